This is an optimization exercise on Yosys and OpenROAD, whose aim is small area, not a production implementation. At most, simulation tests tie the RTL to the original design; equivalence was not proved. The runs stand in the order in which they began. Some may have run side by side, so a run need not build on the results above it, and the first need not be the original design. The series may have gaps, and a smaller design here may also do less where the tests do not look. Function not checked in runs 1, 11 to 14, 18, 19, 25 and 26: the RTL went through the layout flow alone.

[design.v]
`timescale 1ns / 1ps
module clock_divider #(
    parameter ONE_HZ_DIV = 100_000_000,
    parameter FAST_DIV = 5_000
)(
    input wire clk,
    input wire rst,
    output reg one_hz_clk,
    output reg fast_clk,
    output wire fast_tick  
);
    reg [27:0] counter1;
    reg [18:0] counterFast;
    always @(posedge clk) begin
        if (rst) begin
            counter1 <= 0;
            one_hz_clk <= 0;
        end
        else if (counter1 >= ONE_HZ_DIV - 1) begin
            counter1 <= 0;
            one_hz_clk <= 1;
        end else begin
            counter1 <= counter1 + 1;
            one_hz_clk <= 0;
        end
    end
    assign fast_tick = !rst && (counterFast >= FAST_DIV - 1) && !fast_clk;
    always @(posedge clk) begin
        if (rst) begin
            counterFast <= 0;
            fast_clk <= 0;
        end
        else if (counterFast >= FAST_DIV - 1) begin
            counterFast <= 0;
            fast_clk <= ~fast_clk;
        end else begin
            counterFast <= counterFast + 1;
        end
    end
endmodule
`timescale 1ns / 1ps
module decoder(
    input clk,
    input rst,
    input [3:0] row,
    output reg [3:0] col,
    output reg [3:0] dec_out,
    output reg button_pressed
    );
    parameter SCAN_INTERVAL = 100_000;   
    parameter SAMPLE_DELAY = 3_000_000; 
    reg [30:0] timer;
    reg [1:0] col_select;
    reg sampling;
    always @(posedge clk) begin
      if (rst) begin
        timer <= 0;
        col_select <= 0;
        sampling <= 0;
        col <= 4'b0111;
        dec_out <= 4'b0000;
        button_pressed <= 0;
      end
      else begin
        timer <= timer + 1;
        if (!sampling && timer >= SCAN_INTERVAL) begin
            timer <= 0;
            col_select <= col_select + 1;
            sampling <= 1;
        end
        case (col_select)
            2'b00: col <= 4'b0111;
            2'b01: col <= 4'b1011;
            2'b10: col <= 4'b1101;
            2'b11: col <= 4'b1110;
        endcase
        if (sampling && timer >= SAMPLE_DELAY) begin
            sampling <= 0;   
            if (row != 4'b1111 && button_pressed == 0) begin
                button_pressed <= 1;
                case(col_select)
                    2'b00: begin
                        case(row)
                            4'b0111: dec_out <= 4'b0001;
                            4'b1011: dec_out <= 4'b0100;
                            4'b1101: dec_out <= 4'b0111;
                            4'b1110: dec_out <= 4'b0000;
                        endcase
                    end
                    2'b01: begin
                        case(row)
                            4'b0111: dec_out <= 4'b0010;
                            4'b1011: dec_out <= 4'b0101;
                            4'b1101: dec_out <= 4'b1000;
                            4'b1110: dec_out <= 4'b1111;
                        endcase
                    end
                    2'b10: begin
                        case(row)
                            4'b0111: dec_out <= 4'b0011;
                            4'b1011: dec_out <= 4'b0110;
                            4'b1101: dec_out <= 4'b1001;
                            4'b1110: dec_out <= 4'b1110;
                        endcase
                    end
                    2'b11: begin
                        case(row)
                            4'b0111: dec_out <= 4'b1010;
                            4'b1011: dec_out <= 4'b1011;
                            4'b1101: dec_out <= 4'b1100;
                            4'b1110: dec_out <= 4'b1101;
                        endcase
                    end
                endcase
            end
            if (row == 4'b1111 && button_pressed == 1) begin
                button_pressed <= 0;
            end
        end
      end
    end
endmodule
`timescale 1ns / 1ps
module random_gen(
    input wire clk,
    input wire rst,
    output reg [3:0] rand_one, 
    output reg [3:0] rand_two,
    output reg [3:0] rand_three,
    output reg [3:0] rand_four
);
    reg [15:0] random;
    always @(posedge clk) begin
        if (rst) begin
            random <= 16'hACE1;
            rand_one <= 0;
            rand_two <= 0;
            rand_three <= 0;
            rand_four <= 0;
        end
        else begin
            random <= {random[14:0], random[15] ^ random[13] ^ random[12] ^ random[10]};
            rand_one <= random[3:0] % 10;
            rand_two <= random[7:4] % 10;
            rand_three <= random[11:8] % 10;
            rand_four <= random[15:12] % 10;
        end
    end
endmodule
`timescale 1ns / 1ps
module game(
    input wire clk,  
    input wire rst,  
    input wire one_hz_clk,  
    input [3:0] dec,  
    input wire button_pressed,  
    input wire [3:0] rand_one,  
    input wire [3:0] rand_two,
    input wire [3:0] rand_three,
    input wire [3:0] rand_four,
    output reg one_en,  
    output reg two_en,
    output reg three_en, 
    output reg four_en,
    output reg acc_one_en,  
    output reg acc_two_en,
    output reg [3:0] acc_digit_one,  
    output reg [3:0] acc_digit_two,
    output reg [3:0] digit_one,  
    output reg [3:0] digit_two,
    output reg [3:0] digit_three,
    output reg [3:0] digit_four
    );
    reg [3:0] num_words [0:3];
    integer total_words;
    reg [1:0] mode;  
    integer missed;
    reg [31:0] elapsed_time;
    integer wpm;
    reg [3:0] wpm_one;
    reg [3:0] wpm_two;
    integer accuracy;  
    reg [3:0] curr_word [0:3];  
    integer completed;  
    integer completed_digits;  
    integer current_digit;  
    reg button_pressed_last;
    reg button_rising_edge;
    always @(posedge clk) begin
      if (rst) begin
        num_words[3] <= 4'b0000;
        num_words[2] <= 4'b0000;
        num_words[1] <= 4'b0000;
        num_words[0] <= 4'b0000;
        one_en <= 1;
        two_en <= 1;
        three_en <= 1;
        four_en <= 1;
        acc_one_en <= 0;
        acc_two_en <= 0;
        current_digit <= 3;
        mode <= 2'b00;
        missed <= 0;
        elapsed_time <= 0;
        accuracy <= 100;
        completed <= 1;
        completed_digits <= 0;
        button_pressed_last <= 0;
        button_rising_edge <= 0;
        total_words <= 0;
        curr_word[0] <= 4'b0000;
        curr_word[1] <= 4'b0000;
        curr_word[2] <= 4'b0000;
        curr_word[3] <= 4'b0000;
        acc_digit_one <= 4'b0000;
        acc_digit_two <= 4'b0000;
      end
      else begin
        if (mode == 2'b01 && one_hz_clk) begin
            elapsed_time <= elapsed_time + 1;
        end
        else if (mode == 2'b00) begin
            elapsed_time <= 0;
        end
        button_rising_edge <= button_pressed & ~button_pressed_last;
        button_pressed_last <= button_pressed;
        if (button_rising_edge) begin
            if (dec == 4'b1011) begin
                if(mode == 2'b00) begin  
                    num_words[3] = 4'b0000;
                    num_words[2] = 4'b0000;
                    num_words[1] = 4'b0000;
                    num_words[0] = 4'b0000;
                end
                else begin
                    mode <= 2'b00;  
                end
                current_digit <= 3;
                completed_digits <= 0;
                completed <= 1;
                accuracy <= 100;
                acc_digit_one <= 0;
                acc_digit_two <= 0;
                missed <= 0;
                one_en <= 1;
                two_en <= 1;
                three_en <= 1;
                four_en <= 1;
                acc_one_en <= 0;
                acc_two_en <= 0;
            end
            else if (mode == 2'b00) begin
                one_en <= 1;
                two_en <= 1;
                three_en <= 1;
                four_en <= 1;
                if (dec == 4'b1010 &&
                    !(num_words[3] == 4'b0000 &&
                    num_words[2] == 4'b0000 &&
                    num_words[1] == 4'b0000 &&
                    num_words[0] == 4'b0000))
                begin
                    mode <= 2'b01;
                    current_digit <= 3;
                    missed <= 0;
                    acc_one_en <= 1;
                    acc_two_en <= 1;
                    total_words <= num_words[0] + num_words[1] * 10 + num_words[2] * 100 + num_words[3] * 1000;
                    curr_word[0] <= rand_four;
                    curr_word[1] <= rand_three;
                    curr_word[2] <= rand_two;
                    curr_word[3] <= rand_one;
                end
                else begin
                    num_words[3] <= num_words[2];
                    num_words[2] <= num_words[1];
                    num_words[1] <= num_words[0];
                    num_words[0] <= dec;
                end
            end
            else if (mode == 2'b01) begin
                if (completed_digits != 0) begin
                    accuracy <= (completed_digits * 100) / (completed_digits + missed);
                end
                else begin
                    accuracy <= 100;  
                end
                if (accuracy == 100) begin
                    acc_digit_one <= 4'b1010;
                    acc_digit_two <= 4'b1010;
                end
                else begin
                    acc_digit_two <= accuracy % 10;  
                    acc_digit_one <= (accuracy - acc_digit_two) / 10;  
                end
                if (dec == curr_word[current_digit]) begin
                    completed_digits <= completed_digits + 1;
                    if (current_digit > 0) begin
                        current_digit <= current_digit - 1;
                        if (current_digit == 3) begin
                            one_en <= 0;
                        end
                        else if (current_digit == 2) begin
                            two_en <= 0;
                        end
                        else if (current_digit == 1) begin
                            three_en <= 0;
                        end
                    end
                    else begin
                        curr_word[0] <= rand_one;
                        curr_word[1] <= rand_two;
                        curr_word[2] <= rand_three;
                        curr_word[3] <= rand_four;
                        one_en <= 1;
                        two_en <= 1;
                        three_en <= 1;
                        current_digit <= 3;
                        completed <= completed + 1;
                        if (completed >= total_words) begin
                            mode <= 2'b10;
                        end
                    end
                end
                else begin
                    missed <= missed + 1;
                end
            end
        end
        if (mode == 2'b10) begin
            one_en <= 0;
            two_en <= 0;
            three_en <= 1;
            four_en <= 1;
        end
        else if(mode == 2'b00) begin
            one_en <= 1;
            two_en <= 1;
            three_en <= 1;
            four_en <= 1;
        end
      end
    end
    always @(*) begin
        wpm = 0;
        wpm_one = 4'b0000;
        wpm_two = 4'b0000;
        if (mode == 2'b00) begin
            digit_one = num_words[3];
            digit_two = num_words[2];
            digit_three = num_words[1];
            digit_four = num_words[0];
        end
        else if (mode == 2'b01) begin
            digit_one = curr_word[3];
            digit_two = curr_word[2];
            digit_three = curr_word[1];
            digit_four = curr_word[0];
        end
        else if (mode == 2'b10) begin
            if (elapsed_time == 0)
                wpm = 0;  
            else
                wpm = (total_words) * 60 / elapsed_time;
            wpm_one = (wpm - (wpm % 10)) / 10;
            wpm_two = wpm % 10;
            digit_one = (elapsed_time / 10);
            digit_two = elapsed_time % 10;
            digit_three = wpm_one;
            digit_four = wpm_two;
        end
        else begin
            digit_one = 4'b0000;
            digit_two = 4'b0000;
            digit_three = 4'b0000;
            digit_four = 4'b0000;
        end
    end
endmodule
`timescale 1ns / 1ps
module basys3display(
    input wire [3:0] digit_one,
    input wire [3:0] digit_two,
    input wire [3:0] digit_three,
    input wire [3:0] digit_four,
    input wire clk,
    input wire rst,
    input wire fast_tick,
    input wire one_en,
    input wire two_en,
    input wire three_en,
    input wire four_en,
    output reg [3:0] Anode_Activate,
    output reg [6:0] LED_out
    );
    reg[3:0] LED_BCD;
    reg [1:0] led_select;
    always @(posedge clk) begin
        if (rst)
            led_select <= 0;
        else if (!fast_tick)
            led_select <= led_select;
        else if (led_select < 3)
            led_select <= led_select + 1;
        else
            led_select <= 0;
    end
    always @(*) begin
        if(led_select == 2'b00 && one_en) begin
            Anode_Activate = 4'b0111;
            LED_BCD = digit_one;
        end
        else if(led_select == 2'b01 && two_en) begin
            Anode_Activate = 4'b1011;
            LED_BCD = digit_two;
        end
        else if(led_select == 2'b10 && three_en) begin
            Anode_Activate = 4'b1101; 
            LED_BCD = digit_three;
        end
        else if(led_select == 2'b11 && four_en) begin
            Anode_Activate = 4'b1110; 
            LED_BCD = digit_four;
        end
        else begin  
            Anode_Activate = 4'b1111; 
            LED_BCD = 4'b0000;  
        end
    end
    always @(*)
    begin
        case(LED_BCD)
        4'b0000: LED_out = 7'b0000001;  
        4'b0001: LED_out = 7'b1001111;  
        4'b0010: LED_out = 7'b0010010;  
        4'b0011: LED_out = 7'b0000110;  
        4'b0100: LED_out = 7'b1001100;  
        4'b0101: LED_out = 7'b0100100;  
        4'b0110: LED_out = 7'b0100000;  
        4'b0111: LED_out = 7'b0001111;  
        4'b1000: LED_out = 7'b0000000;  
        4'b1001: LED_out = 7'b0000100;  
        default: LED_out = 7'b0000001;  
        endcase
    end
endmodule
`timescale 1ns / 1ps
module ssd_display(
    input wire [3:0] digit_one,
    input wire [3:0] digit_two,
    input wire clk,
    input wire rst,
    input wire fast_tick,
    input wire one_en,
    input wire two_en,
    output reg SSD_Anode_Activate,  
    output reg [6:0] SSD_LED_out
    );
    reg[3:0] LED_BCD;
    reg led_select;
    always @(posedge clk) begin
        if (rst)
            led_select <= 0;
        else if (fast_tick)
            led_select <= ~led_select;
    end
    always @(*) begin
        if(led_select == 1'b0 && one_en) begin
            SSD_Anode_Activate = 0;
            LED_BCD = digit_one;
        end
        else if(led_select == 1'b1 && two_en) begin
            SSD_Anode_Activate = 1;
            LED_BCD = digit_two;
        end
        else begin
            SSD_Anode_Activate = led_select;
            LED_BCD = 4'b1111;  
        end
    end
    always @(*)
    begin
        case(LED_BCD)
        4'b0000: SSD_LED_out = 7'b0111111;  
        4'b0001: SSD_LED_out = 7'b0110000;  
        4'b0010: SSD_LED_out = 7'b1011011;  
        4'b0011: SSD_LED_out = 7'b1111001;  
        4'b0100: SSD_LED_out = 7'b1110100;  
        4'b0101: SSD_LED_out = 7'b1101101;  
        4'b0110: SSD_LED_out = 7'b1101111;  
        4'b0111: SSD_LED_out = 7'b0111000;  
        4'b1000: SSD_LED_out = 7'b1111111;  
        4'b1001: SSD_LED_out = 7'b1111101;  
        4'b1010: SSD_LED_out = 7'b1111110;  
        default: SSD_LED_out = 7'b1000000;  
        endcase
    end
endmodule
`timescale 1ns / 1ps
module typing_test_top(
        input wire clk,
        input wire rst,  
        input wire [3:0] rows,  
        output wire [3:0] cols,
        output wire [3:0] Anode_Activate,
        output wire [6:0] LED_out,
        output wire SSD_Anode_Activate,
        output wire [6:0] SSD_LED_out
    );
    localparam ONE_HZ_DIV = 6_000;     
    localparam FAST_DIV = 8;           
    localparam SCAN_INTERVAL = 40;     
    localparam SAMPLE_DELAY = 120;     
    wire one_hz_clk, fast_clk, fast_tick;
    clock_divider #(
        .ONE_HZ_DIV(ONE_HZ_DIV),
        .FAST_DIV(FAST_DIV)
    ) cd_inst (
        .clk(clk),
        .rst(rst),
        .one_hz_clk(one_hz_clk),
        .fast_clk(fast_clk),
        .fast_tick(fast_tick)
    );
    wire [3:0] dec_out;
    wire button_pressed;
    decoder #(
        .SCAN_INTERVAL(SCAN_INTERVAL),
        .SAMPLE_DELAY(SAMPLE_DELAY)
    ) dec_inst (
        .clk(clk),
        .rst(rst),
        .row(rows),
        .col(cols),
        .dec_out(dec_out),
        .button_pressed(button_pressed)
    );
    wire [3:0] rand_one, rand_two, rand_three, rand_four;
    random_gen rg_inst(
        .clk(clk),
        .rst(rst),
        .rand_one(rand_one),
        .rand_two(rand_two),
        .rand_three(rand_three),
        .rand_four(rand_four)
    );
    wire one_en, two_en, three_en, four_en;
    wire [3:0] digit_one, digit_two, digit_three, digit_four;
    wire acc_one_en, acc_two_en;
    wire [3:0] acc_digit_one, acc_digit_two;
    game game_inst(
        .clk(clk),
        .rst(rst),
        .one_hz_clk(one_hz_clk),
        .dec(dec_out),
        .button_pressed(button_pressed),
        .rand_one(rand_one),
        .rand_two(rand_two),
        .rand_three(rand_three),
        .rand_four(rand_four),
        .one_en(one_en),
        .two_en(two_en),
        .three_en(three_en),
        .four_en(four_en),
        .acc_one_en(acc_one_en),
        .acc_two_en(acc_two_en),
        .acc_digit_one(acc_digit_one),
        .acc_digit_two(acc_digit_two),
        .digit_one(digit_one),
        .digit_two(digit_two),
        .digit_three(digit_three),
        .digit_four(digit_four)
    );
    basys3display disp_inst(
        .digit_one(digit_one),
        .digit_two(digit_two),
        .digit_three(digit_three),
        .digit_four(digit_four),
        .clk(clk),
        .rst(rst),
        .fast_tick(fast_tick),
        .one_en(one_en),
        .two_en(two_en),
        .three_en(three_en),
        .four_en(four_en),
        .Anode_Activate(Anode_Activate),
        .LED_out(LED_out)
    );
    ssd_display ssd_inst(
        .digit_one(acc_digit_one),
        .digit_two(acc_digit_two),
        .clk(clk),
        .rst(rst),
        .fast_tick(fast_tick),
        .one_en(acc_one_en),
        .two_en(acc_two_en),
        .SSD_Anode_Activate(SSD_Anode_Activate),
        .SSD_LED_out(SSD_LED_out)
    );
endmodule
[run.sh]
#!/bin/bash
# synth_recipe.tcl (not shown) runs the flow's synth.tcl, then flattens the netlist and writes it again
# the make line also repeats each setting of config.mk as NAME=value (left out here)
make -C /OpenROAD-flow-scripts/flow DESIGN_CONFIG=/design/flow/config.mk WORK_HOME=/design/flow/orfs CLKGATE_MAP_FILE= SYNTH_SCRIPT=/design/flow/synth_recipe.tcl finish
[constraint.sdc]
create_clock -name core_clock -period 160.0 [get_ports {clk}]
set_input_delay 32.0000 -clock core_clock [delete_from_list [all_inputs] [get_ports {clk}]]
set_output_delay 32.0000 -clock core_clock [all_outputs]
set_load 0.01 [all_outputs]
[config.mk]
export PLATFORM = sky130hd
export DESIGN_NAME = typing_test_top
export DESIGN_NICKNAME = typing_test_top
export VERILOG_FILES = /design/flow/design.v
export SDC_FILE = /design/flow/constraint.sdc
export NUM_CORES = 4
export LEC_CHECK = 0
export CAP_MARGIN = 20
export CORE_MARGIN = 2
export CORE_UTILIZATION = 40
export SLEW_MARGIN = 20
==> results.py, run 1 <==
metrics = {
    "run_status": {
        "status": "no timing/DRC/antenna violations",
    },
    "critical_path": {
        "cp_max_fo": 48,
        "crit_path_end_kind": "primary output",
        "critical_path.endpoint": "LED_out[2]",
        "critPathLaunch": "game_inst.elapsed_time[9]",
        "critical_path.slowest_cell": "or4_2",
        "worst_path_dominant_cell_family": "compound AO/OA/AOI/OAI gates",
        "start_kind": "register",
        "timing.critical_path.arrival_ns": 117.70,
        "reg2reg_depth": 674,
        "cp_depth": 465,
        "buf_inv_on_cp": 21,
        "r2r-end": "game_inst.accuracy[31]",
        "category_of_the_most_critical_setup_path": "register to primary output",
        "beginning_of_the_worst_register_to_register_path": "game_inst.completed_digits[0]",
        "critPathMaxStageDelay_ns": 1.08,
        "timing.critical_path.required_ns": 128.00,
        "rrSetupSlack_ns": 27.09,
        "crit_top_cell": "a21o_1",
    },
    "drt": {
        "routed-via-count": 113650,
        "drt_wl_total_um": 362000,
        "first_iter_violations": 9798,
        "wl_per_cell_um": 19.1,
        "remaining_drc_errors": 0,
        "via_per_inst": 6.01,
        "drt_pre_antenna_iters": 6,
        "drt.antenna.violating_nets": 0,
    },
    "yosys": {
        "synth_edf_count": 0,
        "post_synth_instance_area_sq_mm": 0.108,
        "synth-async-reset-ratio_pct": 0,
        "synth_warnings": 8,
        "synth.lib_cells_used.distinct": 168,
        "synth.avg_cell_area_sq_um": 6.95,
        "ys.flop_type": "dfxtp_1",
        "syn-instance-count": 15544,
        "fraction_of_the_yosys_area_taken_by_sequential_cells_pct": 7.04,
        "synthesis_stage_register_bit_count": 380,
    },
    "clock_tree": {
        "ctsHtreeMaxLevel": 2,
        "cts_buffers": 43,
        "post_cts.repair.setup_buffers": 0,
        "post_cts_resized": 0,
        "tritoncts_num_sinks": 380,
        "tritoncts": "yes",
        "worst_skew_pair.late_latency_ns": 0.66,
        "clock-root-buffer": "clkbuf_16",
        "cts_hold_buffers": 0,
        "cts-root-to-sink-buffers": 3,
        "clkSlewWorstSetupHoldPaths_ns": 0.07,
    },
    "sta": {
        "timing.final.setup_violations": 0,
        "final.setup.worst_slack_ns": 10.30,
        "report.final.slew_viol_count": 0,
        "finalCritPeriodShare_pct": 93.6,
        "timing.max_slew.rel_slack_pct": 20.7,
        "setup_repair_after_global_routing_missed_its_margin": "no",
        "tightest_slew_ns": 1.18,
        "finalClockSkew_ns": 0.0405,
        "timing.setup.tns_ns": 0,
        "post-route-min-period_ns": 149.70,
        "maximum_achievable_frequency_mhz": 6.68,
        "report.final.hold_viol_count": 0,
    },
    "floorplan": {
        "die_width_um": 524,
        "placement_rows": 190,
        "die-area_sq_mm": 0.274,
        "fp.coreArea_sq_mm": 0.268,
        "start_util_pct": 40.3,
        "floorplan.die.height_um": 524,
        "ios": 29,
    },
    "cells_and_area": {
        "multiInputGateArea_sq_mm": 0.0961,
        "ff_latch_area_sq_mm": 0.00761,
        "relative_area_change_from_synthesis_to_final_layout_pct": 5.61,
        "num-fill-cells": 28048,
        "post_route_cells_drive_above_1_share_pct": 6.23,
        "finalNetCount": 16754,
    },
    "placed_design": {
        "placement.io_buffers": 28,
        "gp_congestion": 0.964,
        "dp_hpwl_um": 287000,
        "preCtsSetupSlack_ns": 12.65,
    },
    "job": {
        "max_cap_violations": 0,
    },
    "grt": {
        "global_route.overflow_total": 0,
        "antenna_violations_before_repair": 9,
        "number_of_global_route_vias_before_repair": 102595,
        "pin_count_of_the_biggest_net_entering_global_routing": 77,
        "track_usage_pct": 25.2,
        "grt_first_pass_wirelength_um": 569000,
    },
    "hold_path": {
        "hold_path.class": "register to register",
    },
}
## synth_stat cells (50+ instances only)
master	number	area share, %
o21bai_1	80	0.56
a22oi_1	63	0.44
o21ai_0	1003	4.6
nand2b_1	297	1.7
clkbuf_1	391	1.4
nand2_1	1337	4.6
or2_2	93	0.54
o211ai_1	139	0.97
nor3_1	501	2.3
or3_1	171	0.99
xor2_1	517	4.2
mux2i_1	167	1.5
dfxtp_1	380	7.0
buf_2	50	0.23
o31ai_1	267	1.9
and2_1	253	1.5
nand4_1	241	1.4
mux2_2	276	2.9
o21a_1	311	2.2
nor4_1	127	0.74
and3_1	152	0.88
nor2_1	1765	6.1
nand3_1	438	2.0
o21ai_1	73	0.34
inv_1	658	2.3
xnor2_1	867	7.0
a21oi_1	1407	6.5
a31oi_1	119	0.69
or4_1	53	0.37
a21o_1	409	2.8
nor2b_1	193	1.1
fa_1	73	1.4
a211oi_1	127	0.88
ha_1	1356	16
## worst min-delay path by stage
stage,startpoint,endpoint,slack [ns],cells past startpoint
floorplan,game_inst.button_pressed_last,game_inst.button_rising_edge,0.37,1
global placement,game_inst.button_pressed_last,game_inst.button_rising_edge,0.37,1
detailed placement,game_inst.button_pressed_last,game_inst.button_rising_edge,0.38,1
CTS,game_inst.button_pressed_last,game_inst.button_rising_edge,0.39,1
global route,game_inst.button_pressed_last,game_inst.button_rising_edge,0.42,1
finish,game_inst.button_pressed_last,game_inst.button_rising_edge,0.39,1
## worst register-to-register path, delay by kind of cell (launching register included)
| family | cells | cell delay, ns |
|---|---|---|
| compound gates | 328 | 62.44 |
| simple gates | 265 | 43.79 |
| fa+ha+maj | 35 | 11.46 |
| buf+inv | 34 | 10.32 |
| mux | 7 | 2.58 |
| xor+xnor | 5 | 1.57 |
| flops | 1 | 0.70 |
## routing by layer
metal | share of wire (%) | up-vias | wire length, um | track usage (%)
met3 | 6.1 | 507 | 22000 | 2.35
met2 | 44 | 3362 | 158000 | 40.3
li1 | - | 56666 | - | -
met1 | 47 | 53111 | 171000 | 35.5
met4 | 3.2 | 4 | 11500 | 7.28
met5 | 0.0072 | - | 26 | 0
## kinds of logic after synthesis
logic type / count (synthesis) / share of synthesized area (%)
DFF: 380 / 7.04
adders and majority gates: 1445 / 17.2
xor gates and xnor gates: 1398 / 11.4
AOI/OAI and AO/OA: 4793 / 28.8
other: 1 / 0.00347
and+or+nand+nor: 5855 / 26.3
buffers and inverters: 1222 / 4.68
muxes: 450 / 4.54
## registers in the layout, summed over array words and instances, names as in the netlist, 15 cells and up
register	count
game_inst.curr_word	16
game_inst.completed_digits	32
cd_inst.counterFast	19
game_inst.current_digit	32
game_inst.num_words	16
rg_inst.random	16
game_inst.completed	32
game_inst.elapsed_time	32
dec_inst.timer	31
game_inst.missed	32
game_inst.total_words	15
game_inst.accuracy	32
cd_inst.counter1	28
## metrics by stage
step           hold WS [ns]  util [%]  instances  area (sq um)
2_1_floorplan         0.367         -      15583        108000
3_3_place_gp          0.373      41.9      18823        112000
3_5_place_dp          0.382      41.9      18823        112000
4_1_cts               0.391      42.5      18902        114000
5_1_grt               0.415      42.5      18906        114000
6_report              0.387      42.5      18910        114000
## layout make-up
type	instances	share of cell area [%]
antenna	5	0.0110
clock buffer	49	1.01
sequential	380	6.67
multi-input combinational	13981	84.2
inverter	674	2.22
tap	3552	3.89
timing repair buffer	239	1.63
clock inverter	30	0.366
## layout by cell type, fill, tap and decap left out, types with 124 or more instances in the layout
cell type  count
nand4_1      241
o21ai_0     1001
o211ai_1     139
ha_1        1355
a211oi_1     126
nor2b_1      192
nor4_1       124
nand3_1      437
nor3_1       497
and3_1       152
and2_1       253
nor2_1      1760
o21a_1       310
a21oi_1     1402
inv_1        655
nand2_1     1335
mux2_2       276
xnor2_1      848
o31ai_1      266
xor2_1       512
buf_4        208
nand2b_1     295
a21o_1       409
or3_1        170
mux2i_1      165
dfxtp_1      380
Power of run 1 is not shown: default switching activity piles up to over one toggle a cycle in this logic, so the estimate is an artifact.
==> run 2: changes to the inputs <==
==> design.v (replaced) <==
`timescale 1ns / 1ps
module typing_test_top(
        input wire clk,
        input wire rst,  
        input wire [3:0] rows,
        output wire [3:0] cols,
        output wire [3:0] Anode_Activate,
        output wire [6:0] LED_out,
        output wire SSD_Anode_Activate,
        output wire [6:0] SSD_LED_out
    );
    reg [12:0] cnt;
    wire cnt_wrap = &{cnt[12], cnt[10:8], cnt[6:5], cnt[3:0]};  
    wire one_hz = (cnt == 13'd0);
    wire fast_tick = (cnt[3:0] == 4'd7);
    always @(posedge clk) begin
        if (rst || cnt_wrap) cnt <= 13'd0;
        else cnt <= cnt + 13'd1;
    end
    reg [1:0] led_select;
    always @(posedge clk) begin
        if (rst) led_select <= 2'd0;
        else if (fast_tick) led_select <= led_select + 2'd1;
    end
    reg [6:0] timer;
    reg sampling;
    reg [1:0] col_select;    
    reg [3:0] dec;
    reg bp;                  
    reg rise;                
    wire scan   = !sampling && timer[5] && timer[3];                
    wire sample = sampling && (&timer[6:3]);                        
    wire scan1  = sampling && (timer == 7'd0);                      
    wire press  = scan1 && rise;                                    
    wire any_row = (rows != 4'b1111);
    reg [3:0] dec_next;
    reg dec_hit;
    always @(*) begin
        dec_hit = 1'b1;
        dec_next = 4'd0;
        case ({col_select, rows})
            6'b00_0111: dec_next = 4'h1;
            6'b00_1011: dec_next = 4'h4;
            6'b00_1101: dec_next = 4'h7;
            6'b00_1110: dec_next = 4'h0;
            6'b01_0111: dec_next = 4'h2;
            6'b01_1011: dec_next = 4'h5;
            6'b01_1101: dec_next = 4'h8;
            6'b01_1110: dec_next = 4'hF;
            6'b10_0111: dec_next = 4'h3;
            6'b10_1011: dec_next = 4'h6;
            6'b10_1101: dec_next = 4'h9;
            6'b10_1110: dec_next = 4'hE;
            6'b11_0111: dec_next = 4'hA;
            6'b11_1011: dec_next = 4'hB;
            6'b11_1101: dec_next = 4'hC;
            6'b11_1110: dec_next = 4'hD;
            default: dec_hit = 1'b0;
        endcase
    end
    always @(posedge clk) begin
        if (rst) begin
            timer <= 7'd0;
            sampling <= 1'b0;
            col_select <= 2'd0;
            dec <= 4'd0;
            bp <= 1'b0;
            rise <= 1'b0;
        end else begin
            if (scan) begin
                timer <= 7'd0;
                sampling <= 1'b1;
            end else begin
                timer <= timer + 7'd1;
                if (sample) sampling <= 1'b0;
            end
            if (scan1) col_select <= col_select + 2'd1;
            if (sample) begin
                rise <= any_row && !bp;
                if (any_row && !bp) begin
                    bp <= 1'b1;
                    if (dec_hit) dec <= dec_next;
                end
                if (!any_row && bp) bp <= 1'b0;
            end
        end
    end
    assign cols = (col_select == 2'd0) ? 4'b0111 :
                  (col_select == 2'd1) ? 4'b1011 :
                  (col_select == 2'd2) ? 4'b1101 : 4'b1110;
    reg [15:0] lfsr;
    always @(posedge clk) begin
        if (rst) lfsr <= 16'hD670;
        else lfsr <= {lfsr[14:0], lfsr[15] ^ lfsr[13] ^ lfsr[12] ^ lfsr[10]};
    end
    function [3:0] mod10(input [3:0] x);
        mod10 = (x >= 4'd10) ? x - 4'd10 : x;
    endfunction
    wire [3:0] rand_one   = mod10(lfsr[3:0]);
    wire [3:0] rand_two   = mod10(lfsr[7:4]);
    wire [3:0] rand_three = mod10(lfsr[11:8]);
    wire [3:0] rand_four  = mod10(lfsr[15:12]);
    reg [1:0] mode;          
    reg pm10;                
    reg [1:0] cdig;          
    reg [3:0] nw0, nw1, nw2, nw3;    
    reg [3:0] cw0, cw1, cw2, cw3;    
    reg [3:0] rw0, rw1, rw2, rw3;    
    reg [3:0] acc_d1, acc_d2;        
    reg [6:0] acc;                   
    reg [15:0] S;            
    reg signed [17:0] D;
    reg [6:0] q;
    reg nz;                  
    reg [15:0] E;
    reg [3:0] e_one, e_ten;          
    wire is_sel  = (mode == 2'd0);
    wire is_test = (mode == 2'd1);
    wire is_res  = (mode == 2'd2);
    wire key_b = (dec == 4'hB);
    wire nw_zero = (nw0 == 4'd0) && (nw1 == 4'd0) && (nw2 == 4'd0) && (nw3 == 4'd0);
    wire start = press && !key_b && is_sel && (dec == 4'hA) && !nw_zero;
    wire tpress = press && !key_b && is_test;
    reg [3:0] cur_digit;
    always @(*) begin
        case (cdig)
            2'd0: cur_digit = cw0;
            2'd1: cur_digit = cw1;
            2'd2: cur_digit = cw2;
            default: cur_digit = cw3;
        endcase
    end
    wire correct = (dec == cur_digit);
    wire word_done = tpress && correct && (cdig == 2'd0);
    wire last_word = (rw3 == 4'd0) && (rw2 == 4'd0) && (rw1 == 4'd0) && (rw0 == 4'd1);
    wire tick = one_hz && is_test;
    wire [6:0] acc_m = acc - {3'd0, acc_d2};
    reg [3:0] nd1, nd2;
    always @(*) begin
        if (acc == 7'd100) begin
            nd1 = 4'd10;
            nd2 = 4'd10;
        end else begin
            nd2 = acc % 7'd10;
            if (acc >= {3'd0, acc_d2}) nd1 = acc_m / 7'd10;
            else if ({3'd0, acc_d2} - acc <= 7'd6) nd1 = 4'd9;
            else nd1 = 4'd8;
        end
    end
    wire [7:0] kq = (correct ? 8'd100 : 8'd0) - {1'b0, q};
    wire signed [17:0] addend = tpress ? {{10{kq[7]}}, kq} :
                                D[17] ? {2'b00, S} : ~{2'b00, S};
    wire signed [17:0] dsum = D + addend + ((!tpress && !D[17]) ? 18'sd1 : 18'sd0);
    always @(posedge clk) begin
        if (rst) begin
            mode <= 2'd0;
            pm10 <= 1'b0;
            cdig <= 2'd3;
            {nw3, nw2, nw1, nw0} <= 16'd0;
            {cw3, cw2, cw1, cw0} <= 16'd0;
            {rw3, rw2, rw1, rw0} <= 16'd0;
            acc_d1 <= 4'd0;
            acc_d2 <= 4'd0;
            acc <= 7'd100;
            S <= 16'd0;
            D <= 18'sd0;
            q <= 7'd0;
            nz <= 1'b0;
            E <= 16'd0;
            e_one <= 4'd0;
            e_ten <= 4'd0;
        end else begin
            pm10 <= is_res;
            if (tick) begin
                E <= E + 16'd1;
                if (e_one == 4'd9) begin
                    e_one <= 4'd0;
                    e_ten <= e_ten + 4'd1;
                end else e_one <= e_one + 4'd1;
            end else if (is_sel) begin
                E <= 16'd0;
                e_one <= 4'd0;
                e_ten <= 4'd0;
            end
            if (!tpress && nz) begin
                if (D[17]) begin
                    D <= dsum;
                    q <= q - 7'd1;
                end else if (!dsum[17]) begin
                    D <= dsum;
                    q <= q + 7'd1;
                end
            end
            if (press) begin
                if (key_b) begin
                    if (is_sel) {nw3, nw2, nw1, nw0} <= 16'd0;
                    else mode <= 2'd0;
                    cdig <= 2'd3;
                    acc <= 7'd100;
                    acc_d1 <= 4'd0;
                    acc_d2 <= 4'd0;
                    S <= 16'd0;
                    D <= 18'sd0;
                    q <= 7'd0;
                    nz <= 1'b0;
                end else if (is_sel) begin
                    if (start) begin
                        mode <= 2'd1;
                        cdig <= 2'd3;
                        {rw3, rw2, rw1, rw0} <= {nw3, nw2, nw1, nw0};
                        cw0 <= rand_four;
                        cw1 <= rand_three;
                        cw2 <= rand_two;
                        cw3 <= rand_one;
                    end else begin
                        {nw3, nw2, nw1, nw0} <= {nw2, nw1, nw0, dec};
                    end
                end else if (is_test) begin
                    acc <= nz ? q : 7'd100;
                    acc_d1 <= nd1;
                    acc_d2 <= nd2;
                    S <= S + 16'd1;
                    D <= dsum;
                    if (correct) begin
                        nz <= 1'b1;
                        cdig <= cdig - 2'd1;
                        if (cdig == 2'd0) begin
                            cw0 <= rand_one;
                            cw1 <= rand_two;
                            cw2 <= rand_three;
                            cw3 <= rand_four;
                            if (last_word) mode <= 2'd2;
                            else begin
                                if (rw0 != 4'd0) rw0 <= rw0 - 4'd1;
                                else begin
                                    rw0 <= 4'd9;
                                    if (rw1 != 4'd0) rw1 <= rw1 - 4'd1;
                                    else begin
                                        rw1 <= 4'd9;
                                        if (rw2 != 4'd0) rw2 <= rw2 - 4'd1;
                                        else begin
                                            rw2 <= 4'd9;
                                            rw3 <= rw3 - 4'd1;
                                        end
                                    end
                                end
                            end
                        end
                    end
                end
            end
        end
    end
    wire [19:0] N = nw0 * 20'd60 + nw1 * 20'd600 + nw2 * 20'd6000 + nw3 * 20'd60000;
    reg busy, job1;
    reg [4:0] bc;
    reg [15:0] R;
    reg [3:0] wm, wh;        
    reg [3:0] cur_m, cur_h;
    wire nbit = N[5'd19 - bc];
    wire [16:0] R2 = {R, nbit};
    wire [17:0] rdiff = {1'b0, R2} - {2'b00, E} - {17'd0, !job1};
    wire qb = !rdiff[17];
    wire [4:0] m2 = {wm, qb};
    wire qq = (m2 >= 5'd10);
    wire [3:0] wm_n = qq ? m2 - 5'd10 : m2[3:0];
    wire [3:0] wh_n = {wh[2:0], qq};
    wire last = busy && (bc == 5'd19);
    always @(posedge clk) begin
        if (rst) begin
            busy <= 1'b0;
            job1 <= 1'b0;
            bc <= 5'd0;
            R <= 16'd0;
            wm <= 4'd0;
            wh <= 4'd0;
            cur_m <= 4'd0;
            cur_h <= 4'd0;
        end else if (start || (is_test && ((tick && !busy) || (last && (job1 || tick))))) begin
            if (start) begin
                cur_m <= 4'd0;
                cur_h <= 4'd0;
            end else if (last) begin
                cur_m <= wm_n;
                cur_h <= wh_n;
            end else begin
                cur_m <= wm;
                cur_h <= wh;
            end
            busy <= 1'b1;
            job1 <= 1'b0;
            bc <= 5'd0;
            R <= 16'd0;
            wm <= 4'd0;
            wh <= 4'd0;
        end else if (busy) begin
            if (tick) job1 <= 1'b1;
            bc <= bc + 5'd1;
            R <= qb ? rdiff[15:0] : R2[15:0];
            wm <= wm_n;
            wh <= wh_n;
            if (last) busy <= 1'b0;
        end
    end
    wire one_en = !pm10 && (cdig == 2'd3);
    wire two_en = !pm10 && cdig[1];
    wire three_en = (cdig != 2'd0);
    reg [3:0] digit_one, digit_two, digit_three, digit_four;
    always @(*) begin
        case (mode)
            2'd0: {digit_one, digit_two, digit_three, digit_four} = {nw3, nw2, nw1, nw0};
            2'd1: {digit_one, digit_two, digit_three, digit_four} = {cw3, cw2, cw1, cw0};
            2'd2: {digit_one, digit_two, digit_three, digit_four} = {e_ten, e_one, cur_h, cur_m};
            default: {digit_one, digit_two, digit_three, digit_four} = 16'd0;
        endcase
    end
    reg [3:0] an;
    reg [3:0] bcd;
    always @(*) begin
        an = 4'b1111;
        bcd = 4'd0;
        case (led_select)
            2'd0: if (one_en) begin an = 4'b0111; bcd = digit_one; end
            2'd1: if (two_en) begin an = 4'b1011; bcd = digit_two; end
            2'd2: if (three_en) begin an = 4'b1101; bcd = digit_three; end
            default: begin an = 4'b1110; bcd = digit_four; end
        endcase
    end
    assign Anode_Activate = an;
    reg [6:0] seg;
    always @(*) begin
        case (bcd)
            4'd1: seg = 7'b1001111;
            4'd2: seg = 7'b0010010;
            4'd3: seg = 7'b0000110;
            4'd4: seg = 7'b1001100;
            4'd5: seg = 7'b0100100;
            4'd6: seg = 7'b0100000;
            4'd7: seg = 7'b0001111;
            4'd8: seg = 7'b0000000;
            4'd9: seg = 7'b0000100;
            default: seg = 7'b0000001;
        endcase
    end
    assign LED_out = seg;
    wire acc_en = !is_sel;
    wire [3:0] sbcd = !acc_en ? 4'hF : (led_select[0] ? acc_d2 : acc_d1);
    assign SSD_Anode_Activate = led_select[0];
    reg [6:0] sseg;
    always @(*) begin
        case (sbcd)
            4'd0: sseg = 7'b0111111;
            4'd1: sseg = 7'b0110000;
            4'd2: sseg = 7'b1011011;
            4'd3: sseg = 7'b1111001;
            4'd4: sseg = 7'b1110100;
            4'd5: sseg = 7'b1101101;
            4'd6: sseg = 7'b1101111;
            4'd7: sseg = 7'b0111000;
            4'd8: sseg = 7'b1111111;
            4'd9: sseg = 7'b1111101;
            4'd10: sseg = 7'b1111110;
            default: sseg = 7'b1000000;
        endcase
    end
    assign SSD_LED_out = sseg;
endmodule
==> run 2 against run 1 <==
Worst setup slack improved by 110 ns. Non-clock buffer count decreased by 197. Still clean. Cell count decreased by 86%. Largest cell class unchanged. Die area decreased by 84%. Sequential cell count decreased by 160.
==> results.py, run 2 <==
metrics = {
    "sta": {
        "finalCritPeriodShare_pct": 22.7,
        "finalClockSkew_ns": 0.0176,
        "report.final.slew_viol_count": 0,
        "maximum_achievable_frequency_mhz": 27.6,
        "post-route-min-period_ns": 36.25,
        "tightest_slew_ns": 1.08,
        "final.setup.worst_slack_ns": 123.75,
        "timing.max_slew.rel_slack_pct": 28.1,
        "timing.setup.tns_ns": 0,
        "report.final.hold_viol_count": 0,
        "timing.final.setup_violations": 0,
        "setup_repair_after_global_routing_missed_its_margin": "no",
        "whs_ns": 0.451,
    },
    "yosys": {
        "synth_top_cell_area_share_pct": 25.3,
        "fraction_of_the_yosys_area_taken_by_sequential_cells_pct": 25.3,
        "synthesis_stage_register_bit_count": 220,
        "synth.avg_cell_area_sq_um": 8.05,
        "synth_top_cell_by_area": "dfxtp_1",
        "syn-instance-count": 2164,
        "synth.lib_cells_used.distinct": 83,
        "synth-async-reset-ratio_pct": 0,
        "synth_edf_count": 0,
        "post_synth_instance_area_sq_mm": 0.0174,
        "synth_warnings": 1,
        "post_synth_most_frequent_cells": "nor2_1, dfxtp_1, ha_1",
        "synthMostInstantiatedCell": "nor2_1",
        "ys.flop_type": "dfxtp_1",
        "synth.top_cells.by_area": "dfxtp_1, ha_1, nor2_1",
    },
    "critical_path": {
        "worst_path_dominant_cell_family": "buffers and inverters",
        "critPathMaxStageDelay_ns": 1.03,
        "reg2reg_depth": 35,
        "crit_path_end_kind": "primary output",
        "timing.critical_path.required_ns": 128.00,
        "cp_max_fo": 22,
        "timing.critical_path.arrival_ns": 4.25,
        "timing.critical_path.cells": "inv_1, nand2_1, o22ai_1, a222oi_1, o21ai_0, nand2_1, inv_1, ha_1, nor3b_1, clkdlybuf4s50_1",
        "start_kind": "register",
        "critical_path.slowest_cell": "dfxtp_1",
        "buf_inv_on_cp": 3,
        "cp_depth": 10,
        "category_of_the_most_critical_setup_path": "register to primary output",
    },
    "cells_and_area": {
        "layout.cells.most_common_list": "nor2_1, dfxtp_1, ha_1, inv_1, a21oi_1",
        "multiInputGateArea_sq_mm": 0.0119,
        "num-fill-cells": 4295,
        "post-route-util_pct": 44.1,
        "relative_area_change_from_synthesis_to_final_layout_pct": 8.71,
        "post_route_cells_drive_above_1_share_pct": 4.23,
        "finalNetCount": 2383,
        "mostFrequentLayoutCell": "nor2_1",
        "largest-register": "D",
        "largest_register_ff_count": 18,
        "ff_latch_area_sq_mm": 0.00440,
    },
    "clock_tree": {
        "tritoncts": "yes",
        "post_cts.repair.setup_buffers": 0,
        "tritoncts_num_sinks": 220,
        "cts_buffers": 26,
        "cts-root-to-sink-buffers": 3,
        "ctsHtreeMaxLevel": 1,
        "cts_hold_buffers": 0,
        "clock-root-buffer": "clkbuf_16",
        "post_cts_resized": 0,
        "worst_skew_pair.late_latency_ns": 0.55,
        "clkSlewWorstSetupHoldPaths_ns": 0.06,
    },
    "hold_path": {
        "hold_path.class": "register to register",
        "min_path_cells": 1,
    },
    "drt": {
        "drt.antenna.violating_nets": 0,
        "first_iter_violations": 899,
        "remaining_drc_errors": 0,
        "wl_per_cell_um": 15.2,
        "drt_wl_total_um": 41700,
        "drt_pre_antenna_iters": 5,
        "routed-via-count": 14908,
        "via_per_inst": 5.45,
    },
    "grt": {
        "pin_count_of_the_biggest_net_entering_global_routing": 76,
        "global_route.overflow_total": 0,
        "antenna_violations_before_repair": 0,
        "number_of_global_route_vias_before_repair": 14129,
        "track_usage_pct": 18.4,
        "grt_first_pass_wirelength_um": 69400,
    },
    "placed_design": {
        "placement.io_buffers": 28,
        "gp_congestion": 0.871,
        "preCtsSetupSlack_ns": 124.36,
        "dp_hpwl_um": 30900,
    },
    "floorplan": {
        "fp.coreArea_sq_mm": 0.0430,
        "floorplan.die.height_um": 213,
        "die-area_sq_mm": 0.0452,
        "ios": 29,
        "placement_rows": 76,
        "die_width_um": 213,
        "start_util_pct": 40.5,
    },
    "run_status": {
        "status": "no timing/DRC/antenna violations",
    },
    "job": {
        "max_cap_violations": 0,
    },
}
-- run 2: cell types whose count changed after synthesis, sizes merged, moves of 334 or more --
cell and change:
nor2 -1519, ha -1150, nor3 -469, clkbuf -334, o21ai -964, xnor2 -786
nand2 -1202, a21oi -1265, inv -457, xor2 -475, a21o -378, nand3 -383
-- run 2: area by class of cell --
type                    instances  area share, %
multi-input cells            1641           62.6
flip-flops and latches        220           23.3
inverters                     203           4.02
clock buffers                  38           3.99
well taps                     585           3.87
repair buffers                 42           2.00
clock inverters                 6          0.218
diodes                          1         0.0132
-- run 2: layer usage --
layer	vias to the layer above	GRT usage (%)	wire, um
met5	-	0	0
met4	0	3.91	633
met2	286	31.6	19500
met1	7027	24.6	19800
met3	44	2.40	1760
li1	7551	-	-
-- run 2: cell families (layout without fill, tap and decap cells) --
| logic type | after synthesis | after routing | synth area share, % |
|---|---|---|---|
| simple gates | 634 | 634 | 17.1 |
| compound gates | 567 | 567 | 21.5 |
| buf+inv | 303 | 289 | 6.71 |
| fa+ha+maj | 244 | 244 | 19.1 |
| flops | 220 | 220 | 25.3 |
| xor+xnor | 135 | 135 | 6.79 |
| mux | 61 | 61 | 3.51 |
| other cells | 0 | 1 | 0 |
-- run 2: per-stage QoR --
stage | instances | instance area (sq um)
after detailed placement | 2691 | 18100
after global placement | 2690 | 18100
after floorplan | 2164 | 17400
after CTS | 2735 | 18900
after global routing | 2735 | 18900
final | 2736 | 18900
-- run 2: path summary, 6_finish.rpt --
path | slack [ns] | from | end
worst max-delay path | 123.75 | mode[1] | LED_out[5]
worst min-delay path | 0.45 | timer[0] | timer[0]
worst max register to register | 150.48 | nw0[2] | R[12]
worst min register to register | 0.45 | timer[0] | timer[0]
Power of run 2 is not shown: the default activity estimate is doubtful for this run.
==> run 3: changes to the inputs <==
==> design.v (replaced) <==
`timescale 1ns / 1ps
module typing_test_top(
        input wire clk,
        input wire rst,  
        input wire [3:0] rows,
        output wire [3:0] cols,
        output wire [3:0] Anode_Activate,
        output wire [6:0] LED_out,
        output wire SSD_Anode_Activate,
        output wire [6:0] SSD_LED_out
    );
    function [20:0] add20(input [19:0] a, input [19:0] b, input ci);
        integer i;
        reg c;
        begin
            c = ci;
            for (i = 0; i < 20; i = i + 1) begin
                add20[i] = a[i] ^ b[i] ^ c;
                c = (a[i] & b[i]) | (c & (a[i] ^ b[i]));
            end
            add20[20] = c;
        end
    endfunction
    function [15:0] inc16(input [15:0] a);
        integer i;
        reg c;
        begin
            c = 1'b1;
            for (i = 0; i < 16; i = i + 1) begin
                inc16[i] = a[i] ^ c;
                c = c & a[i];
            end
        end
    endfunction
    function [3:0] mod10(input [3:0] x);
        mod10 = (x[3] & (x[2] | x[1])) ? {1'b0, x[2] & x[1], ~x[1], x[0]} : x;
    endfunction
    reg [12:0] cnt;
    wire cnt_wrap = &{cnt[12], cnt[10:8], cnt[6:5], cnt[3:0]};  
    wire one_hz = ~|cnt;
    wire fast_tick = (cnt[3:0] == 4'd7);
    wire [15:0] cnt_inc = inc16({3'd0, cnt});
    always @(posedge clk) begin
        if (rst || cnt_wrap) cnt <= 13'd0;
        else cnt <= cnt_inc[12:0];
    end
    reg [1:0] led_select;
    always @(posedge clk) begin
        if (rst) led_select <= 2'd0;
        else if (fast_tick) led_select <= {led_select[1] ^ led_select[0], ~led_select[0]};
    end
    reg [6:0] timer;
    reg sampling;
    reg [1:0] col_select;    
    reg [3:0] dec;
    reg bp;                  
    reg rise;                
    wire scan   = !sampling && timer[5] && timer[3];                
    wire sample = sampling && (&timer[6:3]);                        
    wire scan1  = sampling && ~|timer;                              
    wire press  = scan1 && rise;                                    
    wire any_row = ~&rows;
    wire [15:0] timer_inc = inc16({9'd0, timer});
    reg [3:0] dec_next;
    reg dec_hit;
    always @(*) begin
        dec_hit = 1'b1;
        dec_next = 4'd0;
        case ({col_select, rows})
            6'b00_0111: dec_next = 4'h1;
            6'b00_1011: dec_next = 4'h4;
            6'b00_1101: dec_next = 4'h7;
            6'b00_1110: dec_next = 4'h0;
            6'b01_0111: dec_next = 4'h2;
            6'b01_1011: dec_next = 4'h5;
            6'b01_1101: dec_next = 4'h8;
            6'b01_1110: dec_next = 4'hF;
            6'b10_0111: dec_next = 4'h3;
            6'b10_1011: dec_next = 4'h6;
            6'b10_1101: dec_next = 4'h9;
            6'b10_1110: dec_next = 4'hE;
            6'b11_0111: dec_next = 4'hA;
            6'b11_1011: dec_next = 4'hB;
            6'b11_1101: dec_next = 4'hC;
            6'b11_1110: dec_next = 4'hD;
            default: dec_hit = 1'b0;
        endcase
    end
    always @(posedge clk) begin
        if (rst) begin
            timer <= 7'd0;
            sampling <= 1'b0;
            col_select <= 2'd0;
            dec <= 4'd0;
            bp <= 1'b0;
            rise <= 1'b0;
        end else begin
            if (scan) begin
                timer <= 7'd0;
                sampling <= 1'b1;
            end else begin
                timer <= timer_inc[6:0];
                if (sample) sampling <= 1'b0;
            end
            if (scan1) col_select <= {col_select[1] ^ col_select[0], ~col_select[0]};
            if (sample) begin
                rise <= any_row && !bp;
                if (any_row && !bp) begin
                    bp <= 1'b1;
                    if (dec_hit) dec <= dec_next;
                end
                if (!any_row && bp) bp <= 1'b0;
            end
        end
    end
    assign cols = {~(col_select == 2'd0), ~(col_select == 2'd1),
                   ~(col_select == 2'd2), ~(col_select == 2'd3)};
    reg [15:0] lfsr;
    always @(posedge clk) begin
        if (rst) lfsr <= 16'hD670;
        else lfsr <= {lfsr[14:0], lfsr[15] ^ lfsr[13] ^ lfsr[12] ^ lfsr[10]};
    end
    reg [1:0] mode;          
    reg pm10;                
    reg [1:0] cdig;          
    reg [3:0] nw0, nw1, nw2, nw3;    
    reg [15:0] cw;           
    reg cw_rev;              
    reg [3:0] rw0, rw1, rw2, rw3;    
    reg [3:0] acc_d1, acc_d2;        
    reg [6:0] acc;                   
    reg [15:0] S;            
    reg [17:0] D;            
    reg [6:0] q;
    reg nz;                  
    reg [15:0] E;
    reg [3:0] e_one, e_ten;          
    wire is_sel  = (mode == 2'd0);
    wire is_test = (mode == 2'd1);
    wire is_res  = mode[1];
    wire key_b = (dec == 4'hB);
    wire nw_zero = ~|{nw3, nw2, nw1, nw0};
    wire start = press && !key_b && is_sel && (dec == 4'hA) && !nw_zero;
    wire tpress = press && !key_b && is_test;
    function [3:0] cw_nib(input [1:0] i);
        case (i ^ {cw_rev, cw_rev})
            2'd0: cw_nib = cw[3:0];
            2'd1: cw_nib = cw[7:4];
            2'd2: cw_nib = cw[11:8];
            default: cw_nib = cw[15:12];
        endcase
    endfunction
    wire correct = (dec == mod10(cw_nib(cdig)));
    wire last_word = ~|{rw3, rw2, rw1, rw0[3:1]} & rw0[0];
    wire tick = one_hz && is_test;
    reg [3:0] at, ao;
    always @(*) begin
        at = acc / 7'd10;
        ao = acc % 7'd10;
    end
    wire o_lt = (ao < acc_d2);
    wire [3:0] dlt = acc_d2 - ao;
    reg [3:0] nd1, nd2;
    always @(*) begin
        if (acc[6] & acc[5] & acc[2]) begin      
            nd1 = 4'd10;
            nd2 = 4'd10;
        end else begin
            nd2 = ao;
            if (at == 4'd0 && o_lt) nd1 = (dlt <= 4'd6) ? 4'd9 : 4'd8;
            else nd1 = at - {3'd0, o_lt};
        end
    end
    wire [7:0] kq = add20({12'd0, correct, correct, 2'b00, correct, 2'b00}, {12'hFFF, 1'b1, ~q}, 1'b1);
    wire [17:0] addend = tpress ? {{10{kq[7]}}, kq} :
                         D[17] ? {2'b00, S} : ~{2'b00, S};
    wire [20:0] dsum_w = add20({{2{D[17]}}, D}, {{2{addend[17]}}, addend}, !tpress && !D[17]);
    wire [17:0] dsum = dsum_w[17:0];
    wire [15:0] q_up = inc16({9'd0, q});
    wire [15:0] q_dn = ~inc16({9'd0, ~q});
    wire [15:0] S_inc = inc16(S);
    wire [15:0] E_inc = inc16(E);
    wire rz0 = ~|rw0, rz1 = ~|rw1, rz2 = ~|rw2;
    wire [15:0] rd0 = ~inc16({12'd0, ~rw0});
    wire [15:0] rd1 = ~inc16({12'd0, ~rw1});
    wire [15:0] rd2 = ~inc16({12'd0, ~rw2});
    wire [15:0] rd3 = ~inc16({12'd0, ~rw3});
    always @(posedge clk) begin
        if (rst) begin
            mode <= 2'd0;
            pm10 <= 1'b0;
            cdig <= 2'd3;
            {nw3, nw2, nw1, nw0} <= 16'd0;
        end else begin
            pm10 <= is_res;
            if (press) begin
                if (key_b) begin
                    if (is_sel) {nw3, nw2, nw1, nw0} <= 16'd0;
                    else mode <= 2'd0;
                    cdig <= 2'd3;
                end else if (is_sel) begin
                    if (start) begin
                        mode <= 2'd1;
                        cdig <= 2'd3;
                    end else begin
                        {nw3, nw2, nw1, nw0} <= {nw2, nw1, nw0, dec};
                    end
                end else if (is_test && correct) begin
                    cdig <= cdig - 2'd1;
                    if (cdig == 2'd0 && last_word) mode <= 2'd2;
                end
            end
        end
    end
    always @(posedge clk) begin
        if (start || (tpress && correct && cdig == 2'd0)) begin
            cw <= lfsr;
            cw_rev <= start;
        end
        if (start) {rw3, rw2, rw1, rw0} <= {nw3, nw2, nw1, nw0};
        else if (tpress && correct && cdig == 2'd0) begin
            rw0 <= rz0 ? 4'd9 : rd0[3:0];
            if (rz0) begin
                rw1 <= rz1 ? 4'd9 : rd1[3:0];
                if (rz1) begin
                    rw2 <= rz2 ? 4'd9 : rd2[3:0];
                    if (rz2) rw3 <= rd3[3:0];
                end
            end
        end
        if (start) begin
            E <= 16'd0;
            e_one <= 4'd0;
            e_ten <= 4'd0;
        end else if (tick) begin
            E <= E_inc;
            if (e_one == 4'd9) begin
                e_one <= 4'd0;
                e_ten <= e_ten + 4'd1;
            end else e_one <= e_one + 4'd1;
        end
        if (start) begin
            acc <= 7'd100;
            acc_d1 <= 4'd0;
            acc_d2 <= 4'd0;
            S <= 16'd0;
            D <= 18'd0;
            q <= 7'd0;
            nz <= 1'b0;
        end else if (tpress) begin
            acc <= nz ? q : 7'd100;
            acc_d1 <= nd1;
            acc_d2 <= nd2;
            S <= S_inc;
            D <= dsum;
            if (correct) nz <= 1'b1;
        end else if (nz) begin
            if (D[17]) begin
                D <= dsum;
                q <= q_dn[6:0];
            end else if (!dsum[17]) begin
                D <= dsum;
                q <= q_up[6:0];
            end
        end
    end
    reg [19:0] X;
    reg [3:0] vh, vo;
    reg [3:0] ch, co;        
    reg [2:0] p;             
    reg [1:0] st;            
    reg busy, job1;
    reg [3:0] a;
    always @(*) begin
        case (p)
            3'd0: a = nw3;
            3'd1: a = nw2;
            3'd2: a = nw1;
            3'd3: a = nw0;
            default: a = 4'd0;
        endcase
    end
    wire st_add = st[0];
    wire [20:0] xs = add20(X, st_add ? {16'd0, a} : {4'hF, ~E}, !st_add && job1);
    wire fits = xs[20];
    wire p5 = p[2] & p[0];
    wire [20:0] xm = add20({2'd0, X[17:0]}, p5 ? {1'b0, X[17:0], 1'b0} : {X[17:0], 2'b00}, 1'b0);
    wire [19:0] xsc = {xm[18:0], 1'b0};
    wire [3:0] vh10 = vo + {vh[2:0], 1'b0} + {vh[0], 3'b000};            
    reg [3:0] f6, g6;
    always @(*) begin
        case (vo)
            4'd0: begin f6 = 4'd0; g6 = 4'd0; end
            4'd1: begin f6 = 4'd0; g6 = 4'd6; end
            4'd2: begin f6 = 4'd1; g6 = 4'd2; end
            4'd3: begin f6 = 4'd1; g6 = 4'd8; end
            4'd4: begin f6 = 4'd2; g6 = 4'd4; end
            4'd5: begin f6 = 4'd3; g6 = 4'd0; end
            4'd6: begin f6 = 4'd3; g6 = 4'd6; end
            4'd7: begin f6 = 4'd4; g6 = 4'd2; end
            4'd8: begin f6 = 4'd4; g6 = 4'd8; end
            default: begin f6 = 4'd5; g6 = 4'd4; end
        endcase
    end
    wire [3:0] vh6 = {vh[1:0], 2'b00} + {vh[2:0], 1'b0} + f6;              
    wire vo9 = vo[3] & vo[0];
    wire done = busy && st[1] && !fits && p5;
    wire restart = start || (is_test && ((tick && !busy) || (done && (job1 || tick))));
    always @(posedge clk) begin
        if (restart) begin
            if (start) begin
                ch <= 4'd0;
                co <= 4'd0;
            end else begin
                ch <= vh;
                co <= vo;
            end
            busy <= 1'b1;
            job1 <= 1'b0;
            X <= 20'd0;
            vh <= 4'd0;
            vo <= 4'd0;
            p <= 3'd0;
            st <= 2'd0;
        end else if (busy) begin
            if (tick) job1 <= 1'b1;
            case (st)
                2'd0: begin
                    X <= xsc;
                    if (p5) begin
                        vh <= vh6;
                        vo <= g6;
                    end else begin
                        vh <= vh10;
                        vo <= 4'd0;
                    end
                    st <= 2'd1;
                end
                2'd1: begin
                    X <= xs[19:0];
                    st <= 2'd2;
                end
                default: begin
                    if (fits) begin
                        X <= xs[19:0];
                        vo <= vo9 ? 4'd0 : vo + 4'd1;
                        if (vo9) vh <= vh + 4'd1;
                    end else if (p5) begin
                        busy <= 1'b0;
                    end else begin
                        p <= p + 3'd1;
                        st <= 2'd0;
                    end
                end
            endcase
        end
    end
    wire one_en = !pm10 && (cdig == 2'd3);
    wire two_en = !pm10 && cdig[1];
    wire three_en = |cdig;
    wire [1:0] ls = led_select;
    wire en = (ls == 2'd0) ? one_en : (ls == 2'd1) ? two_en : (ls == 2'd2) ? three_en : 1'b1;
    reg [3:0] dsel;
    always @(*) begin
        case ({mode[1], ls})
            3'b000: dsel = mode[0] ? mod10(cw_nib(2'd3)) : nw3;
            3'b001: dsel = mode[0] ? mod10(cw_nib(2'd2)) : nw2;
            3'b010: dsel = mode[0] ? mod10(cw_nib(2'd1)) : nw1;
            3'b011: dsel = mode[0] ? mod10(cw_nib(2'd0)) : nw0;
            3'b100: dsel = e_ten;
            3'b101: dsel = e_one;
            3'b110: dsel = ch;
            default: dsel = co;
        endcase
    end
    wire [3:0] bcd = en ? dsel : 4'd0;
    assign Anode_Activate = en ? ~(4'b1000 >> ls) : 4'b1111;
    reg [6:0] seg;
    always @(*) begin
        case (bcd)
            4'd1: seg = 7'b1001111;
            4'd2: seg = 7'b0010010;
            4'd3: seg = 7'b0000110;
            4'd4: seg = 7'b1001100;
            4'd5: seg = 7'b0100100;
            4'd6: seg = 7'b0100000;
            4'd7: seg = 7'b0001111;
            4'd8: seg = 7'b0000000;
            4'd9: seg = 7'b0000100;
            default: seg = 7'b0000001;
        endcase
    end
    assign LED_out = seg;
    wire [3:0] sbcd = is_sel ? 4'hF : (ls[0] ? acc_d2 : acc_d1);
    assign SSD_Anode_Activate = ls[0];
    reg [6:0] sseg;
    always @(*) begin
        case (sbcd)
            4'd0: sseg = 7'b0111111;
            4'd1: sseg = 7'b0110000;
            4'd2: sseg = 7'b1011011;
            4'd3: sseg = 7'b1111001;
            4'd4: sseg = 7'b1110100;
            4'd5: sseg = 7'b1101101;
            4'd6: sseg = 7'b1101111;
            4'd7: sseg = 7'b0111000;
            4'd8: sseg = 7'b1111111;
            4'd9: sseg = 7'b1111101;
            4'd10: sseg = 7'b1111110;
            default: sseg = 7'b1000000;
        endcase
    end
    assign SSD_LED_out = sseg;
endmodule
==> run 3 against run 2 <==
First-iteration DRC count shrank 38%. Maximum frequency is essentially flat. Clock-buffer cell count grew 2. Cell area shrank 16%. Via count shrank 25%. Highest routed layer unchanged. Largest cell class unchanged.
==> results.py, run 3 <==
metrics = {
    "run_status": {
        "status": "no timing/DRC/antenna violations",
    },
    "cells_and_area": {
        "multiInputGateArea_sq_mm": 0.00870,
        "n_antenna_cell": 0,
        "relative_area_change_from_synthesis_to_final_layout_pct": 10.0,
        "largestRegisters": "X (20), D (18)",
        "ff_latch_area_sq_mm": 0.00503,
        "largest_register_ff_count": 20,
        "num-fill-cells": 3488,
        "post_route_cells_drive_above_1_share_pct": 5.99,
        "largest-register": "X",
        "finalNetCount": 1795,
        "mostFrequentLayoutCell": "dfxtp_1",
        "layout.cells.most_common_list": "dfxtp_1, nor2_1, nand2_1, a21oi_1, ha_1",
    },
    "floorplan": {
        "ios": 29,
        "start_util_pct": 40.7,
        "placement_rows": 69,
        "fp.coreArea_sq_mm": 0.0357,
        "die_width_um": 195,
        "floorplan.die.height_um": 195,
        "die-area_sq_mm": 0.0379,
    },
    "sta": {
        "finalClockSkew_ns": 0.0215,
        "timing.max_slew.rel_slack_pct": 32.7,
        "report.final.hold_viol_count": 0,
        "finalCritPeriodShare_pct": 22.6,
        "timing.final.setup_violations": 0,
        "maximum_achievable_frequency_mhz": 27.6,
        "timing.setup.tns_ns": 0,
        "post-route-min-period_ns": 36.23,
        "tightest_slew_ns": 1.01,
        "setup_repair_after_global_routing_missed_its_margin": "no",
        "report.final.slew_viol_count": 0,
    },
    "clock_tree": {
        "cts_buffers": 27,
        "ctsHtreeMaxLevel": 1,
        "post_cts.repair.setup_buffers": 0,
        "tritoncts_num_sinks": 231,
        "clkSlewWorstSetupHoldPaths_ns": 0.06,
        "post_cts_resized": 0,
        "worst_skew_pair.late_latency_ns": 0.54,
        "cts-root-to-sink-buffers": 3,
        "cts_hold_buffers": 0,
        "tritoncts": "yes",
        "clock-root-buffer": "clkbuf_16",
    },
    "yosys": {
        "synth.lib_cells_used.distinct": 83,
        "fraction_of_the_yosys_area_taken_by_sequential_cells_pct": 34.7,
        "synth-simple-area-share_pct": 17.7,
        "synth_warnings": 1,
        "synthAdderAreaFrac_pct": 18.0,
        "syn-instance-count": 1629,
        "synth.avg_cell_area_sq_um": 8.92,
        "post_synth_instance_area_sq_mm": 0.0145,
        "synthesis_stage_register_bit_count": 231,
        "synth_top_cell_area_share_pct": 26.2,
        "ys.flop_type": "dfxtp_1",
        "synthMostInstantiatedCell": "dfxtp_1",
        "synth_top_cell_by_area": "dfxtp_1",
        "synth-xor-area-share_pct": 3.26,
        "synth_top_family_by_area": "adder cells",
        "synth-async-reset-ratio_pct": 0,
        "post_synth_most_frequent_cells": "dfxtp_1, nor2_1, nand2_1",
        "synth.mux.area_fraction_pct": 4.68,
        "synth.top_cells.by_area": "dfxtp_1, ha_1, edfxtp_1",
        "synth_edf_count": 41,
        "synth-compound-area-share_pct": 16.2,
    },
    "grt": {
        "antenna_violations_before_repair": 1,
        "track_usage_pct": 17.1,
        "pin_count_of_the_biggest_net_entering_global_routing": 97,
        "grt_first_pass_wirelength_um": 54900,
        "number_of_global_route_vias_before_repair": 11044,
        "global_route.overflow_total": 0,
    },
    "placed_design": {
        "gp_congestion": 0.856,
        "dp_hpwl_um": 22300,
        "placement.io_buffers": 28,
    },
    "drt": {
        "routed-via-count": 11190,
        "drt_wl_total_um": 31900,
        "drt.antenna.violating_nets": 0,
        "via_per_inst": 5.34,
        "remaining_drc_errors": 0,
        "wl_per_cell_um": 15.2,
        "drt_pre_antenna_iters": 5,
        "first_iter_violations": 558,
    },
    "critical_path": {
        "category_of_the_most_critical_setup_path": "register to primary output",
        "cp_max_fo": 14,
        "timing.critical_path.required_ns": 128.00,
        "crit_path_end_kind": "primary output",
        "timing.critical_path.arrival_ns": 4.23,
        "start_kind": "register",
    },
    "job": {
        "max_cap_violations": 0,
    },
    "hold_path": {
        "hold_path.class": "register to register",
    },
}
==> run 3: cell types whose count changed after synthesis, moves of 41 or more <==
cell / delta
edfxtp_1: +41
inv_1: -92
o21ai_0: -61
ha_1: -90
xnor2_1: -53
nor2_1: -88
==> run 3: metrics by stage <==
| stage | instances | hold slack [ns] | util (%) | cell area [sq um] | worst slack [ns] |
|---|---|---|---|---|---|
| after floorplan | 1629 | 0.400 | - | 14500 | 125.29 |
| after global routing | 2097 | 0.444 | 44.8 | 16000 | 123.44 |
| final | 2097 | 0.419 | 44.8 | 16000 | 123.77 |
| after CTS | 2096 | 0.420 | 44.7 | 16000 | 123.75 |
| after detailed placement | 2046 | 0.407 | 42.5 | 15100 | 124.33 |
| after global placement | 2045 | 0.407 | 42.4 | 15100 | 124.44 |
==> run 3: kinds of logic after synthesis <==
group,Yosys count
muxes,58
xor gates and xnor gates,54
AOI/OAI and AO/OA,367
buffers and inverters,203
and+or+nand+nor,542
DFF,231
adders and majority gates,174
==> run 3: final cells by class <==
type,instances,area share (%)
Inverter,116,2.72
Clock inverter,10,0.360
Multi-Input combinational cell,1195,54.4
Timing Repair Buffer,44,2.65
Sequential cell,231,31.5
Clock buffer,40,4.72
Tap cell,461,3.61
==> run 3: routing by layer <==
layer | part of all wire [%] | global-route usage [%] | up-vias
met1 | 50 | 24.4 | 5315
met5 | 0 | 0 | -
met3 | 3.8 | 2.08 | 37
li1 | - | - | 5638
met4 | 2.0 | 3.93 | 0
met2 | 45 | 27.6 | 200
==> run 3: critical path, stage by stage (launching register included) <==
cell and delay [ns]:
dfxtp_1 0.64, ha_1 0.57, o21ai_0 0.17, o21ai_1 0.55, o21ai_0 0.39, inv_1 0.18
ha_1 0.19, o22ai_1 0.08, mux2i_1 0.29, clkdlybuf4s50_1 0.62
==> run 3: final timing paths <==
path                                    to  slack, ns          start  cells after the start
worst max register to register        D[0]     149.17         dec[3]                     27
worst max-delay path            LED_out[0]     123.77  led_select[0]                      9
worst min-delay path                 cw[0]       0.42        lfsr[0]                      0
worst min register to register       cw[0]       0.42        lfsr[0]                      0
Power of run 3 is not shown: the default activity estimate is doubtful for this run.
==> run 4: changes to the inputs <==
--- a/design.v
+++ b/design.v
@@ -129,9 +129,8 @@
     reg [3:0] rw0, rw1, rw2, rw3;    
     reg [3:0] acc_d1, acc_d2;        
-    reg [6:0] acc;                   
-    reg [15:0] S;            
-    reg [17:0] D;            
-    reg [6:0] q;
-    reg nz;                  
+    reg [3:0] at, ao;                
+    reg [15:0] cd;                   
+    reg [15:0] S;                    
+    reg nz;                          
     reg [15:0] E;
     reg [3:0] e_one, e_ten;          
@@ -152,32 +151,24 @@
     endfunction
     wire correct = (dec == mod10(cw_nib(cdig)));
+    wire word_done = tpress && correct && (cdig == 2'd0);
     wire last_word = ~|{rw3, rw2, rw1, rw0[3:1]} & rw0[0];
     wire tick = one_hz && is_test;
-    reg [3:0] at, ao;
-    always @(*) begin
-        at = acc / 7'd10;
-        ao = acc % 7'd10;
-    end
-    wire o_lt = (ao < acc_d2);
-    wire [3:0] dlt = acc_d2 - ao;
+    wire [4:0] dlt_w = add20({16'd0, ao}, {16'hFFFF, ~acc_d2}, 1'b1);    
+    wire o_lt = dlt_w[4];                        
+    wire le6 = dlt_w[3] & (dlt_w[2] | dlt_w[1]);  
+    wire [4:0] at_m = add20({16'd0, at}, {19'h7FFFF, 1'b1}, 1'b0);       
     reg [3:0] nd1, nd2;
     always @(*) begin
-        if (acc[6] & acc[5] & acc[2]) begin      
+        if (at[3] & at[1]) begin                 
             nd1 = 4'd10;
             nd2 = 4'd10;
         end else begin
             nd2 = ao;
-            if (at == 4'd0 && o_lt) nd1 = (dlt <= 4'd6) ? 4'd9 : 4'd8;
-            else nd1 = at - {3'd0, o_lt};
+            if (at == 4'd0 && o_lt) nd1 = le6 ? 4'd9 : 4'd8;
+            else nd1 = o_lt ? at_m[3:0] : at;
         end
     end
-    wire [7:0] kq = add20({12'd0, correct, correct, 2'b00, correct, 2'b00}, {12'hFFF, 1'b1, ~q}, 1'b1);
-    wire [17:0] addend = tpress ? {{10{kq[7]}}, kq} :
-                         D[17] ? {2'b00, S} : ~{2'b00, S};
-    wire [20:0] dsum_w = add20({{2{D[17]}}, D}, {{2{addend[17]}}, addend}, !tpress && !D[17]);
-    wire [17:0] dsum = dsum_w[17:0];
-    wire [15:0] q_up = inc16({9'd0, q});
-    wire [15:0] q_dn = ~inc16({9'd0, ~q});
     wire [15:0] S_inc = inc16(S);
+    wire [15:0] cd_inc = inc16(cd);
     wire [15:0] E_inc = inc16(E);
     wire rz0 = ~|rw0, rz1 = ~|rw1, rz2 = ~|rw2;
@@ -213,56 +204,4 @@
         end
     end
-    always @(posedge clk) begin
-        if (start || (tpress && correct && cdig == 2'd0)) begin
-            cw <= lfsr;
-            cw_rev <= start;
-        end
-        if (start) {rw3, rw2, rw1, rw0} <= {nw3, nw2, nw1, nw0};
-        else if (tpress && correct && cdig == 2'd0) begin
-            rw0 <= rz0 ? 4'd9 : rd0[3:0];
-            if (rz0) begin
-                rw1 <= rz1 ? 4'd9 : rd1[3:0];
-                if (rz1) begin
-                    rw2 <= rz2 ? 4'd9 : rd2[3:0];
-                    if (rz2) rw3 <= rd3[3:0];
-                end
-            end
-        end
-        if (start) begin
-            E <= 16'd0;
-            e_one <= 4'd0;
-            e_ten <= 4'd0;
-        end else if (tick) begin
-            E <= E_inc;
-            if (e_one == 4'd9) begin
-                e_one <= 4'd0;
-                e_ten <= e_ten + 4'd1;
-            end else e_one <= e_one + 4'd1;
-        end
-        if (start) begin
-            acc <= 7'd100;
-            acc_d1 <= 4'd0;
-            acc_d2 <= 4'd0;
-            S <= 16'd0;
-            D <= 18'd0;
-            q <= 7'd0;
-            nz <= 1'b0;
-        end else if (tpress) begin
-            acc <= nz ? q : 7'd100;
-            acc_d1 <= nd1;
-            acc_d2 <= nd2;
-            S <= S_inc;
-            D <= dsum;
-            if (correct) nz <= 1'b1;
-        end else if (nz) begin
-            if (D[17]) begin
-                D <= dsum;
-                q <= q_dn[6:0];
-            end else if (!dsum[17]) begin
-                D <= dsum;
-                q <= q_up[6:0];
-            end
-        end
-    end
     reg [19:0] X;
     reg [3:0] vh, vo;
@@ -270,5 +209,8 @@
     reg [2:0] p;             
     reg [1:0] st;            
-    reg busy, job1;
+    reg aj;                  
+    reg wjp;                 
+    reg job1;
+    wire running = aj || wjp;
     reg [3:0] a;
     always @(*) begin
@@ -282,13 +224,18 @@
     end
     wire st_add = st[0];
-    wire [20:0] xs = add20(X, st_add ? {16'd0, a} : {4'hF, ~E}, !st_add && job1);
+    wire [15:0] dv = aj ? S : E;
+    wire [20:0] xs = add20(X, st_add ? {16'd0, a} : {4'hF, ~dv}, !st_add && (aj || job1));
     wire fits = xs[20];
     wire p5 = p[2] & p[0];
-    wire [20:0] xm = add20({2'd0, X[17:0]}, p5 ? {1'b0, X[17:0], 1'b0} : {X[17:0], 2'b00}, 1'b0);
+    wire m6 = p5 && !aj;
+    wire [20:0] xm = add20({2'd0, X[17:0]}, m6 ? {1'b0, X[17:0], 1'b0} : {X[17:0], 2'b00}, 1'b0);
     wire [19:0] xsc = {xm[18:0], 1'b0};
-    wire [3:0] vh10 = vo + {vh[2:0], 1'b0} + {vh[0], 3'b000};            
+    wire [3:0] uh = aj ? at : vh;
+    wire [3:0] uo = aj ? ao : vo;
+    wire [20:0] uh10_w = add20({16'd0, uo}, {16'd0, uh[2:0], 1'b0}, 1'b0);
+    wire [3:0] uh10 = {uh10_w[3] ^ uh[0], uh10_w[2:0]};                   
     reg [3:0] f6, g6;
     always @(*) begin
-        case (vo)
+        case (uo)
             4'd0: begin f6 = 4'd0; g6 = 4'd0; end
             4'd1: begin f6 = 4'd0; g6 = 4'd6; end
@@ -303,36 +250,70 @@
         endcase
     end
-    wire [3:0] vh6 = {vh[1:0], 2'b00} + {vh[2:0], 1'b0} + f6;              
-    wire vo9 = vo[3] & vo[0];
-    wire done = busy && st[1] && !fits && p5;
-    wire restart = start || (is_test && ((tick && !busy) || (done && (job1 || tick))));
-    always @(posedge clk) begin
-        if (restart) begin
-            if (start) begin
-                ch <= 4'd0;
-                co <= 4'd0;
+    wire [20:0] uh6_w = add20({16'd0, uh[1:0], 2'b00}, {16'd0, uh[2:0], 1'b0}, 1'b0);
+    wire [20:0] uh6_x = add20({16'd0, uh6_w[3:0]}, {16'd0, f6}, 1'b0);
+    wire [3:0] uh6 = uh6_x[3:0];                                           
+    wire uo9 = uo[3] & uo[0];
+    wire [15:0] uh_inc = inc16({12'd0, uh});
+    wire [15:0] uo_inc = inc16({12'd0, uo});
+    reg [3:0] un_h, un_o;    
+    always @(*) begin
+        un_h = uh;
+        un_o = uo;
+        if (st == 2'd0) begin
+            if (m6) begin
+                un_h = uh6;
+                un_o = g6;
             end else begin
-                ch <= vh;
-                co <= vo;
+                un_h = uh10;
+                un_o = 4'd0;
             end
-            busy <= 1'b1;
+        end else if (st[1] && fits) begin
+            un_h = uo9 ? uh_inc[3:0] : uh;
+            un_o = uo9 ? 4'd0 : uo_inc[3:0];
+        end
+    end
+    wire done = running && st[1] && !fits && p5;
+    wire aj_done = done && aj;
+    wire wj_done = done && !aj;
+    wire init_aj = tpress && nz;
+    wire init_wj = start || (tick && !wjp && !aj) || (wj_done && (job1 || tick)) ||
+                   (aj_done && (wjp || tick));
+    always @(posedge clk) begin
+        if (start) begin
+            ch <= 4'd0;
+            co <= 4'd0;
+            wjp <= 1'b1;
             job1 <= 1'b0;
+        end else begin
+            if (wj_done) begin
+                if (job1 || tick) begin
+                    ch <= vh;
+                    co <= vo;
+                    job1 <= 1'b0;
+                end else wjp <= 1'b0;
+            end else if (tick) begin
+                if (wjp) job1 <= 1'b1;
+                else begin
+                    ch <= vh;
+                    co <= vo;
+                    wjp <= 1'b1;
+                end
+            end
+        end
+        if (init_aj) begin
+            X <= {4'd0, cd};
+            p <= 3'd3;
+            st <= 2'd2;
+            aj <= 1'b1;
+        end else if (init_wj) begin
             X <= 20'd0;
-            vh <= 4'd0;
-            vo <= 4'd0;
             p <= 3'd0;
             st <= 2'd0;
-        end else if (busy) begin
-            if (tick) job1 <= 1'b1;
+            aj <= 1'b0;
+        end else if (running) begin
+            if (aj_done) aj <= 1'b0;
             case (st)
                 2'd0: begin
                     X <= xsc;
-                    if (p5) begin
-                        vh <= vh6;
-                        vo <= g6;
-                    end else begin
-                        vh <= vh10;
-                        vo <= 4'd0;
-                    end
                     st <= 2'd1;
                 end
@@ -342,11 +323,6 @@
                 end
                 default: begin
-                    if (fits) begin
-                        X <= xs[19:0];
-                        vo <= vo9 ? 4'd0 : vo + 4'd1;
-                        if (vo9) vh <= vh + 4'd1;
-                    end else if (p5) begin
-                        busy <= 1'b0;
-                    end else begin
+                    if (fits) X <= xs[19:0];
+                    else if (!p5) begin
                         p <= p + 3'd1;
                         st <= 2'd0;
@@ -355,4 +331,69 @@
             endcase
         end
+        if (init_wj) begin
+            vh <= 4'd0;
+            vo <= 4'd0;
+        end else if (running && !aj) begin
+            vh <= un_h;
+            vo <= un_o;
+        end
+        if (start) begin
+            at <= 4'd10;
+            ao <= 4'd0;
+            acc_d1 <= 4'd0;
+            acc_d2 <= 4'd0;
+            cd <= 16'd0;
+            S <= 16'd0;
+            nz <= 1'b0;
+        end else if (tpress) begin
+            acc_d1 <= nd1;
+            acc_d2 <= nd2;
+            if (correct) begin
+                cd <= cd_inc;
+                nz <= 1'b1;
+            end
+            if (nz) begin
+                at <= 4'd0;
+                ao <= 4'd0;
+            end else begin
+                at <= 4'd10;
+                ao <= 4'd0;
+                S <= S_inc;
+            end
+        end else begin
+            if (aj) begin
+                at <= un_h;
+                ao <= un_o;
+            end
+            if (aj_done) S <= S_inc;
+        end
+    end
+    always @(posedge clk) begin
+        if (start || word_done) begin
+            cw <= lfsr;
+            cw_rev <= start;
+        end
+        if (start) {rw3, rw2, rw1, rw0} <= {nw3, nw2, nw1, nw0};
+        else if (word_done) begin
+            rw0 <= rz0 ? 4'd9 : rd0[3:0];
+            if (rz0) begin
+                rw1 <= rz1 ? 4'd9 : rd1[3:0];
+                if (rz1) begin
+                    rw2 <= rz2 ? 4'd9 : rd2[3:0];
+                    if (rz2) rw3 <= rd3[3:0];
+                end
+            end
+        end
+        if (start) begin
+            E <= 16'd0;
+            e_one <= 4'd0;
+            e_ten <= 4'd0;
+        end else if (tick) begin
+            E <= E_inc;
+            if (e_one == 4'd9) begin
+                e_one <= 4'd0;
+                e_ten <= e_ten + 4'd1;
+            end else e_one <= e_one + 4'd1;
+        end
     end
     wire one_en = !pm10 && (cdig == 2'd3);
@@ -361,17 +402,9 @@
     wire [1:0] ls = led_select;
     wire en = (ls == 2'd0) ? one_en : (ls == 2'd1) ? two_en : (ls == 2'd2) ? three_en : 1'b1;
-    reg [3:0] dsel;
-    always @(*) begin
-        case ({mode[1], ls})
-            3'b000: dsel = mode[0] ? mod10(cw_nib(2'd3)) : nw3;
-            3'b001: dsel = mode[0] ? mod10(cw_nib(2'd2)) : nw2;
-            3'b010: dsel = mode[0] ? mod10(cw_nib(2'd1)) : nw1;
-            3'b011: dsel = mode[0] ? mod10(cw_nib(2'd0)) : nw0;
-            3'b100: dsel = e_ten;
-            3'b101: dsel = e_one;
-            3'b110: dsel = ch;
-            default: dsel = co;
-        endcase
-    end
+    wire [1:0] ci = ~ls ^ {cw_rev, cw_rev};
+    wire [3:0] cwn = ci[1] ? (ci[0] ? cw[15:12] : cw[11:8]) : (ci[0] ? cw[7:4] : cw[3:0]);
+    wire [3:0] nwn = ls[1] ? (ls[0] ? nw0 : nw1) : (ls[0] ? nw2 : nw3);
+    wire [3:0] rsn = ls[1] ? (ls[0] ? co : ch) : (ls[0] ? e_one : e_ten);
+    wire [3:0] dsel = mode[1] ? rsn : mode[0] ? mod10(cwn) : nwn;
     wire [3:0] bcd = en ? dsel : 4'd0;
     assign Anode_Activate = en ? ~(4'b1000 >> ls) : 4'b1111;
==> run 4 against run 3 <==
Die area shrank 7.5%. Cell count fell by 9.5%. Maximum frequency is 0.96% lower. Clock skew grew 0.0017 ns. Non-clock buffer count decreased by 5. Critical path depth grew 1. Highest routed layer unchanged. First-iteration DRC count grew 14%. Register-to-register slack got worse by 0.06 ns. Sequential share of layout area grew 1.1 points. Critical endpoint is now LED_out[2]. Synthesized area shrank 7.6%. Critical path type unchanged.
==> results.py, run 4 <==
metrics = {
    "run_status": {
        "status": "no timing/DRC/antenna violations",
    },
    "clock_tree": {
        "clock-root-buffer": "clkbuf_16",
        "clkSlewWorstSetupHoldPaths_ns": 0.06,
        "cts-root-to-sink-buffers": 3,
        "worst_skew_pair.late_latency_ns": 0.55,
        "ctsHtreeMaxLevel": 1,
        "cts_hold_buffers": 0,
        "post_cts.repair.setup_buffers": 0,
        "tritoncts_num_sinks": 218,
        "post_cts_resized": 0,
        "cts_buffers": 27,
        "tritoncts": "yes",
    },
    "sta": {
        "finalCritPeriodShare_pct": 22.9,
        "timing.setup.tns_ns": 0,
        "post-route-min-period_ns": 36.58,
        "timing.max_slew.rel_slack_pct": 31.7,
        "report.final.slew_viol_count": 0,
        "timing.final.setup_violations": 0,
        "maximum_achievable_frequency_mhz": 27.3,
        "setup_repair_after_global_routing_missed_its_margin": "no",
        "tightest_slew_ns": 1.02,
        "report.final.hold_viol_count": 0,
        "finalClockSkew_ns": 0.0232,
    },
    "critical_path": {
        "timing.critical_path.required_ns": 128.00,
        "start_kind": "register",
        "timing.critical_path.arrival_ns": 4.58,
        "crit_path_end_kind": "primary output",
        "cp_max_fo": 18,
        "category_of_the_most_critical_setup_path": "register to primary output",
    },
    "job": {
        "max_cap_violations": 0,
    },
    "floorplan": {
        "die-area_sq_mm": 0.0350,
        "start_util_pct": 40.3,
        "floorplan.die.height_um": 187,
        "die_width_um": 187,
        "placement_rows": 67,
        "ios": 29,
        "fp.coreArea_sq_mm": 0.0333,
    },
    "hold_path": {
        "hold_path.class": "register to register",
    },
    "cells_and_area": {
        "largest_register_ff_count": 20,
        "finalNetCount": 1588,
        "layout.cells.most_common_list": "nand2_1, dfxtp_1, nor2_1, ha_1",
        "largest-register": "X",
        "mostFrequentLayoutCell": "nand2_1",
        "relative_area_change_from_synthesis_to_final_layout_pct": 11.1,
        "n_antenna_cell": 0,
        "layoutNonFillerInstCount": 1898,
        "post_route_cells_drive_above_1_share_pct": 7.10,
        "post-route-util_pct": 44.8,
        "num-fill-cells": 3217,
        "finalInstanceArea_sq_mm": 0.0149,
    },
    "grt": {
        "track_usage_pct": 17.0,
        "number_of_global_route_vias_before_repair": 9835,
        "pin_count_of_the_biggest_net_entering_global_routing": 83,
        "grt_first_pass_wirelength_um": 49900,
        "antenna_violations_before_repair": 0,
        "global_route.overflow_total": 0,
    },
    "yosys": {
        "synth.top_cells.by_area": "dfxtp_1, edfxtp_1, ha_1",
        "post_synth_most_frequent_cells": "nand2_1, dfxtp_1, nor2_1",
        "fraction_of_the_yosys_area_taken_by_sequential_cells_pct": 36.2,
        "post_synth_instance_area_sq_mm": 0.0134,
        "ys.flop_type": "dfxtp_1",
        "synth.avg_cell_area_sq_um": 9.29,
        "synth-async-reset-ratio_pct": 0,
        "syn-instance-count": 1444,
        "synth_warnings": 1,
        "synthesis_stage_register_bit_count": 218,
        "synth_top_cell_by_area": "dfxtp_1",
        "synth_top_cell_area_share_pct": 25.2,
        "synth_edf_count": 49,
        "synth.lib_cells_used.distinct": 81,
        "synthMostInstantiatedCell": "nand2_1",
    },
    "drt": {
        "routed-via-count": 10050,
        "via_per_inst": 5.30,
        "drt.antenna.violating_nets": 0,
        "first_iter_violations": 637,
        "drt_pre_antenna_iters": 6,
        "wl_per_cell_um": 15.7,
        "remaining_drc_errors": 0,
        "drt_wl_total_um": 29800,
    },
    "placed_design": {
        "gp_congestion": 0.848,
        "place_inst": 1847,
        "placedInstanceArea_sq_mm": 0.0139,
        "dp_hpwl_um": 20900,
        "placement.io_buffers": 28,
    },
}
-- run 4: cell count changes after synthesis, sizes merged, moves of 21 or more --
cell	delta
nor2	-36
mux2i	+30
a211oi	-32
dfxtp	-21
a21oi	-54
inv	-29
nand2	+39
-- run 4: worst paths after layout --
| kind | endpoint | cells past startpoint | startpoint | slack [ns] |
|---|---|---|---|---|
| hold reg to reg | cw[0] | 0 | lfsr[0] | 0.42 |
| hold / removal | cw[0] | 0 | lfsr[0] | 0.42 |
| setup / recovery | LED_out[2] | 10 | led_select[0] | 123.42 |
| setup reg to reg | X[0] | 34 | aj | 149.11 |
-- run 4: kinds of logic after synthesis --
group | count (synthesis) | synth area share, %
AOI/OAI and AO/OA | 257 | 12.3
xor gates and xnor gates | 34 | 2.32
adders and majority gates | 153 | 16.6
buffers and inverters | 168 | 5.27
DFF | 218 | 36.2
muxes | 105 | 9.83
and+or+nand+nor | 509 | 17.5
-- run 4: through the flow --
| stage | hold WS (ns) | worst slack (ns) |
|---|---|---|
| 2_1_floorplan | 0.400 | 125.02 |
| 3_5_place_dp | 0.408 | 123.92 |
| 4_1_cts | 0.422 | 123.33 |
| 5_1_grt | 0.436 | 123.06 |
| 6_report | 0.419 | 123.42 |
| 3_3_place_gp | 0.407 | 124.07 |
-- run 4: critical path, stage by stage, from the launching register on --
cell,delay [ns]
dfxtp_1,0.97
xor2_1,0.51
mux4_2,0.60
nand2b_1,0.10
a311oi_1,0.09
o21ai_0,0.45
inv_1,0.14
ha_1,0.22
mux2_2,0.25
o21ai_0,0.14
clkdlybuf4s50_1,0.55
-- run 4: area by class of cell --
type	count	area, sq um	area share, %
inverters	85	319	2.14
well taps	448	561	3.76
clock inverters	13	204	1.37
multi-input cells	1058	7860	52.7
clock buffers	37	743	4.98
flip-flops and latches	218	4860	32.6
repair buffers	39	365	2.45
-- run 4: metal layers --
layer	GRT usage, %	up-vias	part of all wire (%)
li1	-	5013	-
met1	22.9	4836	47
met2	29.2	163	48
met3	2.05	38	3.5
met4	4.12	0	1.9
met5	0	-	0
Power of run 4 is not shown: the default activity estimate is doubtful for this run.
==> run 5: changes to the inputs <==
--- a/config.mk
+++ b/config.mk
@@ -6,6 +6,8 @@
 export NUM_CORES = 4
 export LEC_CHECK = 0
+export ABC_AREA = 1
 export CAP_MARGIN = 20
 export CORE_MARGIN = 2
-export CORE_UTILIZATION = 40
+export CORE_UTILIZATION = 60
+export CTS_BUF_LIST = sky130_fd_sc_hd__clkbuf_4
 export SLEW_MARGIN = 20
==> run 5 against run 4 <==
Die area decreased by 34%. Worst hold slack improved by 0.0035 ns. Maximum frequency decreased by 1.3%. Worst setup slack got worse by 0.49 ns. Register-to-register slack improved by 0.86 ns. Clock skew increased by 0.011 ns. Non-clock buffer count decreased by 5. Synthesized cell count increased by 13%. Via count increased by 7.6%. Sequential cell count unchanged. Cell area decreased by 4.1%. Critical path depth increased by 2. Critical endpoint is now LED_out[1]. Largest cell class unchanged. Highest routed layer unchanged.
==> results.py, run 5 <==
metrics = {
    "yosys": {
        "synth_edf_count": 49,
        "synth.avg_cell_area_sq_um": 8.07,
        "synth_top_cell_area_share_pct": 25.7,
        "synth_top_cell_by_area": "dfxtp_1",
        "syn-instance-count": 1629,
        "synthMostInstantiatedCell": "nand2_1",
        "post_synth_most_frequent_cells": "nand2_1, inv_1, dfxtp_1",
        "synth_warnings": 1,
        "synthesis_stage_register_bit_count": 218,
        "synth.top_cells.by_area": "dfxtp_1, edfxtp_1, ha_1",
        "fraction_of_the_yosys_area_taken_by_sequential_cells_pct": 36.9,
        "ys.flop_type": "dfxtp_1",
        "synth.lib_cells_used.distinct": 65,
        "synth-async-reset-ratio_pct": 0,
        "post_synth_instance_area_sq_mm": 0.0132,
    },
    "drt": {
        "drt_pre_antenna_iters": 5,
        "drt-met1-wl_um": 13400,
        "wl_met3_um": 1530,
        "via_per_inst": 5.42,
        "drt_wl_total_um": 30800,
        "top_signal_layer_used": "met4",
        "met2_wirelength_um": 15200,
        "wl_per_cell_um": 15.4,
        "routed-via-count": 10814,
        "first_iter_violations": 595,
        "drt.antenna.violating_nets": 0,
        "remaining_drc_errors": 0,
    },
    "run_status": {
        "status": "no timing/DRC/antenna violations",
    },
    "sta": {
        "maximum_achievable_frequency_mhz": 27.0,
        "setup_repair_after_global_routing_missed_its_margin": "no",
        "timing.final.setup_violations": 0,
        "report.final.slew_viol_count": 0,
        "finalCritPeriodShare_pct": 23.2,
        "timing.max_slew.rel_slack_pct": 30.5,
        "post-route-min-period_ns": 37.08,
        "finalClockSkew_ns": 0.0345,
        "report.final.hold_viol_count": 0,
        "tightest_slew_ns": 1.04,
        "whs_ns": 0.422,
        "timing.setup.tns_ns": 0,
    },
    "grt": {
        "pin_count_of_the_biggest_net_entering_global_routing": 44,
        "antenna_violations_before_repair": 1,
        "grt_first_pass_wirelength_um": 51600,
        "number_of_global_route_vias_before_repair": 10703,
        "global_route.overflow_total": 0,
        "track_usage_pct": 26.8,
    },
    "cells_and_area": {
        "layout.cells.most_common_list": "nand2_1, inv_1, dfxtp_1, nor2_1, o21ai_0",
        "finalNetCount": 1828,
        "mostFrequentLayoutCell": "nand2_1",
        "largest-register": "X",
        "relative_area_change_from_synthesis_to_final_layout_pct": 8.73,
        "post_route_cells_drive_above_1_share_pct": 9.62,
        "largest_register_ff_count": 20,
        "finalInstanceArea_sq_mm": 0.0143,
        "post-route-util_pct": 65.9,
    },
    "hold_path": {
        "min_path_cells": 2,
        "hold_path.class": "register to register",
    },
    "job": {
        "max_cap_violations": 0,
    },
    "critical_path": {
        "r2r-end": "X[15]",
        "timing.critical_path.required_ns": 128.00,
        "reg2reg_depth": 38,
        "critical_path.slowest_cell": "dfxtp_1",
        "crit_path_end_kind": "primary output",
        "beginning_of_the_worst_register_to_register_path": "st[0]",
        "timing.critical_path.cells": "clkinv_1, ha_1, nand2_1, o21ai_0, o21ai_2, inv_1, a21oi_1, inv_1, ha_1, or2_2, a21oi_1, clkdlybuf4s50_1",
        "rrSetupSlack_ns": 149.97,
        "critPathMaxStageDelay_ns": 1.01,
        "timing.critical_path.arrival_ns": 5.08,
        "category_of_the_most_critical_setup_path": "register to primary output",
        "critical_path.endpoint": "LED_out[1]",
        "start_kind": "register",
        "critPathLaunch": "led_select[0]",
        "cp_max_fo": 29,
    },
    "floorplan": {
        "die_width_um": 152,
        "ios": 29,
        "placement_rows": 54,
        "fp.coreArea_sq_mm": 0.0217,
        "start_util_pct": 60.6,
        "die-area_sq_mm": 0.0231,
        "floorplan.die.height_um": 152,
    },
    "clock_tree": {
        "ctsHtreeMaxLevel": 2,
        "worst_skew_pair.late_latency_ns": 0.69,
        "cts-root-to-sink-buffers": 3,
        "post_cts.repair.setup_buffers": 0,
        "tritoncts": "yes",
        "cts_hold_buffers": 0,
        "clock-root-buffer": "clkbuf_4",
        "post_cts_resized": 0,
        "cts_buffers": 60,
        "clkSlewWorstSetupHoldPaths_ns": 0.07,
        "tritoncts_num_sinks": 218,
    },
    "placed_design": {
        "gp_congestion": 0.914,
        "placement.io_buffers": 28,
        "dp_hpwl_um": 22500,
        "placedInstanceArea_sq_mm": 0.0135,
    },
}
-- run 5: cell types whose count changed after synthesis, sizes merged, moves of 30 or more --
cell | previous run | this run
nand3 | 33 | 72
o21ai | 54 | 157
nor2 | 130 | 162
mux2i | 75 | 3
a21oi | 83 | 117
nor2b | 30 | 0
nand2 | 200 | 297
inv | 84 | 226
clkbuf | 67 | 31
-- run 5: per-stage QoR --
| step | cells | setup slack (ns) |
|---|---|---|
| final | 1997 | 122.92 |
| after global routing | 1997 | 122.58 |
| after CTS | 1996 | 122.92 |
| after detailed placement | 1887 | 123.69 |
| after global placement | 1887 | 123.77 |
| after floorplan | 1629 | 125.34 |
-- run 5: routing by layer --
metal	vias up	GRT usage (%)
met5	-	0
li1	5516	-
met4	0	8.32
met1	4960	33.4
met2	282	47.4
met3	56	4.51
-- run 5: worst min-delay path by stage --
| stage | end | from | slack [ns] |
|---|---|---|---|
| after global placement | cw[14] | lfsr[14] | 0.40 |
| final | lfsr[8] | lfsr[7] | 0.42 |
| after CTS | lfsr[8] | lfsr[7] | 0.43 |
| after detailed placement | lfsr[8] | lfsr[7] | 0.41 |
| after floorplan | cw[11] | lfsr[11] | 0.40 |
| after global routing | cw[11] | lfsr[11] | 0.43 |
-- run 5: cell type report --
type	count	area, sq um
Clock inverter	18	75.1
Antenna cell	1	2.50
Tap cell	280	350
Fill cell	1923	7390
Multi-Input combinational cell	1127	7150
Inverter	228	861
Clock buffer	91	683
Timing Repair Buffer	34	325
Sequential cell	218	4850
-- run 5: cells by family after synthesis --
family | after synthesis | synth area share (%)
buffers and inverters | 284 | 8.87
adder cells (fa/ha/maj) | 153 | 16.9
AO/OA/AOI/OAI | 356 | 15.2
multiplexers | 4 | 0.314
XOR/XNOR | 28 | 2.06
flip-flops | 218 | 36.9
AND/OR/NAND/NOR | 586 | 19.8
-- run 5: worst max-delay path: cells and delay by family (launching register included) --
kind | cells | cell delay (ns)
compound gates | 4 | 0.82
fa+ha+maj | 2 | 0.68
buf+inv | 4 | 1.52
flops | 1 | 1.01
simple gates | 2 | 0.35
Power of run 5 is not shown: the default activity estimate is doubtful for this run.
==> run 6: changes to the inputs <==
--- a/design.v
+++ b/design.v
@@ -127,5 +127,4 @@
     reg [15:0] cw;           
     reg cw_rev;              
-    reg [3:0] rw0, rw1, rw2, rw3;    
     reg [3:0] acc_d1, acc_d2;        
     reg [3:0] at, ao;                
@@ -152,5 +151,4 @@
     wire correct = (dec == mod10(cw_nib(cdig)));
     wire word_done = tpress && correct && (cdig == 2'd0);
-    wire last_word = ~|{rw3, rw2, rw1, rw0[3:1]} & rw0[0];
     wire tick = one_hz && is_test;
     wire [4:0] dlt_w = add20({16'd0, ao}, {16'hFFFF, ~acc_d2}, 1'b1);    
@@ -172,9 +170,6 @@
     wire [15:0] cd_inc = inc16(cd);
     wire [15:0] E_inc = inc16(E);
-    wire rz0 = ~|rw0, rz1 = ~|rw1, rz2 = ~|rw2;
-    wire [15:0] rd0 = ~inc16({12'd0, ~rw0});
-    wire [15:0] rd1 = ~inc16({12'd0, ~rw1});
-    wire [15:0] rd2 = ~inc16({12'd0, ~rw2});
-    wire [15:0] rd3 = ~inc16({12'd0, ~rw3});
+    wire [15:0] e_one_inc = inc16({12'd0, e_one});
+    wire [15:0] e_ten_inc = inc16({12'd0, e_ten});
     always @(posedge clk) begin
         if (rst) begin
@@ -198,6 +193,6 @@
                     end
                 end else if (is_test && correct) begin
-                    cdig <= cdig - 2'd1;
-                    if (cdig == 2'd0 && last_word) mode <= 2'd2;
+                    cdig <= {cdig[1] ^ ~cdig[0], ~cdig[0]};
+                    if (cdig == 2'd0 && lastw) mode <= 2'd2;
                 end
             end
@@ -208,9 +203,12 @@
     reg [3:0] ch, co;        
     reg [2:0] p;             
-    reg [1:0] st;            
+    reg st;                  
     reg aj;                  
+    reg lj;                  
     reg wjp;                 
     reg job1;
-    wire running = aj || wjp;
+    reg lastw;
+    wire ax = aj || lj;
+    wire running = ax || wjp;
     reg [3:0] a;
     always @(*) begin
@@ -223,10 +221,13 @@
         endcase
     end
-    wire st_add = st[0];
-    wire [15:0] dv = aj ? S : E;
-    wire [20:0] xs = add20(X, st_add ? {16'd0, a} : {4'hF, ~dv}, !st_add && (aj || job1));
+    wire st_add = !st;
+    wire [15:0] dv = aj ? S : lj ? {2'd0, cd_inc[15:2]} : E;
+    wire [20:0] xs = add20(X, st_add ? {16'd0, a} : {4'hF, ~dv}, !st_add && (aj || (!lj && job1)));
     wire fits = xs[20];
+    wire fits_e = fits && !lj;
     wire p5 = p[2] & p[0];
-    wire m6 = p5 && !aj;
+    wire p3 = !p[2] & p[1] & p[0];
+    wire last = lj ? p3 : p5;
+    wire m6 = p[2] && !p[0] && !ax;      
     wire [20:0] xm = add20({2'd0, X[17:0]}, m6 ? {1'b0, X[17:0], 1'b0} : {X[17:0], 2'b00}, 1'b0);
     wire [19:0] xsc = {xm[18:0], 1'b0};
@@ -260,5 +261,8 @@
         un_h = uh;
         un_o = uo;
-        if (st == 2'd0) begin
+        if (st && fits) begin
+            un_h = uo9 ? uh_inc[3:0] : uh;
+            un_o = uo9 ? 4'd0 : uo_inc[3:0];
+        end else if (st && !p5) begin
             if (m6) begin
                 un_h = uh6;
@@ -268,15 +272,14 @@
                 un_o = 4'd0;
             end
-        end else if (st[1] && fits) begin
-            un_h = uo9 ? uh_inc[3:0] : uh;
-            un_o = uo9 ? 4'd0 : uo_inc[3:0];
         end
     end
-    wire done = running && st[1] && !fits && p5;
+    wire done = running && st && !fits_e && last;
     wire aj_done = done && aj;
-    wire wj_done = done && !aj;
+    wire lj_done = done && lj;
+    wire wj_done = done && !ax;
     wire init_aj = tpress && nz;
-    wire init_wj = start || (tick && !wjp && !aj) || (wj_done && (job1 || tick)) ||
-                   (aj_done && (wjp || tick));
+    wire init_lj = (tpress && !nz) || aj_done;
+    wire init_wj = start || (tick && !wjp && !ax) || (wj_done && (job1 || tick)) ||
+                   (lj_done && (wjp || tick));
     always @(posedge clk) begin
         if (start) begin
@@ -301,38 +304,34 @@
             end
         end
+        if (lj_done) lastw <= !fits;
         if (init_aj) begin
             X <= {4'd0, cd};
             p <= 3'd3;
-            st <= 2'd2;
-            aj <= 1'b1;
-        end else if (init_wj) begin
+            st <= 1'b1;
+        end else if (init_lj || init_wj) begin
             X <= 20'd0;
             p <= 3'd0;
-            st <= 2'd0;
+            st <= 1'b0;
+        end else begin
+            X <= (!st || fits_e) ? xs[19:0] : xsc;
+            if (!st) st <= 1'b1;
+            else if (!fits_e && !last) begin
+                p <= {p[2] | (p[1] & p[0]), p[1] ^ p[0], ~p[0]};
+                st <= 1'b0;
+            end
+        end
+        if (start) begin
             aj <= 1'b0;
-        end else if (running) begin
-            if (aj_done) aj <= 1'b0;
-            case (st)
-                2'd0: begin
-                    X <= xsc;
-                    st <= 2'd1;
-                end
-                2'd1: begin
-                    X <= xs[19:0];
-                    st <= 2'd2;
-                end
-                default: begin
-                    if (fits) X <= xs[19:0];
-                    else if (!p5) begin
-                        p <= p + 3'd1;
-                        st <= 2'd0;
-                    end
-                end
-            endcase
+            lj <= 1'b0;
+        end else begin
+            if (init_aj) aj <= 1'b1;
+            else if (aj_done) aj <= 1'b0;
+            if (init_lj) lj <= 1'b1;
+            else if (lj_done) lj <= 1'b0;
         end
         if (init_wj) begin
             vh <= 4'd0;
             vo <= 4'd0;
-        end else if (running && !aj) begin
+        end else if (running && !ax) begin
             vh <= un_h;
             vo <= un_o;
@@ -374,15 +373,4 @@
             cw_rev <= start;
         end
-        if (start) {rw3, rw2, rw1, rw0} <= {nw3, nw2, nw1, nw0};
-        else if (word_done) begin
-            rw0 <= rz0 ? 4'd9 : rd0[3:0];
-            if (rz0) begin
-                rw1 <= rz1 ? 4'd9 : rd1[3:0];
-                if (rz1) begin
-                    rw2 <= rz2 ? 4'd9 : rd2[3:0];
-                    if (rz2) rw3 <= rd3[3:0];
-                end
-            end
-        end
         if (start) begin
             E <= 16'd0;
@@ -391,8 +379,8 @@
         end else if (tick) begin
             E <= E_inc;
-            if (e_one == 4'd9) begin
+            if (e_one[3] & e_one[0]) begin
                 e_one <= 4'd0;
-                e_ten <= e_ten + 4'd1;
-            end else e_one <= e_one + 4'd1;
+                e_ten <= e_ten_inc[3:0];
+            end else e_one <= e_one_inc[3:0];
         end
     end
--- a/config.mk
+++ b/config.mk
@@ -11,3 +11,5 @@
 export CORE_UTILIZATION = 60
 export CTS_BUF_LIST = sky130_fd_sc_hd__clkbuf_4
+export CTS_CLUSTER_DIAMETER = 50
+export CTS_CLUSTER_SIZE = 8
 export SLEW_MARGIN = 20
==> run 6 against run 5 <==
Clock skew grew 0.0061 ns. Synthesized area fell by 6.8%. Critical path depth did not move. Critical path type unchanged. Highest routed layer unchanged. Sequential cell count decreased by 15. Core utilization is 1.4 points lower. Non-clock buffer count increased by 3. First-iteration DRC count decreased by 10%. Still clean on timing, DRC and antenna. Worst setup slack better by 0.85 ns.
==> results.py, run 6 <==
metrics = {
    "yosys": {
        "ys.flop_type": "dfxtp_1",
        "syn-instance-count": 1569,
        "post_synth_most_frequent_cells": "nand2_1, dfxtp_1, inv_1",
        "synth.lib_cells_used.distinct": 65,
        "synth_top_family_by_area": "simple AND/OR/NAND/NOR gates",
        "post_synth_instance_area_sq_mm": 0.0123,
        "synth.mux.area_fraction_pct": 0.245,
        "synthAdderAreaFrac_pct": 17.5,
        "synthesis_stage_register_bit_count": 203,
        "synth-xor-area-share_pct": 1.49,
        "synth-simple-area-share_pct": 21.2,
        "synth.avg_cell_area_sq_um": 7.81,
        "synth-async-reset-ratio_pct": 0,
        "synth.top_cells.by_area": "dfxtp_1, ha_1, nand2_1",
        "synth_edf_count": 18,
        "synth_top_cell_area_share_pct": 30.2,
        "synth_warnings": 1,
        "synth_top_cell_by_area": "dfxtp_1",
        "fraction_of_the_yosys_area_taken_by_sequential_cells_pct": 34.6,
        "synthMostInstantiatedCell": "nand2_1",
        "synth-compound-area-share_pct": 16.2,
    },
    "drt": {
        "routed-via-count": 10268,
        "drt.antenna.violating_nets": 0,
        "first_iter_violations": 534,
        "wl_per_cell_um": 15.0,
        "drt_pre_antenna_iters": 5,
        "via_per_inst": 5.50,
        "remaining_drc_errors": 0,
        "drt_wl_total_um": 28100,
    },
    "hold_path": {
        "worst_hold_startpoint": "lfsr[7]",
        "hold_path.class": "register to register",
        "hold_crit_endpoint": "lfsr[8]",
        "min_path_cells": 2,
    },
    "floorplan": {
        "start_util_pct": 60.8,
        "fp.coreArea_sq_mm": 0.0202,
        "die_width_um": 147,
        "placement_rows": 52,
        "die-area_sq_mm": 0.0216,
        "floorplan.die.height_um": 147,
        "ios": 29,
    },
    "sta": {
        "timing.final.setup_violations": 0,
        "finalClockSkew_ns": 0.0406,
        "timing.max_slew.rel_slack_pct": 42.4,
        "report.final.hold_viol_count": 0,
        "setup_repair_after_global_routing_missed_its_margin": "no",
        "maximum_achievable_frequency_mhz": 27.6,
        "post-route-min-period_ns": 36.23,
        "report.final.slew_viol_count": 0,
        "timing.setup.tns_ns": 0,
        "tightest_slew_ns": 0.863,
        "finalCritPeriodShare_pct": 22.6,
    },
    "clock_tree": {
        "ctsHtreeMaxLevel": 1,
        "clock-root-buffer": "clkbuf_4",
        "post_cts.repair.setup_buffers": 0,
        "cts_hold_buffers": 0,
        "clkSlewWorstSetupHoldPaths_ns": 0.09,
        "cts-root-to-sink-buffers": 3,
        "post_cts_resized": 0,
        "cts_buffers": 30,
        "worst_skew_pair.late_latency_ns": 0.69,
        "tritoncts": "yes",
        "tritoncts_num_sinks": 203,
    },
    "cells_and_area": {
        "relative_area_change_from_synthesis_to_final_layout_pct": 6.26,
        "largest_register_ff_count": 20,
        "largest-register": "X",
        "mostFrequentLayoutCell": "nand2_1",
        "finalNetCount": 1738,
        "layout.cells.most_common_list": "nand2_1, dfxtp_1, inv_1, nor2_1, o21ai_0",
        "post_route_cells_drive_above_1_share_pct": 7.90,
        "post-route-util_pct": 64.6,
    },
    "job": {
        "max_cap_violations": 0,
    },
    "critical_path": {
        "r2r-end": "X[16]",
        "timing.critical_path.cells": "inv_2, ha_1, nand2_1, o21ai_0, o21ai_2, inv_1, a21oi_1, inv_1, ha_1, or2_0, a21oi_1, clkdlybuf4s50_1",
        "timing.critical_path.arrival_ns": 4.23,
        "critical_path.slowest_cell": "dfxtp_1",
        "cp_max_fo": 25,
        "critPathMaxStageDelay_ns": 0.86,
        "timing.critical_path.required_ns": 128.00,
        "category_of_the_most_critical_setup_path": "register to primary output",
        "crit_path_end_kind": "primary output",
        "beginning_of_the_worst_register_to_register_path": "st",
        "rrSetupSlack_ns": 149.78,
        "reg2reg_depth": 37,
        "start_kind": "register",
    },
    "grt": {
        "grt_first_pass_wirelength_um": 47200,
        "pin_count_of_the_biggest_net_entering_global_routing": 43,
        "number_of_global_route_vias_before_repair": 9631,
        "track_usage_pct": 26.5,
        "antenna_violations_before_repair": 1,
        "global_route.overflow_total": 0,
    },
    "placed_design": {
        "dp_hpwl_um": 20700,
        "placement.io_buffers": 28,
        "gp_congestion": 0.878,
    },
    "run_status": {
        "status": "no timing/DRC/antenna violations",
    },
}
## run 6: cell count changes in the layout (fill, tap and decap cells not counted), sizes merged, moves of 5 or more
cell | previous run | this run
clkinv | 20 | 5
edfxtp | 49 | 18
ha | 112 | 106
a21oi | 117 | 122
nand2 | 297 | 288
clkbuf | 91 | 37
inv | 226 | 207
dfxtp | 169 | 185
## run 6: kinds of logic after synthesis
group / after synthesis
and+or+nand+nor: 583
DFF: 203
buffers and inverters: 262
xor gates and xnor gates: 20
adders and majority gates: 147
AOI/OAI and AO/OA: 351
muxes: 3
## run 6: stage by stage
| step | instances | instance area, sq um | setup WS, ns | hold slack, ns |
|---|---|---|---|---|
| after floorplan | 1569 | 12300 | 125.66 | 0.400 |
| after global placement | 1823 | 12700 | 124.60 | 0.402 |
| after detailed placement | 1823 | 12700 | 124.49 | 0.411 |
| after CTS | 1864 | 13000 | 123.75 | 0.425 |
| after global routing | 1866 | 13000 | 123.36 | 0.434 |
| final | 1866 | 13000 | 123.77 | 0.421 |
## run 6: cell type report
cell class                      count  area [sq um]
Fill cell                        1871          7140
Multi-Input combinational cell   1104          6970
Sequential cell                   203          4240
Inverter                          209           797
Timing Repair Buffer               37           348
Tap cell                          270           338
Clock buffer                       37           278
Clock inverter                      4          42.5
Antenna cell                        2          5.00
## run 6: layer usage
| layer | part of all wire (%) | global-route usage (%) | wire, um |
|---|---|---|---|
| met5 | 0 | 0 | 0 |
| met2 | 45 | 42.8 | 12700 |
| met4 | 2.8 | 7.26 | 775 |
| met1 | 48 | 37.9 | 13400 |
| met3 | 4.1 | 3.32 | 1140 |
## run 6: worst max path at each step
stage | startpoint | endpoint | slack (ns) | cells past startpoint
after floorplan | led_select[0] | LED_out[1] | 125.66 | 12
after global placement | led_select[0] | LED_out[1] | 124.60 | 12
after detailed placement | led_select[0] | LED_out[1] | 124.49 | 12
after CTS | led_select[0] | LED_out[1] | 123.75 | 12
after global routing | led_select[0] | LED_out[1] | 123.36 | 15
final | led_select[0] | LED_out[1] | 123.77 | 12
## run 6: worst max-delay path, delay by kind of cell (launching register included)
| family | cells | cell delay, ns |
|---|---|---|
| flip-flops | 1 | 0.86 |
| adder cells (fa/ha/maj) | 2 | 0.55 |
| AND/OR/NAND/NOR | 2 | 0.28 |
| AO/OA/AOI/OAI | 4 | 0.78 |
| buffers and inverters | 4 | 1.11 |
Power of run 6 is not shown: the default activity estimate is doubtful for this run.
==> run 7: changes to the inputs <==
--- a/config.mk
+++ b/config.mk
@@ -10,6 +10,6 @@
 export CORE_MARGIN = 2
 export CORE_UTILIZATION = 60
-export CTS_BUF_LIST = sky130_fd_sc_hd__clkbuf_4
-export CTS_CLUSTER_DIAMETER = 50
-export CTS_CLUSTER_SIZE = 8
+export CTS_BUF_LIST = sky130_fd_sc_hd__clkbuf_8
+export CTS_CLUSTER_DIAMETER = 60
+export CTS_CLUSTER_SIZE = 10
 export SLEW_MARGIN = 20
==> run 7 against run 6 <==
Synthesized cell count unchanged. Maximum frequency grew 0.31%. Cell count is 0.43% lower. Non-clock buffer count unchanged. Largest cell class unchanged.
==> results.py, run 7 <==
metrics = {
    "run_status": {
        "status": "no timing/DRC/antenna violations",
    },
    "floorplan": {
        "die-area_sq_mm": 0.0216,
        "start_util_pct": 60.8,
        "die_width_um": 147,
        "fp.coreArea_sq_mm": 0.0202,
        "placement_rows": 52,
        "floorplan.die.height_um": 147,
        "ios": 29,
    },
    "yosys": {
        "post_synth_instance_area_sq_mm": 0.0123,
        "synth.avg_cell_area_sq_um": 7.81,
        "synth_edf_count": 18,
        "synthesis_stage_register_bit_count": 203,
        "synth.top_cells.by_area": "dfxtp_1, ha_1, nand2_1",
        "syn-instance-count": 1569,
        "synth-async-reset-ratio_pct": 0,
        "ys.flop_type": "dfxtp_1",
        "synth.lib_cells_used.distinct": 65,
        "synth_top_cell_area_share_pct": 30.2,
        "synth_warnings": 1,
        "synth_top_cell_by_area": "dfxtp_1",
        "synthMostInstantiatedCell": "nand2_1",
        "fraction_of_the_yosys_area_taken_by_sequential_cells_pct": 34.6,
        "post_synth_most_frequent_cells": "nand2_1, dfxtp_1, inv_1",
    },
    "cells_and_area": {
        "largest-register": "X",
        "largest_register_ff_count": 20,
        "relative_area_change_from_synthesis_to_final_layout_pct": 7.05,
        "layout.cells.most_common_list": "nand2_1, inv_1, dfxtp_1, nor2_1, o21ai_0",
        "layoutNonFillerInstCount": 1858,
        "n_antenna_cell": 0,
        "num-fill-cells": 1852,
        "finalNetCount": 1733,
        "mostFrequentLayoutCell": "nand2_1",
        "post_route_cells_drive_above_1_share_pct": 7.24,
    },
    "critical_path": {
        "critical_path.slowest_cell": "dfxtp_1",
        "r2r-end": "X[16]",
        "crit_path_end_kind": "primary output",
        "timing.critical_path.cells": "inv_2, ha_1, nand2_1, o21ai_0, o21ai_2, nand3_1, a31oi_1, inv_1, ha_1, or2_0, a21oi_1, clkdlybuf4s50_1",
        "crit_top_cell": "ha_1",
        "timing.critical_path.arrival_ns": 4.12,
        "critPathMaxStageDelay_ns": 0.87,
        "beginning_of_the_worst_register_to_register_path": "st",
        "cp_max_fo": 25,
        "timing.critical_path.required_ns": 128.00,
        "start_kind": "register",
        "rrSetupSlack_ns": 149.80,
        "reg2reg_depth": 37,
        "category_of_the_most_critical_setup_path": "register to primary output",
    },
    "drt": {
        "remaining_drc_errors": 0,
        "drt_wl_total_um": 28100,
        "drt_pre_antenna_iters": 5,
        "wl_per_cell_um": 15.1,
        "first_iter_violations": 616,
        "routed-via-count": 10225,
        "via_per_inst": 5.50,
        "drt.antenna.violating_nets": 0,
    },
    "clock_tree": {
        "post_cts.repair.setup_buffers": 0,
        "clkSlewWorstSetupHoldPaths_ns": 0.08,
        "tritoncts": "yes",
        "post_cts_resized": 0,
        "ctsHtreeMaxLevel": 1,
        "worst_skew_pair.late_latency_ns": 0.53,
        "cts_buffers": 25,
        "cts-root-to-sink-buffers": 3,
        "tritoncts_num_sinks": 203,
        "clock-root-buffer": "clkbuf_8",
        "cts_hold_buffers": 0,
    },
    "sta": {
        "setup_repair_after_global_routing_missed_its_margin": "no",
        "timing.setup.tns_ns": 0,
        "maximum_achievable_frequency_mhz": 27.7,
        "post-route-min-period_ns": 36.12,
        "finalCritPeriodShare_pct": 22.6,
        "timing.max_slew.rel_slack_pct": 43.0,
        "report.final.slew_viol_count": 0,
        "report.final.hold_viol_count": 0,
        "timing.final.setup_violations": 0,
        "tightest_slew_ns": 0.855,
        "finalClockSkew_ns": 0.0272,
    },
    "grt": {
        "antenna_violations_before_repair": 0,
        "global_route.overflow_total": 0,
        "number_of_global_route_vias_before_repair": 9601,
        "grt_first_pass_wirelength_um": 47300,
        "track_usage_pct": 26.6,
        "pin_count_of_the_biggest_net_entering_global_routing": 43,
    },
    "placed_design": {
        "gp_congestion": 0.878,
        "placement.io_buffers": 28,
        "place_inst": 1823,
        "dp_hpwl_um": 20700,
    },
    "hold_path": {
        "min_path_cells": 2,
        "worst_hold_startpoint": "lfsr[7]",
        "hold_path.class": "register to register",
        "hold_crit_endpoint": "lfsr[8]",
    },
    "job": {
        "max_cap_violations": 0,
    },
}
[run 7: kinds of logic after synthesis]
logic type / after synthesis / synth area share [%]
mux: 3 / 0.245
compound gates: 351 / 16.2
xor+xnor: 20 / 1.49
simple gates: 583 / 21.2
fa+ha+maj: 147 / 17.5
buf+inv: 262 / 8.65
flops: 203 / 34.6
[run 7: area by class of cell]
type	instances	area (sq um)	share of cell area (%)
multi-input combinational	1104	6970	53.1
clock buffer	26	358	2.73
clock inverter	9	65.1	0.496
timing repair buffer	37	348	2.65
sequential	203	4240	32.3
inverter	209	797	6.07
tap	270	338	2.57
[run 7: per-stage QoR]
stage | area, sq um | worst slack, ns | utilization (%) | hold WS (ns)
3_5_place_dp | 12700 | 124.49 | 62.9 | 0.411
3_3_place_gp | 12700 | 124.60 | 62.9 | 0.402
6_report | 13100 | 123.88 | 65.1 | 0.421
2_1_floorplan | 12300 | 125.66 | - | 0.400
4_1_cts | 13100 | 123.90 | 65.0 | 0.418
5_1_grt | 13100 | 123.52 | 65.1 | 0.433
[run 7: worst max-delay path by stage]
stage,start,to,slack (ns)
3_3_place_gp,led_select[0],LED_out[1],124.60
6_report,led_select[0],LED_out[1],123.88
4_1_cts,led_select[0],LED_out[1],123.90
5_1_grt,led_select[0],LED_out[1],123.52
3_5_place_dp,led_select[0],LED_out[1],124.49
2_1_floorplan,led_select[0],LED_out[1],125.66
[run 7: critical path, delay by kind of cell, from the launching register on]
| kind | cells | cell delay, ns |
|---|---|---|
| AO/OA/AOI/OAI | 4 | 0.73 |
| adder cells (fa/ha/maj) | 2 | 0.53 |
| flip-flops | 1 | 0.87 |
| buffers and inverters | 3 | 1.05 |
| AND/OR/NAND/NOR | 3 | 0.42 |
[run 7: per-layer routing]
layer / global-route usage (%) / vias up / wire length, um
met1: 38.2 / 4786 / 13500
met2: 43.0 / 205 / 12800
met3: 3.07 / 44 / 1170
met5: 0 / - / 0
met4: 6.78 / 0 / 672
li1: - / 5190 / -
Power of run 7 is not shown: the default activity estimate is doubtful for this run.
==> run 8: changes to the inputs <==
==> config.mk (replaced) <==
export PLATFORM = sky130hd
export DESIGN_NAME = typing_test_top
export DESIGN_NICKNAME = typing_test_top
export VERILOG_FILES = /design/flow/design.v
export SDC_FILE = /design/flow/constraint.sdc
export NUM_CORES = 4
export LEC_CHECK = 0
export ABC_AREA = 1
export CAP_MARGIN = 0
export CORE_MARGIN = 2
export CORE_UTILIZATION = 60
export CTS_BUF_LIST = sky130_fd_sc_hd__clkbuf_4
export CTS_CLUSTER_DIAMETER = 50
export CTS_CLUSTER_SIZE = 8
export SLEW_MARGIN = 0
==> run 8 against run 7 <==
Still clean. Register-to-register slack got worse by 0.02 ns. Maximum frequency shrank 0.36%. Clock skew rose by 0.017 ns. Sequential cell count did not move. Critical path type unchanged. Critical endpoint unchanged. Largest cell class unchanged.
==> results.py, run 8 <==
metrics = {
    "critical_path": {
        "category_of_the_most_critical_setup_path": "register to primary output",
        "reg2reg_depth": 37,
        "crit_path_end_kind": "primary output",
        "start_kind": "register",
        "rrSetupSlack_ns": 149.78,
        "cp_max_fo": 25,
        "timing.critical_path.arrival_ns": 4.25,
        "timing.critical_path.required_ns": 128.00,
        "beginning_of_the_worst_register_to_register_path": "st",
        "r2r-end": "X[19]",
    },
    "grt": {
        "pin_count_of_the_biggest_net_entering_global_routing": 43,
        "antenna_violations_before_repair": 1,
        "global_route.overflow_total": 0,
        "grt_first_pass_wirelength_um": 47200,
        "track_usage_pct": 26.5,
        "number_of_global_route_vias_before_repair": 9631,
    },
    "sta": {
        "post-route-min-period_ns": 36.25,
        "setup_repair_after_global_routing_missed_its_margin": "no",
        "timing.final.setup_violations": 0,
        "timing.max_slew.rel_slack_pct": 19.8,
        "timing.setup.tns_ns": 0,
        "report.final.slew_viol_count": 0,
        "finalClockSkew_ns": 0.0440,
        "finalCritPeriodShare_pct": 22.7,
        "tightest_slew_ns": 1.19,
        "maximum_achievable_frequency_mhz": 27.6,
        "report.final.hold_viol_count": 0,
    },
    "cells_and_area": {
        "largest_register_ff_count": 20,
        "mostFrequentLayoutCell": "nand2_1",
        "num-fill-cells": 1872,
        "largest-register": "X",
        "relative_area_change_from_synthesis_to_final_layout_pct": 6.16,
        "post_route_cells_drive_above_1_share_pct": 7.90,
        "finalInstanceArea_sq_mm": 0.0130,
        "layout.cells.most_common_list": "nand2_1, dfxtp_1, inv_1, nor2_1, o21ai_0",
        "finalNetCount": 1738,
    },
    "drt": {
        "first_iter_violations": 579,
        "remaining_drc_errors": 0,
        "via_per_inst": 5.51,
        "routed-via-count": 10275,
        "drt_pre_antenna_iters": 4,
        "wl_per_cell_um": 15.1,
        "drt.antenna.violating_nets": 0,
        "drt_wl_total_um": 28100,
    },
    "yosys": {
        "synthMostInstantiatedCell": "nand2_1",
        "fraction_of_the_yosys_area_taken_by_sequential_cells_pct": 34.6,
        "synth_top_cell_area_share_pct": 30.2,
        "synth.lib_cells_used.distinct": 65,
        "synth_edf_count": 18,
        "synth-async-reset-ratio_pct": 0,
        "syn-instance-count": 1569,
        "ys.flop_type": "dfxtp_1",
        "synth.top_cells.by_area": "dfxtp_1, ha_1, nand2_1",
        "synth.avg_cell_area_sq_um": 7.81,
        "synth_warnings": 1,
        "synthesis_stage_register_bit_count": 203,
        "synth_top_cell_by_area": "dfxtp_1",
        "post_synth_instance_area_sq_mm": 0.0123,
        "post_synth_most_frequent_cells": "nand2_1, dfxtp_1, inv_1",
    },
    "hold_path": {
        "hold_crit_endpoint": "lfsr[8]",
        "min_path_cells": 2,
        "worst_hold_startpoint": "lfsr[7]",
        "hold_path.class": "register to register",
    },
    "clock_tree": {
        "cts_buffers": 30,
        "cts_hold_buffers": 0,
        "clkSlewWorstSetupHoldPaths_ns": 0.09,
        "post_cts_resized": 0,
        "tritoncts": "yes",
        "ctsHtreeMaxLevel": 1,
        "worst_skew_pair.late_latency_ns": 0.69,
        "cts-root-to-sink-buffers": 3,
        "clock-root-buffer": "clkbuf_4",
        "tritoncts_num_sinks": 203,
        "post_cts.repair.setup_buffers": 0,
    },
    "floorplan": {
        "start_util_pct": 60.8,
        "die_width_um": 147,
        "ios": 29,
        "floorplan.die.height_um": 147,
        "fp.coreArea_sq_mm": 0.0202,
        "die-area_sq_mm": 0.0216,
        "placement_rows": 52,
    },
    "placed_design": {
        "dp_hpwl_um": 20700,
        "placedInstanceArea_sq_mm": 0.0127,
        "placement.io_buffers": 28,
        "gp_congestion": 0.878,
    },
    "run_status": {
        "status": "no timing/DRC/antenna violations",
    },
    "job": {
        "max_cap_violations": 0,
    },
}
==> run 8: cell counts after synthesis <==
No cell type changed its count.
==> run 8: routing by layer <==
| layer | share of wire, % | GRT usage [%] |
|---|---|---|
| met5 | 0 | 0 |
| met4 | 2.6 | 7.26 |
| met3 | 4.1 | 3.32 |
| met2 | 45 | 42.8 |
| met1 | 48 | 37.9 |
==> run 8: area by class of cell <==
class	instances	area, sq um	share of cell area (%)
clock inverter	4	42.5	0.327
antenna	2	5.00	0.0385
multi-input combinational	1104	6960	53.5
clock buffer	37	278	2.13
sequential	203	4240	32.6
inverter	209	797	6.12
timing repair buffer	37	348	2.67
tap	270	338	2.60
==> run 8: how the worst max path moves through the flow <==
stage | startpoint | to | slack [ns]
after CTS | led_select[0] | LED_out[1] | 123.75
after global placement | led_select[0] | LED_out[1] | 124.60
after detailed placement | led_select[0] | LED_out[1] | 124.49
after global routing | led_select[0] | LED_out[1] | 123.36
after floorplan | led_select[0] | LED_out[1] | 125.66
final | led_select[0] | LED_out[1] | 123.75
==> run 8: cell families (layout without fill, tap and decap cells) <==
group           after synthesis  after routing  share of synthesized area, %
simple gates                583            583                          21.2
compound gates              351            351                          16.2
buf+inv                     262            287                          8.65
flops                       203            203                          34.6
fa+ha+maj                   147            147                          17.5
xor+xnor                     20             20                          1.49
mux                           3              3                         0.245
other cells                   0              2                             0
==> run 8: critical path: stages (launching register included) <==
cell and delay [ns]:
dfxtp_1 0.87, inv_2 0.37, ha_1 0.32, nand2_1 0.06, o21ai_0 0.09, o21ai_2 0.25, inv_1 0.09, a21oi_1 0.31
inv_1 0.11, ha_1 0.23, or2_0 0.22, a21oi_1 0.13, clkdlybuf4s50_1 0.55
==> run 8: metrics by stage <==
stage | worst slack (ns) | instances | util (%) | hold WS [ns]
after floorplan | 125.66 | 1569 | - | 0.400
after global placement | 124.60 | 1823 | 62.9 | 0.402
after detailed placement | 124.49 | 1823 | 62.9 | 0.411
after CTS | 123.75 | 1864 | 64.5 | 0.425
after global routing | 123.36 | 1866 | 64.5 | 0.434
final | 123.75 | 1866 | 64.5 | 0.421
Power of run 8 is not shown: the default activity estimate is doubtful for this run.
==> run 9: changes to the inputs <==
==> flow/run.sh (new file) <==
#!/bin/bash
# The standard layout (standard.sh), with two changes: the ports are buffered
# with the smallest buffer, and clock tree synthesis adds no dummy loads.
set -euo pipefail
export BUFFER_PORTS_ARGS="-buffer_cell sky130_fd_sc_hd__buf_1"
export CTS_ARGS="-sink_clustering_enable -repair_clock_nets -dont_use_dummy_load -buf_list sky130_fd_sc_hd__clkbuf_4 -sink_clustering_size 8 -sink_clustering_max_diameter 50"
bash standard.sh finish > standard.log 2>&1
==> standard.sh (new file) <==
#!/bin/bash
# synth_recipe.tcl (not shown) runs the flow's synth.tcl, then flattens the netlist and writes it again
# the make line also repeats each setting of config.mk as NAME=value (left out here)
make -C /OpenROAD-flow-scripts/flow DESIGN_CONFIG=/design/flow/config.mk WORK_HOME=/design/flow/orfs CLKGATE_MAP_FILE= SYNTH_SCRIPT=/design/flow/synth_recipe.tcl "${@:-finish}"
--- a/config.mk
+++ b/config.mk
@@ -7,5 +7,5 @@
 export LEC_CHECK = 0
 export ABC_AREA = 1
-export CAP_MARGIN = 0
+export CAP_MARGIN = 20
 export CORE_MARGIN = 2
 export CORE_UTILIZATION = 60
@@ -13,3 +13,3 @@
 export CTS_CLUSTER_DIAMETER = 50
 export CTS_CLUSTER_SIZE = 8
-export SLEW_MARGIN = 0
+export SLEW_MARGIN = 20
removed: run.sh
==> run 9 against run 8 <==
Cell area down 2.1%. Synthesized cell count unchanged. Cell count down 0.70%. Sequential share of layout area up 0.69 points. Synthesized area unchanged. Critical path depth unchanged. Critical path type unchanged. Sequential cell count unchanged. Clock skew up 0.059 ns.
==> results.py, run 9 <==
metrics = {
    "drt": {
        "drt.antenna.violating_nets": 0,
        "remaining_drc_errors": 0,
        "drt_wl_total_um": 27800,
        "drt_pre_antenna_iters": 5,
        "drt-met1-wl_um": 13200,
        "wl_met3_um": 1440,
        "via_per_inst": 5.46,
        "met2_wirelength_um": 12500,
        "top_signal_layer_used": "met4",
        "wl_per_cell_um": 15.0,
        "first_iter_violations": 667,
        "routed-via-count": 10111,
    },
    "critical_path": {
        "cp_depth": 12,
        "reg2reg_depth": 37,
        "category_of_the_most_critical_setup_path": "register to primary output",
        "timing.critical_path.required_ns": 128.00,
        "buf_inv_on_cp": 4,
        "timing.critical_path.cells": "inv_2, ha_1, nand2_1, o21ai_0, o21ai_2, inv_1, a21oi_1, inv_1, ha_1, or2_0, a21oi_1, buf_1",
        "worst_path_dominant_cell_family": "flip-flops",
        "crit_path_end_kind": "primary output",
        "cp_max_fo": 25,
        "start_kind": "register",
        "critPathMaxStageDelay_ns": 0.85,
        "critical_path.slowest_cell": "dfxtp_1",
        "timing.critical_path.arrival_ns": 3.82,
    },
    "sta": {
        "timing.setup.tns_ns": 0,
        "finalCritPeriodShare_pct": 22.4,
        "timing.max_slew.rel_slack_pct": 40.6,
        "report.final.slew_viol_count": 0,
        "timing.final.setup_violations": 0,
        "tightest_slew_ns": 0.891,
        "setup_repair_after_global_routing_missed_its_margin": "no",
        "post-route-min-period_ns": 35.82,
        "finalClockSkew_ns": 0.103,
        "maximum_achievable_frequency_mhz": 27.9,
        "report.final.hold_viol_count": 0,
    },
    "yosys": {
        "synth.avg_cell_area_sq_um": 7.81,
        "synthMostInstantiatedCell": "nand2_1",
        "synthesis_stage_register_bit_count": 203,
        "post_synth_most_frequent_cells": "nand2_1, dfxtp_1, inv_1",
        "post_synth_instance_area_sq_mm": 0.0123,
        "synth_top_cell_by_area": "dfxtp_1",
        "synth_top_cell_area_share_pct": 30.2,
        "synth_warnings": 1,
        "synth_edf_count": 18,
        "synth-async-reset-ratio_pct": 0,
        "syn-instance-count": 1569,
        "synth.top_cells.by_area": "dfxtp_1, ha_1, nand2_1",
        "ys.flop_type": "dfxtp_1",
        "fraction_of_the_yosys_area_taken_by_sequential_cells_pct": 34.6,
        "synth.lib_cells_used.distinct": 65,
    },
    "clock_tree": {
        "post_cts.repair.setup_buffers": 0,
        "ctsHtreeMaxLevel": 1,
        "cts_hold_buffers": 0,
        "worst_skew_pair.late_latency_ns": 0.71,
        "clock-root-buffer": "clkbuf_4",
        "tritoncts_num_sinks": 203,
        "tritoncts": "yes",
        "clkSlewWorstSetupHoldPaths_ns": 0.10,
        "post_cts_resized": 0,
        "cts-root-to-sink-buffers": 3,
        "cts_buffers": 30,
    },
    "grt": {
        "grt_first_pass_wirelength_um": 46700,
        "number_of_global_route_vias_before_repair": 9570,
        "track_usage_pct": 26.1,
        "global_route.overflow_total": 0,
        "pin_count_of_the_biggest_net_entering_global_routing": 43,
        "antenna_violations_before_repair": 1,
    },
    "floorplan": {
        "start_util_pct": 60.8,
        "ios": 29,
        "die_width_um": 147,
        "floorplan.die.height_um": 147,
        "die-area_sq_mm": 0.0216,
        "placement_rows": 52,
        "fp.coreArea_sq_mm": 0.0202,
    },
    "placed_design": {
        "gp_congestion": 0.888,
        "place_inst": 1822,
        "placement.io_buffers": 28,
        "dp_hpwl_um": 20400,
    },
    "cells_and_area": {
        "largest_register_ff_count": 20,
        "layoutNonFillerInstCount": 1853,
        "finalNetCount": 1737,
        "largest-register": "X",
        "layout.cells.most_common_list": "nand2_1, dfxtp_1, inv_1, nor2_1, o21ai_0",
        "relative_area_change_from_synthesis_to_final_layout_pct": 3.97,
        "post_route_cells_drive_above_1_share_pct": 7.33,
        "mostFrequentLayoutCell": "nand2_1",
        "num-fill-cells": 1875,
    },
    "job": {
        "max_cap_violations": 0,
    },
    "run_status": {
        "status": "no timing/DRC/antenna violations",
    },
    "hold_path": {
        "min_path_cells": 2,
        "hold_path.class": "register to register",
    },
}
run 9: cell counts after synthesis:
No cell type changed its count.
run 9: layer usage:
metal	global-route usage, %	vias up
li1	-	5209
met1	37.0	4639
met2	42.0	210
met3	3.94	53
met4	6.78	0
met5	0	-
run 9: path summary, 6_finish.rpt:
path,startpoint,slack [ns],end
min,lfsr[1],0.40,lfsr[2]
max reg2reg,st,149.85,X[19]
max,led_select[0],124.18,LED_out[1]
min reg2reg,lfsr[1],0.40,lfsr[2]
run 9: tightest hold or removal path: stages (launching register included):
cell and delay [ns]:
dfxtp_1 0.33, inv_1 0.06, nor2_1 0.03
run 9: cells by family after synthesis:
group	synth area share (%)
fa+ha+maj	17.5
buf+inv	8.65
compound gates	16.2
mux	0.245
simple gates	21.2
flops	34.6
xor+xnor	1.49
run 9: final cells by class:
cell class              instances  area, sq um  share of cell area, %
clock buffers                  30          225                   1.77
repair buffers                 36          165                   1.30
inverters                     209          797                   6.25
diodes                          1         2.50                 0.0196
flip-flops and latches        203         4240                   33.3
multi-input cells            1104         6970                   54.7
well taps                     270          338                   2.65
run 9: metrics by stage:
step | area, sq um | setup slack, ns | hold slack [ns] | util [%]
2_1_floorplan | 12300 | 125.66 | 0.400 | -
3_3_place_gp | 12500 | 125.00 | 0.403 | 62.0
3_5_place_dp | 12500 | 124.90 | 0.408 | 62.1
4_1_cts | 12700 | 124.15 | 0.395 | 63.2
5_1_grt | 12700 | 123.81 | 0.404 | 63.2
6_report | 12700 | 124.18 | 0.400 | 63.2
Power of run 9 is not shown: the default activity estimate is doubtful for this run.
==> run 10: changes to the inputs <==
--- a/config.mk
+++ b/config.mk
@@ -6,5 +6,5 @@
 export NUM_CORES = 4
 export LEC_CHECK = 0
-export ABC_AREA = 1
+export ABC_AREA = 0
 export CAP_MARGIN = 20
 export CORE_MARGIN = 2
==> run 10 against run 9 <==
Synthesized cell count down 14%. Clock skew decreased by 0.058 ns. Clock-buffer cell count did not move. Sequential cell count stayed put. Global-route usage fell by 0.35 points. Via count decreased by 6.8%. Critical path depth decreased by 4. Critical path type unchanged.
==> results.py, run 10 <==
metrics = {
    "run_status": {
        "status": "no timing/DRC/antenna violations",
    },
    "drt": {
        "via_per_inst": 5.83,
        "remaining_drc_errors": 0,
        "wl_per_cell_um": 16.8,
        "first_iter_violations": 590,
        "drt_wl_total_um": 27200,
        "routed-via-count": 9419,
        "drt.antenna.violating_nets": 0,
        "drt_pre_antenna_iters": 5,
    },
    "yosys": {
        "synthesis_stage_register_bit_count": 203,
        "post_synth_instance_area_sq_mm": 0.0122,
        "synth.lib_cells_used.distinct": 75,
        "post_synth_most_frequent_cells": "dfxtp_1, nand2_1, nor2_1",
        "synthMostInstantiatedCell": "dfxtp_1",
        "syn-instance-count": 1345,
        "fraction_of_the_yosys_area_taken_by_sequential_cells_pct": 34.7,
        "synth.top_cells.by_area": "dfxtp_1, ha_1, fa_1",
        "synth_edf_count": 18,
        "synth-async-reset-ratio_pct": 0,
        "ys.flop_type": "dfxtp_1",
        "synth.avg_cell_area_sq_um": 9.08,
        "synth_top_cell_by_area": "dfxtp_1",
        "synth_top_cell_area_share_pct": 30.3,
        "synth_warnings": 1,
    },
    "clock_tree": {
        "tritoncts": "yes",
        "tritoncts_num_sinks": 203,
        "clock-root-buffer": "clkbuf_4",
        "ctsHtreeMaxLevel": 1,
        "cts_buffers": 30,
        "clkSlewWorstSetupHoldPaths_ns": 0.09,
        "post_cts_resized": 0,
        "cts_hold_buffers": 0,
        "cts-root-to-sink-buffers": 3,
        "post_cts.repair.setup_buffers": 0,
        "worst_skew_pair.late_latency_ns": 0.69,
    },
    "critical_path": {
        "timing.critical_path.required_ns": 128.00,
        "timing.critical_path.arrival_ns": 4.09,
        "critical_path.slowest_cell": "dfxtp_1",
        "cp_max_fo": 18,
        "buf_inv_on_cp": 1,
        "start_kind": "register",
        "worst_path_dominant_cell_family": "flip-flops",
        "crit_path_end_kind": "primary output",
        "timing.critical_path.cells": "xor2_2, mux4_2, mux2_1, a221o_1, ha_1, nand2b_1, a21oi_1, buf_1",
        "category_of_the_most_critical_setup_path": "register to primary output",
        "critPathMaxStageDelay_ns": 0.97,
    },
    "sta": {
        "timing.final.setup_violations": 0,
        "report.final.slew_viol_count": 0,
        "final.setup.worst_slack_ns": 123.91,
        "finalCritPeriodShare_pct": 22.6,
        "report.final.hold_viol_count": 0,
        "timing.setup.tns_ns": 0,
        "maximum_achievable_frequency_mhz": 27.7,
        "timing.max_slew.rel_slack_pct": 35.4,
        "finalClockSkew_ns": 0.0454,
        "setup_repair_after_global_routing_missed_its_margin": "no",
        "tightest_slew_ns": 0.968,
        "post-route-min-period_ns": 36.10,
    },
    "cells_and_area": {
        "largest_register_ff_count": 20,
        "mostFrequentLayoutCell": "dfxtp_1",
        "finalNetCount": 1500,
        "largest-register": "X",
        "num-fill-cells": 1745,
        "relative_area_change_from_synthesis_to_final_layout_pct": 4.03,
        "post_route_cells_drive_above_1_share_pct": 7.51,
        "layout.cells.most_common_list": "dfxtp_1, nand2_1, nor2_1, ha_1, a21oi_1",
    },
    "grt": {
        "track_usage_pct": 25.7,
        "grt_first_pass_wirelength_um": 45900,
        "antenna_violations_before_repair": 3,
        "global_route.overflow_total": 0,
        "pin_count_of_the_biggest_net_entering_global_routing": 76,
        "number_of_global_route_vias_before_repair": 9076,
    },
    "floorplan": {
        "die-area_sq_mm": 0.0215,
        "fp.coreArea_sq_mm": 0.0201,
        "die_width_um": 147,
        "placement_rows": 52,
        "start_util_pct": 60.8,
        "floorplan.die.height_um": 147,
        "ios": 29,
    },
    "placed_design": {
        "gp_congestion": 0.911,
        "placement.io_buffers": 28,
        "preCtsSetupSlack_ns": 124.61,
        "dp_hpwl_um": 19300,
    },
    "hold_path": {
        "hold_path.class": "register to register",
    },
    "job": {
        "max_cap_violations": 0,
    },
}
## run 10: layout make-up
class	count	area, sq um	share of cell area (%)
antenna	1	2.50	0.0197
clock buffer	30	225	1.77
inverter	75	282	2.22
multi-input combinational	995	7400	58.3
sequential	203	4250	33.4
tap	270	338	2.66
timing repair buffer	42	211	1.66
## run 10: layer usage
| layer | vias to the layer above | GRT usage (%) | wire length (um) | share of wire (%) |
|---|---|---|---|---|
| met5 | - | 0 | 16 | 0.059 |
| met2 | 199 | 40.4 | 12100 | 45 |
| met4 | 4 | 6.65 | 610 | 2.2 |
| li1 | 4693 | - | - | - |
| met3 | 57 | 3.28 | 1210 | 4.4 |
| met1 | 4466 | 37.8 | 13200 | 49 |
## run 10: kinds of logic (layout without fill, tap and decap cells)
kind of cell / count (synthesis) / after routing / share of synthesized area [%]
buffers and inverters: 147 / 147 / 4.79
flip-flops: 203 / 203 / 34.7
other: 0 / 1 / 0
AND/OR/NAND/NOR: 437 / 437 / 16.2
adder cells (fa/ha/maj): 147 / 147 / 17.6
AO/OA/AOI/OAI: 284 / 284 / 14.1
XOR/XNOR: 26 / 26 / 2.04
multiplexers: 101 / 101 / 10.5
## run 10: path summary, 6_finish.rpt
path	start	to	slack (ns)	cells after the start
worst max-delay path	led_select[0]	LED_out[3]	123.91	8
worst min-delay path	lfsr[4]	cw[4]	0.42	0
worst max register to register	cd[0]	X[19]	150.05	34
worst min register to register	lfsr[4]	cw[4]	0.42	0
## run 10: per-stage QoR
step	utilization [%]	cell area [sq um]	hold WS, ns	cells
global route	63.2	12700	0.427	1616
finish	63.2	12700	0.420	1616
floorplan	-	12200	0.400	1345
detailed placement	62.0	12500	0.407	1585
CTS	63.2	12700	0.425	1615
global placement	62.0	12500	0.411	1585
## run 10: worst reg2reg max path, delay by kind of cell (launching register included)
family | cells | cell delay, ns
adders and majority gates | 22 | 6.95
AOI/OAI and AO/OA | 4 | 0.98
and+or+nand+nor | 4 | 0.98
muxes | 2 | 0.49
DFF | 1 | 0.35
buffers and inverters | 2 | 0.12
Power of run 10 is not shown: the default activity estimate is doubtful for this run.
==> run 11: changes to the inputs <==
--- a/design.v
+++ b/design.v
@@ -343,27 +343,19 @@
             acc_d2 <= 4'd0;
             cd <= 16'd0;
-            S <= 16'd0;
+            S <= 16'hFFFF;
             nz <= 1'b0;
         end else if (tpress) begin
             acc_d1 <= nd1;
             acc_d2 <= nd2;
+            S <= S_inc;
             if (correct) begin
                 cd <= cd_inc;
                 nz <= 1'b1;
             end
-            if (nz) begin
-                at <= 4'd0;
-                ao <= 4'd0;
-            end else begin
-                at <= 4'd10;
-                ao <= 4'd0;
-                S <= S_inc;
-            end
-        end else begin
-            if (aj) begin
-                at <= un_h;
-                ao <= un_o;
-            end
-            if (aj_done) S <= S_inc;
+            at <= nz ? 4'd0 : 4'd10;
+            ao <= 4'd0;
+        end else if (aj) begin
+            at <= un_h;
+            ao <= un_o;
         end
     end
--- a/config.mk
+++ b/config.mk
@@ -6,10 +6,11 @@
 export NUM_CORES = 4
 export LEC_CHECK = 0
-export ABC_AREA = 0
+export ABC_AREA = 1
 export CAP_MARGIN = 20
 export CORE_MARGIN = 2
-export CORE_UTILIZATION = 60
+export CORE_UTILIZATION = 70
 export CTS_BUF_LIST = sky130_fd_sc_hd__clkbuf_4
 export CTS_CLUSTER_DIAMETER = 50
 export CTS_CLUSTER_SIZE = 8
+export GPL_TIMING_DRIVEN = 0
 export SLEW_MARGIN = 20
==> run 11 against run 10 <==
Still clean. Critical path depth is 7 higher. Clock skew is 0.011 ns lower. Sequential share of layout area is 0.34 points lower. Worst setup slack better by 0.0060 ns. Worst hold slack better by 0.0041 ns. Via count is 13% higher. Synthesized area hardly changed.
==> results.py, run 11 <==
metrics = {
    "run_status": {
        "status": "no timing/DRC/antenna violations",
    },
    "sta": {
        "finalCritPeriodShare_pct": 22.6,
        "timing.setup.tns_ns": 0,
        "whs_ns": 0.425,
        "post-route-min-period_ns": 36.09,
        "finalClockSkew_ns": 0.0341,
        "report.final.hold_viol_count": 0,
        "timing.max_slew.rel_slack_pct": 38.1,
        "setup_repair_after_global_routing_missed_its_margin": "no",
        "timing.final.setup_violations": 0,
        "tightest_slew_ns": 0.929,
        "maximum_achievable_frequency_mhz": 27.7,
        "report.final.slew_viol_count": 0,
    },
    "hold_path": {
        "worst_hold_startpoint": "lfsr[14]",
        "hold_path.class": "register to register",
        "min_path_cells": 0,
        "hold_crit_endpoint": "cw[14]",
    },
    "critical_path": {
        "critPathMaxStageDelay_ns": 0.61,
        "crit_top_cell": "nand2_1",
        "beginning_of_the_worst_register_to_register_path": "st",
        "buf_inv_on_cp": 5,
        "timing.critical_path.arrival_ns": 4.09,
        "category_of_the_most_critical_setup_path": "register to primary output",
        "start_kind": "register",
        "worst_path_dominant_cell_family": "buffers and inverters",
        "critical_path.slowest_cell": "dfxtp_1",
        "r2r-end": "p[1]",
        "crit_path_end_kind": "primary output",
        "timing.critical_path.required_ns": 128.00,
        "timing.critical_path.cells": "inv_1, buf_2, buf_1, ha_1, nand2_1, o21ai_0, o21ai_1, nor3b_1, nand2_1, inv_2, nand2_1, nand2_1, nand2_1, nand2_1, buf_1",
        "cp_max_fo": 11,
        "cp_depth": 15,
        "reg2reg_depth": 36,
        "rrSetupSlack_ns": 150.06,
    },
    "yosys": {
        "synth_top_cell_by_area": "dfxtp_1",
        "synth_top_cell_area_share_pct": 30.3,
        "synth.top_cells.by_area": "dfxtp_1, ha_1, nand2_1",
        "synth_warnings": 1,
        "fraction_of_the_yosys_area_taken_by_sequential_cells_pct": 34.7,
        "syn-instance-count": 1585,
        "synth.avg_cell_area_sq_um": 7.71,
        "post_synth_most_frequent_cells": "nand2_1, dfxtp_1, inv_1",
        "post_synth_instance_area_sq_mm": 0.0122,
        "ys.flop_type": "dfxtp_1",
        "synthMostInstantiatedCell": "nand2_1",
        "synth-async-reset-ratio_pct": 0,
        "synth.lib_cells_used.distinct": 57,
        "synth_edf_count": 18,
        "synthesis_stage_register_bit_count": 203,
    },
    "grt": {
        "grt_first_pass_wirelength_um": 48000,
        "number_of_global_route_vias_before_repair": 10155,
        "global_route.overflow_total": 0,
        "antenna_violations_before_repair": 1,
        "track_usage_pct": 32.5,
        "pin_count_of_the_biggest_net_entering_global_routing": 18,
    },
    "floorplan": {
        "placement_rows": 48,
        "floorplan.die.height_um": 136,
        "die-area_sq_mm": 0.0185,
        "die_width_um": 136,
        "fp.coreArea_sq_mm": 0.0172,
        "start_util_pct": 71.1,
        "ios": 29,
    },
    "cells_and_area": {
        "post_route_cells_drive_above_1_share_pct": 7.19,
        "post-route-util_pct": 74.7,
        "relative_area_change_from_synthesis_to_final_layout_pct": 5.03,
        "largest_register_ff_count": 20,
        "layout.cells.most_common_list": "nand2_1, dfxtp_1, inv_1, nor2_1, o21ai_0",
        "finalNetCount": 1797,
        "mostFrequentLayoutCell": "nand2_1",
        "largest-register": "X",
    },
    "drt": {
        "via_per_inst": 5.71,
        "routed-via-count": 10664,
        "drt.antenna.violating_nets": 0,
        "remaining_drc_errors": 0,
        "drt_pre_antenna_iters": 5,
        "first_iter_violations": 857,
        "wl_per_cell_um": 15.9,
        "drt_wl_total_um": 29600,
    },
    "clock_tree": {
        "clkSlewWorstSetupHoldPaths_ns": 0.09,
        "post_cts_resized": 0,
        "clock-root-buffer": "clkbuf_4",
        "cts_buffers": 30,
        "ctsHtreeMaxLevel": 1,
        "tritoncts": "yes",
        "cts-root-to-sink-buffers": 3,
        "tritoncts_num_sinks": 203,
        "cts_hold_buffers": 0,
        "post_cts.repair.setup_buffers": 0,
        "worst_skew_pair.late_latency_ns": 0.68,
    },
    "placed_design": {
        "gp_congestion": 0.918,
        "placement.io_buffers": 27,
        "dp_hpwl_um": 22800,
    },
    "job": {
        "max_cap_violations": 0,
    },
}
==> run 11: cell types whose count changed in the layout (fill, tap and decap cells not counted), moves of 22 or more <==
| cell | before | now |
|---|---|---|
| clkbuf_1 | 0 | 22 |
| nor2_1 | 122 | 150 |
| and2_1 | 25 | 0 |
| nand3_1 | 32 | 89 |
| o21ai_0 | 68 | 116 |
| inv_1 | 70 | 180 |
| nand2_1 | 169 | 346 |
| mux2i_1 | 62 | 3 |
==> run 11: worst register-to-register path: cells and delay by family (launching register included) <==
family                   cells  cell delay [ns]
AND/OR/NAND/NOR              4             0.78
buffers and inverters        7             1.02
flip-flops                   1             0.48
AO/OA/AOI/OAI                5             1.19
adder cells (fa/ha/maj)     20             6.42
==> run 11: per-stage QoR <==
step / worst slack [ns] / std cells / cell area, sq um
3_5_place_dp: 124.67 / 1837 / 12600
2_1_floorplan: 125.48 / 1585 / 12200
4_1_cts: 123.94 / 1867 / 12800
6_report: 123.91 / 1868 / 12800
3_3_place_gp: 124.71 / 1837 / 12600
5_1_grt: 123.53 / 1868 / 12800
==> run 11: cells by family after synthesis <==
group / synth area share [%]
AND/OR/NAND/NOR: 23.6
AO/OA/AOI/OAI: 14.3
buffers and inverters: 8.05
flip-flops: 34.7
adder cells (fa/ha/maj): 17.6
XOR/XNOR: 1.58
multiplexers: 0.246
==> run 11: layout make-up <==
type	instances	area, sq um
antenna	1	2.50
buffer	53	265
clock buffer	30	225
fill	1356	4340
inverter	190	718
multi-input combinational	1139	7000
sequential	203	4240
tap	225	282
timing repair buffer	27	101
==> run 11: worst max path at each step <==
stage / start / endpoint
2_1_floorplan: led_select[0] / LED_out[1]
3_3_place_gp: led_select[0] / LED_out[0]
3_5_place_dp: led_select[0] / LED_out[3]
4_1_cts: led_select[0] / LED_out[0]
5_1_grt: led_select[0] / LED_out[0]
6_report: led_select[0] / LED_out[0]
==> run 11: routing by layer <==
layer  up-vias  global-route usage [%]  wire length, um  share of wire (%)
li1       5307                       -                -                  -
met1      4895                    40.5            12600                 43
met2       360                    55.1            13900                 47
met3       102                    5.11             1750                5.9
met4         0                    15.6             1410                4.7
met5         -                       0                0                  0
Power of run 11 is not shown: the default activity estimate is doubtful for this run.
==> run 12: changes to the inputs <==
--- a/config.mk
+++ b/config.mk
@@ -6,11 +6,10 @@
 export NUM_CORES = 4
 export LEC_CHECK = 0
-export ABC_AREA = 1
+export ABC_AREA = 0
 export CAP_MARGIN = 20
 export CORE_MARGIN = 2
-export CORE_UTILIZATION = 70
+export CORE_UTILIZATION = 60
 export CTS_BUF_LIST = sky130_fd_sc_hd__clkbuf_4
 export CTS_CLUSTER_DIAMETER = 50
 export CTS_CLUSTER_SIZE = 8
-export GPL_TIMING_DRIVEN = 0
 export SLEW_MARGIN = 20
==> run 12 against run 11 <==
Still clean. Register-to-register slack better by 0.03 ns. Cell count decreased by 12%. Global-route usage is 6.8 points lower. Synthesized cell count shrank 14%. Clock skew grew 0.015 ns.
==> results.py, run 12 <==
metrics = {
    "yosys": {
        "syn-instance-count": 1359,
        "synthMostInstantiatedCell": "nand2_1",
        "post_synth_instance_area_sq_mm": 0.0122,
        "synth_top_cell_by_area": "dfxtp_1",
        "synth-async-reset-ratio_pct": 0,
        "synth.top_cells.by_area": "dfxtp_1, ha_1, nand2_1",
        "synth.lib_cells_used.distinct": 72,
        "synth_edf_count": 18,
        "post_synth_most_frequent_cells": "nand2_1, dfxtp_1, nor2_1",
        "fraction_of_the_yosys_area_taken_by_sequential_cells_pct": 34.9,
        "synth.avg_cell_area_sq_um": 8.96,
        "synth_warnings": 1,
        "synthesis_stage_register_bit_count": 203,
        "synth_top_cell_area_share_pct": 30.4,
        "ys.flop_type": "dfxtp_1",
    },
    "clock_tree": {
        "post_cts.repair.setup_buffers": 0,
        "worst_skew_pair.late_latency_ns": 0.68,
        "clock-root-buffer": "clkbuf_4",
        "cts_hold_buffers": 0,
        "ctsHtreeMaxLevel": 1,
        "cts_buffers": 31,
        "post_cts_resized": 0,
        "tritoncts": "yes",
        "clkSlewWorstSetupHoldPaths_ns": 0.09,
        "cts-root-to-sink-buffers": 3,
        "tritoncts_num_sinks": 203,
    },
    "floorplan": {
        "fp.coreArea_sq_mm": 0.0200,
        "die_width_um": 146,
        "placement_rows": 52,
        "ios": 29,
        "start_util_pct": 60.7,
        "floorplan.die.height_um": 146,
        "die-area_sq_mm": 0.0214,
    },
    "cells_and_area": {
        "ff_latch_area_sq_mm": 0.00425,
        "layout.cells.most_common_list": "nand2_1, dfxtp_1, nor2_1, ha_1, o21ai_0",
        "multiInputGateArea_sq_mm": 0.00741,
        "post_route_cells_drive_above_1_share_pct": 8.19,
        "largest-register": "X",
        "relative_area_change_from_synthesis_to_final_layout_pct": 4.56,
        "mostFrequentLayoutCell": "nand2_1",
        "largest_register_ff_count": 20,
        "num-fill-cells": 1784,
        "finalNetCount": 1523,
    },
    "drt": {
        "remaining_drc_errors": 0,
        "drt.antenna.violating_nets": 0,
        "wl_per_cell_um": 16.3,
        "first_iter_violations": 767,
        "drt_pre_antenna_iters": 5,
        "routed-via-count": 9376,
        "drt_wl_total_um": 26700,
        "via_per_inst": 5.72,
    },
    "critical_path": {
        "r2r-end": "X[15]",
        "timing.critical_path.required_ns": 128.00,
        "rrSetupSlack_ns": 150.09,
        "reg2reg_depth": 36,
        "beginning_of_the_worst_register_to_register_path": "cd[0]",
        "cp_max_fo": 22,
        "critPathMaxStageDelay_ns": 0.71,
        "crit_path_end_kind": "primary output",
        "critical_path.slowest_cell": "edfxtp_1",
        "start_kind": "register",
        "timing.critical_path.cells": "xnor2_1, mux4_2, nor2b_2, a21oi_1, a211oi_1, inv_2, ha_1, o21ai_0, buf_1",
        "timing.critical_path.arrival_ns": 4.00,
        "category_of_the_most_critical_setup_path": "register to primary output",
    },
    "hold_path": {
        "hold_crit_endpoint": "cw[2]",
        "hold_path.class": "register to register",
        "min_path_cells": 0,
        "worst_hold_startpoint": "lfsr[2]",
    },
    "sta": {
        "finalClockSkew_ns": 0.0492,
        "timing.setup.tns_ns": 0,
        "setup_repair_after_global_routing_missed_its_margin": "no",
        "maximum_achievable_frequency_mhz": 27.8,
        "report.final.slew_viol_count": 0,
        "finalCritPeriodShare_pct": 22.5,
        "timing.final.setup_violations": 0,
        "tightest_slew_ns": 1.00,
        "report.final.hold_viol_count": 0,
        "timing.max_slew.rel_slack_pct": 32.8,
        "post-route-min-period_ns": 36.00,
    },
    "placed_design": {
        "gp_congestion": 0.916,
        "dp_hpwl_um": 19300,
        "placement.io_buffers": 28,
    },
    "grt": {
        "antenna_violations_before_repair": 1,
        "pin_count_of_the_biggest_net_entering_global_routing": 56,
        "grt_first_pass_wirelength_um": 45900,
        "number_of_global_route_vias_before_repair": 9143,
        "global_route.overflow_total": 0,
        "track_usage_pct": 25.7,
    },
    "run_status": {
        "status": "no timing/DRC/antenna violations",
    },
    "job": {
        "max_cap_violations": 0,
    },
}
-- run 12: changes by cell type in the layout (fill, tap and decap cells not counted), sizes merged, moves of 18 or more --
| cell | change |
|---|---|
| nand3 | -57 |
| buf | -18 |
| nor2 | -49 |
| inv | -114 |
| clkbuf | -20 |
| mux2 | +19 |
| mux2i | +59 |
| and2 | +25 |
| nor2b | +18 |
| o21ai | -43 |
| a21oi | -28 |
| nand2 | -134 |
-- run 12: stage by stage --
stage	area (sq um)	hold WS (ns)	utilization (%)	cells	setup slack, ns
2_1_floorplan	12200	0.400	-	1359	125.18
3_3_place_gp	12500	0.409	62.2	1606	124.76
3_5_place_dp	12500	0.413	62.2	1606	124.68
4_1_cts	12700	0.415	63.4	1637	123.93
5_1_grt	12700	0.442	63.5	1640	123.62
6_report	12700	0.420	63.5	1640	124.00
-- run 12: logic make-up after synthesis --
| kind of cell | share of synthesized area (%) |
|---|---|
| AOI/OAI and AO/OA | 13.1 |
| xor gates and xnor gates | 2.00 |
| adders and majority gates | 17.7 |
| buffers and inverters | 4.47 |
| DFF | 34.9 |
| muxes | 10.0 |
| and+or+nand+nor | 17.8 |
-- run 12: worst max path at each step --
stage           start          to  slack [ns]  depth (start not counted)
3_5_place_dp   cw_rev  LED_out[3]      124.68                          9
5_1_grt        cw_rev  LED_out[3]      123.62                          9
6_report       cw_rev  LED_out[3]      124.00                          9
4_1_cts        cw_rev  LED_out[3]      123.93                          9
3_3_place_gp   cw_rev  LED_out[2]      124.76                         10
2_1_floorplan  cw_rev  LED_out[3]      125.18                          9
-- run 12: worst max-delay path: cells and delay by family (launching register included) --
family | cells | cell delay, ns
compound gates | 3 | 0.80
xor+xnor | 1 | 0.51
fa+ha+maj | 1 | 0.31
buf+inv | 2 | 0.27
flops | 1 | 0.71
mux | 1 | 0.58
simple gates | 1 | 0.17
-- run 12: metal layers --
metal / up-vias / routed length, um / global-route usage (%)
met4: 0 / 619 / 6.12
met2: 185 / 11600 / 40.4
met1: 4422 / 13200 / 37.8
met5: - / 0 / 0
met3: 43 / 1310 / 3.81
li1: 4726 / - / -
-- run 12: final cells by class --
cell class / instances / area share, %
antenna: 2 / 0.0393
clock buffer: 31 / 1.83
inverter: 76 / 2.24
multi-input combinational: 1017 / 58.2
sequential: 203 / 33.4
tap: 270 / 2.65
timing repair buffer: 41 / 1.66
Power of run 12 is not shown: the default activity estimate is doubtful for this run.
==> run 13: changes to the inputs <==
--- a/config.mk
+++ b/config.mk
@@ -6,5 +6,5 @@
 export NUM_CORES = 4
 export LEC_CHECK = 0
-export ABC_AREA = 0
+export ABC_AREA = 1
 export CAP_MARGIN = 20
 export CORE_MARGIN = 2
==> run 13 against run 12 <==
Still clean on timing, DRC and antenna. First-iteration DRC count shrank 26%. Cell area about the same. Clock-buffer cell count down 1. Via count rose by 11%. Global-route usage rose by 1.5 points. Critical endpoint is now LED_out[1].
==> results.py, run 13 <==
metrics = {
    "yosys": {
        "ys.flop_type": "dfxtp_1",
        "post_synth_instance_area_sq_mm": 0.0122,
        "synth-async-reset-ratio_pct": 0,
        "synth_edf_count": 18,
        "synth_warnings": 1,
        "synth_top_cell_by_area": "dfxtp_1",
        "fraction_of_the_yosys_area_taken_by_sequential_cells_pct": 34.7,
        "synthMostInstantiatedCell": "nand2_1",
        "synth_top_cell_area_share_pct": 30.3,
        "synth.avg_cell_area_sq_um": 7.71,
        "post_synth_most_frequent_cells": "nand2_1, dfxtp_1, inv_1",
        "synth.top_cells.by_area": "dfxtp_1, ha_1, nand2_1",
        "syn-instance-count": 1585,
        "synth.lib_cells_used.distinct": 57,
        "synthesis_stage_register_bit_count": 203,
    },
    "cells_and_area": {
        "post_route_cells_drive_above_1_share_pct": 6.31,
        "relative_area_change_from_synthesis_to_final_layout_pct": 4.09,
        "ff_latch_area_sq_mm": 0.00424,
        "finalNetCount": 1755,
        "mostFrequentLayoutCell": "nand2_1",
        "multiInputGateArea_sq_mm": 0.00701,
        "layout.cells.most_common_list": "nand2_1, dfxtp_1, inv_1, nor2_1, o21ai_0",
        "largest_register_ff_count": 20,
        "num-fill-cells": 1890,
        "largest-register": "X",
    },
    "clock_tree": {
        "cts_buffers": 30,
        "post_cts_resized": 0,
        "clkSlewWorstSetupHoldPaths_ns": 0.09,
        "tritoncts_num_sinks": 203,
        "clock-root-buffer": "clkbuf_4",
        "ctsHtreeMaxLevel": 1,
        "cts_hold_buffers": 0,
        "cts-root-to-sink-buffers": 3,
        "post_cts.repair.setup_buffers": 0,
        "tritoncts": "yes",
        "worst_skew_pair.late_latency_ns": 0.71,
    },
    "critical_path": {
        "r2r-end": "X[7]",
        "crit_path_end_kind": "primary output",
        "rrSetupSlack_ns": 149.86,
        "timing.critical_path.required_ns": 128.00,
        "reg2reg_depth": 36,
        "timing.critical_path.arrival_ns": 4.20,
        "beginning_of_the_worst_register_to_register_path": "aj",
        "category_of_the_most_critical_setup_path": "register to primary output",
        "cp_max_fo": 28,
        "start_kind": "register",
    },
    "sta": {
        "timing.final.setup_violations": 0,
        "tightest_slew_ns": 1.08,
        "post-route-min-period_ns": 36.20,
        "finalCritPeriodShare_pct": 22.6,
        "finalClockSkew_ns": 0.0669,
        "timing.max_slew.rel_slack_pct": 27.6,
        "setup_repair_after_global_routing_missed_its_margin": "no",
        "maximum_achievable_frequency_mhz": 27.6,
        "report.final.hold_viol_count": 0,
        "report.final.slew_viol_count": 0,
        "timing.setup.tns_ns": 0,
    },
    "grt": {
        "track_usage_pct": 27.2,
        "number_of_global_route_vias_before_repair": 9800,
        "global_route.usage.met3_pct": 3.39,
        "pin_count_of_the_biggest_net_entering_global_routing": 39,
        "met1_global_route_usage_pct": 35.3,
        "antenna_violations_before_repair": 1,
        "grt_first_pass_wirelength_um": 48000,
        "globalRouteMet2Util_pct": 47.5,
        "grt-busiest-layer": "met2",
        "global_route.overflow_total": 0,
    },
    "drt": {
        "via_per_inst": 5.56,
        "first_iter_violations": 569,
        "drt.antenna.violating_nets": 0,
        "remaining_drc_errors": 0,
        "routed-via-count": 10410,
        "drt_pre_antenna_iters": 6,
        "drt_wl_total_um": 29200,
        "wl_per_cell_um": 15.6,
    },
    "hold_path": {
        "hold_crit_endpoint": "lfsr[7]",
        "min_path_cells": 2,
        "hold_path.class": "register to register",
        "worst_hold_startpoint": "lfsr[6]",
    },
    "floorplan": {
        "die_width_um": 147,
        "start_util_pct": 60.8,
        "ios": 29,
        "die-area_sq_mm": 0.0215,
        "fp.coreArea_sq_mm": 0.0201,
        "placement_rows": 52,
        "floorplan.die.height_um": 147,
    },
    "job": {
        "max_cap_violations": 0,
    },
    "run_status": {
        "status": "no timing/DRC/antenna violations",
    },
    "placed_design": {
        "dp_hpwl_um": 21400,
        "gp_congestion": 0.931,
        "placement.io_buffers": 28,
    },
}
-- run 13: layout make-up --
class / count / share of cell area (%)
multi-input combinational: 1139 / 55.1
antenna: 1 / 0.0197
inverter: 190 / 5.65
tap: 270 / 2.66
clock buffer: 30 / 1.77
sequential: 203 / 33.4
timing repair buffer: 38 / 1.42
-- run 13: worst max-delay path by stage --
| stage | depth (start not counted) | slack, ns | start | to |
|---|---|---|---|---|
| floorplan | 13 | 125.48 | led_select[0] | LED_out[1] |
| global placement | 12 | 124.66 | led_select[0] | LED_out[1] |
| detailed placement | 12 | 124.60 | led_select[0] | LED_out[1] |
| CTS | 12 | 123.81 | led_select[0] | LED_out[1] |
| global route | 15 | 123.46 | led_select[0] | LED_out[1] |
| finish | 12 | 123.80 | led_select[0] | LED_out[1] |
-- run 13: kinds of logic (layout without fill, tap and decap cells) --
logic type	count (synthesis)	in the layout	share of synthesized area (%)
AO/OA/AOI/OAI	306	306	14.3
XOR/XNOR	22	22	1.58
adder cells (fa/ha/maj)	147	147	17.6
buffers and inverters	243	258	8.05
flip-flops	203	203	34.7
multiplexers	3	3	0.246
other	0	1	0
AND/OR/NAND/NOR	661	661	23.6
-- run 13: through the flow --
stage	worst slack [ns]	cells	util, %	cell area, sq um	hold slack, ns
after floorplan	125.48	1585	-	12200	0.400
after global placement	124.66	1840	62.1	12500	0.404
after detailed placement	124.60	1840	62.1	12500	0.404
after CTS	123.81	1870	63.2	12700	0.425
after global routing	123.46	1871	63.3	12700	0.432
final	123.80	1871	63.3	12700	0.422
-- run 13: layer usage --
metal	routed length (um)	vias to the layer above	share of wire, %
li1	-	5218	-
met1	12900	4877	44
met2	13900	254	48
met3	1430	61	4.9
met4	914	0	3.1
met5	0	-	0
-- run 13: worst max-delay path, stage by stage (launching register included) --
cell and delay (ns):
dfxtp_1 0.93, inv_1 0.60, ha_1 0.40, nand2_1 0.06, o21ai_0 0.07, o21ai_1 0.34, nand2_1 0.11, inv_1 0.07
nand3_1 0.15, ha_1 0.24, or2_1 0.22, a21oi_1 0.13, buf_1 0.16
Power of run 13 is not shown: the default activity estimate is doubtful for this run.
==> run 14: changes to the inputs <==
==> flow/run.sh (replaced) <==
#!/bin/bash
# The standard layout (standard.sh), with two changes: the ports are buffered
# with the smallest buffer, and clock tree synthesis adds no dummy loads.
set -euo pipefail
export BUFFER_PORTS_ARGS="-buffer_cell sky130_fd_sc_hd__buf_1"
export CTS_ARGS="-sink_clustering_enable -repair_clock_nets -dont_use_dummy_load -buf_list sky130_fd_sc_hd__clkbuf_4 -sink_clustering_size 10 -sink_clustering_max_diameter 60"
bash standard.sh finish > standard.log 2>&1
--- a/config.mk
+++ b/config.mk
@@ -6,10 +6,7 @@
 export NUM_CORES = 4
 export LEC_CHECK = 0
-export ABC_AREA = 1
+export ABC_AREA = 0
 export CAP_MARGIN = 20
 export CORE_MARGIN = 2
 export CORE_UTILIZATION = 60
-export CTS_BUF_LIST = sky130_fd_sc_hd__clkbuf_4
-export CTS_CLUSTER_DIAMETER = 50
-export CTS_CLUSTER_SIZE = 8
 export SLEW_MARGIN = 20
==> run 14 against run 13 <==
Still clean on timing, DRC and antenna. Maximum frequency rose by 0.77%. Sequential cell count stayed put. Register-to-register slack better by 0.23 ns. Worst setup slack better by 0.28 ns. Sequential share of layout area grew 0.11 points. Synthesized cell count down 14%. Synthesized area fell by 0.40%. Core utilization hardly changed. Global-route usage is 1.4 points lower.
==> results.py, run 14 <==
metrics = {
    "run_status": {
        "status": "no timing/DRC/antenna violations",
    },
    "yosys": {
        "synth.top_cells.by_area": "dfxtp_1, ha_1, nand2_1",
        "synth.lib_cells_used.distinct": 72,
        "synth_top_family_by_area": "simple AND/OR/NAND/NOR gates",
        "post_synth_instance_area_sq_mm": 0.0122,
        "synth_top_cell_area_share_pct": 30.4,
        "synth.mux.area_fraction_pct": 10.0,
        "fraction_of_the_yosys_area_taken_by_sequential_cells_pct": 34.9,
        "synth_top_cell_by_area": "dfxtp_1",
        "synth-simple-area-share_pct": 17.8,
        "post_synth_most_frequent_cells": "nand2_1, dfxtp_1, nor2_1",
        "synth-compound-area-share_pct": 13.1,
        "synthAdderAreaFrac_pct": 17.7,
        "synth_edf_count": 18,
        "synthesis_stage_register_bit_count": 203,
        "synth_warnings": 1,
        "synth.avg_cell_area_sq_um": 8.96,
        "synthMostInstantiatedCell": "nand2_1",
        "syn-instance-count": 1359,
        "synth-xor-area-share_pct": 2.00,
        "ys.flop_type": "dfxtp_1",
        "synth-async-reset-ratio_pct": 0,
    },
    "drt": {
        "first_iter_violations": 742,
        "drt.antenna.violating_nets": 0,
        "wl_per_cell_um": 16.3,
        "via_per_inst": 5.73,
        "drt_wl_total_um": 26700,
        "routed-via-count": 9365,
        "remaining_drc_errors": 0,
        "drt_pre_antenna_iters": 5,
    },
    "sta": {
        "timing.setup.tns_ns": 0,
        "report.final.slew_viol_count": 0,
        "post-route-min-period_ns": 35.92,
        "timing.max_slew.rel_slack_pct": 34.8,
        "tightest_slew_ns": 0.974,
        "report.final.hold_viol_count": 0,
        "maximum_achievable_frequency_mhz": 27.8,
        "finalClockSkew_ns": 0.0789,
        "finalCritPeriodShare_pct": 22.5,
        "setup_repair_after_global_routing_missed_its_margin": "no",
        "timing.final.setup_violations": 0,
    },
    "hold_path": {
        "hold_crit_endpoint": "cw[8]",
        "worst_hold_startpoint": "lfsr[8]",
        "min_path_cells": 0,
        "hold_path.class": "register to register",
    },
    "floorplan": {
        "die_width_um": 146,
        "placement_rows": 52,
        "fp.coreArea_sq_mm": 0.0200,
        "die-area_sq_mm": 0.0214,
        "start_util_pct": 60.7,
        "ios": 29,
        "floorplan.die.height_um": 146,
    },
    "clock_tree": {
        "post_cts.repair.setup_buffers": 0,
        "clkSlewWorstSetupHoldPaths_ns": 0.10,
        "cts-root-to-sink-buffers": 3,
        "cts_buffers": 25,
        "cts_hold_buffers": 0,
        "post_cts_resized": 0,
        "tritoncts_num_sinks": 203,
        "tritoncts": "yes",
        "clock-root-buffer": "clkbuf_4",
        "worst_skew_pair.late_latency_ns": 0.66,
        "ctsHtreeMaxLevel": 1,
    },
    "grt": {
        "track_usage_pct": 25.8,
        "number_of_global_route_vias_before_repair": 9131,
        "global_route.overflow_total": 0,
        "pin_count_of_the_biggest_net_entering_global_routing": 56,
        "antenna_violations_before_repair": 1,
        "grt_first_pass_wirelength_um": 45900,
    },
    "critical_path": {
        "start_kind": "register",
        "timing.critical_path.required_ns": 128.00,
        "timing.critical_path.arrival_ns": 3.92,
        "r2r-end": "X[9]",
        "category_of_the_most_critical_setup_path": "register to primary output",
        "critPathLaunch": "cw_rev",
        "beginning_of_the_worst_register_to_register_path": "cd[0]",
        "crit_path_end_kind": "primary output",
        "rrSetupSlack_ns": 150.09,
        "reg2reg_depth": 36,
        "cp_max_fo": 22,
    },
    "cells_and_area": {
        "mostFrequentLayoutCell": "nand2_1",
        "layout.cells.most_common_list": "nand2_1, dfxtp_1, nor2_1, ha_1, o21ai_0",
        "ff_latch_area_sq_mm": 0.00425,
        "largest_register_ff_count": 20,
        "multiInputGateArea_sq_mm": 0.00741,
        "finalNetCount": 1517,
        "post_route_cells_drive_above_1_share_pct": 7.78,
        "relative_area_change_from_synthesis_to_final_layout_pct": 4.19,
        "largest-register": "X",
        "num-fill-cells": 1790,
    },
    "placed_design": {
        "gp_congestion": 0.916,
        "dp_hpwl_um": 19300,
        "placement.io_buffers": 28,
    },
    "job": {
        "max_cap_violations": 0,
    },
}
[run 14: cell count changes in the layout (fill, tap and decap cells not counted), moves of 25 or more]
cell	before	now
a21oi_1	99	74
mux2i_1	3	62
nand2_1	346	221
and2_1	0	25
o21ai_0	116	78
nor2_1	150	111
nand3_1	89	37
inv_1	180	71
[run 14: worst max-delay path by stage]
stage,end,cells after the start
after floorplan,LED_out[3],9
after global placement,LED_out[2],10
after detailed placement,LED_out[3],9
after CTS,LED_out[3],9
after global routing,LED_out[3],9
final,LED_out[3],9
[run 14: cell families (layout without fill, tap and decap cells)]
family                     after synthesis  count (layout)
DFF                                    203             203
xor gates and xnor gates                27              27
adders and majority gates              148             148
and+or+nand+nor                        484             484
AOI/OAI and AO/OA                      260             260
other                                    0               2
buffers and inverters                  139             142
muxes                                   98              98
[run 14: worst max-delay path: stages (launching register included)]
cell	delay (ns)
edfxtp_1	0.71
xnor2_1	0.51
mux4_2	0.58
nor2b_2	0.17
a21oi_1	0.09
a211oi_1	0.55
inv_2	0.10
ha_1	0.31
o21ai_0	0.16
buf_1	0.17
[run 14: per-layer routing]
| metal | GRT usage [%] | share of wire, % |
|---|---|---|
| met1 | 38.2 | 49 |
| met2 | 40.5 | 44 |
| met3 | 3.50 | 4.4 |
| met4 | 5.73 | 2.1 |
| met5 | 0 | 0 |
[run 14: stage by stage]
| step | worst slack (ns) | std cells | area (sq um) | hold WS, ns | utilization (%) |
|---|---|---|---|---|---|
| after global placement | 124.76 | 1606 | 12500 | 0.409 | 62.2 |
| final | 124.08 | 1634 | 12700 | 0.402 | 63.3 |
| after floorplan | 125.18 | 1359 | 12200 | 0.400 | - |
| after detailed placement | 124.68 | 1606 | 12500 | 0.413 | 62.2 |
| after CTS | 124.00 | 1631 | 12700 | 0.402 | 63.2 |
| after global routing | 123.72 | 1634 | 12700 | 0.428 | 63.3 |
[run 14: final cells by class]
cell class | instances | area share (%)
multi-input cells | 1017 | 58.4
flip-flops and latches | 203 | 33.5
well taps | 270 | 2.66
inverters | 76 | 2.25
repair buffers | 41 | 1.67
clock buffers | 25 | 1.48
diodes | 2 | 0.0395
Power of run 14 is not shown: the default activity estimate is doubtful for this run.
==> run 15: changes to the inputs <==
--- a/design.v
+++ b/design.v
@@ -129,7 +129,6 @@
     reg [3:0] acc_d1, acc_d2;        
     reg [3:0] at, ao;                
-    reg [15:0] cd;                   
+    reg [13:0] wc;                   
     reg [15:0] S;                    
-    reg nz;                          
     reg [15:0] E;
     reg [3:0] e_one, e_ten;          
@@ -168,5 +167,6 @@
     end
     wire [15:0] S_inc = inc16(S);
-    wire [15:0] cd_inc = inc16(cd);
+    wire [15:0] wc_inc = inc16({2'd0, wc});
+    wire nz = (|wc) | ~&cdig;        
     wire [15:0] E_inc = inc16(E);
     wire [15:0] e_one_inc = inc16({12'd0, e_one});
@@ -222,5 +222,5 @@
     end
     wire st_add = !st;
-    wire [15:0] dv = aj ? S : lj ? {2'd0, cd_inc[15:2]} : E;
+    wire [15:0] dv = aj ? S : lj ? wc_inc : E;
     wire [20:0] xs = add20(X, st_add ? {16'd0, a} : {4'hF, ~dv}, !st_add && (aj || (!lj && job1)));
     wire fits = xs[20];
@@ -306,5 +306,5 @@
         if (lj_done) lastw <= !fits;
         if (init_aj) begin
-            X <= {4'd0, cd};
+            X <= {4'd0, wc, ~cdig};
             p <= 3'd3;
             st <= 1'b1;
@@ -342,15 +342,11 @@
             acc_d1 <= 4'd0;
             acc_d2 <= 4'd0;
-            cd <= 16'd0;
+            wc <= 14'd0;
             S <= 16'hFFFF;
-            nz <= 1'b0;
         end else if (tpress) begin
             acc_d1 <= nd1;
             acc_d2 <= nd2;
             S <= S_inc;
-            if (correct) begin
-                cd <= cd_inc;
-                nz <= 1'b1;
-            end
+            if (correct && cdig == 2'd0) wc <= wc_inc[13:0];
             at <= nz ? 4'd0 : 4'd10;
             ao <= 4'd0;
==> flow/run.sh (replaced) <==
#!/bin/bash
# The standard layout (standard.sh), with two changes: the ports are buffered
# with the smallest buffer, and clock tree synthesis adds no dummy loads and
# builds its tree from clkbuf_8.
set -euo pipefail
export BUFFER_PORTS_ARGS="-buffer_cell sky130_fd_sc_hd__buf_1"
export CTS_ARGS="-sink_clustering_enable -repair_clock_nets -dont_use_dummy_load -buf_list sky130_fd_sc_hd__clkbuf_8"
bash standard.sh finish > standard.log 2>&1
==> run 15 against run 14 <==
Cell count fell by 3.4%. Worst setup slack improved by 0.24 ns. Cell area fell by 1.3%. Clock-buffer cell count fell by 8. Die area fell by 1.1%. Critical path depth rose by 1. Core utilization rose by 0.64 points. Wire length rose by 2.4%. Highest routed layer unchanged.
==> results.py, run 15 <==
metrics = {
    "drt": {
        "drt_pre_antenna_iters": 5,
        "wl_per_cell_um": 17.3,
        "drt_wl_total_um": 27300,
        "remaining_drc_errors": 0,
        "via_per_inst": 5.80,
        "first_iter_violations": 668,
        "routed-via-count": 9157,
        "drt.antenna.violating_nets": 0,
    },
    "sta": {
        "timing.final.setup_violations": 0,
        "post-route-min-period_ns": 35.69,
        "maximum_achievable_frequency_mhz": 28.0,
        "report.final.hold_viol_count": 0,
        "setup_repair_after_global_routing_missed_its_margin": "no",
        "timing.max_slew.rel_slack_pct": 33.2,
        "finalClockSkew_ns": 0.0374,
        "finalCritPeriodShare_pct": 22.3,
        "report.final.slew_viol_count": 0,
        "whs_ns": 0.429,
        "timing.setup.tns_ns": 0,
        "tightest_slew_ns": 0.999,
    },
    "floorplan": {
        "die-area_sq_mm": 0.0212,
        "ios": 29,
        "die_width_um": 146,
        "start_util_pct": 61.4,
        "floorplan.die.height_um": 146,
        "fp.coreArea_sq_mm": 0.0196,
        "placement_rows": 51,
    },
    "critical_path": {
        "timing.critical_path.required_ns": 128.00,
        "start_kind": "register",
        "critical_path.endpoint": "LED_out[0]",
        "cp_max_fo": 11,
        "beginning_of_the_worst_register_to_register_path": "lj",
        "rrSetupSlack_ns": 149.66,
        "crit_path_end_kind": "primary output",
        "reg2reg_depth": 35,
        "timing.critical_path.arrival_ns": 3.69,
        "category_of_the_most_critical_setup_path": "register to primary output",
        "r2r-end": "X[19]",
        "critPathLaunch": "cw_rev",
    },
    "run_status": {
        "status": "no timing/DRC/antenna violations",
    },
    "yosys": {
        "synthMostInstantiatedCell": "nand2_1",
        "synth_warnings": 1,
        "post_synth_most_frequent_cells": "nand2_1, dfxtp_1, nor2_1",
        "synth.avg_cell_area_sq_um": 9.12,
        "post_synth_instance_area_sq_mm": 0.0120,
        "synth_edf_count": 18,
        "fraction_of_the_yosys_area_taken_by_sequential_cells_pct": 34.8,
        "ys.flop_type": "dfxtp_1",
        "synthesis_stage_register_bit_count": 200,
        "synth-async-reset-ratio_pct": 0,
        "synth.top_cells.by_area": "dfxtp_1, ha_1, fa_1",
        "syn-instance-count": 1320,
        "synth_top_cell_area_share_pct": 30.3,
        "synth.lib_cells_used.distinct": 73,
        "synth_top_cell_by_area": "dfxtp_1",
    },
    "clock_tree": {
        "tritoncts_num_sinks": 200,
        "cts_buffers": 17,
        "clkSlewWorstSetupHoldPaths_ns": 0.10,
        "post_cts.repair.setup_buffers": 0,
        "ctsHtreeMaxLevel": 4,
        "clock-root-buffer": "clkbuf_8",
        "cts-root-to-sink-buffers": 2,
        "tritoncts": "yes",
        "cts_hold_buffers": 0,
        "worst_skew_pair.late_latency_ns": 0.49,
        "post_cts_resized": 0,
    },
    "cells_and_area": {
        "post_route_cells_drive_above_1_share_pct": 7.00,
        "finalNetCount": 1469,
        "post-route-util_pct": 63.9,
        "largest-register": "X",
        "n_antenna_cell": 0,
        "layout.cells.most_common_list": "nand2_1, dfxtp_1, nor2_1, ha_1, a21oi_1",
        "mostFrequentLayoutCell": "nand2_1",
        "largest_register_ff_count": 20,
        "relative_area_change_from_synthesis_to_final_layout_pct": 4.07,
    },
    "grt": {
        "grt_first_pass_wirelength_um": 45100,
        "pin_count_of_the_biggest_net_entering_global_routing": 59,
        "global_route.overflow_total": 0,
        "track_usage_pct": 26.4,
        "number_of_global_route_vias_before_repair": 8515,
        "antenna_violations_before_repair": 0,
    },
    "placed_design": {
        "dp_hpwl_um": 20200,
        "placement.io_buffers": 28,
        "gp_congestion": 0.849,
    },
    "job": {
        "max_cap_violations": 0,
    },
    "hold_path": {
        "hold_path.class": "register to register",
    },
}
## run 15: changes by cell type after synthesis, moves of 4 or more
cell and change:
buf_1 -4, inv_1 -6, inv_2 -4, mux2i_1 -4, nand2_1 -33, nand2b_1 +5
nor2_1 +12, nor3_1 -5, o21ai_0 -4
## run 15: layer usage
layer | part of all wire (%) | up-vias | global-route usage, %
li1 | - | 4545 | -
met3 | 4.8 | 16 | 4.83
met4 | 0.76 | 0 | 4.90
met1 | 51 | 4392 | 40.7
met5 | 0 | - | 0
met2 | 43 | 204 | 39.2
## run 15: cell families (layout without fill, tap and decap cells)
logic type / count (synthesis) / in the layout / synth area share [%]
flip-flops: 200 / 200 / 34.8
XOR/XNOR: 29 / 29 / 2.30
buffers and inverters: 132 / 126 / 4.49
AND/OR/NAND/NOR: 464 / 464 / 17.6
AO/OA/AOI/OAI: 249 / 249 / 12.5
adder cells (fa/ha/maj): 148 / 148 / 17.9
multiplexers: 98 / 98 / 10.4
## run 15: critical path, stage by stage (launching register included)
cell and delay, ns:
edfxtp_1 0.61, xnor2_1 0.46, mux4_2 0.58, mux2_1 0.22, a21oi_1 0.06, o211ai_1 0.38, inv_1 0.11, ha_1 0.22
mux2_2 0.26, o22a_1 0.18, buf_1 0.13
## run 15: stage by stage
step	setup slack [ns]	instances	cell area [sq um]
finish	124.31	1579	12500
global route	124.04	1579	12500
CTS	124.28	1579	12500
detailed placement	124.81	1562	12300
global placement	124.89	1562	12300
floorplan	125.18	1320	12000
## run 15: final cells by class
type | instances | area [sq um]
clock buffer | 17 | 234
fill | 1774 | 7070
inverter | 68 | 255
tap | 265 | 332
timing repair buffer | 41 | 204
sequential | 200 | 4190
multi-input combinational | 988 | 7310
## run 15: how the worst min path moves through the flow
stage	cells past startpoint	slack, ns	endpoint	startpoint
2_1_floorplan	0	0.40	cw[11]	lfsr[11]
3_3_place_gp	0	0.40	cw[8]	lfsr[8]
3_5_place_dp	0	0.40	cw[7]	lfsr[7]
4_1_cts	0	0.43	cw[7]	lfsr[7]
5_1_grt	0	0.45	cw[2]	lfsr[2]
6_report	0	0.43	cw[7]	lfsr[7]
Power of run 15 is not shown: the default activity estimate is doubtful for this run.
==> run 16: changes to the inputs <==
--- a/config.mk
+++ b/config.mk
@@ -9,4 +9,4 @@
 export CAP_MARGIN = 20
 export CORE_MARGIN = 2
-export CORE_UTILIZATION = 60
+export CORE_UTILIZATION = 75
 export SLEW_MARGIN = 20
==> run 16 against run 15 <==
Synthesized area unchanged. Worst setup slack got worse by 0.082 ns. Sequential cell count unchanged. Cell area decreased by 0.56%. Maximum frequency decreased by 0.23%. Wire length decreased by 1.6%. Die area decreased by 19%. Register-to-register slack improved by 0.11 ns. Critical path depth unchanged. Non-clock buffer count decreased by 2.
==> results.py, run 16 <==
metrics = {
    "grt": {
        "global_route.overflow_total": 0,
        "grt_first_pass_wirelength_um": 43500,
        "number_of_global_route_vias_before_repair": 8753,
        "track_usage_pct": 32.6,
        "antenna_violations_before_repair": 0,
        "pin_count_of_the_biggest_net_entering_global_routing": 55,
    },
    "sta": {
        "maximum_achievable_frequency_mhz": 28.0,
        "timing.setup.tns_ns": 0,
        "whs_ns": 0.398,
        "finalCritPeriodShare_pct": 22.4,
        "report.final.hold_viol_count": 0,
        "timing.final.setup_violations": 0,
        "final.setup.worst_slack_ns": 124.23,
        "finalClockSkew_ns": 0.0408,
        "tightest_slew_ns": 1.04,
        "report.final.slew_viol_count": 0,
        "timing.max_slew.rel_slack_pct": 30.6,
        "setup_repair_after_global_routing_missed_its_margin": "no",
        "post-route-min-period_ns": 35.77,
    },
    "yosys": {
        "synth_edf_count": 18,
        "synth_top_cell_by_area": "dfxtp_1",
        "synth.top_cells.by_area": "dfxtp_1, ha_1, fa_1",
        "syn-instance-count": 1320,
        "ys.flop_type": "dfxtp_1",
        "synth-simple-area-share_pct": 17.6,
        "post_synth_instance_area_sq_mm": 0.0120,
        "synthAdderAreaFrac_pct": 17.9,
        "synth.mux.area_fraction_pct": 10.4,
        "synth.lib_cells_used.distinct": 73,
        "synthesis_stage_register_bit_count": 200,
        "synth_top_cell_area_share_pct": 30.3,
        "synthMostInstantiatedCell": "nand2_1",
        "synth.avg_cell_area_sq_um": 9.12,
        "synth_top_family_by_area": "adder cells",
        "fraction_of_the_yosys_area_taken_by_sequential_cells_pct": 34.8,
        "synth-compound-area-share_pct": 12.5,
        "synth-async-reset-ratio_pct": 0,
        "synth_warnings": 1,
        "post_synth_most_frequent_cells": "nand2_1, dfxtp_1, nor2_1",
        "synth-xor-area-share_pct": 2.30,
    },
    "critical_path": {
        "timing.critical_path.required_ns": 128.00,
        "timing.critical_path.arrival_ns": 3.77,
        "critPathMaxStageDelay_ns": 0.61,
        "start_kind": "register",
        "category_of_the_most_critical_setup_path": "register to primary output",
        "crit_path_end_kind": "primary output",
        "cp_max_fo": 11,
        "timing.critical_path.cells": "xnor2_1, mux4_2, mux2_1, a21oi_1, o211ai_1, inv_1, ha_1, mux2_2, mux2i_1, buf_1",
        "critical_path.slowest_cell": "edfxtp_1",
    },
    "floorplan": {
        "die-area_sq_mm": 0.0171,
        "placement_rows": 46,
        "fp.coreArea_sq_mm": 0.0158,
        "ios": 29,
        "floorplan.die.height_um": 131,
        "die_width_um": 131,
        "start_util_pct": 76.3,
    },
    "drt": {
        "remaining_drc_errors": 0,
        "first_iter_violations": 907,
        "via_per_inst": 6.16,
        "drt_wl_total_um": 26900,
        "routed-via-count": 9409,
        "wl_per_cell_um": 17.6,
        "drt.antenna.violating_nets": 0,
        "drt_pre_antenna_iters": 6,
    },
    "placed_design": {
        "placement.io_buffers": 28,
        "preCtsSetupSlack_ns": 124.49,
        "gp_congestion": 0.883,
        "place_inst": 1511,
        "dp_hpwl_um": 19900,
    },
    "run_status": {
        "status": "no timing/DRC/antenna violations",
    },
    "hold_path": {
        "hold_path.class": "register to register",
    },
    "cells_and_area": {
        "largest_register_ff_count": 20,
        "relative_area_change_from_synthesis_to_final_layout_pct": 3.48,
        "post_route_cells_drive_above_1_share_pct": 7.01,
        "n_antenna_cell": 0,
        "layout.cells.most_common_list": "nand2_1, dfxtp_1, nor2_1, ha_1, a21oi_1",
        "finalNetCount": 1467,
        "mostFrequentLayoutCell": "nand2_1",
        "largest-register": "X",
        "layoutNonFillerInstCount": 1528,
    },
    "clock_tree": {
        "clock-root-buffer": "clkbuf_8",
        "cts_hold_buffers": 0,
        "ctsHtreeMaxLevel": 4,
        "worst_skew_pair.late_latency_ns": 0.49,
        "tritoncts": "yes",
        "clkSlewWorstSetupHoldPaths_ns": 0.11,
        "cts_buffers": 17,
        "post_cts.repair.setup_buffers": 0,
        "post_cts_resized": 0,
        "cts-root-to-sink-buffers": 2,
        "tritoncts_num_sinks": 200,
    },
    "job": {
        "max_cap_violations": 0,
    },
}
[run 16: changes by cell type in the layout (fill, tap and decap cells not counted), sizes merged]
cell  before  now
buf       40   38
[run 16: path summary, 6_finish.rpt]
check                               from          to  slack (ns)  cells past startpoint
worst min-delay path            lfsr[11]      cw[11]        0.40                      0
worst max-delay path              cw_rev  LED_out[2]      124.23                     10
worst max register to register        lj       X[19]      149.77                     36
worst min register to register  lfsr[11]      cw[11]        0.40                      0
[run 16: cell families (layout without fill, tap and decap cells)]
group | after synthesis | count (layout)
simple gates | 464 | 464
compound gates | 249 | 249
flops | 200 | 200
fa+ha+maj | 148 | 148
buf+inv | 132 | 124
mux | 98 | 98
xor+xnor | 29 | 29
[run 16: metal layers]
| metal | GRT usage (%) | wire, um | vias up |
|---|---|---|---|
| li1 | - | - | 4547 |
| met1 | 46.9 | 12400 | 4451 |
| met2 | 50.4 | 12100 | 359 |
| met3 | 6.39 | 1930 | 52 |
| met4 | 9.95 | 521 | 0 |
| met5 | 0 | 0 | - |
[run 16: worst max-delay path: cells and delay by family, from the launching register on]
family | cells | cell delay, ns
multiplexers | 4 | 1.23
flip-flops | 1 | 0.61
XOR/XNOR | 1 | 0.51
AO/OA/AOI/OAI | 2 | 0.45
buffers and inverters | 2 | 0.30
adder cells (fa/ha/maj) | 1 | 0.21
[run 16: layout make-up]
type                    count  area, sq um
fillers                  1131         3320
repair buffers             39          189
clock buffers              17          234
well taps                 216          270
multi-input cells         988         7320
inverters                  68          255
flip-flops and latches    200         4190
[run 16: through the flow]
step,util (%),instance area [sq um]
after floorplan,-,12000
after global placement,77.5,12200
after detailed placement,77.5,12200
after CTS,79.0,12500
after global routing,79.0,12500
final,79.0,12500
Power of run 16 is not shown: the default activity estimate is doubtful for this run.
==> run 17: changes to the inputs <==
--- a/design.v
+++ b/design.v
@@ -211,14 +211,7 @@
     wire ax = aj || lj;
     wire running = ax || wjp;
-    reg [3:0] a;
-    always @(*) begin
-        case (p)
-            3'd0: a = nw3;
-            3'd1: a = nw2;
-            3'd2: a = nw1;
-            3'd3: a = nw0;
-            default: a = 4'd0;
-        endcase
-    end
+    wire [1:0] ni = is_sel ? led_select : p[1:0];
+    wire [3:0] nwn = ni[1] ? (ni[0] ? nw0 : nw1) : (ni[0] ? nw2 : nw3);
+    wire [3:0] a = p[2] ? 4'd0 : nwn;
     wire st_add = !st;
     wire [15:0] dv = aj ? S : lj ? wc_inc : E;
@@ -380,5 +373,4 @@
     wire [1:0] ci = ~ls ^ {cw_rev, cw_rev};
     wire [3:0] cwn = ci[1] ? (ci[0] ? cw[15:12] : cw[11:8]) : (ci[0] ? cw[7:4] : cw[3:0]);
-    wire [3:0] nwn = ls[1] ? (ls[0] ? nw0 : nw1) : (ls[0] ? nw2 : nw3);
     wire [3:0] rsn = ls[1] ? (ls[0] ? co : ch) : (ls[0] ? e_one : e_ten);
     wire [3:0] dsel = mode[1] ? rsn : mode[0] ? mod10(cwn) : nwn;
==> run 17 against run 16 <==
Still clean. Worst setup slack got worse by 0.11 ns. Non-clock buffer count increased by 1. Clock skew decreased by 0.0059 ns. Core utilization increased by 0.19 points. Via count decreased by 0.52%. Die area about the same. Synthesized cell count increased by 0.38%. Wire length decreased by 3.2%. Synthesized area about the same. Cell area increased by 0.24%. First-iteration DRC count decreased by 29%. Clock-buffer cell count unchanged.
==> results.py, run 17 <==
metrics = {
    "run_status": {
        "status": "no timing/DRC/antenna violations",
    },
    "placed_design": {
        "gp_congestion": 0.881,
        "place_inst": 1516,
        "placement.io_buffers": 28,
        "dp_hpwl_um": 18800,
    },
    "grt": {
        "grt-busiest-layer": "met2",
        "track_usage_pct": 31.7,
        "global_route.usage.met3_pct": 6.43,
        "antenna_violations_before_repair": 0,
        "pin_count_of_the_biggest_net_entering_global_routing": 53,
        "globalRouteMet2Util_pct": 54.1,
        "grt_first_pass_wirelength_um": 42400,
        "met1_global_route_usage_pct": 41.2,
        "global_route.overflow_total": 0,
        "number_of_global_route_vias_before_repair": 8921,
    },
    "yosys": {
        "synthesis_stage_register_bit_count": 200,
        "fraction_of_the_yosys_area_taken_by_sequential_cells_pct": 34.8,
        "post_synth_most_frequent_cells": "nand2_1, dfxtp_1, ha_1",
        "ys.flop_type": "dfxtp_1",
        "synth.avg_cell_area_sq_um": 9.09,
        "post_synth_instance_area_sq_mm": 0.0120,
        "synth.lib_cells_used.distinct": 77,
        "synthMostInstantiatedCell": "nand2_1",
        "synth_edf_count": 18,
        "synth_top_cell_by_area": "dfxtp_1",
        "synth_warnings": 1,
        "synth_top_cell_area_share_pct": 30.3,
        "syn-instance-count": 1325,
        "synth.top_cells.by_area": "dfxtp_1, ha_1, fa_1",
        "synth-async-reset-ratio_pct": 0,
    },
    "floorplan": {
        "start_util_pct": 76.3,
        "fp.coreArea_sq_mm": 0.0158,
        "die-area_sq_mm": 0.0171,
        "placement_rows": 46,
        "die_width_um": 131,
        "ios": 29,
        "floorplan.die.height_um": 131,
    },
    "cells_and_area": {
        "layout.cells.most_common_list": "nand2_1, dfxtp_1, ha_1, nor2_1, a21oi_1",
        "relative_area_change_from_synthesis_to_final_layout_pct": 3.67,
        "finalNetCount": 1469,
        "layoutNonFillerInstCount": 1533,
        "multiInputGateArea_sq_mm": 0.00733,
        "num-fill-cells": 1132,
        "n_antenna_cell": 0,
        "largest-register": "X",
        "post_route_cells_drive_above_1_share_pct": 8.20,
        "ff_latch_area_sq_mm": 0.00419,
        "mostFrequentLayoutCell": "nand2_1",
        "largest_register_ff_count": 20,
    },
    "sta": {
        "report.final.slew_viol_count": 0,
        "timing.final.setup_violations": 0,
        "setup_repair_after_global_routing_missed_its_margin": "no",
        "maximum_achievable_frequency_mhz": 27.9,
        "finalClockSkew_ns": 0.0350,
        "report.final.hold_viol_count": 0,
        "finalCritPeriodShare_pct": 22.4,
        "post-route-min-period_ns": 35.88,
        "timing.setup.tns_ns": 0,
        "tightest_slew_ns": 1.06,
        "timing.max_slew.rel_slack_pct": 29.1,
    },
    "clock_tree": {
        "clkSlewWorstSetupHoldPaths_ns": 0.11,
        "ctsHtreeMaxLevel": 4,
        "cts-root-to-sink-buffers": 2,
        "tritoncts": "yes",
        "worst_skew_pair.late_latency_ns": 0.48,
        "cts_buffers": 17,
        "post_cts.repair.setup_buffers": 0,
        "clock-root-buffer": "clkbuf_8",
        "post_cts_resized": 0,
        "tritoncts_num_sinks": 200,
        "cts_hold_buffers": 0,
    },
    "drt": {
        "routed-via-count": 9360,
        "remaining_drc_errors": 0,
        "first_iter_violations": 641,
        "drt_pre_antenna_iters": 5,
        "drt.antenna.violating_nets": 0,
        "wl_per_cell_um": 17.0,
        "drt_wl_total_um": 26000,
        "via_per_inst": 6.11,
    },
    "critical_path": {
        "timing.critical_path.required_ns": 128.00,
        "crit_path_end_kind": "primary output",
        "category_of_the_most_critical_setup_path": "register to primary output",
        "start_kind": "register",
        "timing.critical_path.arrival_ns": 3.88,
        "cp_max_fo": 16,
    },
    "hold_path": {
        "hold_path.class": "register to register",
    },
    "job": {
        "max_cap_violations": 0,
    },
}
## run 17: cell types whose count changed after synthesis, sizes merged, moves of 4 or more
| cell | delta |
|---|---|
| a21oi | +18 |
| a22oi | -16 |
| and3 | -4 |
| buf | +4 |
| inv | +4 |
| nand2 | +25 |
| nand2b | -8 |
| nand3 | +17 |
| nor2 | -26 |
| o211ai | -4 |
| o21ai | -5 |
| o22ai | -5 |
| o311ai | -4 |
| o31ai | +12 |
## run 17: per-stage QoR
stage | cell area [sq um] | hold slack, ns | util [%] | worst slack, ns
2_1_floorplan | 12000 | 0.400 | - | 125.25
3_3_place_gp | 12200 | 0.410 | 77.7 | 124.82
3_5_place_dp | 12200 | 0.407 | 77.7 | 124.70
4_1_cts | 12500 | 0.414 | 79.1 | 124.18
5_1_grt | 12500 | 0.425 | 79.1 | 123.79
6_report | 12500 | 0.411 | 79.1 | 124.12
## run 17: worst paths after layout
| kind | start | endpoint | cells past startpoint | slack, ns |
|---|---|---|---|---|
| setup / recovery | led_select[0] | LED_out[1] | 12 | 124.12 |
| hold / removal | lfsr[6] | cw[6] | 0 | 0.41 |
| setup reg to reg | led_select[0] | X[19] | 34 | 149.26 |
| hold reg to reg | lfsr[6] | cw[6] | 0 | 0.41 |
## run 17: kinds of logic after synthesis
| kind of cell | count (synthesis) | synth area share (%) |
|---|---|---|
| AND/OR/NAND/NOR | 471 | 18.1 |
| AO/OA/AOI/OAI | 245 | 12.1 |
| flip-flops | 200 | 34.8 |
| adder cells (fa/ha/maj) | 144 | 17.5 |
| buffers and inverters | 136 | 4.52 |
| multiplexers | 97 | 10.5 |
| XOR/XNOR | 32 | 2.51 |
## run 17: cell type report
cell class	count	share of cell area, %
multi-input cells	989	58.7
flip-flops and latches	200	33.5
well taps	216	2.17
inverters	71	2.14
clock buffers	17	1.87
repair buffers	40	1.57
## run 17: layer usage
metal	vias to the layer above	part of all wire, %
li1	4553	-
met1	4491	44
met2	278	48
met3	38	6.0
met4	0	1.8
met5	-	0
## run 17: critical path, cell delays in order (launching register included)
cell and delay, ns:
dfxtp_1 0.86, inv_1 0.23, ha_1 0.28, nand2_1 0.06, o21ai_0 0.07, o21ai_1 0.41, o221ai_1 0.22, a21oi_1 0.42
inv_1 0.13, ha_1 0.22, or2_1 0.22, a21oi_1 0.14, buf_1 0.17
Power of run 17 is not shown: the default activity estimate is doubtful for this run.
==> run 18: changes to the inputs <==
--- a/design.v
+++ b/design.v
@@ -225,6 +225,6 @@
     wire [20:0] xm = add20({2'd0, X[17:0]}, m6 ? {1'b0, X[17:0], 1'b0} : {X[17:0], 2'b00}, 1'b0);
     wire [19:0] xsc = {xm[18:0], 1'b0};
-    wire [3:0] uh = aj ? at : vh;
-    wire [3:0] uo = aj ? ao : vo;
+    wire [3:0] uh = vh;
+    wire [3:0] uo = vo;
     wire [20:0] uh10_w = add20({16'd0, uo}, {16'd0, uh[2:0], 1'b0}, 1'b0);
     wire [3:0] uh10 = {uh10_w[3] ^ uh[0], uh10_w[2:0]};                   
@@ -287,5 +287,7 @@
                     co <= vo;
                     job1 <= 1'b0;
-                end else wjp <= 1'b0;
+                end else if (!init_aj) wjp <= 1'b0;
+            end else if (init_aj) begin
+                wjp <= 1'b1;     
             end else if (tick) begin
                 if (wjp) job1 <= 1'b1;
@@ -323,8 +325,8 @@
             else if (lj_done) lj <= 1'b0;
         end
-        if (init_wj) begin
+        if (init_wj || init_aj) begin
             vh <= 4'd0;
             vo <= 4'd0;
-        end else if (running && !ax) begin
+        end else if (running && !lj) begin
             vh <= un_h;
             vo <= un_o;
@@ -342,9 +344,11 @@
             S <= S_inc;
             if (correct && cdig == 2'd0) wc <= wc_inc[13:0];
-            at <= nz ? 4'd0 : 4'd10;
-            ao <= 4'd0;
-        end else if (aj) begin
-            at <= un_h;
-            ao <= un_o;
+            if (!nz) begin
+                at <= 4'd10;
+                ao <= 4'd0;
+            end
+        end else if (aj_done) begin
+            at <= vh;
+            ao <= vo;
         end
     end
--- a/config.mk
+++ b/config.mk
@@ -9,4 +9,4 @@
 export CAP_MARGIN = 20
 export CORE_MARGIN = 2
-export CORE_UTILIZATION = 75
+export CORE_UTILIZATION = 60
 export SLEW_MARGIN = 20
==> run 18 against run 17 <==
Still clean. Sequential cell count grew 6. Clock skew rose by 0.015 ns. Clock-buffer cell count increased by 19. Synthesized area rose by 0.68%. Cell area up 3.0%. Non-clock buffer count grew 2. Register-to-register slack improved by 0.07 ns. Critical endpoint is now LED_out[3]. Highest routed layer unchanged.
==> results.py, run 18 <==
metrics = {
    "cells_and_area": {
        "layoutNonFillerInstCount": 1598,
        "mostFrequentLayoutCell": "nand2_1",
        "num-fill-cells": 1742,
        "post_route_cells_drive_above_1_share_pct": 9.60,
        "largest-register": "X",
        "layout.cells.most_common_list": "nand2_1, dfxtp_1, nor2_1, ha_1, a21oi_1",
        "largest_register_ff_count": 20,
        "n_antenna_cell": 0,
        "finalNetCount": 1484,
        "relative_area_change_from_synthesis_to_final_layout_pct": 6.10,
    },
    "yosys": {
        "synth.avg_cell_area_sq_um": 9.16,
        "synthMostInstantiatedCell": "nand2_1",
        "synth_top_cell_by_area": "dfxtp_1",
        "post_synth_most_frequent_cells": "nand2_1, dfxtp_1, ha_1, nor2_1, a21oi_1",
        "synth.top_cells.by_area": "dfxtp_1, ha_1, fa_1",
        "synth_warnings": 1,
        "synth-async-reset-ratio_pct": 0,
        "synth.lib_cells_used.distinct": 78,
        "synth_edf_count": 18,
        "syn-instance-count": 1324,
        "synth_top_cell_area_share_pct": 31.0,
        "post_synth_instance_area_sq_mm": 0.0121,
        "ys.flop_type": "dfxtp_1",
        "synthesis_stage_register_bit_count": 206,
        "fraction_of_the_yosys_area_taken_by_sequential_cells_pct": 35.5,
    },
    "floorplan": {
        "placement_rows": 51,
        "ios": 29,
        "die-area_sq_mm": 0.0214,
        "floorplan.die.height_um": 146,
        "fp.coreArea_sq_mm": 0.0197,
        "start_util_pct": 61.7,
        "die_width_um": 146,
    },
    "grt": {
        "global_route.overflow_total": 0,
        "grt_first_pass_wirelength_um": 44900,
        "pin_count_of_the_biggest_net_entering_global_routing": 54,
        "number_of_global_route_vias_before_repair": 8852,
        "track_usage_pct": 25.6,
        "antenna_violations_before_repair": 0,
    },
    "clock_tree": {
        "ctsHtreeMaxLevel": 2,
        "post_cts_resized": 0,
        "cts-root-to-sink-buffers": 3,
        "tritoncts_num_sinks": 206,
        "post_cts.repair.setup_buffers": 0,
        "cts_hold_buffers": 0,
        "tritoncts": "yes",
        "worst_skew_pair.late_latency_ns": 0.52,
        "clkSlewWorstSetupHoldPaths_ns": 0.05,
        "clock-root-buffer": "clkbuf_8",
        "cts_buffers": 36,
    },
    "sta": {
        "timing.final.setup_violations": 0,
        "post-route-min-period_ns": 35.75,
        "timing.setup.tns_ns": 0,
        "setup_repair_after_global_routing_missed_its_margin": "no",
        "tightest_slew_ns": 1.07,
        "report.final.hold_viol_count": 0,
        "report.final.slew_viol_count": 0,
        "maximum_achievable_frequency_mhz": 28.0,
        "finalClockSkew_ns": 0.0497,
        "finalCritPeriodShare_pct": 22.3,
        "timing.max_slew.rel_slack_pct": 28.4,
    },
    "critical_path": {
        "timing.critical_path.arrival_ns": 3.75,
        "start_kind": "register",
        "timing.critical_path.required_ns": 128.00,
        "crit_path_end_kind": "primary output",
        "category_of_the_most_critical_setup_path": "register to primary output",
        "cp_max_fo": 11,
    },
    "placed_design": {
        "place_inst": 1561,
        "placement.io_buffers": 28,
        "dp_hpwl_um": 19100,
        "gp_congestion": 0.898,
    },
    "drt": {
        "routed-via-count": 9252,
        "first_iter_violations": 583,
        "via_per_inst": 5.79,
        "drt_wl_total_um": 26900,
        "wl_per_cell_um": 16.9,
        "remaining_drc_errors": 0,
        "drt.antenna.violating_nets": 0,
        "drt_pre_antenna_iters": 5,
    },
    "hold_path": {
        "hold_path.class": "register to register",
    },
    "job": {
        "max_cap_violations": 0,
    },
    "run_status": {
        "status": "no timing/DRC/antenna violations",
    },
}
-- run 18: changes by cell type after synthesis, moves of 5 or more --
| cell | change |
|---|---|
| a22oi_1 | +13 |
| o31ai_1 | -12 |
| o21ai_0 | +8 |
| a21oi_1 | -15 |
| nor2b_1 | -6 |
| nor2_1 | +5 |
| a31oi_1 | -5 |
| dfxtp_1 | +6 |
-- run 18: cells by family after synthesis --
kind of cell / share of synthesized area (%)
compound gates: 11.7
xor+xnor: 2.29
fa+ha+maj: 17.3
buf+inv: 4.60
flops: 35.5
mux: 9.97
simple gates: 18.6
-- run 18: final timing paths --
| path | from | end | slack [ns] | depth (start not counted) |
|---|---|---|---|---|
| hold / removal | lfsr[14] | cw[14] | 0.42 | 0 |
| setup reg to reg | mode[1] | add20$func$/design/flow/design.v:247$5487.$result[0] | 149.33 | 36 |
| hold reg to reg | lfsr[14] | cw[14] | 0.42 | 0 |
| setup / recovery | mode[1] | LED_out[3] | 124.25 | 11 |
-- run 18: area by class of cell --
class	instances	area, sq um	area share [%]
inverter	66	248	1.93
timing repair buffer	42	209	1.62
sequential	206	4300	33.5
multi-input combinational	983	7270	56.6
tap	265	332	2.58
clock buffer	36	495	3.85
-- run 18: stage by stage --
| step | cell area (sq um) | hold WS [ns] | util [%] | setup WS [ns] |
|---|---|---|---|---|
| final | 12900 | 0.419 | 65.4 | 124.25 |
| after floorplan | 12100 | 0.400 | - | 125.29 |
| after detailed placement | 12400 | 0.407 | 62.9 | 124.79 |
| after global routing | 12900 | 0.431 | 65.4 | 123.95 |
| after CTS | 12900 | 0.418 | 65.4 | 124.24 |
| after global placement | 12400 | 0.405 | 62.9 | 124.92 |
-- run 18: routing by layer --
layer / global-route usage (%) / vias to the layer above / share of wire, %
met5: 0 / - / 0
met4: 6.99 / 0 / 1.9
met3: 3.84 / 43 / 5.4
met2: 41.5 / 237 / 46
met1: 36.1 / 4386 / 47
li1: - / 4586 / -
-- run 18: critical path: stages (launching register included) --
cell and delay, ns:
dfxtp_1 0.42, nor2_2 0.48, mux2i_2 0.50, mux4_2 0.31, nand2_1 0.06, a311oi_1 0.57, inv_1 0.17, ha_1 0.32
inv_1 0.07, mux2i_1 0.07, nor2_1 0.11, buf_1 0.16
Power of run 18 is not shown: the default activity estimate is doubtful for this run.
==> run 19: changes to the inputs <==
--- a/config.mk
+++ b/config.mk
@@ -6,5 +6,5 @@
 export NUM_CORES = 4
 export LEC_CHECK = 0
-export ABC_AREA = 0
+export ABC_AREA = 1
 export CAP_MARGIN = 20
 export CORE_MARGIN = 2
==> run 19 against run 18 <==
Still clean. First-iteration DRC count grew 36%. Via count grew 10%. Core utilization grew 0.46 points. Cell count grew 16%. Non-clock buffer count shrank 4. Maximum frequency grew 0.26%. Sequential cell count is the same. Sequential share of layout area shrank 0.12 points. Global-route usage grew 2.4 points. Worst setup slack gained 0.092 ns. Cell area grew 0.37%. Critical path type unchanged.
==> results.py, run 19 <==
metrics = {
    "sta": {
        "timing.final.setup_violations": 0,
        "tightest_slew_ns": 0.835,
        "maximum_achievable_frequency_mhz": 28.0,
        "finalCritPeriodShare_pct": 22.3,
        "post-route-min-period_ns": 35.66,
        "whs_ns": 0.396,
        "report.final.hold_viol_count": 0,
        "report.final.slew_viol_count": 0,
        "finalClockSkew_ns": 0.0652,
        "timing.setup.tns_ns": 0,
        "setup_repair_after_global_routing_missed_its_margin": "no",
        "timing.max_slew.rel_slack_pct": 44.2,
    },
    "hold_path": {
        "hold_path.class": "register to register",
    },
    "run_status": {
        "status": "no timing/DRC/antenna violations",
    },
    "floorplan": {
        "placement_rows": 51,
        "ios": 29,
        "die_width_um": 146,
        "die-area_sq_mm": 0.0213,
        "start_util_pct": 61.7,
        "floorplan.die.height_um": 146,
        "fp.coreArea_sq_mm": 0.0196,
    },
    "critical_path": {
        "critPathMaxStageDelay_ns": 0.71,
        "start_kind": "register",
        "category_of_the_most_critical_setup_path": "register to primary output",
        "timing.critical_path.arrival_ns": 3.66,
        "critical_path.slowest_cell": "dfxtp_1",
        "timing.critical_path.cells": "inv_2, ha_1, nand2_1, o21ai_0, o21ai_1, nand2_1, o21bai_1, inv_1, nand2_1, inv_1, ha_1, inv_1, nor2_1, o21ai_0, o21ai_0, buf_1",
        "buf_inv_on_cp": 5,
        "rrSetupSlack_ns": 148.97,
        "timing.critical_path.required_ns": 128.00,
        "cp_max_fo": 19,
        "worst_path_dominant_cell_family": "compound AO/OA/AOI/OAI gates",
        "crit_path_end_kind": "primary output",
    },
    "yosys": {
        "ys.flop_type": "dfxtp_1",
        "synth.top_cells.by_area": "dfxtp_1, ha_1, nand2_1",
        "synthMostInstantiatedCell": "nand2_1",
        "synth_warnings": 1,
        "syn-instance-count": 1567,
        "post_synth_instance_area_sq_mm": 0.0121,
        "synth_top_cell_by_area": "dfxtp_1",
        "synth_edf_count": 18,
        "synthesis_stage_register_bit_count": 206,
        "synth.lib_cells_used.distinct": 57,
        "post_synth_most_frequent_cells": "nand2_1, dfxtp_1, inv_1",
        "synth_top_cell_area_share_pct": 31.1,
        "fraction_of_the_yosys_area_taken_by_sequential_cells_pct": 35.6,
        "synth-async-reset-ratio_pct": 0,
        "synth.avg_cell_area_sq_um": 7.72,
    },
    "drt": {
        "via_per_inst": 5.48,
        "drt.antenna.violating_nets": 0,
        "routed-via-count": 10177,
        "drt_pre_antenna_iters": 7,
        "first_iter_violations": 790,
        "wl_per_cell_um": 15.6,
        "remaining_drc_errors": 0,
        "drt_wl_total_um": 29100,
    },
    "grt": {
        "number_of_global_route_vias_before_repair": 9944,
        "antenna_violations_before_repair": 0,
        "pin_count_of_the_biggest_net_entering_global_routing": 43,
        "track_usage_pct": 28.1,
        "grt_first_pass_wirelength_um": 49300,
        "global_route.overflow_total": 0,
    },
    "clock_tree": {
        "worst_skew_pair.late_latency_ns": 0.54,
        "post_cts_resized": 0,
        "tritoncts_num_sinks": 206,
        "clkSlewWorstSetupHoldPaths_ns": 0.05,
        "ctsHtreeMaxLevel": 2,
        "cts-root-to-sink-buffers": 3,
        "post_cts.repair.setup_buffers": 0,
        "cts_buffers": 39,
        "tritoncts": "yes",
        "clock-root-buffer": "clkbuf_8",
        "cts_hold_buffers": 0,
    },
    "cells_and_area": {
        "finalInstanceArea_sq_mm": 0.0129,
        "largest_register_ff_count": 20,
        "n_antenna_cell": 0,
        "largest-register": "X",
        "relative_area_change_from_synthesis_to_final_layout_pct": 6.75,
        "layoutNonFillerInstCount": 1857,
        "finalNetCount": 1743,
        "mostFrequentLayoutCell": "nand2_1",
        "layout.cells.most_common_list": "nand2_1, dfxtp_1, inv_1, nor2_1, o21ai_0",
        "post_route_cells_drive_above_1_share_pct": 7.41,
    },
    "job": {
        "max_cap_violations": 0,
    },
    "placed_design": {
        "placedInstanceArea_sq_mm": 0.0124,
        "place_inst": 1818,
        "dp_hpwl_um": 20800,
        "placement.io_buffers": 28,
        "gp_congestion": 0.971,
    },
}
[run 19: changes by cell type in the layout (fill, tap and decap cells not counted), sizes merged, moves of 26 or more]
cell,before,now
inv,64,200
mux2i,56,2
nor2,104,184
and2,27,1
nand2,210,346
o21ai,85,121
[run 19: stage by stage]
stage	util, %	worst slack (ns)
finish	65.9	124.35
CTS	65.9	124.36
global route	65.9	123.91
global placement	63.1	125.02
floorplan	-	125.59
detailed placement	63.2	124.94
[run 19: worst reg2reg max path: cells and delay by family (launching register included)]
kind | cells | cell delay (ns)
adders and majority gates | 21 | 6.63
and+or+nand+nor | 13 | 1.42
buffers and inverters | 8 | 1.21
AOI/OAI and AO/OA | 5 | 0.97
DFF | 1 | 0.71
[run 19: path summary, 6_finish.rpt]
| kind | startpoint | endpoint | cells past startpoint |
|---|---|---|---|
| max | led_select[0] | LED_out[0] | 16 |
| min | lfsr[1] | lfsr[2] | 2 |
| max reg2reg | led_select[0] | g6[2] | 47 |
| min reg2reg | lfsr[1] | lfsr[2] | 2 |
[run 19: layer usage]
layer	vias to the layer above	GRT usage [%]	share of wire, %
met5	-	0	0
met4	0	7.94	2.4
met3	60	4.33	6.0
met2	259	45.2	45
met1	4718	39.3	46
li1	5140	-	-
[run 19: final cells by class]
| cell class | count | area, sq um |
|---|---|---|
| clock buffers | 39 | 537 |
| multi-input cells | 1108 | 6800 |
| flip-flops and latches | 206 | 4300 |
| inverters | 201 | 759 |
| repair buffers | 38 | 180 |
| fillers | 1770 | 6680 |
| well taps | 265 | 332 |
[run 19: cell families after synthesis]
logic type,count (synthesis),synth area share [%]
simple gates,641,22.6
flops,206,35.6
compound gates,299,14.3
fa+ha+maj,143,17.3
buf+inv,253,8.31
xor+xnor,23,1.67
mux,2,0.166
Power of run 19 is not shown: the default activity estimate is doubtful for this run.
==> run 20: changes to the inputs <==
--- a/design.v
+++ b/design.v
@@ -33,4 +33,15 @@
         end
     endfunction
+    function [15:0] inc16c(input [15:0] a, input ci);
+        integer i;
+        reg c;
+        begin
+            c = ci;
+            for (i = 0; i < 16; i = i + 1) begin
+                inc16c[i] = a[i] ^ c;
+                c = c & a[i];
+            end
+        end
+    endfunction
     function [3:0] mod10(input [3:0] x);
         mod10 = (x[3] & (x[2] | x[1])) ? {1'b0, x[2] & x[1], ~x[1], x[0]} : x;
@@ -48,5 +59,5 @@
     always @(posedge clk) begin
         if (rst) led_select <= 2'd0;
-        else if (fast_tick) led_select <= {led_select[1] ^ led_select[0], ~led_select[0]};
+        else led_select <= {led_select[1] ^ (led_select[0] & fast_tick), led_select[0] ^ fast_tick};
     end
     reg [6:0] timer;
@@ -103,5 +114,5 @@
                 if (sample) sampling <= 1'b0;
             end
-            if (scan1) col_select <= {col_select[1] ^ col_select[0], ~col_select[0]};
+            col_select <= {col_select[1] ^ (col_select[0] & scan1), col_select[0] ^ scan1};
             if (sample) begin
                 rise <= any_row && !bp;
@@ -166,10 +177,11 @@
         end
     end
-    wire [15:0] S_inc = inc16(S);
     wire [15:0] wc_inc = inc16({2'd0, wc});
     wire nz = (|wc) | ~&cdig;        
-    wire [15:0] E_inc = inc16(E);
-    wire [15:0] e_one_inc = inc16({12'd0, e_one});
-    wire [15:0] e_ten_inc = inc16({12'd0, e_ten});
+    wire e_one9 = e_one[3] & e_one[0];
+    wire [15:0] E_next = inc16c(E, tick);
+    wire [15:0] e_one_next = inc16c({12'd0, e_one}, tick);
+    wire [15:0] e_ten_next = inc16c({12'd0, e_ten}, tick && e_one9);
+    wire [15:0] S_next = inc16c(S, tpress);
     always @(posedge clk) begin
         if (rst) begin
@@ -229,19 +241,10 @@
     wire [20:0] uh10_w = add20({16'd0, uo}, {16'd0, uh[2:0], 1'b0}, 1'b0);
     wire [3:0] uh10 = {uh10_w[3] ^ uh[0], uh10_w[2:0]};                   
-    reg [3:0] f6, g6;
-    always @(*) begin
-        case (uo)
-            4'd0: begin f6 = 4'd0; g6 = 4'd0; end
-            4'd1: begin f6 = 4'd0; g6 = 4'd6; end
-            4'd2: begin f6 = 4'd1; g6 = 4'd2; end
-            4'd3: begin f6 = 4'd1; g6 = 4'd8; end
-            4'd4: begin f6 = 4'd2; g6 = 4'd4; end
-            4'd5: begin f6 = 4'd3; g6 = 4'd0; end
-            4'd6: begin f6 = 4'd3; g6 = 4'd6; end
-            4'd7: begin f6 = 4'd4; g6 = 4'd2; end
-            4'd8: begin f6 = 4'd4; g6 = 4'd8; end
-            default: begin f6 = 4'd5; g6 = 4'd4; end
-        endcase
-    end
+    wire [3:0] f6 = {1'b0,
+                     uo[3] | (uo[2] & uo[1] & uo[0]),
+                     ~uo[3] & uo[2] & ~(uo[1] & uo[0]),
+                     (~uo[3] & ~uo[2] & uo[1]) | (uo[2] & (uo[1] ^ uo[0])) | (uo[3] & uo[0])};
+    wire [3:0] g6 = uo[0] ? {~uo[3] & ~uo[2] & uo[1], ~uo[2] & ~uo[1],
+                             (~uo[3] & ~uo[2] & ~uo[1]) | (uo[2] & uo[1]), 1'b0} : uo;
     wire [20:0] uh6_w = add20({16'd0, uh[1:0], 2'b00}, {16'd0, uh[2:0], 1'b0}, 1'b0);
     wire [20:0] uh6_x = add20({16'd0, uh6_w[3:0]}, {16'd0, f6}, 1'b0);
@@ -332,4 +335,5 @@
             vo <= un_o;
         end
+        S <= start ? 16'hFFFF : S_next;
         if (start) begin
             at <= 4'd10;
@@ -338,9 +342,7 @@
             acc_d2 <= 4'd0;
             wc <= 14'd0;
-            S <= 16'hFFFF;
         end else if (tpress) begin
             acc_d1 <= nd1;
             acc_d2 <= nd2;
-            S <= S_inc;
             if (correct && cdig == 2'd0) wc <= wc_inc[13:0];
             if (!nz) begin
@@ -358,15 +360,7 @@
             cw_rev <= start;
         end
-        if (start) begin
-            E <= 16'd0;
-            e_one <= 4'd0;
-            e_ten <= 4'd0;
-        end else if (tick) begin
-            E <= E_inc;
-            if (e_one[3] & e_one[0]) begin
-                e_one <= 4'd0;
-                e_ten <= e_ten_inc[3:0];
-            end else e_one <= e_one_inc[3:0];
-        end
+        E <= start ? 16'd0 : E_next;
+        e_one <= (start || (tick && e_one9)) ? 4'd0 : e_one_next[3:0];
+        e_ten <= start ? 4'd0 : e_ten_next[3:0];
     end
     wire one_en = !pm10 && (cdig == 2'd3);
--- a/config.mk
+++ b/config.mk
@@ -6,5 +6,5 @@
 export NUM_CORES = 4
 export LEC_CHECK = 0
-export ABC_AREA = 1
+export ABC_AREA = 0
 export CAP_MARGIN = 20
 export CORE_MARGIN = 2
==> run 20 against run 19 <==
Core utilization decreased by 2.8 points. Wire length decreased by 14%. Synthesized cell count decreased by 20%. Sequential share of layout area increased by 1.1 points. Register-to-register slack improved by 0.26 ns. Clock-buffer cell count decreased by 22.
==> results.py, run 20 <==
metrics = {
    "clock_tree": {
        "cts-root-to-sink-buffers": 2,
        "cts_buffers": 17,
        "ctsHtreeMaxLevel": 4,
        "clock-root-buffer": "clkbuf_8",
        "worst_skew_pair.late_latency_ns": 0.47,
        "tritoncts": "yes",
        "post_cts.repair.setup_buffers": 0,
        "post_cts_resized": 0,
        "cts_hold_buffers": 0,
        "clkSlewWorstSetupHoldPaths_ns": 0.08,
        "tritoncts_num_sinks": 200,
    },
    "sta": {
        "timing.max_slew.rel_slack_pct": 35.1,
        "finalClockSkew_ns": 0.0382,
        "timing.setup.tns_ns": 0,
        "maximum_achievable_frequency_mhz": 27.8,
        "tightest_slew_ns": 0.972,
        "setup_repair_after_global_routing_missed_its_margin": "no",
        "finalCritPeriodShare_pct": 22.5,
        "post-route-min-period_ns": 36.00,
        "final.setup.worst_slack_ns": 124.01,
        "report.final.hold_viol_count": 0,
        "timing.final.setup_violations": 0,
        "report.final.slew_viol_count": 0,
    },
    "drt": {
        "wl_per_cell_um": 16.7,
        "remaining_drc_errors": 0,
        "routed-via-count": 8635,
        "first_iter_violations": 587,
        "via_per_inst": 5.76,
        "drt.antenna.violating_nets": 0,
        "drt_wl_total_um": 25100,
        "drt_pre_antenna_iters": 5,
    },
    "grt": {
        "pin_count_of_the_biggest_net_entering_global_routing": 67,
        "number_of_global_route_vias_before_repair": 8053,
        "global_route.overflow_total": 0,
        "antenna_violations_before_repair": 0,
        "grt_first_pass_wirelength_um": 41200,
        "track_usage_pct": 25.3,
    },
    "yosys": {
        "synth_top_cell_area_share_pct": 31.1,
        "synth_top_cell_by_area": "dfxtp_1",
        "synth.avg_cell_area_sq_um": 9.39,
        "synth.lib_cells_used.distinct": 82,
        "syn-instance-count": 1246,
        "synth_warnings": 1,
        "post_synth_most_frequent_cells": "dfxtp_1, nand2_1, ha_1",
        "synth.top_cells.by_area": "dfxtp_1, ha_1, fa_1",
        "synthesis_stage_register_bit_count": 200,
        "fraction_of_the_yosys_area_taken_by_sequential_cells_pct": 35.7,
        "synth_edf_count": 18,
        "ys.flop_type": "dfxtp_1",
        "synthMostInstantiatedCell": "dfxtp_1",
        "post_synth_instance_area_sq_mm": 0.0117,
        "synth-async-reset-ratio_pct": 0,
    },
    "critical_path": {
        "cp_max_fo": 19,
        "start_kind": "register",
        "timing.critical_path.required_ns": 128.00,
        "timing.critical_path.arrival_ns": 4.00,
        "category_of_the_most_critical_setup_path": "register to primary output",
        "crit_path_end_kind": "primary output",
    },
    "cells_and_area": {
        "multiInputGateArea_sq_mm": 0.00697,
        "ff_latch_area_sq_mm": 0.00418,
        "finalNetCount": 1380,
        "largest_register_ff_count": 20,
        "n_antenna_cell": 0,
        "mostFrequentLayoutCell": "dfxtp_1",
        "relative_area_change_from_synthesis_to_final_layout_pct": 3.83,
        "layoutNonFillerInstCount": 1500,
        "largest-register": "X",
        "num-fill-cells": 1718,
        "layout.cells.most_common_list": "dfxtp_1, nand2_1, ha_1, nor2_1, inv_1",
        "post-route-util_pct": 63.1,
        "post_route_cells_drive_above_1_share_pct": 7.21,
    },
    "job": {
        "max_cap_violations": 0,
    },
    "run_status": {
        "status": "no timing/DRC/antenna violations",
    },
    "floorplan": {
        "floorplan.die.height_um": 144,
        "die-area_sq_mm": 0.0206,
        "fp.coreArea_sq_mm": 0.0193,
        "start_util_pct": 60.7,
        "die_width_um": 144,
        "placement_rows": 51,
        "ios": 29,
    },
    "placed_design": {
        "gp_congestion": 0.902,
        "dp_hpwl_um": 18300,
        "place_inst": 1483,
        "placement.io_buffers": 28,
        "preCtsSetupSlack_ns": 124.46,
    },
    "hold_path": {
        "hold_path.class": "register to register",
    },
}
-- run 20: changes by cell type after synthesis, moves of 16 or more --
cell	change
nand2_1	-177
inv_1	-120
nor2_1	-81
mux2i_1	+53
o21ai_0	-47
and2_1	+43
a21oi_1	-40
nand2b_1	+24
nand3_1	-23
nor2b_1	+17
o211ai_1	-17
mux4_2	+16
-- run 20: stage by stage --
stage / hold WS, ns / area [sq um]
5_1_grt: 0.437 / 12200
4_1_cts: 0.424 / 12100
6_report: 0.426 / 12200
3_5_place_dp: 0.409 / 11900
2_1_floorplan: 0.400 / 11700
3_3_place_gp: 0.409 / 11900
-- run 20: area by class of cell --
cell class / instances / share of cell area, %
Sequential cell: 200 / 34.4
Timing Repair Buffer: 40 / 1.62
Clock buffer: 17 / 1.93
Multi-Input combinational cell: 914 / 57.3
Inverter: 64 / 1.98
Tap cell: 265 / 2.73
-- run 20: worst max-delay path, cell delays in order, from the launching register on --
cell and delay [ns]:
dfxtp_1 0.92, xnor2_2 0.28, mux4_2 0.60, o211ai_1 0.20, or4b_1 0.55, ha_1 0.33, or3_1 0.37, a21boi_1 0.13
buf_1 0.16
-- run 20: routing by layer --
| metal | GRT usage, % | vias to the layer above | part of all wire, % |
|---|---|---|---|
| met1 | 37.1 | 4142 | 51 |
| met2 | 39.6 | 169 | 44 |
| li1 | - | 4302 | - |
| met4 | 6.04 | 0 | 1.2 |
| met5 | 0 | - | 0 |
| met3 | 3.53 | 22 | 3.7 |
-- run 20: final timing paths --
check | start | cells after the start | slack (ns) | to
worst max register to register | led_select[0] | 34 | 149.23 | X[9]
worst min register to register | lfsr[8] | 0 | 0.43 | cw[8]
worst max-delay path | led_select[0] | 8 | 124.01 | LED_out[3]
worst min-delay path | lfsr[8] | 0 | 0.43 | cw[8]
-- run 20: logic make-up (layout without fill, tap and decap cells) --
kind of cell	Yosys count	after routing	share of synthesized area (%)
muxes	83	83	8.94
DFF	200	200	35.7
xor gates and xnor gates	25	25	1.93
buffers and inverters	132	121	4.84
adders and majority gates	137	137	17.3
AOI/OAI and AO/OA	208	208	11.4
and+or+nand+nor	461	461	19.9
Power of run 20 is not shown: the default activity estimate is doubtful for this run.
==> run 21: changes to the inputs <==
--- a/config.mk
+++ b/config.mk
@@ -6,5 +6,5 @@
 export NUM_CORES = 4
 export LEC_CHECK = 0
-export ABC_AREA = 0
+export ABC_AREA = 1
 export CAP_MARGIN = 20
 export CORE_MARGIN = 2
==> run 21 against run 20 <==
Clock-buffer cell count is the same. Synthesized area fell by 2.2%. Critical path depth up 4. Non-clock buffer count down 5.
==> results.py, run 21 <==
metrics = {
    "sta": {
        "post-route-min-period_ns": 35.34,
        "report.final.hold_viol_count": 0,
        "tightest_slew_ns": 0.837,
        "finalCritPeriodShare_pct": 22.1,
        "setup_repair_after_global_routing_missed_its_margin": "no",
        "whs_ns": 0.405,
        "maximum_achievable_frequency_mhz": 28.3,
        "finalClockSkew_ns": 0.0387,
        "timing.final.setup_violations": 0,
        "timing.setup.tns_ns": 0,
        "report.final.slew_viol_count": 0,
        "timing.max_slew.rel_slack_pct": 43.8,
    },
    "yosys": {
        "synth.lib_cells_used.distinct": 58,
        "post_synth_most_frequent_cells": "nand2_1, inv_1, dfxtp_1",
        "ys.flop_type": "dfxtp_1",
        "synth.avg_cell_area_sq_um": 7.88,
        "synth_edf_count": 18,
        "synth.top_cells.by_area": "dfxtp_1, ha_1, nand2_1",
        "synth_top_cell_area_share_pct": 31.8,
        "post_synth_instance_area_sq_mm": 0.0115,
        "fraction_of_the_yosys_area_taken_by_sequential_cells_pct": 36.5,
        "synthesis_stage_register_bit_count": 200,
        "synth-async-reset-ratio_pct": 0,
        "synth_top_cell_by_area": "dfxtp_1",
        "syn-instance-count": 1453,
        "synth_warnings": 1,
        "synthMostInstantiatedCell": "nand2_1",
    },
    "floorplan": {
        "fp.coreArea_sq_mm": 0.0187,
        "placement_rows": 50,
        "die-area_sq_mm": 0.0202,
        "floorplan.die.height_um": 142,
        "ios": 29,
        "die_width_um": 142,
        "start_util_pct": 61.2,
    },
    "critical_path": {
        "reg2reg_depth": 43,
        "crit_path_end_kind": "primary output",
        "timing.critical_path.required_ns": 128.00,
        "timing.critical_path.arrival_ns": 3.34,
        "beginning_of_the_worst_register_to_register_path": "led_select[0]",
        "r2r-end": "X[4]",
        "category_of_the_most_critical_setup_path": "register to primary output",
        "rrSetupSlack_ns": 149.33,
        "start_kind": "register",
        "cp_max_fo": 13,
    },
    "cells_and_area": {
        "layoutNonFillerInstCount": 1691,
        "multiInputGateArea_sq_mm": 0.00625,
        "post_route_cells_drive_above_1_share_pct": 6.45,
        "n_antenna_cell": 0,
        "mostFrequentLayoutCell": "nand2_1",
        "finalNetCount": 1602,
        "relative_area_change_from_synthesis_to_final_layout_pct": 3.98,
        "num-fill-cells": 1731,
        "largest_register_ff_count": 20,
        "ff_latch_area_sq_mm": 0.00418,
        "layout.cells.most_common_list": "nand2_1, inv_1, dfxtp_1, nor2_1, o21ai_0",
        "largest-register": "X",
    },
    "drt": {
        "drt_wl_total_um": 25000,
        "first_iter_violations": 654,
        "wl_per_cell_um": 14.8,
        "drt.antenna.violating_nets": 0,
        "drt_pre_antenna_iters": 5,
        "remaining_drc_errors": 0,
        "routed-via-count": 9137,
        "via_per_inst": 5.40,
    },
    "clock_tree": {
        "cts-root-to-sink-buffers": 2,
        "post_cts.repair.setup_buffers": 0,
        "clkSlewWorstSetupHoldPaths_ns": 0.09,
        "worst_skew_pair.late_latency_ns": 0.48,
        "cts_buffers": 17,
        "clock-root-buffer": "clkbuf_8",
        "ctsHtreeMaxLevel": 4,
        "cts_hold_buffers": 0,
        "tritoncts": "yes",
        "tritoncts_num_sinks": 200,
        "post_cts_resized": 0,
    },
    "grt": {
        "pin_count_of_the_biggest_net_entering_global_routing": 52,
        "antenna_violations_before_repair": 0,
        "track_usage_pct": 26.0,
        "number_of_global_route_vias_before_repair": 8633,
        "global_route.overflow_total": 0,
        "grt_first_pass_wirelength_um": 41800,
    },
    "run_status": {
        "status": "no timing/DRC/antenna violations",
    },
    "placed_design": {
        "dp_hpwl_um": 18600,
        "placement.io_buffers": 28,
        "gp_congestion": 0.889,
        "place_inst": 1674,
    },
    "hold_path": {
        "hold_crit_endpoint": "lfsr[8]",
        "min_path_cells": 2,
        "hold_path.class": "register to register",
        "worst_hold_startpoint": "lfsr[7]",
    },
    "job": {
        "max_cap_violations": 0,
    },
}
run 21: cell count changes after synthesis, sizes merged, moves of 42 or more:
cell and change:
inv +145, nand2 +119, nor2 +91, mux2i -52, and2 -44, o21ai +42
run 21: worst max path at each step:
stage	start	end	slack [ns]
6_report	led_select[0]	LED_out[2]	124.66
3_3_place_gp	led_select[0]	LED_out[2]	125.33
3_5_place_dp	led_select[0]	LED_out[3]	125.19
5_1_grt	led_select[0]	LED_out[2]	124.30
4_1_cts	led_select[0]	LED_out[2]	124.68
2_1_floorplan	cw_rev	LED_out[3]	125.81
run 21: per-stage QoR:
stage | instance area (sq um) | util [%] | setup WS, ns
after floorplan | 11500 | - | 125.81
final | 11900 | 63.7 | 124.66
after detailed placement | 11700 | 62.4 | 125.19
after global placement | 11700 | 62.4 | 125.33
after global routing | 11900 | 63.7 | 124.30
after CTS | 11900 | 63.7 | 124.68
run 21: cell families (layout without fill, tap and decap cells):
group / count (synthesis) / in the layout / synth area share (%)
AOI/OAI and AO/OA: 263 / 263 / 13.2
muxes: 3 / 3 / 0.262
xor gates and xnor gates: 23 / 23 / 1.82
adders and majority gates: 137 / 137 / 17.7
buffers and inverters: 257 / 261 / 8.96
DFF: 200 / 200 / 36.5
and+or+nand+nor: 570 / 570 / 21.5
run 21: final cells by class:
type | count | area share (%)
Clock buffer | 17 | 1.97
Multi-Input combinational cell | 996 | 52.5
Tap cell | 234 | 2.46
Inverter | 209 | 6.59
Timing Repair Buffer | 35 | 1.33
Sequential cell | 200 | 35.1
run 21: critical path: stages, from the launching register on:
cell and delay, ns:
dfxtp_1 0.63, xor2_2 0.29, inv_1 0.21, o21ai_0 0.27
a21oi_1 0.09, or2_2 0.28, o21bai_1 0.39, inv_1 0.12
ha_1 0.22, nand2_1 0.07, nand3_1 0.08, nand2_1 0.07
buf_1 0.15
run 21: layer usage:
layer / share of wire (%) / global-route usage, % / vias to the layer above
met1: 48 / 36.5 / 4221
met3: 5.4 / 4.34 / 23
li1: - / - / 4700
met2: 45 / 42.4 / 193
met4: 1.1 / 5.53 / 0
met5: 0 / 0 / -
Power of run 21 is not shown: the default activity estimate is doubtful for this run.
==> run 22: changes to the inputs <==
--- a/design.v
+++ b/design.v
@@ -177,5 +177,5 @@
         end
     end
-    wire [15:0] wc_inc = inc16({2'd0, wc});
+    wire [15:0] wc_next = inc16c({2'd0, wc}, word_done);
     wire nz = (|wc) | ~&cdig;        
     wire e_one9 = e_one[3] & e_one[0];
@@ -227,5 +227,5 @@
     wire [3:0] a = p[2] ? 4'd0 : nwn;
     wire st_add = !st;
-    wire [15:0] dv = aj ? S : lj ? wc_inc : E;
+    wire [15:0] dv = aj ? S : lj ? {2'd0, wc} : E;
     wire [20:0] xs = add20(X, st_add ? {16'd0, a} : {4'hF, ~dv}, !st_add && (aj || (!lj && job1)));
     wire fits = xs[20];
@@ -302,5 +302,5 @@
             end
         end
-        if (lj_done) lastw <= !fits;
+        if (lj_done) lastw <= !fits || ~|xs[19:0];     
         if (init_aj) begin
             X <= {4'd0, wc, ~cdig};
@@ -336,4 +336,5 @@
         end
         S <= start ? 16'hFFFF : S_next;
+        wc <= start ? 14'd0 : wc_next[13:0];
         if (start) begin
             at <= 4'd10;
@@ -341,9 +342,7 @@
             acc_d1 <= 4'd0;
             acc_d2 <= 4'd0;
-            wc <= 14'd0;
         end else if (tpress) begin
             acc_d1 <= nd1;
             acc_d2 <= nd2;
-            if (correct && cdig == 2'd0) wc <= wc_inc[13:0];
             if (!nz) begin
                 at <= 4'd10;
==> run 22 against run 21 <==
Worst setup slack worse by 0.17 ns. Via count down 1.1%. Register-to-register slack worse by 1.7 ns. Global-route usage up 0.46 points. Critical endpoint is now LED_out[1]. Non-clock buffer count unchanged. Synthesized cell count down 1.7%. Worst hold slack better by 0.021 ns.
==> results.py, run 22 <==
metrics = {
    "drt": {
        "routed-via-count": 9034,
        "first_iter_violations": 577,
        "via_per_inst": 5.39,
        "drt_pre_antenna_iters": 5,
        "drt_wl_total_um": 25200,
        "remaining_drc_errors": 0,
        "drt.antenna.violating_nets": 0,
        "wl_per_cell_um": 15.0,
    },
    "clock_tree": {
        "worst_skew_pair.late_latency_ns": 0.48,
        "clock-root-buffer": "clkbuf_8",
        "clkSlewWorstSetupHoldPaths_ns": 0.08,
        "ctsHtreeMaxLevel": 4,
        "post_cts_resized": 0,
        "cts_buffers": 17,
        "tritoncts": "yes",
        "tritoncts_num_sinks": 200,
        "cts_hold_buffers": 0,
        "cts-root-to-sink-buffers": 2,
        "post_cts.repair.setup_buffers": 0,
    },
    "critical_path": {
        "timing.critical_path.arrival_ns": 3.51,
        "critical_path.slowest_cell": "dfxtp_1",
        "timing.critical_path.required_ns": 128.00,
        "critPathMaxStageDelay_ns": 0.65,
        "start_kind": "register",
        "timing.critical_path.cells": "inv_1, nand2_1, o21ai_1, inv_1, o21ai_0, o21ai_0, o21ai_0, o21bai_2, ha_1, or2_1, a21oi_1, buf_1",
        "crit_path_end_kind": "primary output",
        "cp_max_fo": 12,
        "category_of_the_most_critical_setup_path": "register to primary output",
        "crit_top_cell": "o21ai_0",
    },
    "grt": {
        "track_usage_pct": 26.4,
        "antenna_violations_before_repair": 0,
        "grt_first_pass_wirelength_um": 42400,
        "pin_count_of_the_biggest_net_entering_global_routing": 63,
        "number_of_global_route_vias_before_repair": 8697,
        "global_route.overflow_total": 0,
    },
    "sta": {
        "setup_repair_after_global_routing_missed_its_margin": "no",
        "finalCritPeriodShare_pct": 22.2,
        "report.final.hold_viol_count": 0,
        "timing.max_slew.rel_slack_pct": 41.1,
        "whs_ns": 0.426,
        "finalClockSkew_ns": 0.0443,
        "tightest_slew_ns": 0.878,
        "timing.final.setup_violations": 0,
        "timing.setup.tns_ns": 0,
        "maximum_achievable_frequency_mhz": 28.2,
        "report.final.slew_viol_count": 0,
        "post-route-min-period_ns": 35.51,
    },
    "floorplan": {
        "placement_rows": 50,
        "start_util_pct": 61.0,
        "floorplan.die.height_um": 142,
        "ios": 29,
        "die_width_um": 142,
        "fp.coreArea_sq_mm": 0.0186,
        "die-area_sq_mm": 0.0201,
    },
    "yosys": {
        "post_synth_instance_area_sq_mm": 0.0114,
        "synth.top_cells.by_area": "dfxtp_1, ha_1, nand2_1",
        "synth_top_cell_area_share_pct": 32.0,
        "synth_edf_count": 18,
        "synth-xor-area-share_pct": 2.09,
        "synth_top_cell_by_area": "dfxtp_1",
        "synthAdderAreaFrac_pct": 17.7,
        "synthesis_stage_register_bit_count": 200,
        "synth.mux.area_fraction_pct": 0.264,
        "synth-async-reset-ratio_pct": 0,
        "synth-simple-area-share_pct": 21.2,
        "post_synth_most_frequent_cells": "nand2_1, inv_1, dfxtp_1",
        "synth-compound-area-share_pct": 13.2,
        "synth.lib_cells_used.distinct": 56,
        "synthMostInstantiatedCell": "nand2_1",
        "synth.avg_cell_area_sq_um": 7.96,
        "ys.flop_type": "dfxtp_1",
        "synth_warnings": 1,
        "syn-instance-count": 1429,
        "synth_top_family_by_area": "simple AND/OR/NAND/NOR gates",
        "fraction_of_the_yosys_area_taken_by_sequential_cells_pct": 36.8,
    },
    "job": {
        "max_cap_violations": 0,
    },
    "placed_design": {
        "dp_hpwl_um": 18900,
        "placedInstanceArea_sq_mm": 0.0116,
        "gp_congestion": 0.888,
        "placement.io_buffers": 28,
    },
    "cells_and_area": {
        "n_antenna_cell": 0,
        "post_route_cells_drive_above_1_share_pct": 6.11,
        "mostFrequentLayoutCell": "nand2_1",
        "relative_area_change_from_synthesis_to_final_layout_pct": 4.42,
        "num-fill-cells": 1681,
        "largest-register": "X",
        "largest_register_ff_count": 20,
        "finalInstanceArea_sq_mm": 0.0119,
        "layout.cells.most_common_list": "nand2_1, inv_1, dfxtp_1, nor2_1, ha_1",
        "finalNetCount": 1585,
        "multiInputGateArea_sq_mm": 0.00620,
        "ff_latch_area_sq_mm": 0.00418,
    },
    "hold_path": {
        "hold_path.class": "register to register",
    },
    "run_status": {
        "status": "no timing/DRC/antenna violations",
    },
}
## run 22: changes by cell type after synthesis, moves of 5 or more
cell / before / now
nor2_1: 169 / 149
inv_1: 199 / 209
a211oi_1: 10 / 29
nand3_1: 47 / 42
o31ai_1: 12 / 3
a21oi_1: 83 / 74
nand4_1: 9 / 14
o22ai_1: 17 / 6
nand2_1: 269 / 277
nor2_2: 8 / 2
o21ai_1: 4 / 12
o21ai_0: 102 / 89
## run 22: cell type report
type / count / area share, %
multi-input cells: 973 / 52.2
flip-flops and latches: 200 / 35.2
inverters: 216 / 6.82
well taps: 234 / 2.46
clock buffers: 17 / 1.97
repair buffers: 35 / 1.34
## run 22: cells by family (layout without fill, tap and decap cells)
| group | count (synthesis) | after routing |
|---|---|---|
| adder cells (fa/ha/maj) | 136 | 136 |
| XOR/XNOR | 25 | 25 |
| AO/OA/AOI/OAI | 255 | 255 |
| flip-flops | 200 | 200 |
| buffers and inverters | 256 | 268 |
| AND/OR/NAND/NOR | 554 | 554 |
| multiplexers | 3 | 3 |
## run 22: final timing paths
path / start / endpoint / slack (ns) / cells past startpoint
worst max-delay path: led_select[0] / LED_out[1] / 124.49 / 12
worst min-delay path: lfsr[2] / lfsr[3] / 0.43 / 2
worst max register to register: led_select[0] / p[2] / 147.66 / 38
worst min register to register: lfsr[2] / lfsr[3] / 0.43 / 2
## run 22: worst max-delay path: cells and delay by family (launching register included)
| family | cells | cell delay (ns) |
|---|---|---|
| AO/OA/AOI/OAI | 6 | 1.24 |
| adder cells (fa/ha/maj) | 1 | 0.21 |
| buffers and inverters | 3 | 0.60 |
| flip-flops | 1 | 0.65 |
| AND/OR/NAND/NOR | 2 | 0.34 |
## run 22: per-stage QoR
step                utilization, %  worst slack [ns]  cells
finish                        63.7            124.49   1675
global route                  63.7            124.18   1675
detailed placement            62.5            125.02   1658
floorplan                        -            125.84   1429
CTS                           63.7            124.50   1675
global placement              62.5            125.15   1658
## run 22: routing by layer
layer	up-vias	track usage [%]	share of wire (%)
li1	4641	-	-
met1	4166	35.0	46
met2	194	44.7	48
met3	33	4.56	4.7
met4	0	7.74	2.0
met5	-	0	0
Power of run 22 is not shown: the default activity estimate is doubtful for this run.
==> run 23: changes to the inputs <==
--- a/config.mk
+++ b/config.mk
@@ -6,5 +6,5 @@
 export NUM_CORES = 4
 export LEC_CHECK = 0
-export ABC_AREA = 1
+export ABC_AREA = 0
 export CAP_MARGIN = 20
 export CORE_MARGIN = 2
==> run 23 against run 22 <==
Die area up 0.26%. Synthesized cell count down 16%. Worst hold slack better by 0.010 ns. Via count down 8.1%. Maximum frequency down 0.54%. Clock-buffer cell count unchanged. Register-to-register slack better by 0.32 ns. Critical endpoint is now LED_out[2]. Largest cell class unchanged.
==> results.py, run 23 <==
metrics = {
    "run_status": {
        "status": "no timing/DRC/antenna violations",
    },
    "floorplan": {
        "placement_rows": 50,
        "start_util_pct": 61.0,
        "die-area_sq_mm": 0.0201,
        "ios": 29,
        "die_width_um": 142,
        "floorplan.die.height_um": 142,
        "fp.coreArea_sq_mm": 0.0187,
    },
    "grt": {
        "grt_first_pass_wirelength_um": 40000,
        "antenna_violations_before_repair": 0,
        "track_usage_pct": 25.1,
        "global_route.overflow_total": 0,
        "number_of_global_route_vias_before_repair": 7917,
        "pin_count_of_the_biggest_net_entering_global_routing": 54,
    },
    "yosys": {
        "synth_edf_count": 18,
        "ys.flop_type": "dfxtp_1",
        "syn-instance-count": 1198,
        "synth_warnings": 1,
        "post_synth_most_frequent_cells": "dfxtp_1, nand2_1, nor2_1",
        "synthMostInstantiatedCell": "dfxtp_1",
        "post_synth_instance_area_sq_mm": 0.0114,
        "synth_top_cell_by_area": "dfxtp_1",
        "fraction_of_the_yosys_area_taken_by_sequential_cells_pct": 36.7,
        "synth-async-reset-ratio_pct": 0,
        "synth.avg_cell_area_sq_um": 9.52,
        "synth.top_cells.by_area": "dfxtp_1, ha_1, fa_1",
        "synthesis_stage_register_bit_count": 200,
        "synth_top_cell_area_share_pct": 31.9,
        "synth.lib_cells_used.distinct": 86,
    },
    "cells_and_area": {
        "n_antenna_cell": 0,
        "largest_register_ff_count": 20,
        "layout.cells.most_common_list": "dfxtp_1, nand2_1, nor2_1, ha_1, a21oi_1",
        "post_route_cells_drive_above_1_share_pct": 7.63,
        "largest-register": "X",
        "relative_area_change_from_synthesis_to_final_layout_pct": 3.44,
        "layoutNonFillerInstCount": 1426,
        "mostFrequentLayoutCell": "dfxtp_1",
        "finalNetCount": 1336,
        "finalInstanceArea_sq_mm": 0.0118,
    },
    "job": {
        "max_cap_violations": 0,
    },
    "clock_tree": {
        "clock-root-buffer": "clkbuf_8",
        "tritoncts": "yes",
        "post_cts_resized": 0,
        "cts_hold_buffers": 0,
        "post_cts.repair.setup_buffers": 0,
        "cts_buffers": 17,
        "ctsHtreeMaxLevel": 4,
        "clkSlewWorstSetupHoldPaths_ns": 0.11,
        "tritoncts_num_sinks": 200,
        "worst_skew_pair.late_latency_ns": 0.48,
        "cts-root-to-sink-buffers": 2,
    },
    "placed_design": {
        "placedInstanceArea_sq_mm": 0.0116,
        "placement.io_buffers": 28,
        "gp_congestion": 0.901,
        "place_inst": 1408,
        "dp_hpwl_um": 17400,
        "preCtsSetupSlack_ns": 124.77,
    },
    "hold_path": {
        "hold_crit_endpoint": "cw[14]",
        "worst_hold_startpoint": "lfsr[14]",
        "min_path_cells": 0,
        "hold_path.class": "register to register",
    },
    "drt": {
        "drt_pre_antenna_iters": 6,
        "drt.antenna.violating_nets": 0,
        "remaining_drc_errors": 0,
        "via_per_inst": 5.82,
        "routed-via-count": 8306,
        "first_iter_violations": 442,
        "wl_per_cell_um": 16.8,
        "drt_wl_total_um": 23900,
    },
    "sta": {
        "timing.max_slew.rel_slack_pct": 37.8,
        "timing.final.setup_violations": 0,
        "post-route-min-period_ns": 35.71,
        "maximum_achievable_frequency_mhz": 28.0,
        "finalClockSkew_ns": 0.0395,
        "final.setup.worst_slack_ns": 124.30,
        "report.final.hold_viol_count": 0,
        "tightest_slew_ns": 0.932,
        "setup_repair_after_global_routing_missed_its_margin": "no",
        "timing.setup.tns_ns": 0,
        "report.final.slew_viol_count": 0,
        "finalCritPeriodShare_pct": 22.3,
    },
    "critical_path": {
        "reg2reg_depth": 30,
        "r2r-end": "X[2]",
        "category_of_the_most_critical_setup_path": "register to primary output",
        "critPathMaxStageDelay_ns": 0.93,
        "timing.critical_path.required_ns": 128.00,
        "start_kind": "register",
        "buf_inv_on_cp": 1,
        "worst_path_dominant_cell_family": "flip-flops",
        "critical_path.slowest_cell": "dfxtp_1",
        "rrSetupSlack_ns": 147.98,
        "crit_path_end_kind": "primary output",
        "beginning_of_the_worst_register_to_register_path": "led_select[0]",
        "timing.critical_path.arrival_ns": 3.70,
        "timing.critical_path.cells": "xnor2_1, mux4_2, nor2b_1, a21oi_1, a21o_1, ha_1, mux2_1, o2bb2ai_1, buf_1",
        "cp_max_fo": 17,
    },
}
==> run 23: cell types whose count changed after synthesis, moves of 34 or more <==
| cell | previous run | this run |
|---|---|---|
| inv_1 | 209 | 47 |
| nand2_1 | 277 | 122 |
| and2_1 | 0 | 56 |
| nor2_1 | 149 | 106 |
| mux2i_1 | 3 | 43 |
| o21ai_0 | 89 | 55 |
==> run 23: cells by family after synthesis <==
group                    share of synthesized area, %
AO/OA/AOI/OAI                                    10.3
buffers and inverters                            4.35
AND/OR/NAND/NOR                                  19.7
adder cells (fa/ha/maj)                          17.6
XOR/XNOR                                         2.07
flip-flops                                       36.7
multiplexers                                     9.26
==> run 23: how the worst max path moves through the flow <==
stage,endpoint,cells past startpoint,from,slack [ns]
after global placement,LED_out[2],9,cw_rev,124.91
after detailed placement,LED_out[2],9,cw_rev,124.77
after global routing,LED_out[2],9,cw_rev,124.06
after floorplan,LED_out[2],9,mode[1],125.35
after CTS,LED_out[2],9,led_select[0],124.25
final,LED_out[2],9,led_select[0],124.30
==> run 23: final cells by class <==
cell class	count	area (sq um)
fillers	1566	6910
clock buffers	17	234
well taps	234	293
repair buffers	36	166
flip-flops and latches	200	4180
multi-input cells	889	6740
inverters	50	188
==> run 23: stage by stage <==
| stage | utilization, % | hold WS [ns] |
|---|---|---|
| finish | 63.1 | 0.437 |
| detailed placement | 61.8 | 0.409 |
| global placement | 61.8 | 0.407 |
| floorplan | - | 0.400 |
| global route | 63.1 | 0.460 |
| CTS | 63.0 | 0.438 |
==> run 23: layer usage <==
layer / share of wire [%] / up-vias / global-route usage [%]
li1: - / 4139 / -
met1: 47 / 3950 / 34.7
met2: 46 / 190 / 39.9
met3: 4.5 / 27 / 4.83
met4: 1.7 / 0 / 8.05
met5: 0 / - / 0
Power of run 23 is not shown: the default activity estimate is doubtful for this run.
==> run 24: changes to the inputs <==
--- a/config.mk
+++ b/config.mk
@@ -9,4 +9,4 @@
 export CAP_MARGIN = 20
 export CORE_MARGIN = 2
-export CORE_UTILIZATION = 60
+export CORE_UTILIZATION = 70
 export SLEW_MARGIN = 20
==> run 24 against run 23 <==
Worst setup slack improved by 0.072 ns. Wire length decreased by 1.8%. Sequential share of layout area increased by 0.068 points. First-iteration DRC count increased by 43%. Critical endpoint unchanged. Highest routed layer unchanged.
==> results.py, run 24 <==
metrics = {
    "placed_design": {
        "placement.io_buffers": 28,
        "dp_hpwl_um": 17000,
        "gp_congestion": 0.919,
    },
    "sta": {
        "setup_repair_after_global_routing_missed_its_margin": "no",
        "post-route-min-period_ns": 35.63,
        "timing.setup.tns_ns": 0,
        "timing.final.setup_violations": 0,
        "finalClockSkew_ns": 0.0422,
        "report.final.slew_viol_count": 0,
        "finalCritPeriodShare_pct": 22.3,
        "maximum_achievable_frequency_mhz": 28.1,
        "tightest_slew_ns": 1.09,
        "report.final.hold_viol_count": 0,
        "timing.max_slew.rel_slack_pct": 27.5,
    },
    "clock_tree": {
        "worst_skew_pair.late_latency_ns": 0.47,
        "cts-root-to-sink-buffers": 2,
        "cts_buffers": 17,
        "tritoncts": "yes",
        "clock-root-buffer": "clkbuf_8",
        "ctsHtreeMaxLevel": 4,
        "post_cts.repair.setup_buffers": 0,
        "cts_hold_buffers": 0,
        "tritoncts_num_sinks": 200,
        "clkSlewWorstSetupHoldPaths_ns": 0.09,
        "post_cts_resized": 0,
    },
    "critical_path": {
        "beginning_of_the_worst_register_to_register_path": "led_select[0]",
        "timing.critical_path.required_ns": 128.00,
        "timing.critical_path.arrival_ns": 3.63,
        "crit_path_end_kind": "primary output",
        "critPathLaunch": "cw_rev",
        "category_of_the_most_critical_setup_path": "register to primary output",
        "cp_max_fo": 21,
        "start_kind": "register",
    },
    "yosys": {
        "synth_top_cell_area_share_pct": 31.9,
        "synth_warnings": 1,
        "synth-async-reset-ratio_pct": 0,
        "post_synth_most_frequent_cells": "dfxtp_1, nand2_1, nor2_1",
        "synth_edf_count": 18,
        "synth.avg_cell_area_sq_um": 9.52,
        "fraction_of_the_yosys_area_taken_by_sequential_cells_pct": 36.7,
        "syn-instance-count": 1198,
        "synthesis_stage_register_bit_count": 200,
        "post_synth_instance_area_sq_mm": 0.0114,
        "ys.flop_type": "dfxtp_1",
        "synth.lib_cells_used.distinct": 86,
        "synthMostInstantiatedCell": "dfxtp_1",
        "synth.top_cells.by_area": "dfxtp_1, ha_1, fa_1",
        "synth_top_cell_by_area": "dfxtp_1",
    },
    "cells_and_area": {
        "layout.cells.most_common_list": "dfxtp_1, nand2_1, nor2_1, ha_1, a21oi_1",
        "mostFrequentLayoutCell": "dfxtp_1",
        "largest_register_ff_count": 20,
        "relative_area_change_from_synthesis_to_final_layout_pct": 3.25,
        "finalNetCount": 1336,
        "largest-register": "X",
        "n_antenna_cell": 0,
        "post_route_cells_drive_above_1_share_pct": 7.63,
    },
    "grt": {
        "grt_first_pass_wirelength_um": 40100,
        "number_of_global_route_vias_before_repair": 8233,
        "pin_count_of_the_biggest_net_entering_global_routing": 54,
        "antenna_violations_before_repair": 0,
        "track_usage_pct": 28.2,
        "global_route.overflow_total": 0,
    },
    "hold_path": {
        "hold_path.class": "register to register",
        "worst_hold_startpoint": "lfsr[2]",
    },
    "run_status": {
        "status": "no timing/DRC/antenna violations",
    },
    "drt": {
        "drt.antenna.violating_nets": 0,
        "remaining_drc_errors": 0,
        "drt_wl_total_um": 23500,
        "via_per_inst": 6.02,
        "wl_per_cell_um": 16.7,
        "drt_pre_antenna_iters": 6,
        "routed-via-count": 8480,
        "first_iter_violations": 634,
    },
    "floorplan": {
        "fp.coreArea_sq_mm": 0.0159,
        "die_width_um": 132,
        "ios": 29,
        "start_util_pct": 71.8,
        "die-area_sq_mm": 0.0173,
        "placement_rows": 46,
        "floorplan.die.height_um": 132,
    },
    "job": {
        "max_cap_violations": 0,
    },
}
[run 24: changes by cell type in the layout (fill, tap and decap cells not counted)]
cell,change
clkbuf_4,-1
buf_4,+1
[run 24: stage by stage]
step                      hold slack, ns  cells  util, %  instance area, sq um  setup slack (ns)
after global routing               0.441   1408     74.1                 11800            124.09
final                              0.430   1408     74.1                 11800            124.37
after global placement             0.410   1391     72.7                 11500            124.94
after detailed placement           0.411   1391     72.7                 11500            124.83
after CTS                          0.434   1408     74.1                 11800            124.35
after floorplan                    0.400   1198        -                 11400            125.35
[run 24: layout make-up]
type	count	area [sq um]
inverter	50	188
tap	216	270
timing repair buffer	36	166
fill	1209	4110
multi-input combinational	889	6740
sequential	200	4180
clock buffer	17	234
[run 24: cell families after synthesis]
kind of cell	Yosys count	synth area share, %
simple gates	453	19.7
fa+ha+maj	136	17.6
flops	200	36.7
buf+inv	109	4.35
compound gates	189	10.3
mux	84	9.26
xor+xnor	27	2.07
[run 24: path summary, 6_finish.rpt]
kind / endpoint / slack, ns / cells past startpoint
worst max-delay path: LED_out[2] / 124.37 / 9
worst min-delay path: cw[2] / 0.43 / 0
worst max register to register: X[1] / 148.11 / 30
worst min register to register: cw[2] / 0.43 / 0
[run 24: layer usage]
layer	up-vias	track usage [%]	routed length, um
met4	0	8.15	523
li1	4137	-	-
met3	39	5.29	1390
met5	-	0	0
met1	4044	38.4	10800
met2	260	46.0	10800
[run 24: worst max-delay path, stage by stage (launching register included)]
cell       delay, ns
edfxtp_1        0.85
xor2_1          0.40
mux4_2          0.57
mux2_2          0.28
nand2_1         0.06
a21boi_0        0.18
ha_1            0.30
mux2_1          0.30
o2bb2ai_1       0.12
buf_1           0.12
Power of run 24 is not shown: the default activity estimate is doubtful for this run.
==> run 25: changes to the inputs <==
--- a/design.v
+++ b/design.v
@@ -235,5 +235,5 @@
     wire last = lj ? p3 : p5;
     wire m6 = p[2] && !p[0] && !ax;      
-    wire [20:0] xm = add20({2'd0, X[17:0]}, m6 ? {1'b0, X[17:0], 1'b0} : {X[17:0], 2'b00}, 1'b0);
+    wire [20:0] xm = add20({4'd0, X[15:0]}, m6 ? {3'd0, X[15:0], 1'b0} : {2'd0, X[15:0], 2'b00}, 1'b0);
     wire [19:0] xsc = {xm[18:0], 1'b0};
     wire [3:0] uh = vh;
--- a/config.mk
+++ b/config.mk
@@ -6,7 +6,7 @@
 export NUM_CORES = 4
 export LEC_CHECK = 0
-export ABC_AREA = 0
+export ABC_AREA = 1
 export CAP_MARGIN = 20
 export CORE_MARGIN = 2
-export CORE_UTILIZATION = 70
+export CORE_UTILIZATION = 60
 export SLEW_MARGIN = 20
==> run 25 against run 24 <==
Largest cell class unchanged. Core utilization is 9.9 points lower. Wire length is 9.9% higher. Global-route usage is 1.6 points lower. Worst setup slack better by 0.30 ns. Still clean on timing, DRC and antenna. Non-clock buffer count stayed put. Clock skew is 0.0044 ns higher.
==> results.py, run 25 <==
metrics = {
    "yosys": {
        "synth.avg_cell_area_sq_um": 7.99,
        "synthesis_stage_register_bit_count": 200,
        "fraction_of_the_yosys_area_taken_by_sequential_cells_pct": 36.0,
        "synth.top_cells.by_area": "dfxtp_1, ha_1, nand2_1",
        "synth_edf_count": 18,
        "synthMostInstantiatedCell": "nand2_1",
        "post_synth_instance_area_sq_mm": 0.0116,
        "synth.lib_cells_used.distinct": 65,
        "synth_top_cell_by_area": "dfxtp_1",
        "synth-async-reset-ratio_pct": 0,
        "ys.flop_type": "dfxtp_1",
        "post_synth_most_frequent_cells": "nand2_1, inv_1, dfxtp_1",
        "synth_warnings": 1,
        "synth_top_cell_area_share_pct": 31.3,
        "syn-instance-count": 1457,
    },
    "clock_tree": {
        "ctsHtreeMaxLevel": 4,
        "cts-root-to-sink-buffers": 2,
        "clkSlewWorstSetupHoldPaths_ns": 0.12,
        "tritoncts_num_sinks": 200,
        "worst_skew_pair.late_latency_ns": 0.48,
        "cts_hold_buffers": 0,
        "cts_buffers": 17,
        "post_cts_resized": 0,
        "clock-root-buffer": "clkbuf_8",
        "tritoncts": "yes",
        "post_cts.repair.setup_buffers": 0,
    },
    "drt": {
        "remaining_drc_errors": 0,
        "wl_per_cell_um": 15.0,
        "routed-via-count": 9171,
        "drt.antenna.violating_nets": 0,
        "drt_pre_antenna_iters": 5,
        "drt_wl_total_um": 25800,
        "first_iter_violations": 566,
        "via_per_inst": 5.31,
    },
    "cells_and_area": {
        "largest_register_ff_count": 20,
        "multiInputGateArea_sq_mm": 0.00641,
        "n_antenna_cell": 0,
        "mostFrequentLayoutCell": "nand2_1",
        "relative_area_change_from_synthesis_to_final_layout_pct": 4.32,
        "post_route_cells_drive_above_1_share_pct": 8.38,
        "finalInstanceArea_sq_mm": 0.0121,
        "finalNetCount": 1611,
        "layout.cells.most_common_list": "nand2_1, inv_1, dfxtp_1, nor2_1, ha_1",
        "num-fill-cells": 1725,
        "largest-register": "X",
        "layoutNonFillerInstCount": 1727,
        "ff_latch_area_sq_mm": 0.00418,
    },
    "critical_path": {
        "timing.critical_path.arrival_ns": 3.33,
        "worst_path_dominant_cell_family": "simple AND/OR/NAND/NOR gates",
        "buf_inv_on_cp": 3,
        "crit_path_end_kind": "primary output",
        "start_kind": "register",
        "timing.critical_path.cells": "nor2_2, nand2_1, o21a_4, inv_2, o21ai_1, o22ai_1, nand2_1, a31oi_1, inv_1, ha_1, or2_1, a21oi_1, buf_1",
        "critPathMaxStageDelay_ns": 0.53,
        "category_of_the_most_critical_setup_path": "register to primary output",
        "beginning_of_the_worst_register_to_register_path": "mode[1]",
        "crit_top_cell": "nand2_1",
        "reg2reg_depth": 39,
        "r2r-end": "co[0]",
        "timing.critical_path.required_ns": 128.00,
        "critical_path.slowest_cell": "nor2_2",
        "cp_max_fo": 12,
        "rrSetupSlack_ns": 147.95,
    },
    "hold_path": {
        "worst_hold_startpoint": "lfsr[9]",
        "hold_crit_endpoint": "lfsr[10]",
        "min_path_cells": 1,
        "hold_path.class": "register to register",
    },
    "sta": {
        "tightest_slew_ns": 0.852,
        "timing.max_slew.rel_slack_pct": 42.7,
        "report.final.slew_viol_count": 0,
        "report.final.hold_viol_count": 0,
        "final.setup.worst_slack_ns": 124.67,
        "finalClockSkew_ns": 0.0466,
        "maximum_achievable_frequency_mhz": 28.3,
        "setup_repair_after_global_routing_missed_its_margin": "no",
        "timing.setup.tns_ns": 0,
        "timing.final.setup_violations": 0,
        "finalCritPeriodShare_pct": 22.1,
        "post-route-min-period_ns": 35.33,
    },
    "grt": {
        "antenna_violations_before_repair": 0,
        "track_usage_pct": 26.6,
        "pin_count_of_the_biggest_net_entering_global_routing": 55,
        "number_of_global_route_vias_before_repair": 8860,
        "grt_first_pass_wirelength_um": 43200,
        "global_route.overflow_total": 0,
    },
    "floorplan": {
        "ios": 29,
        "die-area_sq_mm": 0.0205,
        "floorplan.die.height_um": 143,
        "fp.coreArea_sq_mm": 0.0189,
        "die_width_um": 143,
        "start_util_pct": 61.6,
        "placement_rows": 50,
    },
    "placed_design": {
        "preCtsSetupSlack_ns": 125.18,
        "place_inst": 1710,
        "placement.io_buffers": 28,
        "dp_hpwl_um": 19500,
        "gp_congestion": 0.889,
        "placedInstanceArea_sq_mm": 0.0119,
    },
    "run_status": {
        "status": "no timing/DRC/antenna violations",
    },
    "job": {
        "max_cap_violations": 0,
    },
}
run 25: worst max-delay path by stage:
stage / start / to / slack [ns] / cells after the start
floorplan: mode[1] / LED_out[1] / 125.87 / 12
global placement: mode[1] / LED_out[1] / 125.32 / 13
detailed placement: mode[1] / LED_out[1] / 125.18 / 13
CTS: mode[1] / LED_out[1] / 124.65 / 13
global route: mode[1] / LED_out[1] / 124.37 / 12
finish: mode[1] / LED_out[1] / 124.67 / 13
run 25: final cells by class:
type                    instances  area share, %
inverters                     213           6.74
well taps                     260           2.68
multi-input cells            1001           52.8
clock buffers                  17           1.93
flip-flops and latches        200           34.5
repair buffers                 36           1.36
run 25: per-layer routing:
layer  wire (um)  vias to the layer above  GRT usage, %  share of wire [%]
li1            -                     4718             -                  -
met1       12100                     4244          34.8                 47
met2       12200                      170          45.5                 47
met3        1090                       39          4.63                4.2
met4         496                        0          7.12                1.9
met5           0                        -             0                  0
run 25: cells by family (layout without fill, tap and decap cells):
| kind of cell | after synthesis | after routing | share of synthesized area, % |
|---|---|---|---|
| buf+inv | 256 | 266 | 8.94 |
| xor+xnor | 23 | 23 | 1.80 |
| fa+ha+maj | 136 | 136 | 17.1 |
| compound gates | 245 | 245 | 13.2 |
| simple gates | 594 | 594 | 22.7 |
| mux | 3 | 3 | 0.258 |
| flops | 200 | 200 | 36.0 |
run 25: stage by stage:
step,hold WS [ns],util (%)
2_1_floorplan,0.400,-
3_3_place_gp,0.407,63.0
3_5_place_dp,0.409,63.0
4_1_cts,0.409,64.3
5_1_grt,0.435,64.3
6_report,0.406,64.3
Power of run 25 is not shown: the default activity estimate is doubtful for this run.
==> run 26: changes to the inputs <==
--- a/config.mk
+++ b/config.mk
@@ -6,5 +6,5 @@
 export NUM_CORES = 4
 export LEC_CHECK = 0
-export ABC_AREA = 1
+export ABC_AREA = 0
 export CAP_MARGIN = 20
 export CORE_MARGIN = 2
==> run 26 against run 25 <==
Core utilization down 0.55 points. Wire length down 4.5%. Synthesized cell count down 18%. Non-clock buffer count up 3. Synthesized area down 1.6%.
==> results.py, run 26 <==
metrics = {
    "cells_and_area": {
        "n_antenna_cell": 0,
        "largest_register_ff_count": 20,
        "finalInstanceArea_sq_mm": 0.0119,
        "mostFrequentLayoutCell": "dfxtp_1",
        "layout.cells.most_common_list": "dfxtp_1, nor2_1, nand2_1, ha_1, a21oi_1",
        "relative_area_change_from_synthesis_to_final_layout_pct": 4.12,
        "post_route_cells_drive_above_1_share_pct": 7.24,
        "num-fill-cells": 1629,
        "finalNetCount": 1332,
        "largest-register": "X",
        "multiInputGateArea_sq_mm": 0.00685,
        "layoutNonFillerInstCount": 1422,
        "ff_latch_area_sq_mm": 0.00418,
    },
    "run_status": {
        "status": "no timing/DRC/antenna violations",
    },
    "floorplan": {
        "floorplan.die.height_um": 142,
        "start_util_pct": 61.2,
        "fp.coreArea_sq_mm": 0.0187,
        "placement_rows": 50,
        "ios": 29,
        "die_width_um": 142,
        "die-area_sq_mm": 0.0202,
    },
    "yosys": {
        "synth.top_cells.by_area": "dfxtp_1, ha_1, fa_1",
        "synth_top_cell_by_area": "dfxtp_1",
        "post_synth_instance_area_sq_mm": 0.0114,
        "synth-async-reset-ratio_pct": 0,
        "ys.flop_type": "dfxtp_1",
        "synth_top_family_by_area": "simple AND/OR/NAND/NOR gates",
        "synth-compound-area-share_pct": 10.6,
        "synth.mux.area_fraction_pct": 9.63,
        "syn-instance-count": 1193,
        "synth_warnings": 1,
        "synthAdderAreaFrac_pct": 17.4,
        "synth.lib_cells_used.distinct": 78,
        "synth-simple-area-share_pct": 20.0,
        "synth_edf_count": 18,
        "synthesis_stage_register_bit_count": 200,
        "synthMostInstantiatedCell": "dfxtp_1",
        "synth-xor-area-share_pct": 1.99,
        "synth_top_cell_area_share_pct": 31.8,
        "post_synth_most_frequent_cells": "dfxtp_1, nor2_1, nand2_1",
        "fraction_of_the_yosys_area_taken_by_sequential_cells_pct": 36.6,
        "synth.avg_cell_area_sq_um": 9.59,
    },
    "grt": {
        "antenna_violations_before_repair": 0,
        "grt_first_pass_wirelength_um": 41400,
        "number_of_global_route_vias_before_repair": 8092,
        "track_usage_pct": 25.7,
        "global_route.overflow_total": 0,
        "pin_count_of_the_biggest_net_entering_global_routing": 56,
    },
    "sta": {
        "timing.max_slew.rel_slack_pct": 28.6,
        "finalClockSkew_ns": 0.0376,
        "tightest_slew_ns": 1.07,
        "report.final.hold_viol_count": 0,
        "report.final.slew_viol_count": 0,
        "post-route-min-period_ns": 35.88,
        "finalCritPeriodShare_pct": 22.4,
        "maximum_achievable_frequency_mhz": 27.9,
        "final.setup.worst_slack_ns": 124.12,
        "timing.setup.tns_ns": 0,
        "timing.final.setup_violations": 0,
        "setup_repair_after_global_routing_missed_its_margin": "no",
    },
    "placed_design": {
        "preCtsSetupSlack_ns": 124.66,
        "placement.io_buffers": 28,
        "dp_hpwl_um": 17900,
        "place_inst": 1405,
        "gp_congestion": 0.927,
        "placedInstanceArea_sq_mm": 0.0117,
    },
    "critical_path": {
        "timing.critical_path.required_ns": 128.00,
        "category_of_the_most_critical_setup_path": "register to primary output",
        "cp_max_fo": 20,
        "timing.critical_path.arrival_ns": 3.88,
        "critical_path.endpoint": "LED_out[3]",
        "crit_path_end_kind": "primary output",
        "start_kind": "register",
        "critPathLaunch": "cw_rev",
        "reg2reg_depth": 32,
        "beginning_of_the_worst_register_to_register_path": "mode[1]",
        "r2r-end": "X[3]",
        "rrSetupSlack_ns": 147.97,
    },
    "drt": {
        "via_per_inst": 5.83,
        "drt_pre_antenna_iters": 5,
        "routed-via-count": 8288,
        "drt.antenna.violating_nets": 0,
        "first_iter_violations": 558,
        "drt_wl_total_um": 24700,
        "wl_per_cell_um": 17.3,
        "remaining_drc_errors": 0,
    },
    "clock_tree": {
        "ctsHtreeMaxLevel": 4,
        "clock-root-buffer": "clkbuf_8",
        "worst_skew_pair.late_latency_ns": 0.48,
        "clkSlewWorstSetupHoldPaths_ns": 0.08,
        "tritoncts": "yes",
        "post_cts.repair.setup_buffers": 0,
        "cts_buffers": 17,
        "cts-root-to-sink-buffers": 2,
        "post_cts_resized": 0,
        "tritoncts_num_sinks": 200,
        "cts_hold_buffers": 0,
    },
    "job": {
        "max_cap_violations": 0,
    },
    "hold_path": {
        "hold_path.class": "register to register",
    },
}
-- run 26: worst max-delay path, stage by stage (launching register included) --
cell and delay [ns]:
edfxtp_1 0.67, xnor2_1 0.52, mux4_1 0.68, nor2b_2 0.20, nand2_1 0.09, a311oi_2 0.46
inv_1 0.12, ha_1 0.30, inv_1 0.08, mux2i_1 0.07, nor2_1 0.10, buf_1 0.15
-- run 26: worst min path at each step --
stage / startpoint / end / slack, ns / cells after the start
floorplan: lfsr[11] / cw[11] / 0.40 / 0
global placement: lfsr[8] / cw[8] / 0.41 / 0
detailed placement: lfsr[3] / cw[3] / 0.41 / 0
CTS: lfsr[14] / cw[14] / 0.43 / 0
global route: lfsr[14] / cw[14] / 0.44 / 0
finish: lfsr[0] / cw[0] / 0.43 / 0
-- run 26: layout make-up --
class | count | share of cell area, %
clock buffers | 17 | 1.96
well taps | 234 | 2.46
flip-flops and latches | 200 | 35.1
inverters | 45 | 1.42
repair buffers | 39 | 1.59
multi-input cells | 887 | 57.5
-- run 26: cell families (layout without fill, tap and decap cells) --
kind of cell    count (synthesis)  count (layout)
xor+xnor                       26              26
mux                            86              86
flops                         200             200
buf+inv                       106             101
compound gates                187             187
simple gates                  452             452
fa+ha+maj                     136             136
-- run 26: per-stage QoR --
step                      hold WS, ns  utilization (%)
after floorplan                 0.400                -
after global placement          0.407             62.5
after detailed placement        0.413             62.5
after CTS                       0.430             63.7
after global routing            0.440             63.7
final                           0.432             63.7
-- run 26: layer usage --
metal  part of all wire (%)  vias up  global-route usage, %  wire (um)
li1                       -     4143                      -          -
met1                     48     3945                   35.2      11700
met2                     47      168                   42.7      11700
met3                    3.2       32                   3.06        801
met4                    1.9        0                   8.42        462
met5                      0        -                      0          0
Power of run 26 is not shown: the default activity estimate is doubtful for this run.

[static timing again, ports no longer ideal]
The results above use ideal ports. As a check the final layouts listed here were re-extracted and re-timed, cells and wires unchanged.
Step 1 (the two cells are an assumption about what drives the block):
set clk [get_ports {clk}]
set_driving_cell -lib_cell sky130_fd_sc_hd__clkbuf_16 $clk
set_driving_cell -lib_cell sky130_fd_sc_hd__buf_2 [delete_from_list [all_inputs] $clk]
Step 2 moves the port delays by t, midway between the first and last clock arrival at a register: inputs arrive t later, outputs are due t later. That takes back most of the time a late clock gives input paths.
Slacks: ideal / step 1 / step 2; pairs: ideal / step 1.
run	shift t [ns]	slack for setup (ns)	worst setup path at the end	clock arrival spread, ns	worst data-port slew with drivers (ns)
run 1	0.712	10.303 / 10.228 / 10.940	register to output	0.045 / 0.045	0.04
run 2	0.595	123.754 / 123.700 / 124.295	register to output	0.017 / 0.018	0.03
run 3	0.579	123.766 / 123.719 / 124.298	register to output	0.022 / 0.022	0.03
run 4	0.591	123.417 / 123.365 / 123.957	register to output	0.023 / 0.023	0.03
run 5	0.714	122.923 / 122.880 / 123.595	register to output	0.036 / 0.035	0.03
run 6	0.718	123.771 / 123.726 / 124.444	register to output	0.041 / 0.040	0.03
run 7	0.565	123.881 / 123.833 / 124.398	register to output	0.028 / 0.028	0.03
run 8	0.716	123.751 / 123.705 / 124.421	register to output	0.044 / 0.044	0.03
run 9	0.696	124.179 / 124.141 / 124.837	register to output	0.104 / 0.104	0.03
run 10	0.702	123.905 / 123.867 / 124.569	register to output	0.045 / 0.045	0.04
run 11	0.706	123.911 / 123.869 / 124.574	register to output	0.035 / 0.035	0.03
run 12	0.692	124.000 / 123.961 / 124.653	register to output	0.050 / 0.049	0.03
run 13	0.722	123.801 / 123.759 / 124.481	register to output	0.067 / 0.067	0.03
run 14	0.664	124.078 / 124.039 / 124.703	register to output	0.083 / 0.084	0.03
run 15	0.513	124.314 / 124.270 / 124.783	register to output	0.037 / 0.038	0.03
run 16	0.512	124.232 / 124.190 / 124.702	register to output	0.041 / 0.041	0.03
run 17	0.506	124.120 / 124.081 / 124.587	register to output	0.035 / 0.035	0.03
run 18	0.538	124.253 / 124.209 / 124.747	register to output	0.050 / 0.050	0.03
run 19	0.551	124.345 / 124.303 / 124.854	register to output	0.065 / 0.065	0.03
run 20	0.493	124.005 / 123.963 / 124.456	register to output	0.039 / 0.038	0.03
run 21	0.508	124.659 / 124.615 / 125.123	register to output	0.039 / 0.039	0.03
run 22	0.500	124.488 / 124.444 / 124.945	register to output	0.044 / 0.045	0.04
run 23	0.499	124.295 / 124.257 / 124.756	register to output	0.040 / 0.039	0.03
run 24	0.484	124.367 / 124.330 / 124.814	register to output	0.042 / 0.042	0.03
run 25	0.500	124.667 / 124.623 / 125.123	register to output	0.046 / 0.047	0.03
run 26	0.495	124.122 / 124.083 / 124.579	register to output	0.038 / 0.037	0.03
After both steps setup and hold are still met in every run listed.
